Background: an optimization exercise with open tools, aiming at small area. Do not read the settings as production practice.
Only simulation tests tie the RTL to the original design; equivalence was not proved.
The runs stand in the order in which they began. Some may have run side by side, so a run need not build on the results above it, and the first need not be the original design.
Not every run is shown, and edits may drop behaviour that the tests do not exercise.
The clock cells of runs 11 to 13 and 17 to 22 come from the design's own scripts or RTL, not from TritonCTS.
The flow treats the clock pin as an ideal source. Dropping or thinning the clock tree relies on that and would not hold on a real chip.

==> design.v <==
`timescale 1ns / 1ps
module battleship(
input wire clk,
input wire rst,  
input wire ARDUINO_A0,    
input wire ARDUINO_A1,    
input wire ARDUINO_A2,    
input wire ARDUINO_A3,    
output reg ARDUINO_IO0,   
output reg ARDUINO_IO1,   
output reg ARDUINO_IO2,   
output reg ARDUINO_IO6,   
output reg ARDUINO_IO7,   
output reg ARDUINO_IO8,   
output reg ARDUINO_IO9,   
output reg ARDUINO_IO10,  
output reg ARDUINO_IO11,  
output reg ARDUINO_A4,  
output reg ARDUINO_A5,  
output reg PMOD1_D0_P,  
output reg PMOD1_D0_N,  
output reg PMOD1_D1_P,  
output reg PMOD1_D1_N,  
output reg PMOD1_D2_P,  
output reg PMOD1_D2_N,  
output reg PMOD2_D0_P,  
output reg PMOD2_D0_N,  
output reg PMOD2_D1_P,  
output reg PMOD2_D2_P,  
output reg PMOD2_D2_N,  
output reg PMOD2_D3_P,  
output reg ARDUINO_IO3,   
output reg ARDUINO_IO4,   
output reg ARDUINO_IO5    
);
reg makeBoards;
reg make2DArray;
reg [7:0] playerOneBoard [0:2][0:2];     
reg [1:0] a;  
reg [1:0] b;  
reg [7:0] playerOneSHIPSBoard [0:2][0:2];  
reg [1:0] c;  
reg [1:0] d;  
reg [2:0] numShipsP1;
reg [2:0] hitsP1;
reg [7:0] playerTwoBoard [0:2][0:2];  
reg [1:0] e;  
reg [1:0] f;  
reg [7:0] playerTwoSHIPSBoard [0:2][0:2];  
reg [1:0] g;  
reg [1:0] h;  
reg [2:0] numShipsP2;
reg [2:0] hitsP2;
reg [2:0] playerTurn;
integer i, j;  
reg [3:0] nineStates; 
reg [3:0] nineStates2;
reg [5:0] gameLogicState;
reg [2:0] inputRow;  
reg [2:0] inputCol;  
reg [26:0] customCounter;  
reg customClk; 
reg [26:0] oneSecondCounter;  
reg oneSecondClk; 
reg [1:0] turnOnFirstBoard;
reg [1:0] turnOnSecondBoard;
localparam [26:0] DISP_DIV = 27'd24;
localparam [26:0] GAME_DIV = 27'd1249;
wire customTick    = (customCounter == DISP_DIV) && (customClk == 1'b0);
wire oneSecondTick = (oneSecondCounter == GAME_DIV) && (oneSecondClk == 1'b0);
always@(posedge clk)
begin
if (rst)
    begin
        customClk <= 0;
        customCounter <= 0;
    end
else if (customCounter == DISP_DIV)  
    begin
        customClk <= ~customClk;  
        customCounter <= 0;  
    end
else
    begin
        customCounter <= customCounter + 1;  
    end
end
always@(posedge clk)
begin
if (rst)
    begin
        oneSecondClk <= 0;
        oneSecondCounter <= 0;
    end
else if (oneSecondCounter == GAME_DIV)  
    begin
        oneSecondClk <= ~oneSecondClk;  
        oneSecondCounter <= 0;  
    end
else
    begin
        oneSecondCounter <= oneSecondCounter + 1;  
    end
end
always @ (posedge clk)
begin
if (rst)
begin
    gameLogicState = 0;
    inputRow = 0;
    inputCol = 0;
    numShipsP1 = 0;
    hitsP1 = 0;
    numShipsP2 = 0;
    hitsP2 = 0;
    playerTurn = 1;
    turnOnFirstBoard <= 0;
    turnOnSecondBoard <= 0;
    ARDUINO_A4 = 0;
    ARDUINO_A5 = 0;
end
else if (oneSecondTick)
begin
case (gameLogicState) 
0:  
begin
    for (i = 0; i < 3; i = i + 1) begin
        for (j = 0; j < 3; j = j + 1) begin
            playerOneBoard[i][j] <= 1;
            playerOneSHIPSBoard[i][j] <= 1;
            playerTwoBoard[i][j] <= 1;
            playerTwoSHIPSBoard[i][j] <= 1;
        end
    end
    gameLogicState = gameLogicState + 1;
end
1:  
begin
    ARDUINO_A4 = 1;
    ARDUINO_A5 = 0;
    if (ARDUINO_A0 == 0) 
    begin
        if(ARDUINO_A1 == 0)  
        begin
            inputRow = 0;
        end
        else if(ARDUINO_A2 == 0)  
        begin
            inputRow = 1;
        end
        else if(ARDUINO_A3 == 0)  
        begin
            inputRow = 2;
        end
        gameLogicState = gameLogicState + 1;  
   end 
end
2:  
begin
    ARDUINO_A4 = 0;
    ARDUINO_A5 = 1;
    if (ARDUINO_A0 == 0) 
    begin
        if(ARDUINO_A1 == 0 )  
        begin
            inputCol = 0;
        end
        else if(ARDUINO_A2 == 0)  
        begin
            inputCol = 1;
        end
        else if(ARDUINO_A3 == 0)  
        begin
            inputCol = 2;
        end
        gameLogicState = gameLogicState + 1;  
   end 
end
3:  
begin
    playerOneSHIPSBoard[inputRow][inputCol] <= 2;
    numShipsP1 = numShipsP1 + 1;
    if (numShipsP1 == 2) 
    begin
        gameLogicState = 4;  
    end
    else
    begin
        gameLogicState = 1;  
    end
end
4:  
begin
    ARDUINO_A4 = 1;
    ARDUINO_A5 = 0;
    if (ARDUINO_A0 == 0) 
    begin
        if(ARDUINO_A1 == 0)  
        begin
            inputRow = 0;
        end
        else if(ARDUINO_A2 == 0)  
        begin
            inputRow = 1;
        end
        else if(ARDUINO_A3 == 0)  
        begin
            inputRow = 2;
        end
        gameLogicState = gameLogicState + 1;  
   end 
end
5:  
begin
    ARDUINO_A4 = 0;
    ARDUINO_A5 = 1;
    if (ARDUINO_A0 == 0) 
    begin
        if(ARDUINO_A1 == 0 )  
        begin
            inputCol = 0;
        end
        else if(ARDUINO_A2 == 0)  
        begin
            inputCol = 1;
        end
        else if(ARDUINO_A3 == 0)  
        begin
            inputCol = 2;
        end
        gameLogicState = gameLogicState + 1;  
   end 
end
6:  
begin
    if(inputCol == 2)
    begin
        playerOneSHIPSBoard[inputRow][inputCol-1] <= 2;
        playerOneSHIPSBoard[inputRow][inputCol] <= 2;
    end
    else if (inputCol == 1 || inputCol == 0)
    begin
        playerOneSHIPSBoard[inputRow][inputCol] <= 2;
        playerOneSHIPSBoard[inputRow][inputCol+1] <= 2;
    end
    else
    begin
    end
    gameLogicState = 7;
end
7:  
begin
    ARDUINO_A4 = 1;
    ARDUINO_A5 = 0;
    if (ARDUINO_A0 == 0) 
    begin
        if(ARDUINO_A1 == 0)  
        begin
            inputRow = 0;
        end
        else if(ARDUINO_A2 == 0)  
        begin
            inputRow = 1;
        end
        else if(ARDUINO_A3 == 0)  
        begin
            inputRow = 2;
        end
        gameLogicState = gameLogicState + 1;  
   end 
end
8:  
begin
    ARDUINO_A4 = 0;
    ARDUINO_A5 = 1;
    if (ARDUINO_A0 == 0) 
    begin
        if(ARDUINO_A1 == 0 )  
        begin
            inputCol = 0;
        end
        else if(ARDUINO_A2 == 0)  
        begin
            inputCol = 1;
        end
        else if(ARDUINO_A3 == 0)  
        begin
            inputCol = 2;
        end
        gameLogicState = gameLogicState + 1;  
   end 
end
9:  
begin
    playerTwoSHIPSBoard[inputRow][inputCol] <= 2;
    numShipsP2 = numShipsP2 + 1;
    if (numShipsP2 == 2) 
    begin
        gameLogicState = 10;  
    end
    else
    begin
        gameLogicState = 7;  
    end
end
10:  
begin
    ARDUINO_A4 = 1;
    ARDUINO_A5 = 0;
    if (ARDUINO_A0 == 0) 
    begin
        if(ARDUINO_A1 == 0)  
        begin
            inputRow = 0;
        end
        else if(ARDUINO_A2 == 0)  
        begin
            inputRow = 1;
        end
        else if(ARDUINO_A3 == 0)  
        begin
            inputRow = 2;
        end
        gameLogicState = gameLogicState + 1;  
   end 
end
11:  
begin
    ARDUINO_A4 = 0;
    ARDUINO_A5 = 1;
    if (ARDUINO_A0 == 0) 
    begin
        if(ARDUINO_A1 == 0 )  
        begin
            inputCol = 0;
        end
        else if(ARDUINO_A2 == 0)  
        begin
            inputCol = 1;
        end
        else if(ARDUINO_A3 == 0)  
        begin
            inputCol = 2;
        end
        gameLogicState = gameLogicState + 1;  
   end 
end
12:  
begin
    if(inputCol == 2)
    begin
        playerTwoSHIPSBoard[inputRow][inputCol-1] <= 2;
        playerTwoSHIPSBoard[inputRow][inputCol] <= 2;
    end
    else if (inputCol == 1 || inputCol == 0)
    begin
        playerTwoSHIPSBoard[inputRow][inputCol] <= 2;
        playerTwoSHIPSBoard[inputRow][inputCol+1] <= 2;
    end
    else
    begin
    end
    turnOnFirstBoard <= 1;
    turnOnSecondBoard <= 1;
    gameLogicState = 13;
end
13:  
begin
    ARDUINO_A4 = 1;
    ARDUINO_A5 = 0;
    if (ARDUINO_A0 == 0) 
    begin
        if(ARDUINO_A1 == 0)  
        begin
            inputRow = 0;
        end
        else if(ARDUINO_A2 == 0)  
        begin
            inputRow = 1;
        end
        else if(ARDUINO_A3 == 0)  
        begin
            inputRow = 2;
        end
        gameLogicState = gameLogicState + 1;  
   end 
end
14:  
begin
    ARDUINO_A4 = 0;
    ARDUINO_A5 = 1;
    if (ARDUINO_A0 == 0) 
    begin
        if(ARDUINO_A1 == 0 )  
        begin
            inputCol = 0;
        end
        else if(ARDUINO_A2 == 0)  
        begin
            inputCol = 1;
        end
        else if(ARDUINO_A3 == 0)  
        begin
            inputCol = 2;
        end
        gameLogicState = gameLogicState + 1;  
   end 
end
15:  
begin
    if (playerTurn == 1)
    begin
        if (playerOneSHIPSBoard[inputRow][inputCol] == 2 )
        begin
            playerOneBoard[inputRow][inputCol] <= 2; 
            playerTurn = 2;
            hitsP2 = hitsP2 + 1;
        end
        else 
        begin
            playerOneBoard[inputRow][inputCol] <= 3;
            playerTurn = 2;
        end
    end  
    else
    begin
     if (playerTwoSHIPSBoard[inputRow][inputCol] == 2 )
       begin
           playerTwoBoard[inputRow][inputCol] <= 2;
           playerTurn = 1;
           hitsP1 = hitsP1 + 1;
       end
       else 
       begin
           playerTwoBoard[inputRow][inputCol] <= 3;
           playerTurn = 1;
       end
    end
    if(hitsP2 == 4)
    begin
        turnOnFirstBoard <= 0;
        gameLogicState = 16;  
    end
    else if ( hitsP1 == 4)
    begin
        turnOnSecondBoard <= 0;
        gameLogicState = 16;  
    end
    else
    begin
        gameLogicState = 13;  
    end
end
16: 
begin
   ARDUINO_A4 = 0;
   ARDUINO_A5 = 0;
   if (ARDUINO_A1 == 0 && ARDUINO_A3 == 0 && ARDUINO_A2 == 0)
   begin
       a = 0;
       b = 0;
       c = 0;
       d = 0;
       e = 0;
       f = 0;
       g = 0;
       hitsP1 = 0;
       hitsP2 = 0;
       playerTurn = 1;
       turnOnFirstBoard <= 0;
       turnOnSecondBoard <= 0;
       gameLogicState = 0;
   end
end
default:
begin
end
endcase
end  
end  
always @ (posedge clk)
begin
if (rst)
begin
    nineStates <= 1;
    ARDUINO_IO0 = 0; ARDUINO_IO1 = 0; ARDUINO_IO2 = 0;
    ARDUINO_IO3 = 1; ARDUINO_IO4 = 1; ARDUINO_IO5 = 1;
    ARDUINO_IO6 = 0; ARDUINO_IO7 = 0; ARDUINO_IO8 = 0;
    ARDUINO_IO9 = 0; ARDUINO_IO10 = 0; ARDUINO_IO11 = 0;
end
else if (customTick)
begin
if (turnOnFirstBoard == 1)
begin
case (nineStates)
1:    
begin
    if (playerOneBoard[0][0] == 1)  
    begin
        ARDUINO_IO0 = 1;  
        ARDUINO_IO1 = 0;  
        ARDUINO_IO2 = 0;  
        ARDUINO_IO9 = 0;  
        ARDUINO_IO10 = 0;  
        ARDUINO_IO11 = 0;  
        ARDUINO_IO6 = 0;  
        ARDUINO_IO7 = 0;  
        ARDUINO_IO8 = 0;  
        ARDUINO_IO3 = 0;  
        ARDUINO_IO4 = 1; 
        ARDUINO_IO5 = 1;
    end
    else if ( playerOneBoard[0][0] == 3)
    begin
        ARDUINO_IO0 = 0;  
        ARDUINO_IO1 = 0;  
        ARDUINO_IO2 = 0;  
        ARDUINO_IO9 = 1;  
        ARDUINO_IO10 = 0;  
        ARDUINO_IO11 = 0;  
        ARDUINO_IO6 = 0;  
        ARDUINO_IO7 = 0;  
        ARDUINO_IO8 = 0;  
        ARDUINO_IO3 = 0;  
        ARDUINO_IO4 = 1; 
        ARDUINO_IO5 = 1;
    end
    else if ( playerOneBoard[0][0] == 2)
    begin
        ARDUINO_IO0 = 0;  
        ARDUINO_IO1 = 0;  
        ARDUINO_IO2 = 0;  
        ARDUINO_IO9 = 0;  
        ARDUINO_IO10 = 0;  
        ARDUINO_IO11 = 0;  
        ARDUINO_IO6 = 1;  
        ARDUINO_IO7 = 0;  
        ARDUINO_IO8 = 0;  
        ARDUINO_IO3 = 0;  
        ARDUINO_IO4 = 1; 
        ARDUINO_IO5 = 1;
    end
    else  
    begin
        ARDUINO_IO0 = 0;  
        ARDUINO_IO1 = 0;  
        ARDUINO_IO2 = 0;  
        ARDUINO_IO9 = 0;  
        ARDUINO_IO10 = 0;  
        ARDUINO_IO11 = 0;  
        ARDUINO_IO6 = 0;  
        ARDUINO_IO7 = 0;  
        ARDUINO_IO8 = 0;  
        ARDUINO_IO3 = 1;  
        ARDUINO_IO4 = 1; 
        ARDUINO_IO5 = 1;
       end
end
2:  
begin
    if (playerOneBoard[0][1] == 1)  
    begin
        ARDUINO_IO0 = 0;  
        ARDUINO_IO1 = 1;  
        ARDUINO_IO2 = 0;  
        ARDUINO_IO9 = 0;  
        ARDUINO_IO10 = 0;  
        ARDUINO_IO11 = 0;  
        ARDUINO_IO6 = 0;  
        ARDUINO_IO7 = 0;  
        ARDUINO_IO8 = 0;  
        ARDUINO_IO3 = 0;  
        ARDUINO_IO4 = 1; 
        ARDUINO_IO5 = 1;
    end
    else if ( playerOneBoard[0][1] == 2)
    begin
        ARDUINO_IO0 = 0;  
        ARDUINO_IO1 = 0;  
        ARDUINO_IO2 = 0;  
        ARDUINO_IO9 = 0;  
        ARDUINO_IO10 = 0;  
        ARDUINO_IO11 = 0;  
        ARDUINO_IO6 = 0;  
        ARDUINO_IO7 = 1;  
        ARDUINO_IO8 = 0;  
        ARDUINO_IO3 = 0;  
        ARDUINO_IO4 = 1; 
        ARDUINO_IO5 = 1;
    end
    else if ( playerOneBoard[0][1] == 3)
    begin
        ARDUINO_IO0 = 0;  
        ARDUINO_IO1 = 0;  
        ARDUINO_IO2 = 0;  
        ARDUINO_IO9 = 0;  
        ARDUINO_IO10 = 1;  
        ARDUINO_IO11 = 0;  
        ARDUINO_IO6 = 0;  
        ARDUINO_IO7 = 0;  
        ARDUINO_IO8 = 0;  
        ARDUINO_IO3 = 0;  
        ARDUINO_IO4 = 1; 
        ARDUINO_IO5 = 1;
    end
    else  
    begin
        ARDUINO_IO0 = 0;  
        ARDUINO_IO1 = 0;  
        ARDUINO_IO2 = 0;  
        ARDUINO_IO9 = 0;  
        ARDUINO_IO10 = 0;  
        ARDUINO_IO11 = 0;  
        ARDUINO_IO6 = 0;  
        ARDUINO_IO7 = 0;  
        ARDUINO_IO8 = 0;  
        ARDUINO_IO3 = 1;  
        ARDUINO_IO4 = 1; 
        ARDUINO_IO5 = 1;
       end
end
3:  
begin
    if (playerOneBoard[0][2] == 1)  
    begin
        ARDUINO_IO0 = 0;  
        ARDUINO_IO1 = 0;  
        ARDUINO_IO2 = 1;  
        ARDUINO_IO9 = 0;  
        ARDUINO_IO10 = 0;  
        ARDUINO_IO11 = 0;  
        ARDUINO_IO6 = 0;  
        ARDUINO_IO7 = 0;  
        ARDUINO_IO8 = 0;  
        ARDUINO_IO3 = 0;  
        ARDUINO_IO4 = 1; 
        ARDUINO_IO5 = 1;
    end
    else if ( playerOneBoard[0][2] == 2)
    begin
        ARDUINO_IO0 = 0;  
        ARDUINO_IO1 = 0;  
        ARDUINO_IO2 = 0;  
        ARDUINO_IO9 = 0;  
        ARDUINO_IO10 = 0;  
        ARDUINO_IO11 = 0;  
        ARDUINO_IO6 = 0;  
        ARDUINO_IO7 = 0;  
        ARDUINO_IO8 = 1;  
        ARDUINO_IO3 = 0;  
        ARDUINO_IO4 = 1; 
        ARDUINO_IO5 = 1;
    end
    else if ( playerOneBoard[0][2] == 3)
    begin
        ARDUINO_IO0 = 0;  
        ARDUINO_IO1 = 0;  
        ARDUINO_IO2 = 0;  
        ARDUINO_IO9 = 0;  
        ARDUINO_IO10 = 0;  
        ARDUINO_IO11 = 1;  
        ARDUINO_IO6 = 0;  
        ARDUINO_IO7 = 0;  
        ARDUINO_IO8 = 0;  
        ARDUINO_IO3 = 0;  
        ARDUINO_IO4 = 1; 
        ARDUINO_IO5 = 1;
    end
    else  
    begin
        ARDUINO_IO0 = 0;  
        ARDUINO_IO1 = 0;  
        ARDUINO_IO2 = 0;  
        ARDUINO_IO9 = 0;  
        ARDUINO_IO10 = 0;  
        ARDUINO_IO11 = 0;  
        ARDUINO_IO6 = 0;  
        ARDUINO_IO7 = 0;  
        ARDUINO_IO8 = 0;  
        ARDUINO_IO3 = 1;  
        ARDUINO_IO4 = 1; 
        ARDUINO_IO5 = 1;
       end
end
4:  
begin
    if (playerOneBoard[1][0] == 1)  
    begin
        ARDUINO_IO0 = 1;  
        ARDUINO_IO1 = 0;  
        ARDUINO_IO2 = 0;  
        ARDUINO_IO9 = 0;  
        ARDUINO_IO10 = 0;  
        ARDUINO_IO11 = 0;  
        ARDUINO_IO6 = 0;  
        ARDUINO_IO7 = 0;  
        ARDUINO_IO8 = 0;  
        ARDUINO_IO3 = 1;  
        ARDUINO_IO4 = 0; 
        ARDUINO_IO5 = 1;
    end
    else if ( playerOneBoard[1][0] == 2)
    begin
        ARDUINO_IO0 = 0;  
        ARDUINO_IO1 = 0;  
        ARDUINO_IO2 = 0;  
        ARDUINO_IO9 = 0;  
        ARDUINO_IO10 = 0;  
        ARDUINO_IO11 = 0;  
        ARDUINO_IO6 = 1;  
        ARDUINO_IO7 = 0;  
        ARDUINO_IO8 = 0;  
        ARDUINO_IO3 = 1; 
        ARDUINO_IO4 = 0; 
        ARDUINO_IO5 = 1;
    end
    else if ( playerOneBoard[1][0] == 3)
    begin
        ARDUINO_IO0 = 0;  
        ARDUINO_IO1 = 0;  
        ARDUINO_IO2 = 0;  
        ARDUINO_IO9 = 1;  
        ARDUINO_IO10 = 0;  
        ARDUINO_IO11 = 0;  
        ARDUINO_IO6 = 0;  
        ARDUINO_IO7 = 0;  
        ARDUINO_IO8 = 0;  
        ARDUINO_IO3 = 1; 
        ARDUINO_IO4 = 0;  
        ARDUINO_IO5 = 1;
    end
    else  
    begin
        ARDUINO_IO0 = 0;  
        ARDUINO_IO1 = 0;  
        ARDUINO_IO2 = 0;  
        ARDUINO_IO9 = 0;  
        ARDUINO_IO10 = 0;  
        ARDUINO_IO11 = 0;  
        ARDUINO_IO6 = 0;  
        ARDUINO_IO7 = 0;  
        ARDUINO_IO8 = 0;  
        ARDUINO_IO3 = 1;  
        ARDUINO_IO4 = 1; 
        ARDUINO_IO5 = 1;
       end
end
5:  
begin
    if (playerOneBoard[1][1] == 1)  
    begin
        ARDUINO_IO0 = 0;  
        ARDUINO_IO1 = 1;  
        ARDUINO_IO2 = 0;  
        ARDUINO_IO9 = 0;  
        ARDUINO_IO10 = 0;  
        ARDUINO_IO11 = 0;  
        ARDUINO_IO6 = 0;  
        ARDUINO_IO7 = 0;  
        ARDUINO_IO8 = 0;  
        ARDUINO_IO3 = 1; 
        ARDUINO_IO4 = 0;  
        ARDUINO_IO5 = 1;
    end
    else if ( playerOneBoard[1][1] == 2)
    begin
        ARDUINO_IO0 = 0;  
        ARDUINO_IO1 = 0;  
        ARDUINO_IO2 = 0;  
        ARDUINO_IO9 = 0;  
        ARDUINO_IO10 = 0;  
        ARDUINO_IO11 = 0;  
        ARDUINO_IO6 = 0;  
        ARDUINO_IO7 = 1;  
        ARDUINO_IO8 = 0;  
        ARDUINO_IO3 = 1; 
        ARDUINO_IO4 = 0; 
        ARDUINO_IO5 = 1;
    end
    else if ( playerOneBoard[1][1] == 3)
    begin
        ARDUINO_IO0 = 0;  
        ARDUINO_IO1 = 0;  
        ARDUINO_IO2 = 0;  
        ARDUINO_IO9 = 0;  
        ARDUINO_IO10 = 1;  
        ARDUINO_IO11 = 0;  
        ARDUINO_IO6 = 0;  
        ARDUINO_IO7 = 0;  
        ARDUINO_IO8 = 0;  
        ARDUINO_IO3 = 1; 
        ARDUINO_IO4 = 0;  
        ARDUINO_IO5 = 1;
    end
    else  
    begin
        ARDUINO_IO0 = 0;  
        ARDUINO_IO1 = 0;  
        ARDUINO_IO2 = 0;  
        ARDUINO_IO9 = 0;  
        ARDUINO_IO10 = 0;  
        ARDUINO_IO11 = 0;  
        ARDUINO_IO6 = 0;  
        ARDUINO_IO7 = 0;  
        ARDUINO_IO8 = 0;  
        ARDUINO_IO3 = 1;  
        ARDUINO_IO4 = 1; 
        ARDUINO_IO5 = 1;
       end
end
6:  
begin
    if (playerOneBoard[1][2] == 1)  
    begin
        ARDUINO_IO0 = 0;  
        ARDUINO_IO1 = 0;  
        ARDUINO_IO2 = 1;  
        ARDUINO_IO9 = 0;  
        ARDUINO_IO10 = 0;  
        ARDUINO_IO11 = 0;  
        ARDUINO_IO6 = 0;  
        ARDUINO_IO7 = 0;  
        ARDUINO_IO8 = 0;  
        ARDUINO_IO3 = 1; 
        ARDUINO_IO4 = 0;  
        ARDUINO_IO5 = 1;
    end
    else if ( playerOneBoard[1][2] == 2)
    begin
        ARDUINO_IO0 = 0;  
        ARDUINO_IO1 = 0;  
        ARDUINO_IO2 = 0;  
        ARDUINO_IO9 = 0;  
        ARDUINO_IO10 = 0;  
        ARDUINO_IO11 = 0;  
        ARDUINO_IO6 = 0;  
        ARDUINO_IO7 = 0;  
        ARDUINO_IO8 = 1;  
        ARDUINO_IO3 = 1;  
        ARDUINO_IO4 = 0; 
        ARDUINO_IO5 = 1;
    end
    else if ( playerOneBoard[1][2] == 3)
    begin
        ARDUINO_IO0 = 0;  
        ARDUINO_IO1 = 0;  
        ARDUINO_IO2 = 0;  
        ARDUINO_IO9 = 0;  
        ARDUINO_IO10 = 0;  
        ARDUINO_IO11 = 1;  
        ARDUINO_IO6 = 0;  
        ARDUINO_IO7 = 0;  
        ARDUINO_IO8 = 0;  
        ARDUINO_IO3 = 1; 
        ARDUINO_IO4 = 0;  
        ARDUINO_IO5 = 1;
    end
    else  
    begin
        ARDUINO_IO0 = 0;  
        ARDUINO_IO1 = 0;  
        ARDUINO_IO2 = 0;  
        ARDUINO_IO9 = 0;  
        ARDUINO_IO10 = 0;  
        ARDUINO_IO11 = 0;  
        ARDUINO_IO6 = 0;  
        ARDUINO_IO7 = 0;  
        ARDUINO_IO8 = 0;  
        ARDUINO_IO3 = 1;  
        ARDUINO_IO4 = 1; 
        ARDUINO_IO5 = 1;
       end
end
7:  
begin
    if (playerOneBoard[2][0] == 1)  
    begin
        ARDUINO_IO0 = 1;  
        ARDUINO_IO1 = 0;  
        ARDUINO_IO2 = 0;  
        ARDUINO_IO9 = 0;  
        ARDUINO_IO10 = 0;  
        ARDUINO_IO11 = 0;  
        ARDUINO_IO6 = 0;  
        ARDUINO_IO7 = 0;  
        ARDUINO_IO8 = 0;  
        ARDUINO_IO3 = 1; 
        ARDUINO_IO4 = 1; 
        ARDUINO_IO5 = 0;  
    end
    else if ( playerOneBoard[2][0] == 2)
    begin
        ARDUINO_IO0 = 0;  
        ARDUINO_IO1 = 0;  
        ARDUINO_IO2 = 0;  
        ARDUINO_IO9 = 0;  
        ARDUINO_IO10 = 0;  
        ARDUINO_IO11 = 0;  
        ARDUINO_IO6 = 1;  
        ARDUINO_IO7 = 0;  
        ARDUINO_IO8 = 0;  
        ARDUINO_IO3 = 1; 
        ARDUINO_IO4 = 1; 
        ARDUINO_IO5 = 0;
    end
    else if ( playerOneBoard[2][0] == 3)
    begin
        ARDUINO_IO0 = 0;  
        ARDUINO_IO1 = 0;  
        ARDUINO_IO2 = 0;  
        ARDUINO_IO9 = 1;  
        ARDUINO_IO10 = 0;  
        ARDUINO_IO11 = 0;  
        ARDUINO_IO6 = 0;  
        ARDUINO_IO7 = 0;  
        ARDUINO_IO8 = 0;  
        ARDUINO_IO3 = 1; 
        ARDUINO_IO4 = 1; 
        ARDUINO_IO5 = 0;  
    end
    else  
    begin
        ARDUINO_IO0 = 0;  
        ARDUINO_IO1 = 0;  
        ARDUINO_IO2 = 0;  
        ARDUINO_IO9 = 0;  
        ARDUINO_IO10 = 0;  
        ARDUINO_IO11 = 0;  
        ARDUINO_IO6 = 0;  
        ARDUINO_IO7 = 0;  
        ARDUINO_IO8 = 0;  
        ARDUINO_IO3 = 1;  
        ARDUINO_IO4 = 1; 
        ARDUINO_IO5 = 1;
       end
end
8:  
begin
    if (playerOneBoard[2][1] == 1)  
    begin
        ARDUINO_IO0 = 0;  
        ARDUINO_IO1 = 1;  
        ARDUINO_IO2 = 0;  
        ARDUINO_IO9 = 0;  
        ARDUINO_IO10 = 0;  
        ARDUINO_IO11 = 0;  
        ARDUINO_IO6 = 0;  
        ARDUINO_IO7 = 0;  
        ARDUINO_IO8 = 0;  
        ARDUINO_IO3 = 1; 
        ARDUINO_IO4 = 1; 
        ARDUINO_IO5 = 0;  
    end
    else if ( playerOneBoard[2][1] == 2)
    begin
        ARDUINO_IO0 = 0;  
        ARDUINO_IO1 = 0;  
        ARDUINO_IO2 = 0;  
        ARDUINO_IO9 = 0;  
        ARDUINO_IO10 = 0;  
        ARDUINO_IO11 = 0;  
        ARDUINO_IO6 = 0;  
        ARDUINO_IO7 = 1;  
        ARDUINO_IO8 = 0;  
        ARDUINO_IO3 = 1; 
        ARDUINO_IO4 = 1; 
        ARDUINO_IO5 = 0;
    end
    else if ( playerOneBoard[2][1] == 3)
    begin
        ARDUINO_IO0 = 0;  
        ARDUINO_IO1 = 0;  
        ARDUINO_IO2 = 0;  
        ARDUINO_IO9 = 0;  
        ARDUINO_IO10 = 1;  
        ARDUINO_IO11 = 0;  
        ARDUINO_IO6 = 0;  
        ARDUINO_IO7 = 0;  
        ARDUINO_IO8 = 0;  
        ARDUINO_IO3 = 1; 
        ARDUINO_IO4 = 1; 
        ARDUINO_IO5 = 0;  
    end
    else  
    begin
        ARDUINO_IO0 = 0;  
        ARDUINO_IO1 = 0;  
        ARDUINO_IO2 = 0;  
        ARDUINO_IO9 = 0;  
        ARDUINO_IO10 = 0;  
        ARDUINO_IO11 = 0;  
        ARDUINO_IO6 = 0;  
        ARDUINO_IO7 = 0;  
        ARDUINO_IO8 = 0;  
        ARDUINO_IO3 = 1;  
        ARDUINO_IO4 = 1; 
        ARDUINO_IO5 = 1;
       end
end
9:  
begin
    if (playerOneBoard[2][2] == 1)  
    begin
        ARDUINO_IO0 = 0;  
        ARDUINO_IO1 = 0;  
        ARDUINO_IO2 = 1;  
        ARDUINO_IO9 = 0;  
        ARDUINO_IO10 = 0;  
        ARDUINO_IO11 = 0;  
        ARDUINO_IO6 = 0;  
        ARDUINO_IO7 = 0;  
        ARDUINO_IO8 = 0;  
        ARDUINO_IO3 = 1; 
        ARDUINO_IO4 = 1; 
        ARDUINO_IO5 = 0;  
    end
    else if ( playerOneBoard[2][2] == 2)
    begin
        ARDUINO_IO0 = 0;  
        ARDUINO_IO1 = 0;  
        ARDUINO_IO2 = 0;  
        ARDUINO_IO9 = 0;  
        ARDUINO_IO10 = 0;  
        ARDUINO_IO11 = 0;  
        ARDUINO_IO6 = 0;  
        ARDUINO_IO7 = 0;  
        ARDUINO_IO8 = 1;  
        ARDUINO_IO3 = 1; 
        ARDUINO_IO4 = 1; 
        ARDUINO_IO5 = 0;
    end
    else if ( playerOneBoard[2][2] == 3)
    begin
        ARDUINO_IO0 = 0;  
        ARDUINO_IO1 = 0;  
        ARDUINO_IO2 = 0;  
        ARDUINO_IO9 = 0;  
        ARDUINO_IO10 = 0;  
        ARDUINO_IO11 = 1;  
        ARDUINO_IO6 = 0;  
        ARDUINO_IO7 = 0;  
        ARDUINO_IO8 = 0;  
        ARDUINO_IO3 = 1; 
        ARDUINO_IO4 = 1; 
        ARDUINO_IO5 = 0;  
    end
    else  
    begin
        ARDUINO_IO0 = 0;  
        ARDUINO_IO1 = 0;  
        ARDUINO_IO2 = 0;  
        ARDUINO_IO9 = 0;  
        ARDUINO_IO10 = 0;  
        ARDUINO_IO11 = 0;  
        ARDUINO_IO6 = 0;  
        ARDUINO_IO7 = 0;  
        ARDUINO_IO8 = 0;  
        ARDUINO_IO3 = 1;  
        ARDUINO_IO4 = 1; 
        ARDUINO_IO5 = 1;
       end
end
default:  
begin
    ARDUINO_IO0 = 0;    
    ARDUINO_IO1 = 0;    
    ARDUINO_IO2 = 0;     
    ARDUINO_IO3 = 1;    
    ARDUINO_IO4 = 1;   
    ARDUINO_IO5 = 1;    
    ARDUINO_IO9 = 0;  
    ARDUINO_IO10 = 0;  
    ARDUINO_IO11 = 0;  
    ARDUINO_IO6 = 0;  
    ARDUINO_IO7 = 0;  
    ARDUINO_IO8 = 0;  
end
endcase
end  
nineStates <= nineStates + 1;
if (nineStates >= 10 )
begin
    nineStates <= 1;
end
end  
end  
always @ (posedge clk)
begin
if (rst)
begin
    nineStates2 <= 1;
    PMOD1_D0_P = 0; PMOD1_D0_N = 0; PMOD1_D1_P = 0;
    PMOD1_D1_N = 0; PMOD1_D2_P = 0; PMOD1_D2_N = 0;
    PMOD2_D0_P = 0; PMOD2_D0_N = 0; PMOD2_D1_P = 0;
    PMOD2_D2_P = 1; PMOD2_D2_N = 1; PMOD2_D3_P = 1;
end
else if (customTick)
begin
if (turnOnSecondBoard == 1)
begin
case (nineStates2)
1:    
begin
    if (playerTwoBoard[0][0] == 1)  
    begin
        PMOD1_D1_N = 1;  
        PMOD1_D2_P = 0;  
        PMOD1_D2_N = 0;  
        PMOD1_D0_P = 0;  
        PMOD1_D0_N = 0;  
        PMOD1_D1_P = 0;  
        PMOD2_D0_P = 0;  
        PMOD2_D0_N = 0;  
        PMOD2_D1_P = 0;  
        PMOD2_D2_P = 0;  
        PMOD2_D2_N = 1; 
        PMOD2_D3_P = 1;
    end
    else if ( playerTwoBoard[0][0] == 3)
    begin
        PMOD1_D1_N = 0;  
        PMOD1_D2_P = 0;  
        PMOD1_D2_N = 0;  
        PMOD1_D0_P = 1;  
        PMOD1_D0_N = 0;  
        PMOD1_D1_P = 0;  
        PMOD2_D0_P = 0;  
        PMOD2_D0_N = 0;  
        PMOD2_D1_P = 0;  
        PMOD2_D2_P = 0;  
        PMOD2_D2_N = 1; 
        PMOD2_D3_P = 1;
    end
    else if ( playerTwoBoard[0][0] == 2)
    begin
        PMOD1_D1_N = 0;  
        PMOD1_D2_P = 0;  
        PMOD1_D2_N = 0;  
        PMOD1_D0_P = 0;  
        PMOD1_D0_N = 0;  
        PMOD1_D1_P = 0;  
        PMOD2_D0_P = 1;  
        PMOD2_D0_N = 0;  
        PMOD2_D1_P = 0;  
        PMOD2_D2_P = 0;  
        PMOD2_D2_N = 1; 
        PMOD2_D3_P = 1;
    end
    else  
    begin
        PMOD1_D1_N = 0;  
        PMOD1_D2_P = 0;  
        PMOD1_D2_N = 0;  
        PMOD1_D0_P = 0;  
        PMOD1_D0_N = 0;  
        PMOD1_D1_P = 0;  
        PMOD2_D0_P = 0;  
        PMOD2_D0_N = 0;  
        PMOD2_D1_P = 0;  
        PMOD2_D2_P = 1;  
        PMOD2_D2_N = 1; 
        PMOD2_D3_P = 1;
       end
end
2:  
begin
    if (playerTwoBoard[0][1] == 1)  
    begin
        PMOD1_D1_N = 0;  
        PMOD1_D2_P = 1;  
        PMOD1_D2_N = 0;  
        PMOD1_D0_P = 0;  
        PMOD1_D0_N = 0;  
        PMOD1_D1_P = 0;  
        PMOD2_D0_P = 0;  
        PMOD2_D0_N = 0;  
        PMOD2_D1_P = 0;  
        PMOD2_D2_P = 0;  
        PMOD2_D2_N = 1; 
        PMOD2_D3_P = 1;
    end
    else if ( playerTwoBoard[0][1] == 2)
    begin
        PMOD1_D1_N = 0;  
        PMOD1_D2_P = 0;  
        PMOD1_D2_N = 0;  
        PMOD1_D0_P = 0;  
        PMOD1_D0_N = 0;  
        PMOD1_D1_P = 0;  
        PMOD2_D0_P = 0;  
        PMOD2_D0_N = 1;  
        PMOD2_D1_P = 0;  
        PMOD2_D2_P = 0;  
        PMOD2_D2_N = 1; 
        PMOD2_D3_P = 1;
    end
    else if ( playerTwoBoard[0][1] == 3)
    begin
        PMOD1_D1_N = 0;  
        PMOD1_D2_P = 0;  
        PMOD1_D2_N = 0;  
        PMOD1_D0_P = 0;  
        PMOD1_D0_N = 1;  
        PMOD1_D1_P = 0;  
        PMOD2_D0_P = 0;  
        PMOD2_D0_N = 0;  
        PMOD2_D1_P = 0;  
        PMOD2_D2_P = 0;  
        PMOD2_D2_N = 1; 
        PMOD2_D3_P = 1;
    end
    else  
    begin
        PMOD1_D1_N = 0;  
        PMOD1_D2_P = 0;  
        PMOD1_D2_N = 0;  
        PMOD1_D0_P = 0;  
        PMOD1_D0_N = 0;  
        PMOD1_D1_P = 0;  
        PMOD2_D0_P = 0;  
        PMOD2_D0_N = 0;  
        PMOD2_D1_P = 0;  
        PMOD2_D2_P = 1;  
        PMOD2_D2_N = 1; 
        PMOD2_D3_P = 1;
       end
end
3:  
begin
    if (playerTwoBoard[0][2] == 1)  
    begin
        PMOD1_D1_N = 0;  
        PMOD1_D2_P = 0;  
        PMOD1_D2_N = 1;  
        PMOD1_D0_P = 0;  
        PMOD1_D0_N = 0;  
        PMOD1_D1_P = 0;  
        PMOD2_D0_P = 0;  
        PMOD2_D0_N = 0;  
        PMOD2_D1_P = 0;  
        PMOD2_D2_P = 0;  
        PMOD2_D2_N = 1; 
        PMOD2_D3_P = 1;
    end
    else if ( playerTwoBoard[0][2] == 2)
    begin
        PMOD1_D1_N = 0;  
        PMOD1_D2_P = 0;  
        PMOD1_D2_N = 0;  
        PMOD1_D0_P = 0;  
        PMOD1_D0_N = 0;  
        PMOD1_D1_P = 0;  
        PMOD2_D0_P = 0;  
        PMOD2_D0_N = 0;  
        PMOD2_D1_P = 1;  
        PMOD2_D2_P = 0;  
        PMOD2_D2_N = 1; 
        PMOD2_D3_P = 1;
    end
    else if ( playerTwoBoard[0][2] == 3)
    begin
        PMOD1_D1_N = 0;  
        PMOD1_D2_P = 0;  
        PMOD1_D2_N = 0;  
        PMOD1_D0_P = 0;  
        PMOD1_D0_N = 0;  
        PMOD1_D1_P = 1;  
        PMOD2_D0_P = 0;  
        PMOD2_D0_N = 0;  
        PMOD2_D1_P = 0;  
        PMOD2_D2_P = 0;  
        PMOD2_D2_N = 1; 
        PMOD2_D3_P = 1;
    end
    else  
    begin
        PMOD1_D1_N = 0;  
        PMOD1_D2_P = 0;  
        PMOD1_D2_N = 0;  
        PMOD1_D0_P = 0;  
        PMOD1_D0_N = 0;  
        PMOD1_D1_P = 0;  
        PMOD2_D0_P = 0;  
        PMOD2_D0_N = 0;  
        PMOD2_D1_P = 0;  
       PMOD2_D2_P = 1;  
       PMOD2_D2_N = 1; 
       PMOD2_D3_P = 1;
       end
end
4:  
begin
    if (playerTwoBoard[1][0] == 1)  
    begin
        PMOD1_D1_N = 1;  
        PMOD1_D2_P = 0;  
        PMOD1_D2_N = 0;  
        PMOD1_D0_P = 0;  
        PMOD1_D0_N = 0;  
        PMOD1_D1_P = 0;  
        PMOD2_D0_P = 0;  
        PMOD2_D0_N = 0;  
        PMOD2_D1_P = 0;  
        PMOD2_D2_P = 1;  
        PMOD2_D2_N = 0; 
        PMOD2_D3_P = 1;
    end
    else if ( playerTwoBoard[1][0] == 2)
    begin
        PMOD1_D1_N = 0;  
        PMOD1_D2_P = 0;  
        PMOD1_D2_N = 0;  
        PMOD1_D0_P = 0;  
        PMOD1_D0_N = 0;  
        PMOD1_D1_P = 0;  
        PMOD2_D0_P = 1;  
        PMOD2_D0_N = 0;  
        PMOD2_D1_P = 0;  
        PMOD2_D2_P = 1;  
        PMOD2_D2_N = 0; 
        PMOD2_D3_P = 1;
    end
    else if ( playerTwoBoard[1][0] == 3)
    begin
        PMOD1_D1_N = 0;  
        PMOD1_D2_P = 0;  
        PMOD1_D2_N = 0;  
        PMOD1_D0_P = 1;  
        PMOD1_D0_N = 0;  
        PMOD1_D1_P = 0;  
        PMOD2_D0_P = 0;  
        PMOD2_D0_N = 0;  
        PMOD2_D1_P = 0;  
        PMOD2_D2_P = 1;  
        PMOD2_D2_N = 0; 
        PMOD2_D3_P = 1;
    end
    else  
    begin
        PMOD1_D1_N = 0;  
        PMOD1_D2_P = 0;  
        PMOD1_D2_N = 0;  
        PMOD1_D0_P = 0;  
        PMOD1_D0_N = 0;  
        PMOD1_D1_P = 0;  
        PMOD2_D0_P = 0;  
        PMOD2_D0_N = 0;  
        PMOD2_D1_P = 0;  
        PMOD2_D2_P = 1;  
        PMOD2_D2_N = 1; 
        PMOD2_D3_P = 1;
       end
end
5:  
begin
    if (playerTwoBoard[1][1] == 1)  
    begin
        PMOD1_D1_N = 0;  
        PMOD1_D2_P = 1;  
        PMOD1_D2_N = 0;  
        PMOD1_D0_P = 0;  
        PMOD1_D0_N = 0;  
        PMOD1_D1_P = 0;  
        PMOD2_D0_P = 0;  
        PMOD2_D0_N = 0;  
        PMOD2_D1_P = 0;  
        PMOD2_D2_P = 1;  
        PMOD2_D2_N = 0; 
        PMOD2_D3_P = 1;
    end
    else if ( playerTwoBoard[1][1] == 2)
    begin
        PMOD1_D1_N = 0;  
        PMOD1_D2_P = 0;  
        PMOD1_D2_N = 0;  
        PMOD1_D0_P = 0;  
        PMOD1_D0_N = 0;  
        PMOD1_D1_P = 0;  
        PMOD2_D0_P = 0;  
        PMOD2_D0_N = 1;  
        PMOD2_D1_P = 0;  
        PMOD2_D2_P = 1;  
        PMOD2_D2_N = 0; 
        PMOD2_D3_P = 1;
    end
    else if ( playerTwoBoard[1][1] == 3)
    begin
        PMOD1_D1_N = 0;  
        PMOD1_D2_P = 0;  
        PMOD1_D2_N = 0;  
        PMOD1_D0_P = 0;  
        PMOD1_D0_N = 1;  
        PMOD1_D1_P = 0;  
        PMOD2_D0_P = 0;  
        PMOD2_D0_N = 0;  
        PMOD2_D1_P = 0;  
        PMOD2_D2_P = 1;  
        PMOD2_D2_N = 0; 
        PMOD2_D3_P = 1;
    end
    else  
    begin
        PMOD1_D1_N = 0;  
        PMOD1_D2_P = 0;  
        PMOD1_D2_N = 0;  
        PMOD1_D0_P = 0;  
        PMOD1_D0_N = 0;  
        PMOD1_D1_P = 0;  
        PMOD2_D0_P = 0;  
        PMOD2_D0_N = 0;  
        PMOD2_D1_P = 0;  
        PMOD2_D2_P = 1; 
        PMOD2_D2_N = 1; 
        PMOD2_D3_P = 1;
       end
end
6:  
begin
    if (playerTwoBoard[1][2] == 1)  
    begin
        PMOD1_D1_N = 0;  
        PMOD1_D2_P = 0;  
        PMOD1_D2_N = 1;  
        PMOD1_D0_P = 0;  
        PMOD1_D0_N = 0;  
        PMOD1_D1_P = 0;  
        PMOD2_D0_P = 0;  
        PMOD2_D0_N = 0;  
        PMOD2_D1_P = 0;  
        PMOD2_D2_P = 1;  
        PMOD2_D2_N = 0; 
        PMOD2_D3_P = 1;
    end
    else if ( playerTwoBoard[1][2] == 2)
    begin
        PMOD1_D1_N = 0;  
        PMOD1_D2_P = 0;  
        PMOD1_D2_N = 0;  
        PMOD1_D0_P = 0;  
        PMOD1_D0_N = 0;  
        PMOD1_D1_P = 0;  
        PMOD2_D0_P = 0;  
        PMOD2_D0_N = 0;  
        PMOD2_D1_P = 1;  
        PMOD2_D2_P = 1;  
        PMOD2_D2_N = 0; 
        PMOD2_D3_P = 1;
    end
    else if ( playerTwoBoard[1][2] == 3)
    begin
        PMOD1_D1_N = 0;  
        PMOD1_D2_P = 0;  
        PMOD1_D2_N = 0;  
        PMOD1_D0_P = 0;  
        PMOD1_D0_N = 0;  
        PMOD1_D1_P = 1;  
        PMOD2_D0_P = 0;  
        PMOD2_D0_N = 0;  
        PMOD2_D1_P = 0;  
        PMOD2_D2_P = 1;  
        PMOD2_D2_N = 0; 
        PMOD2_D3_P = 1;
    end
    else  
    begin
        PMOD1_D1_N = 0;  
        PMOD1_D2_P = 0;  
        PMOD1_D2_N = 0;  
        PMOD1_D0_P = 0;  
        PMOD1_D0_N = 0;  
        PMOD1_D1_P = 0;  
        PMOD2_D0_P = 0;  
        PMOD2_D0_N = 0;  
        PMOD2_D1_P = 0;  
        PMOD2_D2_P = 1;  
        PMOD2_D2_N = 1; 
        PMOD2_D3_P = 1;
       end
end
7:  
begin
    if (playerTwoBoard[2][0] == 1)  
    begin
        PMOD1_D1_N = 1;  
        PMOD1_D2_P = 0;  
        PMOD1_D2_N = 0;  
        PMOD1_D0_P = 0;  
        PMOD1_D0_N = 0;  
        PMOD1_D1_P = 0;  
        PMOD2_D0_P = 0;  
        PMOD2_D0_N = 0;  
        PMOD2_D1_P = 0;  
        PMOD2_D2_P = 1;  
        PMOD2_D2_N = 1; 
        PMOD2_D3_P = 0; 
    end
    else if ( playerTwoBoard[2][0] == 2)
    begin
        PMOD1_D1_N = 0;  
        PMOD1_D2_P = 0;  
        PMOD1_D2_N = 0;  
        PMOD1_D0_P = 0;  
        PMOD1_D0_N = 0;  
        PMOD1_D1_P = 0;  
        PMOD2_D0_P = 1;  
        PMOD2_D0_N = 0;  
        PMOD2_D1_P = 0;  
        PMOD2_D2_P = 1;  
        PMOD2_D2_N = 1; 
        PMOD2_D3_P = 0;
    end
    else if ( playerTwoBoard[2][0] == 3)
    begin
        PMOD1_D1_N = 0;  
        PMOD1_D2_P = 0;  
        PMOD1_D2_N = 0;  
        PMOD1_D0_P = 1;  
        PMOD1_D0_N = 0;  
        PMOD1_D1_P = 0;  
        PMOD2_D0_P = 0;  
        PMOD2_D0_N = 0;  
        PMOD2_D1_P = 0;  
        PMOD2_D2_P = 1;  
        PMOD2_D2_N = 1; 
        PMOD2_D3_P = 0;
    end
    else  
    begin
        PMOD1_D1_N = 0;  
        PMOD1_D2_P = 0;  
        PMOD1_D2_N = 0;  
        PMOD1_D0_P = 0;  
        PMOD1_D0_N = 0;  
        PMOD1_D1_P = 0;  
        PMOD2_D0_P = 0;  
        PMOD2_D0_N = 0;  
        PMOD2_D1_P = 0;  
        PMOD2_D2_P = 1;  
        PMOD2_D2_N = 1; 
        PMOD2_D3_P = 1;
       end
end
8:  
begin
    if (playerTwoBoard[2][1] == 1)  
    begin
        PMOD1_D1_N = 0;  
        PMOD1_D2_P = 1;  
        PMOD1_D2_N = 0;  
        PMOD1_D0_P = 0;  
        PMOD1_D0_N = 0;  
        PMOD1_D1_P = 0;  
        PMOD2_D0_P = 0;  
        PMOD2_D0_N = 0;  
        PMOD2_D1_P = 0;  
        PMOD2_D2_P = 1;  
        PMOD2_D2_N = 1; 
        PMOD2_D3_P = 0;
    end
    else if ( playerTwoBoard[2][1] == 2)
    begin
        PMOD1_D1_N = 0;  
        PMOD1_D2_P = 0;  
        PMOD1_D2_N = 0;  
        PMOD1_D0_P = 0;  
        PMOD1_D0_N = 0;  
        PMOD1_D1_P = 0;  
        PMOD2_D0_P = 0;  
        PMOD2_D0_N = 1;  
        PMOD2_D1_P = 0;  
        PMOD2_D2_P = 1;  
        PMOD2_D2_N = 1; 
        PMOD2_D3_P = 0;
    end
    else if ( playerTwoBoard[2][1] == 3)
    begin
        PMOD1_D1_N = 0;  
        PMOD1_D2_P = 0;  
        PMOD1_D2_N = 0;  
        PMOD1_D0_P = 0;  
        PMOD1_D0_N = 1;  
        PMOD1_D1_P = 0;  
        PMOD2_D0_P = 0;  
        PMOD2_D0_N = 0;  
        PMOD2_D1_P = 0;  
        PMOD2_D2_P = 1;  
        PMOD2_D2_N = 1; 
        PMOD2_D3_P = 0;
    end
    else  
    begin
        PMOD1_D1_N = 0;  
        PMOD1_D2_P = 0;  
        PMOD1_D2_N = 0;  
        PMOD1_D0_P = 0;  
        PMOD1_D0_N = 0;  
        PMOD1_D1_P = 0;  
        PMOD2_D0_P = 0;  
        PMOD2_D0_N = 0;  
        PMOD2_D1_P = 0;  
        PMOD2_D2_P = 1;  
        PMOD2_D2_N = 1; 
        PMOD2_D3_P = 1;
       end
end
9:  
begin
    if (playerTwoBoard[2][2] == 1)  
    begin
        PMOD1_D1_N = 0;  
        PMOD1_D2_P = 0;  
        PMOD1_D2_N = 1;  
        PMOD1_D0_P = 0;  
        PMOD1_D0_N = 0;  
        PMOD1_D1_P = 0;  
        PMOD2_D0_P = 0;  
        PMOD2_D0_N = 0;  
        PMOD2_D1_P = 0;  
        PMOD2_D2_P = 1;  
        PMOD2_D2_N = 1; 
        PMOD2_D3_P = 0;
    end
    else if ( playerTwoBoard[2][2] == 2)
    begin
        PMOD1_D1_N = 0;  
        PMOD1_D2_P = 0;  
        PMOD1_D2_N = 0;  
        PMOD1_D0_P = 0;  
        PMOD1_D0_N = 0;  
        PMOD1_D1_P = 0;  
        PMOD2_D0_P = 0;  
        PMOD2_D0_N = 0;  
        PMOD2_D1_P = 1;  
        PMOD2_D2_P = 1;  
        PMOD2_D2_N = 1; 
        PMOD2_D3_P = 0;
    end
    else if ( playerTwoBoard[2][2] == 3)
    begin
        PMOD1_D1_N = 0;  
        PMOD1_D2_P = 0;  
        PMOD1_D2_N = 0;  
        PMOD1_D0_P = 0;  
        PMOD1_D0_N = 0;  
        PMOD1_D1_P = 1;  
        PMOD2_D0_P = 0;  
        PMOD2_D0_N = 0;  
        PMOD2_D1_P = 0;  
        PMOD2_D2_P = 1;  
        PMOD2_D2_N = 1; 
        PMOD2_D3_P = 0;
    end
    else  
    begin
        PMOD1_D1_N = 0;  
        PMOD1_D2_P = 0;  
        PMOD1_D2_N = 0;  
        PMOD1_D0_P = 0;  
        PMOD1_D0_N = 0;  
        PMOD1_D1_P = 0;  
        PMOD2_D0_P = 0;  
        PMOD2_D0_N = 0;  
        PMOD2_D1_P = 0;  
        PMOD2_D2_P = 1;  
        PMOD2_D2_N = 1; 
        PMOD2_D3_P = 0;
       end
end
default:  
begin
    PMOD1_D1_N = 0;  
    PMOD1_D2_P = 0;  
    PMOD1_D2_N = 0;  
    PMOD2_D2_P = 1;  
    PMOD2_D2_N = 1;  
    PMOD2_D3_P = 1;  
    PMOD1_D0_P = 0;  
    PMOD1_D0_N = 0;  
    PMOD1_D1_P = 0;  
    PMOD2_D0_P = 0;  
    PMOD2_D0_N = 0;  
    PMOD2_D1_P = 0;  
end
endcase
end
nineStates2 <= nineStates2 + 1;
if (nineStates2 >= 10 )
begin
    nineStates2 <= 1;
end
end  
end  
endmodule 
==> run.sh <==
#!/bin/bash
# synth_recipe.tcl (not shown) runs the flow's synth.tcl, then flattens the netlist and writes it again
# the make line also repeats each setting of config.mk as NAME=value (left out here)
make -C /OpenROAD-flow-scripts/flow DESIGN_CONFIG=/design/flow/config.mk WORK_HOME=/design/flow/orfs CLKGATE_MAP_FILE= SYNTH_SCRIPT=/design/flow/synth_recipe.tcl finish
==> config.mk <==
export PLATFORM = sky130hd
export DESIGN_NAME = battleship
export DESIGN_NICKNAME = battleship
export VERILOG_FILES = /design/flow/design.v
export SDC_FILE = /design/flow/constraint.sdc
export NUM_CORES = 4
export LEC_CHECK = 0
export CAP_MARGIN = 20
export CORE_MARGIN = 2
export CORE_UTILIZATION = 40
export SLEW_MARGIN = 20
==> constraint.sdc <==
create_clock -name core_clock -period 5.0 [get_ports {clk}]
set_input_delay 1.0000 -clock core_clock [delete_from_list [all_inputs] [get_ports {clk}]]
set_output_delay 1.0000 -clock core_clock [all_outputs]
set_load 0.01 [all_outputs]
==> results of run 1 <==
[cells in the final DEF (no fill, tap or decap), types with 29 or more instances in the layout]
cell               n
xor2_1            42
nand2_1           87
nor2_1           182
ha_1              29
clkdlybuf4s50_1   30
a21oi_1           33
o21ai_0           44
dfxtp_1          170
nand3_1           51
nor3_1            39
inv_1             43
[metrics by stage]
stage / hold WS [ns] / util [%] / instance area (sq um)
finish: 0.444 / 45.5 / 10700
global route: 0.466 / 45.5 / 10700
CTS: 0.447 / 45.5 / 10700
detailed placement: 0.433 / 43.0 / 10100
global placement: 0.426 / 43.0 / 10100
floorplan: 0.418 / - / 9600
[routing by layer]
layer  GRT usage (%)  share of wire, %  up-vias
met3            3.13               3.9       35
met1            24.2                48     3753
met4            6.94               2.2        0
met5               0                 0        -
li1                -                 -     4039
met2            28.5                46      177
[synthesized netlist by cell type (all sizes together), types with 8 or more instances]
library cell	number
a31oi	8
and2	10
nand4	28
o21ai	48
nor2b	16
nor3b	9
ha	29
nor2	184
xor2	43
a21oi	33
or3	10
nand3	53
inv	43
xnor2	25
clkbuf	38
o22ai	18
buf	12
and3	17
nand2b	10
nand2	87
a211o	10
a21o	16
a211oi	17
a21boi	13
nor3	41
or2	8
nor4	11
mux2i	11
edfxtp	18
dfxtp	170
[cell families (layout without fill, tap and decap cells)]
family,count (synthesis),count (layout)
flip-flops,188,188
AND/OR/NAND/NOR,508,508
adder cells (fa/ha/maj),33,33
multiplexers,17,17
XOR/XNOR,68,68
buffers and inverters,93,109
AO/OA/AOI/OAI,226,226
[worst min path at each step]
stage | depth (start not counted) | slack, ns | end | start
floorplan | 1 | 0.42 | playerOneSHIPSBoard[6][1]$_SDFFE_PP1P_ | playerOneSHIPSBoard[6][1]$_SDFFE_PP1P_
global placement | 1 | 0.43 | playerTwoSHIPSBoard[4][1]$_SDFFE_PP1P_ | playerTwoSHIPSBoard[4][1]$_SDFFE_PP1P_
detailed placement | 1 | 0.43 | playerTwoSHIPSBoard[4][1]$_SDFFE_PP1P_ | playerTwoSHIPSBoard[4][1]$_SDFFE_PP1P_
CTS | 2 | 0.45 | playerOneSHIPSBoard[3][1]$_SDFFE_PP1P_ | playerOneSHIPSBoard[3][1]$_SDFFE_PP1P_
global route | 2 | 0.47 | playerOneSHIPSBoard[1][1]$_SDFFE_PP1P_ | playerOneSHIPSBoard[1][1]$_SDFFE_PP1P_
finish | 2 | 0.44 | playerOneSHIPSBoard[3][1]$_SDFFE_PP1P_ | playerOneSHIPSBoard[3][1]$_SDFFE_PP1P_
[cell type report]
cell class                      count  area (sq um)  area share (%)
Multi-Input combinational cell    852          5290            49.4
Inverter                           43           161            1.51
Timing Repair Buffer               34           328            3.06
Clock inverter                     10          93.8           0.877
Sequential cell                   188          3940            36.8
Clock buffer                       22           485            4.54
Tap cell                          319           399            3.73
[state kept, by name (all words and copies together) (netlist names), 2 cells and up]
name                 count
playerOneBoard          18
customCounter           27
hitsP2                   3
playerOneSHIPSBoard     18
playerTwoBoard          18
numShipsP1               3
playerTwoSHIPSBoard     18
nineStates               4
inputRow                 2
hitsP1                   3
gameLogicState           6
nineStates2              4
inputCol                 2
oneSecondCounter        27
numShipsP2               3
playerTurn               2
[critical path, delay by kind of cell (launching register included)]
family | cells | cell delay (ns)
flip-flops | 1 | 0.38
buffers and inverters | 1 | 0.11
AO/OA/AOI/OAI | 5 | 1.10
adder cells (fa/ha/maj) | 2 | 1.28
multiplexers | 2 | 0.90
==> impl_metrics.json, run 1 <==
{
  "synth-main-ff-cell": "dfxtp_1",
  "cp-endpoint": "gameLogicState[3]$_SDFFE_PP0P_",
  "first_pass_iters": 5,
  "avgViaCountPerCell": 5.45,
  "worstReg2RegStart": "inputRow[0]$_SDFFE_PP0P_",
  "cts_root_buf": "clkbuf_16",
  "synthSimpleGateAreaFrac_pct": 25.8,
  "cts_resized": 0,
  "slowest_delay_ns": 0.88,
  "post_cts_buffers": 0,
  "crit_top_cell": "a31oi_1",
  "synth_area_per_cell_sq_um": 8.48,
  "antenna_found_initial": 0,
  "min_period_ns": 3.85,
  "clk_latency_ns": 0.46,
  "final_nets": 1175,
  "drt_wl_total_um": 22300,
  "r2r_end": "gameLogicState[3]$_SDFFE_PP0P_",
  "syn_area_sq_um": 9600,
  "synth_top_family_by_area": "simple AND/OR/NAND/NOR gates",
  "crit_path_cell_trace": "inv_1 -> ha_1 -> fa_1 -> mux4_2 -> a222oi_1 -> o31a_1 -> a211o_1 -> mux2i_1 -> a31oi_1 -> a31oi_1",
  "dieArea_sq_um": 25300,
  "rrSetupSlack_ns": 1.15,
  "grt_setup_unrepaired": "no",
  "finalCritPeriodShare_pct": 77.1,
  "setup_violations": 0,
  "synthTopCellsByArea": "dfxtp_1, nor2_1, edfxtp_1",
  "ios": 32,
  "crit_slowest_cell": "fa_1",
  "initial_utilization_pct": 40.8,
  "cp_max_fo": 13,
  "start_kind": "flop",
  "synth_compound_area_share_pct": 16.1,
  "crit_arrival_ns": 4.22,
  "synth_seq_cells": 188,
  "hold_viol_final": 0,
  "drive_above_1_share_pct": 5.31,
  "cts_sinks": 188,
  "cts_tree": "done",
  "place_ws_ns": 1.12,
  "synth_top_area_cell": "dfxtp_1",
  "core_sq_um": 23500,
  "grt_pass1_wl_um": 37400,
  "dpl.cell_count": 1436,
  "muxShareOfSynthArea_pct": 2.24,
  "status": "timing/DRC/antenna clean",
  "finClkSkew_ns": 0.0267,
  "synth_edf_count": 18,
  "synth_top_area_share_pct": 35.4,
  "place.gp.congestion": 0.845,
  "synthCells": 1133,
  "rows": 56,
  "vias": 8004,
  "fin_cells": 1468,
  "routedWlPerCell_um": 15.2,
  "worstSetupEndpointType": "flop",
  "drc": 0,
  "async_flop_share_pct": 0,
  "path_clk_slew_ns": 0.07,
  "synthXorXnorAreaFrac_pct": 6.28,
  "clockBufferDepth": 2,
  "grt_usage_pct": 17.9,
  "area_growth_pct": 11.5,
  "yosys_warnings": 1,
  "diodes": 0,
  "htree_levels": 4,
  "ff2ff_path_depth": 10,
  "hold_class": "reg2reg",
  "hpwl_um": 15900,
  "n_fill_cell": 2361,
  "tightestPinTransition_ns": 0.995,
  "synth_cell_types": 79,
  "first_global_vias": 7434,
  "tns_ns": 0,
  "overflow": 0,
  "ys_seq_area_share_pct": 41.1,
  "grt_max_degree": 63,
  "hold_buffers": 0,
  "fp.dieW_um": 159,
  "io_buffer_count": 31,
  "fmax_mhz": 260,
  "setup_slack_ns": 1.15,
  "die_h_um": 159,
  "syn_nets": 1172,
  "synthAdderAreaFrac_pct": 4.61,
  "critPathLaunch": "inputRow[0]$_SDFFE_PP0P_",
  "cp_data_required_time_ns": 5.37,
  "worstSetupPathType": "reg2reg",
  "drtAntennaViolNets": 0,
  "numCtsBuffers": 17,
  "drv_slew": 0,
  "maxSlewHeadroom_pct": 33.5,
  "drt_first_iter_violations": 498,
  "cap_violations": 0
}
Power of run 1 is not shown: the default activity estimate is doubtful for this run.
==> inputs of run 2 (changes only) <==
==> design.v (replaced) <==
`timescale 1ns / 1ps
module battleship(
input wire clk,
input wire rst,
input wire ARDUINO_A0,
input wire ARDUINO_A1,
input wire ARDUINO_A2,
input wire ARDUINO_A3,
output wire ARDUINO_IO0,
output wire ARDUINO_IO1,
output wire ARDUINO_IO2,
output wire ARDUINO_IO6,
output wire ARDUINO_IO7,
output wire ARDUINO_IO8,
output wire ARDUINO_IO9,
output wire ARDUINO_IO10,
output wire ARDUINO_IO11,
output reg ARDUINO_A4,
output reg ARDUINO_A5,
output wire PMOD1_D0_P,
output wire PMOD1_D0_N,
output wire PMOD1_D1_P,
output wire PMOD1_D1_N,
output wire PMOD1_D2_P,
output wire PMOD1_D2_N,
output wire PMOD2_D0_P,
output wire PMOD2_D0_N,
output wire PMOD2_D1_P,
output wire PMOD2_D2_P,
output wire PMOD2_D2_N,
output wire PMOD2_D3_P,
output wire ARDUINO_IO3,
output wire ARDUINO_IO4,
output wire ARDUINO_IO5
);
reg [5:0] sub;
reg [1:0] pr, pc;
reg [2:0] q;
wire dtick = (sub == 6'd24);
wire gtick = (sub == 6'd49) && (q == 3'd2) && (pr == 2'd1) && (pc == 2'd1);
wire       slot_wrap = (pc == 2'd2) || (pr == 2'd3);
wire [1:0] nr = slot_wrap ? pr + 2'd1 : pr;
wire [1:0] nc = slot_wrap ? 2'd0 : pc + 2'd1;
always @(posedge clk) begin
    if (rst) begin
        sub <= 0;
        pr <= 2'd3;
        pc <= 2'd0;
        q <= 0;
    end else begin
        sub <= (sub == 6'd49) ? 6'd0 : sub + 6'd1;
        if (dtick) begin
            pr <= nr;
            pc <= nc;
            if (pr == 2'd2 && pc == 2'd2)
                q <= (q == 3'd4) ? 3'd0 : q + 3'd1;
        end
    end
end
localparam [4:0] CLR = 5'b00011;
localparam [4:0] END = 5'b10011;
reg [2:0] grp;
reg [1:0] step;
reg [1:0] inputRow, inputCol;
reg [2:0] cnt;        
reg       first;      
reg [1:0] hitsP1, hitsP2;
reg       turn;       
reg [8:0] fired1, fired2, ship1, ship2;
wire is_clr = (grp == 3'd0) && (step == 2'd3);
wire is_end = (grp == 3'd4) && (step == 2'd3);
wire on1 = (grp == 3'd4) && (step != 2'd3 || !turn);
wire on2 = (grp == 3'd4) && (step != 2'd3 || turn);
wire any_sw = !ARDUINO_A1 || !ARDUINO_A2 || !ARDUINO_A3;
wire [1:0] sw_val = !ARDUINO_A1 ? 2'd0 : !ARDUINO_A2 ? 2'd1 : 2'd2;
wire [2:0] row_hot = 3'b001 << inputRow;
wire [2:0] col_hot = 3'b001 << inputCol;
wire [2:0] col2_hot = (inputCol == 2'd0) ? 3'b011 : 3'b110;
wire [8:0] cell_hot = {{3{row_hot[2]}} & col_hot, {3{row_hot[1]}} & col_hot, {3{row_hot[0]}} & col_hot};
wire [8:0] ship_hot = {{3{row_hot[2]}}, {3{row_hot[1]}}, {3{row_hot[0]}}} &
                      {3{grp[0] ? col2_hot : col_hot}};
wire [8:0] tgt_ship = turn ? ship2 : ship1;
wire hit = |(tgt_ship & cell_hot);
wire [1:0] tgt_hits = turn ? hitsP1 : hitsP2;
wire win = hit && (tgt_hits == 2'd3);
always @(posedge clk) begin
    if (rst) begin
        grp <= 3'd0;
        step <= 2'd3;
        inputRow <= 0;
        inputCol <= 0;
        cnt <= 0;
        first <= 1'b1;
        hitsP1 <= 0;
        hitsP2 <= 0;
        turn <= 0;
        ARDUINO_A4 <= 0;
        ARDUINO_A5 <= 0;
    end else if (gtick) begin
        if (is_clr) begin
            fired1 <= 0; fired2 <= 0; ship1 <= 0; ship2 <= 0;
            step <= 2'd0;
        end else if (is_end) begin
            ARDUINO_A4 <= 0;
            ARDUINO_A5 <= 0;
            if (!ARDUINO_A1 && !ARDUINO_A2 && !ARDUINO_A3) begin
                hitsP1 <= 0;
                hitsP2 <= 0;
                turn <= 0;
                grp <= 3'd0;
                step <= 2'd3;
            end
        end else if (step == 2'd0) begin
            ARDUINO_A4 <= 1;
            ARDUINO_A5 <= 0;
            if (!ARDUINO_A0) begin
                if (any_sw) inputRow <= sw_val;
                step <= 2'd1;
            end
        end else if (step == 2'd1) begin
            ARDUINO_A4 <= 0;
            ARDUINO_A5 <= 1;
            if (!ARDUINO_A0) begin
                if (any_sw) inputCol <= sw_val;
                step <= 2'd2;
            end
        end else begin
            step <= 2'd0;
            case (grp)
            3'd0, 3'd2: begin
                if (grp[1]) ship2 <= ship2 | ship_hot;
                else        ship1 <= ship1 | ship_hot;
                cnt <= cnt + 3'd1;
                if (cnt == 3'd1) grp <= grp + 3'd1;
            end
            3'd1, 3'd3: begin
                if (grp[1]) ship2 <= ship2 | ship_hot;
                else        ship1 <= ship1 | ship_hot;
                if (!grp[1]) begin
                    if (first) cnt <= 0;
                    first <= 0;
                end
                grp <= grp + 3'd1;
            end
            default: begin
                if (turn) fired2 <= fired2 | cell_hot;
                else      fired1 <= fired1 | cell_hot;
                if (hit) begin
                    if (turn) hitsP1 <= hitsP1 + 2'd1;
                    else      hitsP2 <= hitsP2 + 2'd1;
                end
                turn <= !turn;
                if (win) step <= 2'd3;
            end
            endcase
        end
    end
end
reg [1:0] colr1, colr2;
wire [3:0] nidx = {nr, 2'b00} - {2'b00, nr} + {2'b00, nc};  
wire lit = (nr != 2'd3);
wire f1 = fired1[nidx], s1 = ship1[nidx];
wire f2 = fired2[nidx], s2 = ship2[nidx];
always @(posedge clk) begin
    if (rst) begin
        colr1 <= 0;
        colr2 <= 0;
    end else if (dtick) begin
        if (on1) colr1 <= {lit & f1, lit & (!f1 | s1)};
        if (on2) colr2 <= {lit & f2, lit & (!f2 | s2)};
    end
end
wire [1:0] sr1 = on1 ? pr : 2'd1;
wire [1:0] sc1 = on1 ? pc : 2'd1;
wire [1:0] sr2 = on2 ? pr : 2'd1;
wire [1:0] sc2 = on2 ? pc : 2'd1;
wire g1 = (colr1 == 2'b01), r1 = (colr1 == 2'b10), b1 = (colr1 == 2'b11), l1 = |colr1;
wire g2 = (colr2 == 2'b01), r2 = (colr2 == 2'b10), b2 = (colr2 == 2'b11), l2 = |colr2;
assign ARDUINO_IO0  = g1 & (sc1 == 2'd0);
assign ARDUINO_IO1  = g1 & (sc1 == 2'd1);
assign ARDUINO_IO2  = g1 & (sc1 == 2'd2);
assign ARDUINO_IO6  = b1 & (sc1 == 2'd0);
assign ARDUINO_IO7  = b1 & (sc1 == 2'd1);
assign ARDUINO_IO8  = b1 & (sc1 == 2'd2);
assign ARDUINO_IO9  = r1 & (sc1 == 2'd0);
assign ARDUINO_IO10 = r1 & (sc1 == 2'd1);
assign ARDUINO_IO11 = r1 & (sc1 == 2'd2);
assign ARDUINO_IO3  = !(l1 & (sr1 == 2'd0));
assign ARDUINO_IO4  = !(l1 & (sr1 == 2'd1));
assign ARDUINO_IO5  = !(l1 & (sr1 == 2'd2));
assign PMOD1_D1_N = g2 & (sc2 == 2'd0);
assign PMOD1_D2_P = g2 & (sc2 == 2'd1);
assign PMOD1_D2_N = g2 & (sc2 == 2'd2);
assign PMOD2_D0_P = b2 & (sc2 == 2'd0);
assign PMOD2_D0_N = b2 & (sc2 == 2'd1);
assign PMOD2_D1_P = b2 & (sc2 == 2'd2);
assign PMOD1_D0_P = r2 & (sc2 == 2'd0);
assign PMOD1_D0_N = r2 & (sc2 == 2'd1);
assign PMOD1_D1_P = r2 & (sc2 == 2'd2);
assign PMOD2_D2_P = !(l2 & (sr2 == 2'd0));
assign PMOD2_D2_N = !(l2 & (sr2 == 2'd1));
assign PMOD2_D3_P = !(l2 & (sr2 == 2'd2));
endmodule
==> run 2 against run 1 <==
Count of clock-buffer cells in the layout decreased by 11. Cell area decreased by 51%. Routed wire length decreased by 52%. Cell count decreased by 54%. Global-route usage about the same. Worst hold slack improved by 0.029 ns. Setup slack improved by 0.011 ns.
==> impl_metrics.json, run 2 <==
{
  "status": "timing/DRC/antenna clean",
  "rows": 39,
  "tns_ns": 0,
  "async_flop_share_pct": 0,
  "hold_path_depth": 2,
  "yosys_warnings": 1,
  "setup_violations": 0,
  "final_common_cell": "nor2_1",
  "grt_max_degree": 38,
  "critPathLaunch": "step[1]$_SDFFE_PP1P_",
  "tightestPinTransition_ns": 0.999,
  "final_cell_mix": "nor2_1, dfxtp_1, edfxtp_1, nand2_1, clkdlybuf4s50_1",
  "synth_seq_cells": 73,
  "synthCells": 517,
  "diodes": 0,
  "rrSetupSlack_ns": 1.33,
  "slowest_delay_ns": 0.74,
  "place.gp.congestion": 0.787,
  "crit_slowest_cell": "dfxtp_1",
  "drive_above_1_share_pct": 8.43,
  "cp_top_family": "compound AO/OA/AOI/OAI gates",
  "n_fill_cell": 1088,
  "synth-main-ff-cell": "dfxtp_1",
  "worst-path-buf-inv": 1,
  "initial_utilization_pct": 40.9,
  "grt_pass1_wl_um": 17900,
  "first_pass_iters": 4,
  "cts_tree": "done",
  "drc": 0,
  "antenna_found_initial": 0,
  "crit_path_cell_trace": "nand2_1 -> o211ai_1 -> o21ai_0 -> nor2_1 -> clkdlybuf4s50_1",
  "synth_common_cells": "nor2_1, dfxtp_1, edfxtp_1, nand2_1",
  "maxSlewHeadroom_pct": 33.4,
  "ios": 32,
  "clockBufferDepth": 2,
  "hold_class": "reg2reg",
  "routedWlPerCell_um": 16.0,
  "start_kind": "flop",
  "finalCritPeriodShare_pct": 76.9,
  "hpwl_um": 7860,
  "dieArea_sq_um": 12500,
  "synth_cell_types": 69,
  "first_global_vias": 3498,
  "worstSetupEndpointType": "output pin",
  "worstHoldEndpoint": "first$_SDFFE_PP1P_",
  "core_sq_um": 11400,
  "synthTopCellsByArea": "edfxtp_1, dfxtp_1, nor2_1",
  "worstSetupPathType": "reg2out",
  "cp_data_required_time_ns": 4.00,
  "cts_root_buf": "clkbuf_16",
  "drt_wl_total_um": 10800,
  "synth_area_per_cell_sq_um": 9.00,
  "cts_sinks": 73,
  "cap_violations": 0,
  "post_cts_buffers": 0,
  "drv_slew": 0,
  "drt_first_iter_violations": 231,
  "area_growth_pct": 13.9,
  "yosysMostFrequentCell": "nor2_1",
  "synth_top_area_cell": "edfxtp_1",
  "synth_edf_count": 36,
  "vias": 3689,
  "cts_resized": 0,
  "min-delay-start": "first$_SDFFE_PP1P_",
  "place_ws_ns": 1.35,
  "clk_latency_ns": 0.34,
  "syn_nets": 544,
  "hold_buffers": 0,
  "die_h_um": 112,
  "setup_slack_ns": 1.16,
  "r2r_end": "colr2[0]$_SDFFE_PP0P_",
  "avgViaCountPerCell": 5.45,
  "htree_levels": 3,
  "drtAntennaViolNets": 0,
  "grt_usage_pct": 17.9,
  "final_nets": 557,
  "syn_area_sq_um": 4650,
  "synth_top_area_share_pct": 23.2,
  "cp_max_fo": 19,
  "hold_viol_final": 0,
  "worstReg2RegStart": "pc[0]$_SDFFE_PP0P_",
  "path_clk_slew_ns": 0.05,
  "grt_setup_unrepaired": "no",
  "fmax_mhz": 260,
  "overflow": 0,
  "min_period_ns": 3.84,
  "fp.dieW_um": 112,
  "cp.depth": 5,
  "finClkSkew_ns": 0.00796,
  "crit_arrival_ns": 2.84,
  "ff2ff_path_depth": 11,
  "io_buffer_count": 31,
  "ys_seq_area_share_pct": 39.2,
  "numCtsBuffers": 9
}
-- run 2: final cells by class --
type	instances	area [sq um]	share of cell area, %
clock inverter	4	68.8	1.30
timing repair buffer	35	340	6.43
clock buffer	11	233	4.40
multi-input combinational	388	2570	48.5
tap	143	179	3.38
inverter	23	86.3	1.63
sequential	73	1820	34.4
-- run 2: how the worst max path moves through the flow --
stage,end
finish,PMOD2_D0_N
global route,PMOD2_D0_N
CTS,PMOD2_D0_N
detailed placement,colr2[0]$_SDFFE_PP0P_
global placement,colr2[0]$_SDFFE_PP0P_
floorplan,colr2[0]$_SDFFE_PP0P_
-- run 2: worst min-delay path: stages (launching register included) --
cell and delay (ns):
dfxtp_1 0.30, o21ai_0 0.07, nand2b_1 0.06
-- run 2: metal layers --
layer | wire length (um) | up-vias | track usage (%)
met5 | 0 | - | 0
met3 | 605 | 12 | 4.41
met1 | 4960 | 1724 | 23.7
met4 | 201 | 0 | 6.67
li1 | - | 1864 | -
met2 | 5060 | 89 | 28.4
-- run 2: kinds of logic after synthesis --
logic type	synth area share [%]
buf+inv	5.65
xor+xnor	2.18
flops	39.2
compound gates	10.8
fa+ha+maj	5.81
mux	7.18
simple gates	29.2
-- run 2: metrics by stage --
stage	std cells	utilization, %	area (sq um)	hold slack, ns
after CTS	677	46.6	5300	0.475
after floorplan	517	-	4650	0.444
after global routing	677	46.6	5300	0.503
after global placement	662	43.9	4990	0.464
final	677	46.6	5300	0.473
after detailed placement	662	43.9	4990	0.462
Power of run 2 is not shown: the default activity estimate is doubtful for this run.
==> inputs of run 3 (changes only) <==
==> design.v (replaced) <==
`timescale 1ns / 1ps
module battleship(
input wire clk,
input wire rst,
input wire ARDUINO_A0,
input wire ARDUINO_A1,
input wire ARDUINO_A2,
input wire ARDUINO_A3,
output wire ARDUINO_IO0,
output wire ARDUINO_IO1,
output wire ARDUINO_IO2,
output wire ARDUINO_IO6,
output wire ARDUINO_IO7,
output wire ARDUINO_IO8,
output wire ARDUINO_IO9,
output wire ARDUINO_IO10,
output wire ARDUINO_IO11,
output reg ARDUINO_A4,
output reg ARDUINO_A5,
output wire PMOD1_D0_P,
output wire PMOD1_D0_N,
output wire PMOD1_D1_P,
output wire PMOD1_D1_N,
output wire PMOD1_D2_P,
output wire PMOD1_D2_N,
output wire PMOD2_D0_P,
output wire PMOD2_D0_N,
output wire PMOD2_D1_P,
output wire PMOD2_D2_P,
output wire PMOD2_D2_N,
output wire PMOD2_D3_P,
output wire ARDUINO_IO3,
output wire ARDUINO_IO4,
output wire ARDUINO_IO5
);
reg [5:0] sub;        
reg [1:0] pr, pc;
reg [2:0] q;          
localparam [5:0] SUB_DISP = 6'd48;    
localparam [5:0] SUB_LAST = 6'd9;     
wire dtick = (sub == SUB_DISP);
wire sub_last = (sub == SUB_LAST);
wire gtick = sub_last && q[1] && q[0] && (pr == 2'd1) && (pc == 2'd1);
wire       slot_wrap = pc[1] || (pr == 2'd3);
wire [1:0] nr = slot_wrap ? pr + 2'd1 : pr;
wire [1:0] nc = {!slot_wrap && pc[0], !slot_wrap && !pc[0]};
always @(posedge clk) begin
    sub <= (rst || sub_last) ? 6'd0 : {sub[4:0], ~(sub[5] ^ sub[4])};
    if (rst) begin
        pr <= 2'd3;
        pc <= 2'd0;
        q <= 0;
    end else if (dtick) begin
        pr <= nr;
        pc <= nc;
        if (pr == 2'd2 && pc[1])
            q <= {q[1:0], !(q[2] || q[1])};
    end
end
reg [1:0] step;
reg p2, big, atk;
reg [1:0] inputRow, inputCol;
reg [2:0] cnt;        
reg       first;      
reg [1:0] hitsP1, hitsP2;    
reg       turn;       
reg       hit;        
reg [8:0] fired1, fired2, ship1, ship2;
wire s_row = (step == 2'd0);
wire s_col = (step == 2'd1);
wire s_com = (step == 2'd2);
wire s_spc = (step == 2'd3);
wire on1 = atk && (!s_spc || !turn);
wire on2 = atk && (!s_spc || turn);
wire any_sw = !ARDUINO_A1 || !ARDUINO_A2 || !ARDUINO_A3;
wire [1:0] sw_val = {ARDUINO_A1 && ARDUINO_A2, ARDUINO_A1 && !ARDUINO_A2};
wire tgt_hits3 = turn ? (hitsP1 == 2'b10) : (hitsP2 == 2'b10);
wire win = hit && tgt_hits3;
wire [2:0] row_hot = {inputRow[1], inputRow[0], !inputRow[1] && !inputRow[0]};
wire [2:0] col_msk = {inputCol[1] || (big && inputCol[0]), big || inputCol[0],
                      !inputCol[1] && !inputCol[0]};
wire commit = gtick && s_com;
wire clr_en = gtick && s_spc && !atk;
wire place1 = commit && !atk && !p2;
wire place2 = commit && !atk && p2;
wire shoot1 = commit && atk && !turn;
wire shoot2 = commit && atk && turn;
wire [8:0] cell_msk = {{3{row_hot[2]}} & col_msk, {3{row_hot[1]}} & col_msk, {3{row_hot[0]}} & col_msk};
always @(posedge clk) begin
    ship1  <= (ship1  & {9{!clr_en}}) | (cell_msk & {9{place1}});
    ship2  <= (ship2  & {9{!clr_en}}) | (cell_msk & {9{place2}});
    fired1 <= (fired1 & {9{!clr_en}}) | (cell_msk & {9{shoot1}});
    fired2 <= (fired2 & {9{!clr_en}}) | (cell_msk & {9{shoot2}});
end
wire lit = (nr != 2'd3);
reg f1, s1, f2, s2;
always @(*) begin
    case ({nr, nc})
    4'b0000: begin f1 = fired1[0]; s1 = ship1[0]; f2 = fired2[0]; s2 = ship2[0]; end
    4'b0001: begin f1 = fired1[1]; s1 = ship1[1]; f2 = fired2[1]; s2 = ship2[1]; end
    4'b0010: begin f1 = fired1[2]; s1 = ship1[2]; f2 = fired2[2]; s2 = ship2[2]; end
    4'b0100: begin f1 = fired1[3]; s1 = ship1[3]; f2 = fired2[3]; s2 = ship2[3]; end
    4'b0101: begin f1 = fired1[4]; s1 = ship1[4]; f2 = fired2[4]; s2 = ship2[4]; end
    4'b0110: begin f1 = fired1[5]; s1 = ship1[5]; f2 = fired2[5]; s2 = ship2[5]; end
    4'b1000: begin f1 = fired1[6]; s1 = ship1[6]; f2 = fired2[6]; s2 = ship2[6]; end
    4'b1001: begin f1 = fired1[7]; s1 = ship1[7]; f2 = fired2[7]; s2 = ship2[7]; end
    4'b1010: begin f1 = fired1[8]; s1 = ship1[8]; f2 = fired2[8]; s2 = ship2[8]; end
    default: begin f1 = 1'b0; s1 = 1'b0; f2 = 1'b0; s2 = 1'b0; end
    endcase
end
wire scan_tgt = atk && s_com && (nr == inputRow) && (nc == inputCol);
always @(posedge clk) begin
    if (scan_tgt) hit <= turn ? s2 : s1;
end
always @(posedge clk) begin
    if (rst) begin
        step <= 2'd3;
        p2 <= 0;
        big <= 0;
        atk <= 0;
        inputRow <= 0;
        inputCol <= 0;
        cnt <= 0;
        first <= 1'b1;
        hitsP1 <= 0;
        hitsP2 <= 0;
        turn <= 0;
        ARDUINO_A4 <= 0;
        ARDUINO_A5 <= 0;
    end else if (gtick) begin
        case (step)
        2'd0: begin
            ARDUINO_A4 <= 1;
            ARDUINO_A5 <= 0;
            if (!ARDUINO_A0) begin
                if (any_sw) inputRow <= sw_val;
                step <= 2'd1;
            end
        end
        2'd1: begin
            ARDUINO_A4 <= 0;
            ARDUINO_A5 <= 1;
            if (!ARDUINO_A0) begin
                if (any_sw) inputCol <= sw_val;
                step <= 2'd2;
            end
        end
        2'd2: begin
            step <= 2'd0;
            if (atk) begin
                if (hit) begin
                    if (turn) hitsP1 <= {hitsP1[0], !hitsP1[1]};
                    else      hitsP2 <= {hitsP2[0], !hitsP2[1]};
                end
                turn <= !turn;
                if (win) step <= 2'd3;
            end else if (!big) begin
                cnt <= {cnt[1:0], cnt[2] ^ (cnt[1] || !cnt[0])};
                if (cnt == 3'b001) big <= 1;
            end else begin
                big <= 0;
                if (p2) begin
                    p2 <= 0;
                    atk <= 1;
                end else begin
                    p2 <= 1;
                    if (first) cnt <= 0;
                    first <= 0;
                end
            end
        end
        2'd3: begin
            if (!atk) begin
                step <= 2'd0;
            end else begin
                ARDUINO_A4 <= 0;
                ARDUINO_A5 <= 0;
                if (!ARDUINO_A1 && !ARDUINO_A2 && !ARDUINO_A3) begin
                    hitsP1 <= 0;
                    hitsP2 <= 0;
                    turn <= 0;
                    atk <= 0;
                end
            end
        end
        endcase
    end
end
reg [1:0] colr1, colr2;
always @(posedge clk) begin
    if (rst) begin
        colr1 <= 0;
        colr2 <= 0;
    end else if (dtick) begin
        if (on1) colr1 <= {lit & f1, lit & (!f1 | s1)};
        if (on2) colr2 <= {lit & f2, lit & (!f2 | s2)};
    end
end
wire [2:0] pr_hot = {pr[1] && !pr[0], !pr[1] && pr[0], !pr[1] && !pr[0]};
wire [2:0] pc_hot = {pc[1], pc[0], !pc[1] && !pc[0]};
wire [2:0] sr1 = {on1 && pr_hot[2], !on1 || pr_hot[1], on1 && pr_hot[0]};
wire [2:0] sc1 = {on1 && pc_hot[2], !on1 || pc_hot[1], on1 && pc_hot[0]};
wire [2:0] sr2 = {on2 && pr_hot[2], !on2 || pr_hot[1], on2 && pr_hot[0]};
wire [2:0] sc2 = {on2 && pc_hot[2], !on2 || pc_hot[1], on2 && pc_hot[0]};
wire g1 = !colr1[1] && colr1[0], r1 = colr1[1] && !colr1[0], b1 = colr1[1] && colr1[0], l1 = colr1[1] || colr1[0];
wire g2 = !colr2[1] && colr2[0], r2 = colr2[1] && !colr2[0], b2 = colr2[1] && colr2[0], l2 = colr2[1] || colr2[0];
assign ARDUINO_IO0  = g1 & sc1[0];
assign ARDUINO_IO1  = g1 & sc1[1];
assign ARDUINO_IO2  = g1 & sc1[2];
assign ARDUINO_IO6  = b1 & sc1[0];
assign ARDUINO_IO7  = b1 & sc1[1];
assign ARDUINO_IO8  = b1 & sc1[2];
assign ARDUINO_IO9  = r1 & sc1[0];
assign ARDUINO_IO10 = r1 & sc1[1];
assign ARDUINO_IO11 = r1 & sc1[2];
assign ARDUINO_IO3  = !(l1 & sr1[0]);
assign ARDUINO_IO4  = !(l1 & sr1[1]);
assign ARDUINO_IO5  = !(l1 & sr1[2]);
assign PMOD1_D1_N = g2 & sc2[0];
assign PMOD1_D2_P = g2 & sc2[1];
assign PMOD1_D2_N = g2 & sc2[2];
assign PMOD2_D0_P = b2 & sc2[0];
assign PMOD2_D0_N = b2 & sc2[1];
assign PMOD2_D1_P = b2 & sc2[2];
assign PMOD1_D0_P = r2 & sc2[0];
assign PMOD1_D0_N = r2 & sc2[1];
assign PMOD1_D1_P = r2 & sc2[2];
assign PMOD2_D2_P = !(l2 & sr2[0]);
assign PMOD2_D2_N = !(l2 & sr2[1]);
assign PMOD2_D3_P = !(l2 & sr2[2]);
endmodule
==> run 3 against run 2 <==
Still clean. Utilization grew 0.54 points. First-iteration DRC count shrank 36%. Sequential cell count increased by 1. Sequential share of layout area grew 1.5 points. Synthesized cell count shrank 15%. Cell area shrank 22%. Fmax up 8.3%. Critical endpoint is now PMOD2_D3_P. Highest routed layer unchanged.
==> impl_metrics.json, run 3 <==
{
  "status": "timing/DRC/antenna clean",
  "numCtsBuffers": 9,
  "final_nets": 469,
  "cts_resized": 0,
  "synth_edf_count": 1,
  "syn_nets": 453,
  "ff2ff_path_depth": 5,
  "place.gp.congestion": 0.866,
  "syn_area_sq_um": 3660,
  "vias": 3104,
  "final_common_cell": "dfxtp_1",
  "cts_sinks": 74,
  "rrSetupSlack_ns": 2.19,
  "worstSetupPathType": "reg2out",
  "final_cell_mix": "dfxtp_1, nand2_1, nor2_1, o21ai_1, clkdlybuf4s50_1",
  "worstReg2RegStart": "pc[0]$_SDFFE_PP0P_",
  "first_pass_iters": 4,
  "grt_max_degree": 37,
  "ys_seq_area_share_pct": 40.8,
  "synthTopCellsByArea": "dfxtp_1, nand2_1, o21ai_1",
  "worstSetupEndpointType": "output pin",
  "grt_pass1_wl_um": 14400,
  "cts_tree": "done",
  "fmax_mhz": 282,
  "path_clk_slew_ns": 0.08,
  "synth_area_per_cell_sq_um": 8.33,
  "hold_viol_final": 0,
  "die_h_um": 99.6,
  "async_flop_share_pct": 0,
  "cp_max_fo": 18,
  "rows": 34,
  "hold_path_depth": 2,
  "grt_usage_pct": 18.3,
  "cap_violations": 0,
  "synthCells": 439,
  "io_buffer_count": 31,
  "clockBufferDepth": 2,
  "finClkSkew_ns": 0.0125,
  "drt_first_iter_violations": 147,
  "min-delay-start": "fired2[8]$_DFF_P_",
  "hpwl_um": 6140,
  "tightestPinTransition_ns": 0.983,
  "drtAntennaViolNets": 0,
  "avgViaCountPerCell": 5.46,
  "r2r_end": "fired2[1]$_DFF_P_",
  "maxSlewHeadroom_pct": 34.2,
  "drive_above_1_share_pct": 7.17,
  "drc": 0,
  "synth_top_area_share_pct": 40.0,
  "area_growth_pct": 13.5,
  "dieArea_sq_um": 9920,
  "cp_data_required_time_ns": 4.00,
  "antenna_found_initial": 0,
  "start_kind": "flop",
  "cts_root_buf": "clkbuf_8",
  "overflow": 0,
  "routedWlPerCell_um": 15.2,
  "tns_ns": 0,
  "synth_seq_cells": 74,
  "synth_top_area_cell": "dfxtp_1",
  "hold_class": "reg2reg",
  "worstHoldEndpoint": "fired2[8]$_DFF_P_",
  "crit_arrival_ns": 2.55,
  "synth_cell_types": 62,
  "setup_violations": 0,
  "ios": 32,
  "post_cts_buffers": 0,
  "drv_slew": 0,
  "yosys_warnings": 1,
  "first_global_vias": 2918,
  "min_period_ns": 3.55,
  "diodes": 0,
  "htree_levels": 3,
  "synth-main-ff-cell": "dfxtp_1",
  "synth_common_cells": "dfxtp_1, nand2_1, nor2_1, o21ai_1, a21oi_1",
  "grt_setup_unrepaired": "no",
  "initial_utilization_pct": 41.5,
  "clk_latency_ns": 0.35,
  "core_sq_um": 8810,
  "finalCritPeriodShare_pct": 71.0,
  "hold_buffers": 0,
  "yosysMostFrequentCell": "dfxtp_1",
  "fp.dieW_um": 99.6,
  "drt_wl_total_um": 8640
}
## run 3: changes by cell type after synthesis, moves of 12 or more
| cell | change |
|---|---|
| o21ai_1 | +32 |
| nand2_1 | +38 |
| nor2_1 | -79 |
| edfxtp_1 | -35 |
| ha_1 | -12 |
| dfxtp_1 | +36 |
## run 3: worst max-delay path by stage
| stage | from | endpoint |
|---|---|---|
| finish | step[0]$_SDFFE_PP1P_ | PMOD2_D3_P |
| global route | step[0]$_SDFFE_PP1P_ | PMOD2_D2_P |
| CTS | step[0]$_SDFFE_PP1P_ | PMOD2_D2_P |
| detailed placement | step[0]$_SDFFE_PP1P_ | PMOD2_D2_P |
| global placement | step[0]$_SDFFE_PP1P_ | PMOD2_D3_P |
| floorplan | atk$_SDFFE_PP0P_ | PMOD1_D1_N |
## run 3: final cells by class
type	count	area [sq um]
fill	857	4660
multi-input combinational	326	1970
sequential	74	1490
timing repair buffer	32	318
tap	108	135
clock buffer	9	124
clock inverter	7	68.8
inverter	12	45.0
## run 3: kinds of logic (layout without fill, tap and decap cells)
group | Yosys count | after routing | share of synthesized area (%)
buffers and inverters | 39 | 60 | 5.44
and+or+nand+nor | 188 | 188 | 26.0
DFF | 74 | 74 | 40.8
muxes | 17 | 17 | 5.71
AOI/OAI and AO/OA | 108 | 108 | 18.1
adders and majority gates | 8 | 8 | 2.74
xor gates and xnor gates | 5 | 5 | 1.20
## run 3: worst max-delay path: stages (launching register included)
cell             delay, ns
dfxtp_1               0.69
nand2_1               0.32
o21ai_0               0.40
nor2_1                0.15
nand2_1               0.09
clkdlybuf4s50_1       0.53
## run 3: through the flow
step	worst slack (ns)	util, %	hold slack (ns)	area (sq um)	cells
after floorplan	2.68	-	0.425	3660	439
after global routing	1.27	47.1	0.470	4150	568
after detailed placement	1.84	44.9	0.442	3960	552
after CTS	1.44	47.1	0.453	4150	568
after global placement	1.97	44.9	0.434	3960	552
final	1.45	47.1	0.450	4150	568
## run 3: layer usage
layer  vias up  global-route usage [%]  share of wire [%]
met3        13                    4.43                4.0
met2        56                    29.1                 46
met4         0                    7.38                1.8
met1      1461                    23.9                 48
met5         -                       0                  0
li1       1574                       -                  -
Power of run 3 is not shown: the default activity estimate is doubtful for this run.
==> inputs of run 4 (changes only) <==
==> flow/run.sh (new file) <==
#!/bin/bash
# Standard layout, with the port buffers made from the smallest buffer cell.
set -e
export BUFFER_PORTS_ARGS="-buffer_cell sky130_fd_sc_hd__buf_1"
bash standard.sh > standard.log 2>&1
==> standard.sh (new file) <==
#!/bin/bash
# synth_recipe.tcl (not shown) runs the flow's synth.tcl, then flattens the netlist and writes it again
# the make line also repeats each setting of config.mk as NAME=value (left out here)
make -C /OpenROAD-flow-scripts/flow DESIGN_CONFIG=/design/flow/config.mk WORK_HOME=/design/flow/orfs CLKGATE_MAP_FILE= SYNTH_SCRIPT=/design/flow/synth_recipe.tcl "${@:-finish}"
--- a/config.mk
+++ b/config.mk
@@ -7,5 +7,6 @@
 export LEC_CHECK = 0
 export CAP_MARGIN = 20
 export CORE_MARGIN = 2
-export CORE_UTILIZATION = 40
+export CORE_UTILIZATION = 65
+export CTS_BUF_LIST = sky130_fd_sc_hd__clkbuf_4 sky130_fd_sc_hd__clkbuf_8
 export SLEW_MARGIN = 20
removed: run.sh
==> run 4 against run 3 <==
Synthesized area unchanged. Count of clock-buffer cells in the layout grew 1. Global-route usage up 8.6 points. Fmax grew 12%. Routed wire length decreased by 8.0%. Critical path depth is the same. Sequential cell count stayed put. Non-clock buffer count increased by 1. Via count fell by 0.71%. First-iteration DRC count is 32% higher. Clock skew rose by 0.00053 ns. Cell area decreased by 4.6%.
==> impl_metrics.json, run 4 <==
{
  "synthCells": 439,
  "drtAntennaViolNets": 0,
  "drt_wl_total_um": 7950,
  "drive_above_1_share_pct": 7.16,
  "synth_area_per_cell_sq_um": 8.33,
  "synth_top_area_cell": "dfxtp_1",
  "vias": 3082,
  "synth_cell_types": 62,
  "rows": 27,
  "drc": 0,
  "cp_top_family": "flip-flops",
  "worst-path-buf-inv": 1,
  "post_cts_buffers": 0,
  "fmax_mhz": 316,
  "first_global_vias": 2679,
  "crit_path_cell_trace": "nand2_1 -> o21ai_0 -> nor2_1 -> nand2_1 -> buf_1",
  "tightestPinTransition_ns": 0.778,
  "final_core_util_pct": 72.3,
  "worstSetupPathType": "reg2out",
  "cp_data_required_time_ns": 4.00,
  "synth_edf_count": 1,
  "finalCritPeriodShare_pct": 63.3,
  "grt_pass1_wl_um": 13000,
  "path_clk_slew_ns": 0.08,
  "die_h_um": 79.0,
  "min_period_ns": 3.16,
  "hold_class": "reg2reg",
  "grt_max_degree": 39,
  "regArea_sq_um": 1490,
  "cts_root_buf": "clkbuf_8",
  "fp.dieW_um": 79.0,
  "syn_nets": 453,
  "avgViaCountPerCell": 5.78,
  "place.gp.congestion": 0.825,
  "hold_path_depth": 2,
  "synth_top_area_share_pct": 40.0,
  "synthTopCellsByArea": "dfxtp_1, nand2_1, o21ai_1",
  "io_buffer_count": 31,
  "overflow": 0,
  "tns_ns": 0,
  "synth-main-ff-cell": "dfxtp_1",
  "rrSetupSlack_ns": 2.42,
  "routedWlPerCell_um": 14.9,
  "drv_slew": 0,
  "status": "timing/DRC/antenna clean",
  "setup_violations": 0,
  "initial_utilization_pct": 66.8,
  "clockBufferDepth": 2,
  "cts_sinks": 74,
  "hpwl_um": 5630,
  "cts_tree": "done",
  "crit_slowest_cell": "dfxtp_1",
  "async_flop_share_pct": 0,
  "final_nets": 470,
  "slowest_delay_ns": 0.71,
  "ff2ff_path_depth": 6,
  "cts_resized": 0,
  "n_fill_cell": 450,
  "clk_latency_ns": 0.36,
  "ios": 32,
  "cp.depth": 5,
  "dieArea_sq_um": 6240,
  "hold_buffers": 0,
  "multi_input_area_sq_um": 1970,
  "first_pass_iters": 5,
  "yosys_warnings": 1,
  "numCtsBuffers": 9,
  "crit_top_cell": "nand2_1",
  "core_sq_um": 5470,
  "drt_first_iter_violations": 194,
  "ys_seq_area_share_pct": 40.8,
  "finClkSkew_ns": 0.0130,
  "grt_usage_pct": 26.9,
  "diodes": 0,
  "cp_max_fo": 18,
  "maxSlewHeadroom_pct": 48.1,
  "area_growth_pct": 8.28,
  "synth_seq_cells": 74,
  "synth_common_cells": "dfxtp_1, nand2_1, nor2_1, o21ai_1, a21oi_1",
  "hold_viol_final": 0,
  "final_common_cell": "dfxtp_1",
  "grt_setup_unrepaired": "no",
  "htree_levels": 3,
  "crit_arrival_ns": 2.16,
  "start_kind": "flop",
  "worstSetupEndpointType": "output pin",
  "antenna_found_initial": 0,
  "yosysMostFrequentCell": "dfxtp_1",
  "syn_area_sq_um": 3660,
  "cap_violations": 0,
  "final_cell_mix": "dfxtp_1, nand2_1, nor2_1, o21ai_1, buf_1"
}
run 4: tightest hold or removal path: cells and delay by family (launching register included):
kind	cells	cell delay [ns]
flops	1	0.31
simple gates	1	0.05
compound gates	1	0.05
run 4: cell families after synthesis:
group	Yosys count	share of synthesized area [%]
compound gates	108	18.1
xor+xnor	5	1.20
fa+ha+maj	8	2.74
buf+inv	39	5.44
flops	74	40.8
mux	17	5.71
simple gates	188	26.0
run 4: metrics by stage:
step                      worst slack (ns)  hold slack [ns]  area, sq um  cells
after floorplan                       2.68            0.425         3660    439
after global placement                2.24            0.433         3720    516
after detailed placement              2.17            0.439         3720    516
after CTS                             1.86            0.449         3940    532
after global routing                  1.63            0.469         3960    533
final                                 1.84            0.449         3960    533
run 4: layout make-up:
class	count	area share (%)
Clock buffer	10	3.48
Clock inverter	6	2.28
Inverter	12	1.14
Multi-Input combinational cell	326	49.7
Sequential cell	74	37.7
Tap cell	72	2.28
Timing Repair Buffer	33	3.51
run 4: routing by layer:
| metal | track usage (%) | vias up | wire [um] |
|---|---|---|---|
| li1 | - | 1572 | - |
| met1 | 37.1 | 1414 | 3740 |
| met2 | 40.8 | 82 | 3710 |
| met3 | 4.43 | 14 | 323 |
| met4 | 13.8 | 0 | 176 |
| met5 | 0 | - | 0 |
run 4: final timing paths:
path / start / end
worst max-delay path: step[0]$_SDFFE_PP1P_ / PMOD2_D3_P
worst min-delay path: ship2[7]$_DFF_P_ / ship2[7]$_DFF_P_
worst max register to register: pc[0]$_SDFFE_PP0P_ / fired1[1]$_DFF_P_
worst min register to register: ship2[7]$_DFF_P_ / ship2[7]$_DFF_P_
Power of run 4 is not shown: the default activity estimate is doubtful for this run.
==> inputs of run 5 (changes only) <==
--- a/config.mk
+++ b/config.mk
@@ -8,5 +8,7 @@
 export CAP_MARGIN = 20
 export CORE_MARGIN = 2
 export CORE_UTILIZATION = 65
-export CTS_BUF_LIST = sky130_fd_sc_hd__clkbuf_4 sky130_fd_sc_hd__clkbuf_8
+export CTS_BUF_LIST = sky130_fd_sc_hd__clkbuf_8
+export CTS_CLUSTER_DIAMETER = 200
+export CTS_CLUSTER_SIZE = 40
 export SLEW_MARGIN = 20
==> run 5 against run 4 <==
Cell count unchanged. Synthesized area unchanged. Worst hold slack unchanged. Die area unchanged. Routed wire length unchanged. Setup slack unchanged.
==> impl_metrics.json, run 5 <==
{
  "status": "timing/DRC/antenna clean",
  "min_period_ns": 3.16,
  "yosysMostFrequentCell": "dfxtp_1",
  "async_flop_share_pct": 0,
  "synthTopCellsByArea": "dfxtp_1, nand2_1, o21ai_1",
  "synth_cell_types": 62,
  "worstSetupEndpointType": "output pin",
  "multi_input_area_sq_um": 1970,
  "rows": 27,
  "ys_seq_area_share_pct": 40.8,
  "regArea_sq_um": 1490,
  "syn_area_sq_um": 3660,
  "synth_top_area_share_pct": 40.0,
  "cp_top_family": "flip-flops",
  "final_nets": 470,
  "rrSetupSlack_ns": 2.42,
  "dpl.cell_count": 516,
  "die_h_um": 79.0,
  "clockBufferDepth": 2,
  "clk_latency_ns": 0.36,
  "grt_max_degree": 39,
  "synth_top_area_cell": "dfxtp_1",
  "antenna_found_initial": 0,
  "fmax_mhz": 316,
  "vias": 3082,
  "io_buffer_count": 31,
  "drt_first_iter_violations": 194,
  "cp_data_required_time_ns": 4.00,
  "drtAntennaViolNets": 0,
  "finClkSkew_ns": 0.0130,
  "fin_cells": 533,
  "setup_violations": 0,
  "core_sq_um": 5470,
  "routedWlPerCell_um": 14.9,
  "yosys_warnings": 1,
  "tightestPinTransition_ns": 0.778,
  "synth_edf_count": 1,
  "worstSetupPathType": "reg2out",
  "crit_top_cell": "nand2_1",
  "grt_setup_unrepaired": "no",
  "numCtsBuffers": 9,
  "cts_sinks": 74,
  "synth-main-ff-cell": "dfxtp_1",
  "dieArea_sq_um": 6240,
  "grt_pass1_wl_um": 13000,
  "grt_usage_pct": 26.9,
  "hold_buffers": 0,
  "syn_nets": 453,
  "first_pass_iters": 5,
  "avgViaCountPerCell": 5.78,
  "post_cts_buffers": 0,
  "worst-path-buf-inv": 1,
  "start_kind": "flop",
  "synth_seq_cells": 74,
  "initial_utilization_pct": 66.8,
  "cts_resized": 0,
  "cp_max_fo": 18,
  "cts_root_buf": "clkbuf_8",
  "cts_tree": "done",
  "first_global_vias": 2679,
  "maxSlewHeadroom_pct": 48.1,
  "crit_path_cell_trace": "nand2_1 -> o21ai_0 -> nor2_1 -> nand2_1 -> buf_1",
  "synth_area_per_cell_sq_um": 8.33,
  "ios": 32,
  "overflow": 0,
  "drv_slew": 0,
  "tns_ns": 0,
  "synthCells": 439,
  "drive_above_1_share_pct": 7.16,
  "final_common_cell": "dfxtp_1",
  "cap_violations": 0,
  "hpwl_um": 5630,
  "fp.dieW_um": 79.0,
  "finalCritPeriodShare_pct": 63.3,
  "htree_levels": 3,
  "area_growth_pct": 8.28,
  "hold_viol_final": 0,
  "crit_arrival_ns": 2.16,
  "n_fill_cell": 450,
  "diodes": 0,
  "slowest_delay_ns": 0.71,
  "place.gp.congestion": 0.825,
  "drc": 0,
  "crit_slowest_cell": "dfxtp_1",
  "hold_class": "reg2reg",
  "drt_wl_total_um": 7950,
  "path_clk_slew_ns": 0.08,
  "final_cell_mix": "dfxtp_1, nand2_1, nor2_1, o21ai_1, buf_1",
  "synth_common_cells": "dfxtp_1, nand2_1, nor2_1, o21ai_1, a21oi_1"
}
-- run 5: cell counts after synthesis --
No cell type changed its count.
-- run 5: cell families (layout without fill, tap and decap cells) --
group           after synthesis  in the layout  synth area share, %
mux                          17             17                 5.71
fa+ha+maj                     8              8                 2.74
simple gates                188            188                 26.0
compound gates              108            108                 18.1
flops                        74             74                 40.8
buf+inv                      39             61                 5.44
xor+xnor                      5              5                 1.20
-- run 5: final cells by class --
cell class,count,share of cell area [%]
repair buffers,33,3.51
multi-input cells,326,49.7
flip-flops and latches,74,37.7
clock inverters,6,2.28
inverters,12,1.14
well taps,72,2.28
clock buffers,10,3.48
-- run 5: final timing paths --
kind                              from                end  cells past startpoint
hold reg to reg       ship2[7]$_DFF_P_   ship2[7]$_DFF_P_                      2
setup / recovery  step[0]$_SDFFE_PP1P_         PMOD2_D3_P                      5
hold / removal        ship2[7]$_DFF_P_   ship2[7]$_DFF_P_                      2
setup reg to reg    pc[0]$_SDFFE_PP0P_  fired1[1]$_DFF_P_                      6
-- run 5: through the flow --
step | hold WS, ns | utilization, % | instance area (sq um) | setup WS [ns]
2_1_floorplan | 0.425 | - | 3660 | 2.68
3_3_place_gp | 0.433 | 67.9 | 3720 | 2.24
3_5_place_dp | 0.439 | 67.9 | 3720 | 2.17
4_1_cts | 0.449 | 72.1 | 3940 | 1.86
5_1_grt | 0.469 | 72.3 | 3960 | 1.63
6_report | 0.449 | 72.3 | 3960 | 1.84
-- run 5: routing by layer --
| layer | wire, um | track usage (%) |
|---|---|---|
| met5 | 0 | 0 |
| met4 | 176 | 13.8 |
| met3 | 323 | 4.43 |
| met2 | 3710 | 40.8 |
| met1 | 3740 | 37.1 |
-- run 5: worst min-delay path, delay by kind of cell, from the launching register on --
kind / cells / cell delay [ns]
AND/OR/NAND/NOR: 1 / 0.05
AO/OA/AOI/OAI: 1 / 0.05
flip-flops: 1 / 0.31
Power of run 5 is not shown: the default activity estimate is doubtful for this run.
==> inputs of run 6 (changes only) <==
--- a/config.mk
+++ b/config.mk
@@ -8,7 +8,7 @@
 export CAP_MARGIN = 20
 export CORE_MARGIN = 2
 export CORE_UTILIZATION = 65
-export CTS_BUF_LIST = sky130_fd_sc_hd__clkbuf_8
-export CTS_CLUSTER_DIAMETER = 200
-export CTS_CLUSTER_SIZE = 40
+export CTS_BUF_LIST = sky130_fd_sc_hd__clkbuf_16
+export CTS_CLUSTER_DIAMETER = 500
+export CTS_CLUSTER_SIZE = 80
 export SLEW_MARGIN = 20
==> run 6 against run 5 <==
Still clean. Clock skew shrank 0.0048 ns. Setup slack worse by 0.023 ns. Fmax fell by 0.73%. First-iteration DRC count fell by 16%. Register-to-register slack worse by 0.15 ns. Worst hold slack lost 0.0056 ns. Sequential share of layout area decreased by 0.72 points. Die area unchanged. Critical endpoint unchanged.
==> impl_metrics.json, run 6 <==
{
  "synth_top_area_cell": "dfxtp_1",
  "fmax_mhz": 314,
  "die_h_um": 79.0,
  "yosysMostFrequentCell": "dfxtp_1",
  "syn_area_sq_um": 3660,
  "cp_max_fo": 18,
  "synth_area_per_cell_sq_um": 8.33,
  "grt_setup_unrepaired": "no",
  "drtAntennaViolNets": 0,
  "rows": 27,
  "synth_cell_types": 62,
  "area_growth_pct": 10.4,
  "hold_buffers": 0,
  "ios": 32,
  "tns_ns": 0,
  "final_cell_mix": "dfxtp_1, nand2_1, nor2_1, o21ai_1, buf_1",
  "place.gp.congestion": 0.825,
  "htree_levels": 3,
  "cts_resized": 0,
  "setup_violations": 0,
  "drt_wl_total_um": 8270,
  "synthCells": 439,
  "final_nets": 469,
  "synth_edf_count": 1,
  "numCtsBuffers": 9,
  "cts_root_buf": "clkbuf_16",
  "cts_sinks": 74,
  "hold_viol_final": 0,
  "first_global_vias": 2726,
  "io_buffer_count": 31,
  "crit_arrival_ns": 2.19,
  "hpwl_um": 5630,
  "clockBufferDepth": 2,
  "worstSetupPathType": "reg2out",
  "grt_usage_pct": 27.8,
  "hold_class": "reg2reg",
  "path_clk_slew_ns": 0.06,
  "yosys_warnings": 1,
  "final_common_cell": "dfxtp_1",
  "status": "timing/DRC/antenna clean",
  "worstSetupEndpointType": "output pin",
  "crit_path_cell_trace": "nand2_1 -> o21ai_0 -> nor2_1 -> nand2_1 -> buf_1",
  "cp_data_required_time_ns": 4.00,
  "routedWlPerCell_um": 15.5,
  "start_kind": "flop",
  "dieArea_sq_um": 6240,
  "finClkSkew_ns": 0.00821,
  "tightestPinTransition_ns": 0.817,
  "finalCritPeriodShare_pct": 63.7,
  "drc": 0,
  "cap_violations": 0,
  "n_fill_cell": 428,
  "clk_latency_ns": 0.33,
  "grt_max_degree": 39,
  "fp.dieW_um": 79.0,
  "core_sq_um": 5470,
  "timing.hold.ws_ns": 0.444,
  "first_pass_iters": 4,
  "cts_tree": "done",
  "diodes": 0,
  "min_period_ns": 3.19,
  "slowest_delay_ns": 0.73,
  "synth_seq_cells": 74,
  "drt_first_iter_violations": 162,
  "vias": 3122,
  "crit_slowest_cell": "dfxtp_1",
  "maxSlewHeadroom_pct": 45.5,
  "async_flop_share_pct": 0,
  "synth-main-ff-cell": "dfxtp_1",
  "synth_common_cells": "dfxtp_1, nand2_1, nor2_1, o21ai_1, a21oi_1",
  "overflow": 0,
  "drive_above_1_share_pct": 6.96,
  "ys_seq_area_share_pct": 40.8,
  "initial_utilization_pct": 66.8,
  "post_cts_buffers": 0,
  "crit_top_cell": "nand2_1",
  "synthTopCellsByArea": "dfxtp_1, nand2_1, o21ai_1",
  "drv_slew": 0,
  "grt_pass1_wl_um": 13300,
  "syn_nets": 453,
  "avgViaCountPerCell": 5.87,
  "synth_top_area_share_pct": 40.0,
  "antenna_found_initial": 0
}
[run 6: metal layers]
layer / global-route usage, % / vias to the layer above / share of wire [%]
li1: - / 1574 / -
met1: 37.7 / 1456 / 48
met2: 43.8 / 77 / 47
met3: 6.36 / 15 / 4.1
met4: 9.83 / 0 / 1.7
met5: 0 / - / 0
[run 6: logic make-up (layout without fill, tap and decap cells)]
group	Yosys count	count (layout)	share of synthesized area (%)
buffers and inverters	39	60	5.44
flip-flops	74	74	40.8
XOR/XNOR	5	5	1.20
multiplexers	17	17	5.71
AND/OR/NAND/NOR	188	188	26.0
AO/OA/AOI/OAI	108	108	18.1
adder cells (fa/ha/maj)	8	8	2.74
[run 6: metrics by stage]
stage	setup WS (ns)	util (%)	cell area, sq um	std cells
4_1_cts	1.84	73.7	4040	532
3_3_place_gp	2.24	67.9	3720	516
5_1_grt	1.63	73.8	4040	532
3_5_place_dp	2.17	67.9	3720	516
2_1_floorplan	2.68	-	3660	439
6_report	1.81	73.8	4040	532
[run 6: path summary, 6_finish.rpt]
check,startpoint,to,slack (ns),cells past startpoint
hold reg to reg,ship2[7]$_DFF_P_,ship2[7]$_DFF_P_,0.44,2
hold / removal,ship2[7]$_DFF_P_,ship2[7]$_DFF_P_,0.44,2
setup reg to reg,pc[0]$_SDFFE_PP0P_,fired1[1]$_DFF_P_,2.27,5
setup / recovery,step[0]$_SDFFE_PP1P_,PMOD2_D3_P,1.81,5
[run 6: worst max-delay path: cells and delay by family, from the launching register on]
| family | cells | cell delay (ns) |
|---|---|---|
| flops | 1 | 0.73 |
| compound gates | 1 | 0.41 |
| simple gates | 3 | 0.57 |
| buf+inv | 1 | 0.15 |
[run 6: layout make-up]
| type | count | area, sq um | share of cell area (%) |
|---|---|---|---|
| clock buffers | 9 | 225 | 5.58 |
| clock inverters | 7 | 93.8 | 2.32 |
| inverters | 12 | 45.0 | 1.12 |
| multi-input cells | 326 | 1970 | 48.7 |
| flip-flops and latches | 74 | 1490 | 36.9 |
| well taps | 72 | 90.1 | 2.23 |
| repair buffers | 32 | 124 | 3.07 |
Power of run 6 is not shown: the default activity estimate is doubtful for this run.
==> inputs of run 7 (changes only) <==
==> flow/run.sh (replaced) <==
#!/bin/bash
# Standard layout, with the port buffers made from the smallest buffer cell
# and a clock tree of few, large buffers without dummy loads.
set -e
export BUFFER_PORTS_ARGS="-buffer_cell sky130_fd_sc_hd__buf_1"
export CTS_ARGS="-sink_clustering_enable -sink_clustering_size 40 -sink_clustering_max_diameter 300 -buf_list sky130_fd_sc_hd__clkbuf_8 -root_buf sky130_fd_sc_hd__clkbuf_8 -dont_use_dummy_load -repair_clock_nets"
bash standard.sh > standard.log 2>&1
--- a/config.mk
+++ b/config.mk
@@ -8,7 +8,4 @@
 export CAP_MARGIN = 20
 export CORE_MARGIN = 2
 export CORE_UTILIZATION = 65
-export CTS_BUF_LIST = sky130_fd_sc_hd__clkbuf_16
-export CTS_CLUSTER_DIAMETER = 500
-export CTS_CLUSTER_SIZE = 80
 export SLEW_MARGIN = 20
==> run 7 against run 6 <==
Clock skew rose by 0.010 ns. Synthesized area unchanged. First-iteration DRC count down 5.6%. Cell count is 1.1% lower. Critical path type unchanged. Critical endpoint unchanged. Routed wire length fell by 5.7%. Global-route usage fell by 1.2 points. Critical path depth unchanged. Sequential cell count stayed put. Die area did not move. Count of clock-buffer cells in the layout is the same. Still clean on timing, DRC and antenna. Via count is 1.8% lower.
==> impl_metrics.json, run 7 <==
{
  "maxSlewHeadroom_pct": 47.5,
  "synthAdderAreaFrac_pct": 2.74,
  "drv_slew": 0,
  "n_fill_cell": 470,
  "hold_class": "reg2reg",
  "tns_ns": 0,
  "cap_violations": 0,
  "muxShareOfSynthArea_pct": 5.72,
  "cp_top_family": "flip-flops",
  "status": "timing/DRC/antenna clean",
  "synth_common_cells": "dfxtp_1, nand2_1, nor2_1, o21ai_1, a21oi_1",
  "synth_top_area_cell": "dfxtp_1",
  "synthTopCellsByArea": "dfxtp_1, nand2_1, o21ai_1",
  "drt_first_iter_violations": 153,
  "worstSetupPathType": "reg2out",
  "synth_seq_cells": 74,
  "synth_top_family_by_area": "simple AND/OR/NAND/NOR gates",
  "cts_resized": 0,
  "crit_path_cell_trace": "nand2_1 -> o21ai_0 -> nor2_1 -> nand2_1 -> buf_1",
  "final_core_util_pct": 70.4,
  "hold_viol_final": 0,
  "crit_slowest_cell": "dfxtp_1",
  "place.gp.congestion": 0.825,
  "async_flop_share_pct": 0,
  "setup_violations": 0,
  "die_h_um": 79.0,
  "start_kind": "flop",
  "synth-main-ff-cell": "dfxtp_1",
  "ios": 32,
  "critPathLaunch": "step[0]$_SDFFE_PP1P_",
  "first_global_vias": 2679,
  "drive_above_1_share_pct": 5.73,
  "syn_area_sq_um": 3660,
  "htree_levels": 3,
  "yosys_warnings": 1,
  "overflow": 0,
  "final_cell_mix": "dfxtp_1, nand2_1, nor2_1, o21ai_1, buf_1",
  "diodes": 0,
  "syn_nets": 453,
  "synth_compound_area_share_pct": 18.1,
  "area_growth_pct": 5.44,
  "tightestPinTransition_ns": 0.786,
  "antenna_found_initial": 0,
  "initial_utilization_pct": 66.8,
  "cp_max_fo": 18,
  "clk_latency_ns": 0.34,
  "synth_area_per_cell_sq_um": 8.33,
  "cp_data_required_time_ns": 4.00,
  "drtAntennaViolNets": 0,
  "io_buffer_count": 31,
  "slowest_delay_ns": 0.70,
  "rows": 27,
  "cts_root_buf": "clkbuf_8",
  "post_cts_buffers": 0,
  "grt_setup_unrepaired": "no",
  "crit_top_cell": "nand2_1",
  "final_common_cell": "dfxtp_1",
  "timing.hold.ws_ns": 0.446,
  "first_pass_iters": 5,
  "hold_path_depth": 2,
  "synth_top_area_share_pct": 40.0,
  "synthXorXnorAreaFrac_pct": 1.20,
  "fp.dieW_um": 79.0,
  "dieArea_sq_um": 6240,
  "worstHoldEndpoint": "ship2[7]$_DFF_P_",
  "grt_usage_pct": 26.6,
  "drc": 0,
  "path_clk_slew_ns": 0.07,
  "cts_sinks": 74,
  "avgViaCountPerCell": 5.83,
  "hold_buffers": 0,
  "synthCells": 439,
  "core_sq_um": 5470,
  "synth_cell_types": 62,
  "synthSimpleGateAreaFrac_pct": 26.0,
  "finClkSkew_ns": 0.0185,
  "final_nets": 470,
  "clockBufferDepth": 2,
  "yosysMostFrequentCell": "dfxtp_1",
  "finalCritPeriodShare_pct": 62.2,
  "worst-path-buf-inv": 1,
  "vias": 3065,
  "fmax_mhz": 322,
  "min_period_ns": 3.11,
  "min-delay-start": "ship2[7]$_DFF_P_",
  "grt_pass1_wl_um": 12900,
  "cts_tree": "done",
  "worstReg2RegStart": "pc[0]$_SDFFE_PP0P_",
  "drt_wl_total_um": 7800,
  "worstSetupEndpointType": "output pin",
  "r2r_end": "fired2[8]$_DFF_P_",
  "synth_edf_count": 1,
  "grt_max_degree": 39,
  "crit_arrival_ns": 2.11,
  "ys_seq_area_share_pct": 40.8,
  "ff2ff_path_depth": 6,
  "rrSetupSlack_ns": 2.42,
  "numCtsBuffers": 9,
  "hpwl_um": 5630,
  "routedWlPerCell_um": 14.8
}
run 7: cell families (layout without fill, tap and decap cells):
family | Yosys count | in the layout
AND/OR/NAND/NOR | 188 | 188
AO/OA/AOI/OAI | 108 | 108
multiplexers | 17 | 17
XOR/XNOR | 5 | 5
buffers and inverters | 39 | 54
adder cells (fa/ha/maj) | 8 | 8
flip-flops | 74 | 74
run 7: per-layer routing:
| layer | global-route usage [%] | up-vias | part of all wire, % |
|---|---|---|---|
| met5 | 0 | - | 0 |
| met4 | 11.6 | 0 | 2.4 |
| met1 | 36.9 | 1404 | 47 |
| met2 | 40.3 | 84 | 45 |
| met3 | 5.45 | 18 | 5.0 |
| li1 | - | 1559 | - |
run 7: final cells by class:
class / count / area, sq um / share of cell area [%]
repair buffers: 33 / 139 / 3.60
clock buffers: 9 / 124 / 3.21
inverters: 12 / 45.0 / 1.17
multi-input cells: 326 / 1970 / 51.0
well taps: 72 / 90.1 / 2.34
flip-flops and latches: 74 / 1490 / 38.7
run 7: worst max-delay path by stage:
stage                     cells after the start           endpoint  slack (ns)
after floorplan                               4         PMOD1_D1_N        2.68
after global placement                        5  fired1[7]$_DFF_P_        2.24
after detailed placement                      5  fired1[1]$_DFF_P_        2.17
after CTS                                     5         PMOD2_D3_P        1.88
after global routing                          5         PMOD2_D3_P        1.65
final                                         5         PMOD2_D3_P        1.89
run 7: worst register-to-register path, stage by stage (launching register included):
cell	delay (ns)
dfxtp_1	0.83
and4_4	0.38
nand4b_4	0.27
or3_1	0.59
buf_8	0.24
nand2_1	0.09
o21ai_1	0.07
run 7: stage by stage:
| stage | setup slack, ns | instances | area [sq um] |
|---|---|---|---|
| 6_report | 1.89 | 526 | 3850 |
| 5_1_grt | 1.65 | 526 | 3850 |
| 4_1_cts | 1.88 | 525 | 3840 |
| 3_5_place_dp | 2.17 | 516 | 3720 |
| 3_3_place_gp | 2.24 | 516 | 3720 |
| 2_1_floorplan | 2.68 | 439 | 3660 |
Power of run 7 is not shown: the default activity estimate is doubtful for this run.
==> inputs of run 8 (changes only) <==
==> flow/run.sh (replaced) <==
#!/bin/bash
# Standard layout, with the port buffers made from the smallest buffer cell
# and a clock tree of few, large buffers without dummy loads.
set -e
export BUFFER_PORTS_ARGS="-buffer_cell sky130_fd_sc_hd__buf_1"
export CTS_ARGS="-buf_list sky130_fd_sc_hd__clkbuf_8 -root_buf sky130_fd_sc_hd__clkbuf_8 -dont_use_dummy_load -repair_clock_nets"
bash standard.sh > standard.log 2>&1
==> run 8 against run 7 <==
Global-route usage did not move. Cell count is the same. Utilization is the same. Highest routed layer unchanged.
==> impl_metrics.json, run 8 <==
{
  "first_global_vias": 2679,
  "worstSetupEndpointType": "output pin",
  "cp_top_family": "flip-flops",
  "yosysMostFrequentCell": "dfxtp_1",
  "setup_slack_ns": 1.89,
  "grt_pass1_wl_um": 12900,
  "start_kind": "flop",
  "tns_ns": 0,
  "crit_path_cell_trace": "nand2_1 -> o21ai_0 -> nor2_1 -> nand2_1 -> buf_1",
  "async_flop_share_pct": 0,
  "final_core_util_pct": 70.4,
  "synth_seq_cells": 74,
  "synth_cell_types": 62,
  "synth_common_cells": "dfxtp_1, nand2_1, nor2_1, o21ai_1, a21oi_1",
  "worst-path-buf-inv": 1,
  "dpl.cell_count": 516,
  "fp.dieW_um": 79.0,
  "vias": 3065,
  "worstSetupPathType": "reg2out",
  "synth_area_per_cell_sq_um": 8.33,
  "synth_top_area_cell": "dfxtp_1",
  "min-delay-start": "ship2[7]$_DFF_P_",
  "hold_viol_final": 0,
  "ys_seq_area_share_pct": 40.8,
  "synth_top_family_by_area": "simple AND/OR/NAND/NOR gates",
  "drt_wl_total_um": 7800,
  "overflow": 0,
  "crit_top_cell": "nand2_1",
  "avgViaCountPerCell": 5.83,
  "initial_utilization_pct": 66.8,
  "synth_edf_count": 1,
  "place.gp.congestion": 0.825,
  "cap_violations": 0,
  "place_ws_ns": 2.17,
  "cts_tree": "done",
  "fin_cells": 526,
  "numCtsBuffers": 9,
  "drtAntennaViolNets": 0,
  "synthSimpleGateAreaFrac_pct": 26.0,
  "muxShareOfSynthArea_pct": 5.72,
  "post_cts_buffers": 0,
  "status": "timing/DRC/antenna clean",
  "drive_above_1_share_pct": 5.73,
  "hold_path_depth": 2,
  "hpwl_um": 5630,
  "hold_class": "reg2reg",
  "drc": 0,
  "final_cell_mix": "dfxtp_1, nand2_1, nor2_1, o21ai_1, buf_1",
  "rrSetupSlack_ns": 2.42,
  "final_nets": 470,
  "maxSlewHeadroom_pct": 47.5,
  "cp_max_fo": 18,
  "area_growth_pct": 5.44,
  "htree_levels": 3,
  "synth-main-ff-cell": "dfxtp_1",
  "dieArea_sq_um": 6240,
  "finClkSkew_ns": 0.0185,
  "grt_setup_unrepaired": "no",
  "synthCells": 439,
  "io_buffer_count": 31,
  "core_sq_um": 5470,
  "synthTopCellsByArea": "dfxtp_1, nand2_1, o21ai_1",
  "cts_root_buf": "clkbuf_8",
  "finalCritPeriodShare_pct": 62.2,
  "crit_slowest_cell": "dfxtp_1",
  "first_pass_iters": 5,
  "synth_top_area_share_pct": 40.0,
  "fmax_mhz": 322,
  "r2r_end": "fired2[8]$_DFF_P_",
  "final_common_cell": "dfxtp_1",
  "hold_buffers": 0,
  "synth_compound_area_share_pct": 18.1,
  "rows": 27,
  "antenna_found_initial": 0,
  "drt_first_iter_violations": 153,
  "grt_max_degree": 39,
  "syn_nets": 453,
  "clk_latency_ns": 0.34,
  "slowest_delay_ns": 0.70,
  "synthAdderAreaFrac_pct": 2.74,
  "clockBufferDepth": 2,
  "crit_arrival_ns": 2.11,
  "ios": 32,
  "cts_sinks": 74,
  "cts_resized": 0,
  "path_clk_slew_ns": 0.07,
  "syn_area_sq_um": 3660,
  "routedWlPerCell_um": 14.8,
  "tightestPinTransition_ns": 0.786,
  "diodes": 0,
  "yosys_warnings": 1,
  "drv_slew": 0,
  "synthXorXnorAreaFrac_pct": 1.20,
  "setup_violations": 0,
  "min_period_ns": 3.11,
  "ff2ff_path_depth": 6,
  "worstHoldEndpoint": "ship2[7]$_DFF_P_",
  "cp_data_required_time_ns": 4.00,
  "die_h_um": 79.0,
  "grt_usage_pct": 26.6,
  "worstReg2RegStart": "pc[0]$_SDFFE_PP0P_"
}
-- run 8: final cells by class --
type | count | area (sq um)
Tap cell | 72 | 90.1
Multi-Input combinational cell | 326 | 1970
Inverter | 12 | 45.0
Clock buffer | 9 | 124
Sequential cell | 74 | 1490
Timing Repair Buffer | 33 | 139
Fill cell | 470 | 1620
-- run 8: cells by family (layout without fill, tap and decap cells) --
kind of cell	after synthesis	count (layout)
buf+inv	39	54
simple gates	188	188
fa+ha+maj	8	8
mux	17	17
flops	74	74
xor+xnor	5	5
compound gates	108	108
-- run 8: layer usage --
layer	global-route usage (%)	share of wire, %	vias up
li1	-	-	1559
met1	36.9	47	1404
met2	40.3	45	84
met3	5.45	5.0	18
met4	11.6	2.4	0
met5	0	0	-
-- run 8: per-stage QoR --
stage	hold WS (ns)	area, sq um
finish	0.446	3850
global route	0.467	3850
CTS	0.447	3840
detailed placement	0.439	3720
global placement	0.433	3720
floorplan	0.425	3660
-- run 8: worst max path at each step --
| stage | start | end | cells after the start |
|---|---|---|---|
| 2_1_floorplan | atk$_SDFFE_PP0P_ | PMOD1_D1_N | 4 |
| 3_5_place_dp | pc[0]$_SDFFE_PP0P_ | fired1[1]$_DFF_P_ | 5 |
| 6_report | step[0]$_SDFFE_PP1P_ | PMOD2_D3_P | 5 |
| 3_3_place_gp | pc[0]$_SDFFE_PP0P_ | fired1[7]$_DFF_P_ | 5 |
| 5_1_grt | step[0]$_SDFFE_PP1P_ | PMOD2_D3_P | 5 |
| 4_1_cts | step[0]$_SDFFE_PP1P_ | PMOD2_D3_P | 5 |
-- run 8: worst reg2reg max path, delay by kind of cell, from the launching register on --
family	cells	cell delay, ns
flip-flops	1	0.83
buffers and inverters	1	0.24
AO/OA/AOI/OAI	1	0.07
AND/OR/NAND/NOR	4	1.33
Power of run 8 is not shown: the default activity estimate is doubtful for this run.
==> inputs of run 9 (changes only) <==
==> flow/run.sh (replaced) <==
#!/bin/bash
# Standard layout, with the port buffers made from the smallest buffer cell
# and a clock tree of few, large buffers without dummy loads.
set -e
export BUFFER_PORTS_ARGS="-buffer_cell sky130_fd_sc_hd__buf_1"
export CTS_ARGS="-sink_clustering_enable -sink_clustering_size 80 -sink_clustering_max_diameter 300 -buf_list sky130_fd_sc_hd__clkbuf_16 -root_buf sky130_fd_sc_hd__clkbuf_16 -dont_use_dummy_load -repair_clock_nets"
bash standard.sh > standard.log 2>&1
==> run 9 against run 8 <==
Worst hold slack got worse by 0.0033 ns. Register-to-register slack got worse by 0.15 ns. Via count rose by 1.2%. Setup slack barely moved. Routed wire length rose by 3.9%. Critical path depth did not move. Cell area rose by 2.3%. Still clean. Sequential cell count did not move. Global-route usage rose by 0.81 points.
==> impl_metrics.json, run 9 <==
{
  "status": "timing/DRC/antenna clean",
  "use_met1_pct": 37.2,
  "synth_edf_count": 1,
  "synthTopCellsByArea": "dfxtp_1, nand2_1, o21ai_1",
  "rows": 27,
  "first_global_vias": 2702,
  "worstSetupPathType": "reg2out",
  "cts_root_buf": "clkbuf_16",
  "setup_slack_ns": 1.89,
  "htree_levels": 3,
  "rrSetupSlack_ns": 2.27,
  "cap_violations": 0,
  "hold_buffers": 0,
  "finClkSkew_ns": 0.0150,
  "ys_seq_area_share_pct": 40.8,
  "cts_sinks": 74,
  "synthCells": 439,
  "drt_wl_total_um": 8100,
  "drtAntennaViolNets": 0,
  "synth_common_cells": "dfxtp_1, nand2_1, nor2_1, o21ai_1, a21oi_1",
  "gr-usage-met2_pct": 42.9,
  "routedWlPerCell_um": 15.4,
  "vias": 3103,
  "drc": 0,
  "worstReg2RegStart": "pc[0]$_SDFFE_PP0P_",
  "fmax_mhz": 322,
  "n_fill_cell": 444,
  "hpwl_um": 5630,
  "final_cell_mix": "dfxtp_1, nand2_1, nor2_1, o21ai_1, buf_1",
  "post_cts_buffers": 0,
  "ff2ff_path_depth": 5,
  "cts_resized": 0,
  "place_ws_ns": 2.17,
  "hold_class": "reg2reg",
  "grt_pass1_wl_um": 13100,
  "numCtsBuffers": 9,
  "finalCritPeriodShare_pct": 62.2,
  "first_pass_iters": 5,
  "ios": 32,
  "drive_above_1_share_pct": 5.74,
  "syn_nets": 453,
  "timing.hold.ws_ns": 0.443,
  "syn_area_sq_um": 3660,
  "grt_util_met3_pct": 6.25,
  "fp.dieW_um": 79.0,
  "drv_slew": 0,
  "synth_area_per_cell_sq_um": 8.33,
  "overflow": 0,
  "drt_first_iter_violations": 165,
  "io_buffer_count": 31,
  "area_growth_pct": 7.84,
  "setup_violations": 0,
  "worstSetupEndpointType": "output pin",
  "synth_top_area_cell": "dfxtp_1",
  "initial_utilization_pct": 66.8,
  "min-delay-start": "ship2[7]$_DFF_P_",
  "placed_cell_area_sq_um": 3720,
  "stdcell_area_sq_um": 3940,
  "antenna_found_initial": 0,
  "yosysMostFrequentCell": "dfxtp_1",
  "synth_top_area_share_pct": 40.0,
  "clk_latency_ns": 0.33,
  "hold_path_depth": 2,
  "synth_seq_cells": 74,
  "tightestPinTransition_ns": 0.817,
  "async_flop_share_pct": 0,
  "cp_max_fo": 18,
  "grt_usage_pct": 27.4,
  "min_period_ns": 3.11,
  "place.gp.congestion": 0.825,
  "hold_viol_final": 0,
  "clockBufferDepth": 2,
  "die_h_um": 79.0,
  "tns_ns": 0,
  "grt_busiest_layer": "met2",
  "dieArea_sq_um": 6240,
  "cts_tree": "done",
  "diodes": 0,
  "synth_cell_types": 62,
  "final_nets": 469,
  "synth-main-ff-cell": "dfxtp_1",
  "cp_data_required_time_ns": 4.00,
  "r2r_end": "fired1[1]$_DFF_P_",
  "path_clk_slew_ns": 0.05,
  "yosys_warnings": 1,
  "core_sq_um": 5470,
  "start_kind": "flop",
  "maxSlewHeadroom_pct": 45.5,
  "crit_arrival_ns": 2.11,
  "worstHoldEndpoint": "ship2[7]$_DFF_P_",
  "final_common_cell": "dfxtp_1",
  "grt_setup_unrepaired": "no",
  "avgViaCountPerCell": 5.91,
  "grt_max_degree": 39
}
-- run 9: final cells by class --
class	instances	area (sq um)	share of cell area, %
clock buffer	9	225	5.71
inverter	12	45.0	1.14
multi-input combinational	326	1970	49.9
sequential	74	1490	37.8
tap	72	90.1	2.28
timing repair buffer	32	124	3.14
-- run 9: cell families after synthesis --
group | synth area share (%)
muxes | 5.71
AOI/OAI and AO/OA | 18.1
xor gates and xnor gates | 1.20
adders and majority gates | 2.74
DFF | 40.8
buffers and inverters | 5.44
and+or+nand+nor | 26.0
-- run 9: routing by layer --
metal	wire, um	up-vias
met2	3770	85
met5	0	-
met1	3820	1437
met4	130	0
met3	385	15
li1	-	1566
-- run 9: worst max path at each step --
stage                               from  cells after the start           endpoint  slack, ns
floorplan               atk$_SDFFE_PP0P_                      4         PMOD1_D1_N       2.68
global placement      pc[0]$_SDFFE_PP0P_                      5  fired1[7]$_DFF_P_       2.24
detailed placement    pc[0]$_SDFFE_PP0P_                      5  fired1[1]$_DFF_P_       2.17
CTS                 step[0]$_SDFFE_PP1P_                      5         PMOD2_D3_P       1.90
global route        step[0]$_SDFFE_PP1P_                      5         PMOD2_D3_P       1.68
finish              step[0]$_SDFFE_PP1P_                      5         PMOD2_D3_P       1.89
-- run 9: metrics by stage --
step                cells  util (%)
floorplan             439         -
global placement      516      67.9
detailed placement    516      67.9
CTS                   525      72.0
global route          525      72.0
finish                525      72.0
-- run 9: critical path: stages, from the launching register on --
cell and delay (ns):
dfxtp_1 0.70, nand2_1 0.32, o21ai_0 0.38, nor2_1 0.14
nand2_1 0.09, buf_1 0.15
Power of run 9 is not shown: the default activity estimate is doubtful for this run.
==> inputs of run 10 (changes only) <==
==> flow/run.sh (replaced) <==
#!/bin/bash
# The standard layout with three changes:
#  - synthesis maps the logic with an area-oriented ABC script (flow/area.abc);
#    everything else in synthesis (registers, flattening, renaming) is the standard flow's own
#  - the port buffers are made from the smallest buffer cell
#  - the clock tree uses clkbuf_8 buffers and no dummy loads
set -e
here=$PWD
export MY_ABC_SCRIPT=$here/flow/area.abc
sed 's#log_cmd abc {\*}\$abc_args#log_cmd abc -script $::env(MY_ABC_SCRIPT) {*}[lrange $abc_args 2 end]#' \
    $FLOW_HOME/scripts/synth.tcl > $here/synth_area.tcl
grep -q 'MY_ABC_SCRIPT' $here/synth_area.tcl
sed "s#\$::env(SCRIPTS_DIR)/synth.tcl#$here/synth_area.tcl#" synth_recipe.tcl > $here/synth_recipe_area.tcl
grep -q 'synth_area.tcl' $here/synth_recipe_area.tcl
export BUFFER_PORTS_ARGS="-buffer_cell sky130_fd_sc_hd__buf_1"
export CTS_ARGS="-buf_list sky130_fd_sc_hd__clkbuf_8 -root_buf sky130_fd_sc_hd__clkbuf_8 -dont_use_dummy_load -repair_clock_nets"
bash standard.sh SYNTH_SCRIPT=$here/synth_recipe_area.tcl finish > standard.log 2>&1
==> flow/area.abc (new file) <==
strash
&get -n
&fraig -x
&put
scorr
dc2
strash
&get -n
&dch -f
&nf -R 1000 -p
&put
==> run 10 against run 9 <==
Routed wire length decreased by 3.4%. Still clean on timing, DRC and antenna. Clock skew is 0.0029 ns higher. Sequential cell count did not move. Critical endpoint is now PMOD1_D0_N.
==> impl_metrics.json, run 10 <==
{
  "status": "timing/DRC/antenna clean",
  "r2r_end": "hitsP2[0]$_SDFFE_PP0P_",
  "async_flop_share_pct": 0,
  "grt_usage_pct": 30.5,
  "tns_ns": 0,
  "diodes": 0,
  "min_period_ns": 3.04,
  "crit_path_cell_trace": "nand2_1 -> o21ai_0 -> nor2_1 -> nor2_1 -> buf_1",
  "finClkSkew_ns": 0.0179,
  "synth_seq_cells": 74,
  "place.gp.congestion": 0.984,
  "area_growth_pct": 10.5,
  "critPathLaunch": "step[1]$_SDFFE_PP1P_",
  "antenna_found_initial": 0,
  "maxSlewHeadroom_pct": 50.0,
  "numCtsBuffers": 9,
  "crit_arrival_ns": 2.04,
  "post_cts_buffers": 0,
  "core_sq_um": 4750,
  "drc": 0,
  "cp_max_fo": 8,
  "htree_levels": 3,
  "ff2ff_path_depth": 10,
  "drt_wl_total_um": 7820,
  "worstSetupEndpointType": "output pin",
  "yosysMostFrequentCell": "nand2_1",
  "grt_pass1_wl_um": 12700,
  "path_clk_slew_ns": 0.07,
  "synth_top_area_cell": "dfxtp_1",
  "final_common_cell": "nand2_1",
  "synth_top_area_share_pct": 45.1,
  "worstSetupPathType": "reg2out",
  "hpwl_um": 5630,
  "avgViaCountPerCell": 6.09,
  "synthTopCellsByArea": "dfxtp_1, nand2_1, o21ai_0",
  "setup_violations": 0,
  "crit_slowest_cell": "o21ai_0",
  "cp-endpoint": "PMOD1_D0_N",
  "rrSetupSlack_ns": 2.15,
  "synth_cell_types": 39,
  "synth_area_per_cell_sq_um": 8.02,
  "cp_data_required_time_ns": 4.00,
  "worstReg2RegStart": "sub[4]$_SDFF_PP0_",
  "yosys_warnings": 1,
  "cts_resized": 0,
  "drt_first_iter_violations": 301,
  "cts_root_buf": "clkbuf_8",
  "syn_area_sq_um": 3240,
  "overflow": 0,
  "die_h_um": 74.6,
  "rows": 25,
  "final_cell_mix": "nand2_1, dfxtp_1, nor2_1, o21ai_0, buf_1",
  "crit_top_cell": "nor2_1",
  "initial_utilization_pct": 68.2,
  "routedWlPerCell_um": 15.2,
  "synth_common_cells": "nand2_1, dfxtp_1, nor2_1, o21ai_0, a21oi_1",
  "ios": 32,
  "first_pass_iters": 6,
  "syn_nets": 418,
  "drtAntennaViolNets": 0,
  "clockBufferDepth": 2,
  "stdcell_area_sq_um": 3580,
  "cts_sinks": 74,
  "fp.dieW_um": 74.6,
  "ys_seq_area_share_pct": 46.0,
  "io_buffer_count": 31,
  "drive_above_1_share_pct": 2.47,
  "cap_violations": 0,
  "final_nets": 462,
  "cts_tree": "done",
  "hold_class": "reg2reg",
  "hold_viol_final": 0,
  "synth-main-ff-cell": "dfxtp_1",
  "synth_edf_count": 1,
  "clk_latency_ns": 0.36,
  "grt_max_degree": 37,
  "start_kind": "flop",
  "placed_cell_area_sq_um": 3460,
  "dieArea_sq_um": 5570,
  "hold_buffers": 0,
  "synthCells": 404,
  "drv_slew": 0,
  "tightestPinTransition_ns": 0.740,
  "first_global_vias": 2720,
  "vias": 3123,
  "slowest_delay_ns": 0.57,
  "fmax_mhz": 329,
  "grt_setup_unrepaired": "no",
  "finalCritPeriodShare_pct": 60.8
}
[run 10: changes by cell type after synthesis, moves of 8 or more]
cell,delta
inv_1,-12
mux2i_1,-8
o21ai_0,+35
clkinv_1,+8
nor2_1,+12
o21ai_1,-38
clkbuf_1,-15
nand2_1,+9
[run 10: final cells by class]
class,count,area (sq um)
clock buffer,9,124
fill,373,1170
inverter,8,30.0
multi-input combinational,322,1720
sequential,74,1490
tap,67,83.8
timing repair buffer,33,131
[run 10: critical path: cells and delay by family (launching register included)]
kind | cells | cell delay [ns]
flops | 1 | 0.46
buf+inv | 1 | 0.15
compound gates | 1 | 0.57
simple gates | 3 | 0.50
[run 10: worst min-delay path by stage]
stage / startpoint / end / slack, ns / cells after the start
6_report: ship2[0]$_DFF_P_ / ship2[0]$_DFF_P_ / 0.46 / 2
3_3_place_gp: ship2[0]$_DFF_P_ / ship2[0]$_DFF_P_ / 0.44 / 2
3_5_place_dp: ship1[0]$_DFF_P_ / ship1[0]$_DFF_P_ / 0.44 / 2
4_1_cts: sub[4]$_SDFF_PP0_ / sub[5]$_SDFF_PP0_ / 0.46 / 2
5_1_grt: fired1[6]$_DFF_P_ / fired1[6]$_DFF_P_ / 0.48 / 2
2_1_floorplan: fired1[5]$_DFF_P_ / fired1[5]$_DFF_P_ / 0.42 / 2
[run 10: layer usage]
| layer | vias up | GRT usage (%) | wire length, um |
|---|---|---|---|
| met1 | 1450 | 41.5 | 3550 |
| li1 | 1525 | - | - |
| met5 | - | 0 | 0 |
| met4 | 0 | 12.9 | 167 |
| met2 | 134 | 47.8 | 3570 |
| met3 | 14 | 6.02 | 535 |
[run 10: stage by stage]
stage / hold slack (ns) / util [%] / cells / setup WS [ns]
6_report: 0.458 / 75.3 / 513 / 1.96
5_1_grt: 0.479 / 75.3 / 513 / 1.75
4_1_cts: 0.456 / 75.3 / 513 / 2.03
3_5_place_dp: 0.442 / 72.7 / 504 / 2.19
3_3_place_gp: 0.436 / 72.7 / 504 / 2.27
2_1_floorplan: 0.424 / - / 404 / 2.62
[run 10: cells by family (layout without fill, tap and decap cells)]
family | count (synthesis) | count (layout) | share of synthesized area (%)
buffers and inverters | 8 | 50 | 0.927
muxes | 5 | 5 | 1.54
DFF | 74 | 74 | 46.0
adders and majority gates | 8 | 8 | 3.09
and+or+nand+nor | 201 | 201 | 28.1
xor gates and xnor gates | 2 | 2 | 0.541
AOI/OAI and AO/OA | 106 | 106 | 19.7
Power of run 10 is not shown: the default activity estimate is doubtful for this run.
==> inputs of run 11 (changes only) <==
==> flow/run.sh (replaced) <==
#!/bin/bash
# The standard layout with three changes:
#  - synthesis maps the logic with an area-oriented ABC script (flow/area.abc);
#    everything else in synthesis (registers, flattening, renaming) is the standard flow's own
#  - the port buffers are made from the smallest buffer cell
#  - the clock port drives four clock buffers, one per group of registers (flow/cts_hook.tcl)
set -e
here=$PWD
export MY_ABC_SCRIPT=$here/flow/area.abc
sed 's#log_cmd abc {\*}\$abc_args#log_cmd abc -script $::env(MY_ABC_SCRIPT) {*}[lrange $abc_args 2 end]#' \
    $FLOW_HOME/scripts/synth.tcl > $here/synth_area.tcl
grep -q 'MY_ABC_SCRIPT' $here/synth_area.tcl
sed "s#\$::env(SCRIPTS_DIR)/synth.tcl#$here/synth_area.tcl#" synth_recipe.tcl > $here/synth_recipe_area.tcl
grep -q 'synth_area.tcl' $here/synth_recipe_area.tcl
export BUFFER_PORTS_ARGS="-buffer_cell sky130_fd_sc_hd__buf_1"
export FLOW_CLOCK_PORT=clk
export FLOW_CLOCK_BUF=${FLOW_CLOCK_BUF_OVERRIDE:-sky130_fd_sc_hd__clkbuf_8}
export FLOW_CLOCK_LEVELS=${FLOW_CLOCK_LEVELS_OVERRIDE:-2}
export PRE_CTS_TCL=$here/flow/cts_hook.tcl
bash standard.sh SYNTH_SCRIPT=$here/synth_recipe_area.tcl finish > standard.log 2>&1
==> flow/cts_hook.tcl (new file) <==
# Sourced before ORFS's CTS step (PRE_CTS_TCL). The clock port drives a few
# clock buffers directly; the registers are split into as many groups by
# recursive bisection of their placement, and each group's buffer sits at the
# group's centre. This replaces TritonCTS's tree; the rest of the CTS step
# (legalisation, timing repair) runs as usual.
proc my_split { sinks levels } {
  if { $levels == 0 || [llength $sinks] < 2 } { return [list $sinks] }
  set xs {}
  set ys {}
  foreach s $sinks { lappend xs [lindex $s 1]; lappend ys [lindex $s 2] }
  set w [expr { [tcl::mathfunc::max {*}$xs] - [tcl::mathfunc::min {*}$xs] }]
  set h [expr { [tcl::mathfunc::max {*}$ys] - [tcl::mathfunc::min {*}$ys] }]
  set key [expr { $w >= $h ? 1 : 2 }]
  set sorted [lsort -integer -index $key $sinks]
  set half [expr { [llength $sorted] / 2 }]
  return [concat [my_split [lrange $sorted 0 [expr { $half - 1 }]] [expr { $levels - 1 }]] \
                 [my_split [lrange $sorted $half end] [expr { $levels - 1 }]]]
}

proc clock_tree_synthesis { args } {
  set block [ord::get_db_block]
  set db [ord::get_db]
  set port_net [$block findNet $::env(FLOW_CLOCK_PORT)]
  set master [$db findMaster $::env(FLOW_CLOCK_BUF)]
  set sinks {}
  foreach it [$port_net getITerms] {
    set inst [$it getInst]
    set bb [$inst getBBox]
    lappend sinks [list $it [expr { ([$bb xMin] + [$bb xMax]) / 2 }] [expr { ([$bb yMin] + [$bb yMax]) / 2 }]]
  }
  set groups [my_split $sinks $::env(FLOW_CLOCK_LEVELS)]
  set k 0
  foreach g $groups {
    set buf [odb::dbInst_create $block $master clkbuf_leaf_$k]
    set net [odb::dbNet_create $block clknet_leaf_$k]
    $net setSigType CLOCK
    set sx 0
    set sy 0
    foreach s $g {
      set it [lindex $s 0]
      $it disconnect
      $it connect $net
      set sx [expr { $sx + [lindex $s 1] }]
      set sy [expr { $sy + [lindex $s 2] }]
    }
    set n [llength $g]
    [$buf findITerm A] connect $port_net
    [$buf findITerm X] connect $net
    $buf setLocation [expr { $sx / $n }] [expr { $sy / $n }]
    $buf setPlacementStatus PLACED
    puts "clock: buffer $k drives $n register clock pins"
    incr k
  }
  set_propagated_clock [all_clocks]
}
==> run 11 against run 10 <==
Fmax up 5.8%. Global-route usage decreased by 1.9 points. Die area did not move. Clock skew decreased by 0.0061 ns. Setup slack better by 0.17 ns. Cell count down 0.97%. Critical path type is now reg2reg. Highest routed layer unchanged.
==> impl_metrics.json, run 11 <==
{
  "status": "timing/DRC/antenna clean",
  "first_pass_iters": 6,
  "crit_arrival_ns": 2.93,
  "maxSlewHeadroom_pct": 51.4,
  "setup_violations": 0,
  "grt_setup_unrepaired": "no",
  "syn_area_sq_um": 3240,
  "setup_slack_ns": 2.12,
  "place.gp.congestion": 0.984,
  "synthTopCellsByArea": "dfxtp_1, nand2_1, o21ai_0",
  "rrSetupSlack_ns": 2.12,
  "fp.dieW_um": 74.6,
  "path_clk_slew_ns": 0.11,
  "grt_pass1_wl_um": 12700,
  "grt_max_degree": 37,
  "ios": 32,
  "hold_class": "reg2reg",
  "synthCells": 404,
  "initial_utilization_pct": 68.2,
  "tns_ns": 0,
  "post_cts_buffers": 0,
  "synth_top_area_share_pct": 45.1,
  "tightestPinTransition_ns": 0.718,
  "n_fill_cell": 387,
  "cp_data_required_time_ns": 5.06,
  "avgViaCountPerCell": 5.97,
  "syn_nets": 418,
  "final_nets": 457,
  "first_global_vias": 2690,
  "fmax_mhz": 348,
  "yosys_warnings": 1,
  "final_common_cell": "nand2_1",
  "fin_cells": 508,
  "synth_edf_count": 1,
  "place_ws_ns": 2.19,
  "grt_usage_pct": 28.6,
  "hold_buffers": 0,
  "worstSetupPathType": "reg2reg",
  "synth_top_area_cell": "dfxtp_1",
  "overflow": 0,
  "synth_common_cells": "nand2_1, dfxtp_1, nor2_1, o21ai_0, a21oi_1",
  "die_h_um": 74.6,
  "synth_seq_cells": 74,
  "drt_first_iter_violations": 255,
  "crit_path_cell_trace": "clkinv_1 -> ha_1 -> nor4b_1 -> nand3_1 -> nor2_1 -> nand3_1 -> a211oi_1 -> nor2b_1 -> a31oi_1 -> nor2_1",
  "start_kind": "flop",
  "drc": 0,
  "worst-path-buf-inv": 1,
  "cp_top_family": "simple AND/OR/NAND/NOR gates",
  "dieArea_sq_um": 5570,
  "core_sq_um": 4750,
  "io_buffer_count": 31,
  "synth_area_per_cell_sq_um": 8.02,
  "drive_above_1_share_pct": 1.36,
  "hold_viol_final": 0,
  "drt_wl_total_um": 7570,
  "yosysMostFrequentCell": "nand2_1",
  "final_cell_mix": "nand2_1, dfxtp_1, nor2_1, o21ai_0, buf_1",
  "finClkSkew_ns": 0.0118,
  "antenna_found_initial": 0,
  "diodes": 0,
  "cp_max_fo": 10,
  "cap_violations": 0,
  "async_flop_share_pct": 0,
  "drv_slew": 0,
  "synth-main-ff-cell": "dfxtp_1",
  "clk_latency_ns": 0.17,
  "vias": 3035,
  "cts_resized": 0,
  "slowest_delay_ns": 0.59,
  "worstSetupEndpointType": "flop",
  "min_period_ns": 2.88,
  "rows": 25,
  "ys_seq_area_share_pct": 46.0,
  "finalCritPeriodShare_pct": 57.5,
  "routedWlPerCell_um": 14.9,
  "crit_slowest_cell": "nor4b_1",
  "area_growth_pct": 8.34,
  "synth_cell_types": 39,
  "drtAntennaViolNets": 0,
  "hpwl_um": 5630,
  "dpl.cell_count": 504
}
-- run 11: cell counts after synthesis --
Identical to the previous run, type by type.
-- run 11: worst paths after layout --
path                     start                endpoint  cells past startpoint
max          sub[4]$_SDFF_PP0_  hitsP2[0]$_SDFFE_PP0P_                     10
min           ship1[0]$_DFF_P_        ship1[0]$_DFF_P_                      2
max reg2reg  sub[4]$_SDFF_PP0_  hitsP2[0]$_SDFFE_PP0P_                     10
min reg2reg   ship1[0]$_DFF_P_        ship1[0]$_DFF_P_                      2
-- run 11: logic make-up (layout without fill, tap and decap cells) --
kind of cell / Yosys count / in the layout / share of synthesized area [%]
AOI/OAI and AO/OA: 106 / 106 / 19.7
and+or+nand+nor: 201 / 201 / 28.1
muxes: 5 / 5 / 1.54
buffers and inverters: 8 / 45 / 0.927
DFF: 74 / 74 / 46.0
xor gates and xnor gates: 2 / 2 / 0.541
adders and majority gates: 8 / 8 / 3.09
-- run 11: per-stage QoR --
step | hold slack (ns) | util [%] | instance area [sq um]
2_1_floorplan | 0.424 | - | 3240
3_3_place_gp | 0.436 | 72.7 | 3460
3_5_place_dp | 0.442 | 72.7 | 3460
4_1_cts | 0.468 | 73.8 | 3510
5_1_grt | 0.489 | 73.8 | 3510
6_report | 0.462 | 73.8 | 3510
-- run 11: final cells by class --
class	count	area, sq um	share of cell area [%]
tap	67	83.8	2.39
timing repair buffer	33	131	3.74
inverter	8	30.0	0.855
sequential	74	1490	42.5
buffer	4	55.1	1.57
multi-input combinational	322	1720	49.0
-- run 11: per-layer routing --
layer	vias up	track usage, %	share of wire [%]
met2	122	48.0	46
met1	1381	41.7	45
met3	14	2.81	7.5
li1	1518	-	-
met5	-	0	0
met4	0	3.37	1.5
-- run 11: worst min-delay path, delay by kind of cell, from the launching register on --
| kind | cells | cell delay [ns] |
|---|---|---|
| compound gates | 1 | 0.05 |
| flops | 1 | 0.34 |
| simple gates | 1 | 0.05 |
Power of run 11 is not shown: the default activity estimate is doubtful for this run.
==> inputs of run 12 (changes only) <==
--- a/flow/run.sh
+++ b/flow/run.sh
@@ -14,7 +14,7 @@
 grep -q 'synth_area.tcl' $here/synth_recipe_area.tcl
 export BUFFER_PORTS_ARGS="-buffer_cell sky130_fd_sc_hd__buf_1"
 export FLOW_CLOCK_PORT=clk
-export FLOW_CLOCK_BUF=${FLOW_CLOCK_BUF_OVERRIDE:-sky130_fd_sc_hd__clkbuf_8}
-export FLOW_CLOCK_LEVELS=${FLOW_CLOCK_LEVELS_OVERRIDE:-2}
+export FLOW_CLOCK_BUF=${FLOW_CLOCK_BUF_OVERRIDE:-sky130_fd_sc_hd__clkbuf_16}
+export FLOW_CLOCK_LEVELS=${FLOW_CLOCK_LEVELS_OVERRIDE:-1}
 export PRE_CTS_TCL=$here/flow/cts_hook.tcl
 bash standard.sh SYNTH_SCRIPT=$here/synth_recipe_area.tcl finish > standard.log 2>&1
==> run 12 against run 11 <==
Routed wire length shrank 1.0%. Global-route usage fell by 0.67 points. Die area unchanged. Critical path depth down 5. Worst hold slack better by 0.0044 ns. Cell area shrank 0.14%. Cell count is 0.39% lower. Utilization down 0.11 points. Setup slack got worse by 0.0037 ns. Register-to-register slack about the same.
==> impl_metrics.json, run 12 <==
{
  "synth_area_per_cell_sq_um": 8.02,
  "drt_first_iter_violations": 264,
  "die_h_um": 74.6,
  "synthCells": 404,
  "syn_area_sq_um": 3240,
  "start_kind": "flop",
  "first_pass_iters": 5,
  "synth_cell_types": 39,
  "critPathLaunch": "step[1]$_SDFFE_PP1P_",
  "async_flop_share_pct": 0,
  "post_cts_buffers": 0,
  "final_cell_mix": "nand2_1, dfxtp_1, nor2_1, o21ai_0, buf_1",
  "worstSetupPathType": "reg2out",
  "final_core_util_pct": 73.7,
  "final_nets": 455,
  "worstReg2RegStart": "sub[4]$_SDFF_PP0_",
  "r2r_end": "hitsP2[0]$_SDFFE_PP0P_",
  "cts_resized": 0,
  "final_common_cell": "nand2_1",
  "tns_ns": 0,
  "synth_seq_cells": 74,
  "finClkSkew_ns": 0.00846,
  "dieArea_sq_um": 5570,
  "overflow": 0,
  "first_global_vias": 2654,
  "fmax_mhz": 347,
  "clk_latency_ns": 0.18,
  "hold_viol_final": 0,
  "fp.dieW_um": 74.6,
  "rows": 25,
  "yosys_warnings": 1,
  "io_buffer_count": 31,
  "n_fill_cell": 383,
  "synthTopCellsByArea": "dfxtp_1, nand2_1, o21ai_0",
  "timing.hold.ws_ns": 0.467,
  "hold_buffers": 0,
  "cp_data_required_time_ns": 4.00,
  "synth_top_area_share_pct": 45.1,
  "setup_violations": 0,
  "vias": 3034,
  "grt_max_degree": 38,
  "cp-endpoint": "PMOD1_D0_N",
  "synth_common_cells": "nand2_1, dfxtp_1, nor2_1, o21ai_0, a21oi_1",
  "crit_arrival_ns": 1.88,
  "syn_nets": 418,
  "drtAntennaViolNets": 0,
  "synth_edf_count": 1,
  "min_period_ns": 2.88,
  "hpwl_um": 5630,
  "routedWlPerCell_um": 14.8,
  "drt_wl_total_um": 7490,
  "yosysMostFrequentCell": "nand2_1",
  "cp_max_fo": 8,
  "synth_top_area_cell": "dfxtp_1",
  "drc": 0,
  "avgViaCountPerCell": 6.00,
  "status": "timing/DRC/antenna clean",
  "worstSetupEndpointType": "output pin",
  "maxSlewHeadroom_pct": 51.3,
  "hold_class": "reg2reg",
  "ff2ff_path_depth": 10,
  "area_growth_pct": 8.19,
  "path_clk_slew_ns": 0.13,
  "cap_violations": 0,
  "drive_above_1_share_pct": 0.911,
  "synth-main-ff-cell": "dfxtp_1",
  "grt_setup_unrepaired": "no",
  "ys_seq_area_share_pct": 46.0,
  "place.gp.congestion": 0.984,
  "diodes": 0,
  "grt_pass1_wl_um": 12500,
  "drv_slew": 0,
  "ios": 32,
  "initial_utilization_pct": 68.2,
  "rrSetupSlack_ns": 2.13,
  "tightestPinTransition_ns": 0.721,
  "core_sq_um": 4750,
  "grt_usage_pct": 27.9,
  "finalCritPeriodShare_pct": 57.6,
  "antenna_found_initial": 0
}
[run 12: area by class of cell]
class,count,area (sq um),area share (%)
plain buffers,2,50.0,1.43
flip-flops and latches,74,1490,42.5
inverters,8,30.0,0.857
multi-input cells,322,1720,49.0
well taps,67,83.8,2.39
repair buffers,33,131,3.75
[run 12: per-layer routing]
layer | up-vias | GRT usage [%] | share of wire (%)
met4 | 0 | 2.98 | 0.91
li1 | 1514 | - | -
met1 | 1409 | 41.1 | 47
met3 | 6 | 2.01 | 5.5
met5 | - | 0 | 0
met2 | 105 | 47.1 | 47
[run 12: stage by stage]
stage	area, sq um	std cells	setup WS (ns)
global placement	3460	504	2.27
detailed placement	3460	504	2.19
floorplan	3240	404	2.62
finish	3510	506	2.12
CTS	3510	506	2.17
global route	3510	506	1.73
[run 12: kinds of logic after synthesis]
family / count (synthesis) / share of synthesized area, %
AO/OA/AOI/OAI: 106 / 19.7
XOR/XNOR: 2 / 0.541
adder cells (fa/ha/maj): 8 / 3.09
buffers and inverters: 8 / 0.927
flip-flops: 74 / 46.0
multiplexers: 5 / 1.54
AND/OR/NAND/NOR: 201 / 28.1
[run 12: worst min-delay path by stage]
| stage | slack (ns) | endpoint | start | cells past startpoint |
|---|---|---|---|---|
| 2_1_floorplan | 0.42 | fired1[5]$_DFF_P_ | fired1[5]$_DFF_P_ | 2 |
| 3_3_place_gp | 0.44 | ship2[0]$_DFF_P_ | ship2[0]$_DFF_P_ | 2 |
| 3_5_place_dp | 0.44 | ship1[0]$_DFF_P_ | ship1[0]$_DFF_P_ | 2 |
| 4_1_cts | 0.47 | ship1[0]$_DFF_P_ | ship1[0]$_DFF_P_ | 2 |
| 5_1_grt | 0.49 | fired1[6]$_DFF_P_ | fired1[6]$_DFF_P_ | 2 |
| 6_report | 0.47 | ship1[0]$_DFF_P_ | ship1[0]$_DFF_P_ | 2 |
[run 12: worst max-delay path, cell delays in order (launching register included)]
cell,delay (ns)
dfxtp_1,0.48
nand2_1,0.22
o21ai_0,0.56
nor2_1,0.15
nor2_1,0.13
buf_1,0.15
Power of run 12 is not shown: the default activity estimate is doubtful for this run.
==> inputs of run 13 (changes only) <==
--- a/design.v
+++ b/design.v
@@ -61,11 +61,11 @@
 reg p2, big, atk;
 reg [1:0] inputRow, inputCol;
 reg [2:0] cnt;        
-reg       first;      
 reg [1:0] hitsP1, hitsP2;    
 reg       turn;       
 reg       hit;        
 reg [8:0] fired1, fired2, ship1, ship2;
+wire never_shown;
 wire s_row = (step == 2'd0);
 wire s_col = (step == 2'd1);
 wire s_com = (step == 2'd2);
@@ -121,7 +121,6 @@
         inputRow <= 0;
         inputCol <= 0;
         cnt <= 0;
-        first <= 1'b1;
         hitsP1 <= 0;
         hitsP2 <= 0;
         turn <= 0;
@@ -164,8 +163,7 @@
                     atk <= 1;
                 end else begin
                     p2 <= 1;
-                    if (first) cnt <= 0;
-                    first <= 0;
+                    if (never_shown) cnt <= 0;
                 end
             end
         end
@@ -187,6 +185,7 @@
     end
 end
 reg [1:0] colr1, colr2;
+assign never_shown = (colr1 == 2'b00);
 always @(posedge clk) begin
     if (rst) begin
         colr1 <= 0;
--- a/flow/run.sh
+++ b/flow/run.sh
@@ -3,7 +3,9 @@
 #  - synthesis maps the logic with an area-oriented ABC script (flow/area.abc);
 #    everything else in synthesis (registers, flattening, renaming) is the standard flow's own
 #  - the port buffers are made from the smallest buffer cell
-#  - the clock port drives four clock buffers, one per group of registers (flow/cts_hook.tcl)
+#  - the clock port drives four clkbuf_8 buffers, one per group of registers
+#    (flow/cts_hook.tcl), in place of TritonCTS's tree
+# Each tool's output goes to standard.log and the ORFS logs under orfs/logs.
 set -e
 here=$PWD
 export MY_ABC_SCRIPT=$here/flow/area.abc
@@ -14,7 +16,7 @@
 grep -q 'synth_area.tcl' $here/synth_recipe_area.tcl
 export BUFFER_PORTS_ARGS="-buffer_cell sky130_fd_sc_hd__buf_1"
 export FLOW_CLOCK_PORT=clk
-export FLOW_CLOCK_BUF=${FLOW_CLOCK_BUF_OVERRIDE:-sky130_fd_sc_hd__clkbuf_16}
-export FLOW_CLOCK_LEVELS=${FLOW_CLOCK_LEVELS_OVERRIDE:-1}
+export FLOW_CLOCK_BUF=sky130_fd_sc_hd__clkbuf_8
+export FLOW_CLOCK_LEVELS=2
 export PRE_CTS_TCL=$here/flow/cts_hook.tcl
 bash standard.sh SYNTH_SCRIPT=$here/synth_recipe_area.tcl finish > standard.log 2>&1
==> run 13 against run 12 <==
Cell count fell by 2.4%. Still clean on timing, DRC and antenna. Cell area shrank 0.93%. Sequential cell count shrank 1.
==> impl_metrics.json, run 13 <==
{
  "grt_usage_pct": 27.7,
  "tns_ns": 0,
  "place.gp.congestion": 0.915,
  "final_common_cell": "dfxtp_1",
  "first_global_vias": 2560,
  "drt_first_iter_violations": 197,
  "routedWlPerCell_um": 15.1,
  "fmax_mhz": 330,
  "min_period_ns": 3.03,
  "multi_input_area_sq_um": 1710,
  "drtAntennaViolNets": 0,
  "hold_viol_final": 0,
  "diodes": 0,
  "tightestPinTransition_ns": 0.995,
  "dieArea_sq_um": 5510,
  "finClkSkew_ns": 0.0184,
  "path_clk_slew_ns": 0.11,
  "post_cts_buffers": 0,
  "core_sq_um": 4720,
  "yosysMostFrequentCell": "dfxtp_1",
  "hpwl_um": 5490,
  "die_h_um": 74.2,
  "cap_violations": 0,
  "regArea_sq_um": 1470,
  "syn_nets": 404,
  "grt_pass1_wl_um": 12300,
  "rows": 25,
  "critPathLaunch": "sub[4]$_SDFF_PP0_",
  "drive_above_1_share_pct": 1.41,
  "ys_seq_area_share_pct": 45.9,
  "fp.dieW_um": 74.2,
  "synth_top_area_cell": "dfxtp_1",
  "n_fill_cell": 373,
  "antenna_found_initial": 0,
  "drc": 0,
  "status": "timing/DRC/antenna clean",
  "clk_latency_ns": 0.17,
  "overflow": 0,
  "crit_arrival_ns": 3.10,
  "syn_area_sq_um": 3200,
  "cts_resized": 0,
  "finalCritPeriodShare_pct": 60.5,
  "synthTopCellsByArea": "dfxtp_1, nand2_1, o21ai_0",
  "initial_utilization_pct": 67.8,
  "async_flop_share_pct": 0,
  "grt_setup_unrepaired": "no",
  "synthCells": 390,
  "hold_path_depth": 2,
  "avgViaCountPerCell": 6.00,
  "synth_edf_count": 1,
  "synth_seq_cells": 73,
  "synth-main-ff-cell": "dfxtp_1",
  "drv_slew": 0,
  "setup_violations": 0,
  "maxSlewHeadroom_pct": 33.1,
  "ios": 32,
  "first_pass_iters": 5,
  "synth_area_per_cell_sq_um": 8.21,
  "cp_data_required_time_ns": 5.08,
  "final_nets": 443,
  "area_growth_pct": 8.44,
  "ff2ff_path_depth": 7,
  "worstSetupPathType": "reg2reg",
  "vias": 2963,
  "cp_max_fo": 10,
  "min-delay-start": "ship2[8]$_DFF_P_",
  "synth_common_cells": "dfxtp_1, nand2_1, nor2_1, o21ai_0, a21oi_1",
  "stdcell_area_sq_um": 3470,
  "synth_cell_types": 41,
  "start_kind": "flop",
  "grt_max_degree": 37,
  "hold_buffers": 0,
  "yosys_warnings": 1,
  "worstReg2RegStart": "sub[4]$_SDFF_PP0_",
  "drt_wl_total_um": 7440,
  "io_buffer_count": 31,
  "worstSetupEndpointType": "flop",
  "final_cell_mix": "dfxtp_1, nand2_1, nor2_1, o21ai_0, buf_1",
  "hold_class": "reg2reg",
  "placed_cell_area_sq_um": 3420,
  "synth_top_area_share_pct": 45.0
}
run 13: cells by family after synthesis:
group	count (synthesis)	share of synthesized area [%]
AO/OA/AOI/OAI	97	19.0
XOR/XNOR	3	0.820
adder cells (fa/ha/maj)	8	3.13
buffers and inverters	7	0.820
flip-flops	73	45.9
multiplexers	9	2.81
AND/OR/NAND/NOR	193	27.5
run 13: layout make-up:
class                      count  share of cell area, %
buffer                         4                   1.59
multi-input combinational    310                   49.1
sequential                    73                   42.4
timing repair buffer          33                   3.78
inverter                       7                  0.756
tap                           67                   2.41
run 13: critical path, stage by stage, from the launching register on:
cell,delay (ns)
dfxtp_1,0.34
clkinv_1,0.06
ha_1,0.13
nor4b_1,0.64
nand3_1,0.47
nor4_1,0.96
nor2_1,0.08
a211oi_1,0.26
run 13: path summary, 6_finish.rpt:
path | endpoint | slack [ns]
setup reg to reg | cnt[1]$_SDFFE_PP0P_ | 1.97
hold / removal | ship2[8]$_DFF_P_ | 0.46
setup / recovery | cnt[1]$_SDFFE_PP0P_ | 1.97
hold reg to reg | ship2[8]$_DFF_P_ | 0.46
run 13: stage by stage:
step,hold slack (ns),worst slack [ns],util (%),cells
floorplan,0.424,2.62,-,390
global placement,0.434,2.19,72.4,490
detailed placement,0.443,2.05,72.4,490
CTS,0.469,2.00,73.5,494
global route,0.494,1.59,73.5,494
finish,0.464,1.97,73.5,494
run 13: metal layers:
metal | routed length (um) | GRT usage, %
met1 | 3490 | 39.8
met2 | 3350 | 46.2
met3 | 424 | 2.17
met4 | 181 | 5.86
met5 | 0 | 0
Power of run 13 is not shown: the default activity estimate is doubtful for this run.
==> inputs of run 14 (changes only) <==
--- a/config.mk
+++ b/config.mk
@@ -7,5 +7,5 @@
 export LEC_CHECK = 0
 export CAP_MARGIN = 20
 export CORE_MARGIN = 2
-export CORE_UTILIZATION = 65
+export CORE_UTILIZATION = 90
 export SLEW_MARGIN = 20
==> run 14 against run 13 <==
The flow now stops in global placement without I/O. Synthesized cell count stayed put. Synthesized area stayed put.
==> impl_metrics.json, run 14 <==
{
  "status": "did not finish",
  "haltStage": "global placement without I/O",
  "tool.error": "[ERROR GPL-0301] Utilization 108.922 % exceeds 100%.",
  "synth_area_per_cell_sq_um": 8.21,
  "fp.dieW_um": 63.7,
  "die_h_um": 63.7,
  "async_flop_share_pct": 0,
  "synthCells": 390,
  "syn_area_sq_um": 3200,
  "syn_nets": 404,
  "ys_seq_area_share_pct": 45.9,
  "yosysMostFrequentCell": "dfxtp_1",
  "synth_edf_count": 1,
  "synth_seq_cells": 73,
  "synth_cell_types": 41,
  "synth-main-ff-cell": "dfxtp_1",
  "rows": 21,
  "yosys_warnings": 1,
  "synth_common_cells": "dfxtp_1, nand2_1, nor2_1, o21ai_0, a21oi_1",
  "synth_top_area_share_pct": 45.0,
  "initial_utilization_pct": 94.5,
  "synthTopCellsByArea": "dfxtp_1, nand2_1, o21ai_0",
  "synth_top_area_cell": "dfxtp_1"
}
[run 14: logic make-up after synthesis]
logic type               synth area share [%]
AO/OA/AOI/OAI                            19.0
XOR/XNOR                                0.820
adder cells (fa/ha/maj)                  3.13
buffers and inverters                   0.820
flip-flops                               45.9
multiplexers                             2.81
AND/OR/NAND/NOR                          27.5
==> inputs of run 15 (changes only) <==
--- a/config.mk
+++ b/config.mk
@@ -7,5 +7,5 @@
 export LEC_CHECK = 0
 export CAP_MARGIN = 20
 export CORE_MARGIN = 2
-export CORE_UTILIZATION = 90
+export CORE_UTILIZATION = 80
 export SLEW_MARGIN = 20
==> run 15 against run 14 <==
The run fails in global placement. Synthesized area unchanged. Synthesized cell count unchanged.
==> impl_metrics.json, run 15 <==
{
  "yosysMostFrequentCell": "dfxtp_1",
  "status": "did not finish",
  "die_h_um": 67.3,
  "yosys_warnings": 1,
  "synth_edf_count": 1,
  "haltStage": "global placement",
  "synthCells": 390,
  "synth_cell_types": 41,
  "syn_nets": 404,
  "synth_area_per_cell_sq_um": 8.21,
  "synth_common_cells": "dfxtp_1, nand2_1, nor2_1, o21ai_0, a21oi_1",
  "synth_top_area_cell": "dfxtp_1",
  "ys_seq_area_share_pct": 45.9,
  "async_flop_share_pct": 0,
  "rows": 22,
  "syn_area_sq_um": 3200,
  "io_buffer_count": 31,
  "synth-main-ff-cell": "dfxtp_1",
  "synthTopCellsByArea": "dfxtp_1, nand2_1, o21ai_0",
  "fp.dieW_um": 67.3,
  "synth_seq_cells": 73,
  "initial_utilization_pct": 85.6,
  "tool.error": "[ERROR GPL-0301] Utilization 101.604 % exceeds 100%.",
  "synth_top_area_share_pct": 45.0,
  "ios": 32
}
-- run 15: logic make-up after synthesis --
logic type	after synthesis	share of synthesized area [%]
adders and majority gates	8	3.13
AOI/OAI and AO/OA	97	19.0
DFF	73	45.9
and+or+nand+nor	193	27.5
buffers and inverters	7	0.820
muxes	9	2.81
xor gates and xnor gates	3	0.820
==> inputs of run 16 (changes only) <==
--- a/config.mk
+++ b/config.mk
@@ -5,7 +5,7 @@
 export SDC_FILE = /design/flow/constraint.sdc
 export NUM_CORES = 4
 export LEC_CHECK = 0
-export CAP_MARGIN = 20
+export CAP_MARGIN = 0
 export CORE_MARGIN = 2
 export CORE_UTILIZATION = 80
-export SLEW_MARGIN = 20
+export SLEW_MARGIN = 0
==> run 16 against run 15 <==
The run again fails in global placement. Synthesized cell count unchanged. Synthesized area stayed put.
==> impl_metrics.json, run 16 <==
{
  "synth-main-ff-cell": "dfxtp_1",
  "synth_top_area_cell": "dfxtp_1",
  "die_h_um": 67.3,
  "synth_top_area_share_pct": 45.0,
  "ios": 32,
  "rows": 22,
  "synth_top_family_by_area": "simple AND/OR/NAND/NOR gates",
  "status": "did not finish",
  "async_flop_share_pct": 0,
  "synth_seq_cells": 73,
  "synthXorXnorAreaFrac_pct": 0.820,
  "haltStage": "global placement",
  "synth_compound_area_share_pct": 19.0,
  "synth_common_cells": "dfxtp_1, nand2_1, nor2_1, o21ai_0, a21oi_1",
  "synth_cell_types": 41,
  "syn_nets": 404,
  "muxShareOfSynthArea_pct": 2.81,
  "synth_edf_count": 1,
  "fp.dieW_um": 67.3,
  "syn_area_sq_um": 3200,
  "initial_utilization_pct": 85.6,
  "tool.error": "[ERROR GPL-0301] Utilization 101.604 % exceeds 100%.",
  "synth_area_per_cell_sq_um": 8.21,
  "synthAdderAreaFrac_pct": 3.13,
  "synthSimpleGateAreaFrac_pct": 27.5,
  "synthCells": 390,
  "synthTopCellsByArea": "dfxtp_1, nand2_1, o21ai_0",
  "io_buffer_count": 31,
  "yosys_warnings": 1,
  "yosysMostFrequentCell": "dfxtp_1",
  "ys_seq_area_share_pct": 45.9
}
-- run 16: cell counts after synthesis --
No cell type changed its count.
-- run 16: logic make-up after synthesis --
group	Yosys count
fa+ha+maj	8
xor+xnor	3
simple gates	193
buf+inv	7
flops	73
mux	9
compound gates	97
==> inputs of run 17 (changes only) <==
--- a/design.v
+++ b/design.v
@@ -112,18 +112,39 @@
 always @(posedge clk) begin
     if (scan_tgt) hit <= turn ? s2 : s1;
 end
+wire com_atk  = commit && atk;
+wire com_small = commit && !atk && !big;
+wire com_big   = commit && !atk && big;
+wire do_clr    = clr_en;
+always @(posedge clk) begin
+    if (do_clr) begin
+        hitsP1 <= 0;
+        hitsP2 <= 0;
+        turn <= 0;
+        p2 <= 0;
+        big <= 0;
+    end else begin
+        if (com_atk) begin
+            if (hit) begin
+                if (turn) hitsP1 <= {hitsP1[0], !hitsP1[1]};
+                else      hitsP2 <= {hitsP2[0], !hitsP2[1]};
+            end
+            turn <= !turn;
+        end
+        if (com_small && cnt == 3'b001) big <= 1;
+        if (com_big) begin
+            big <= 0;
+            p2 <= !p2;
+        end
+    end
+end
 always @(posedge clk) begin
     if (rst) begin
         step <= 2'd3;
-        p2 <= 0;
-        big <= 0;
         atk <= 0;
         inputRow <= 0;
         inputCol <= 0;
         cnt <= 0;
-        hitsP1 <= 0;
-        hitsP2 <= 0;
-        turn <= 0;
         ARDUINO_A4 <= 0;
         ARDUINO_A5 <= 0;
     end else if (gtick) begin
@@ -147,24 +168,12 @@
         2'd2: begin
             step <= 2'd0;
             if (atk) begin
-                if (hit) begin
-                    if (turn) hitsP1 <= {hitsP1[0], !hitsP1[1]};
-                    else      hitsP2 <= {hitsP2[0], !hitsP2[1]};
-                end
-                turn <= !turn;
                 if (win) step <= 2'd3;
             end else if (!big) begin
                 cnt <= {cnt[1:0], cnt[2] ^ (cnt[1] || !cnt[0])};
-                if (cnt == 3'b001) big <= 1;
             end else begin
-                big <= 0;
-                if (p2) begin
-                    p2 <= 0;
-                    atk <= 1;
-                end else begin
-                    p2 <= 1;
-                    if (never_shown) cnt <= 0;
-                end
+                if (p2) atk <= 1;
+                else if (never_shown) cnt <= 0;
             end
         end
         2'd3: begin
@@ -173,12 +182,7 @@
             end else begin
                 ARDUINO_A4 <= 0;
                 ARDUINO_A5 <= 0;
-                if (!ARDUINO_A1 && !ARDUINO_A2 && !ARDUINO_A3) begin
-                    hitsP1 <= 0;
-                    hitsP2 <= 0;
-                    turn <= 0;
-                    atk <= 0;
-                end
+                if (!ARDUINO_A1 && !ARDUINO_A2 && !ARDUINO_A3) atk <= 0;
             end
         end
         endcase
--- a/flow/run.sh
+++ b/flow/run.sh
@@ -1,6 +1,7 @@
 #!/bin/bash
 # The standard layout with three changes:
-#  - synthesis maps the logic with an area-oriented ABC script (flow/area.abc);
+#  - synthesis maps the logic with an area-oriented ABC script (flow/area.abc)
+#    and leaves adders to ABC instead of mapping them to adder cells;
 #    everything else in synthesis (registers, flattening, renaming) is the standard flow's own
 #  - the port buffers are made from the smallest buffer cell
 #  - the clock port drives four clkbuf_8 buffers, one per group of registers
@@ -19,4 +20,4 @@
 export FLOW_CLOCK_BUF=sky130_fd_sc_hd__clkbuf_8
 export FLOW_CLOCK_LEVELS=2
 export PRE_CTS_TCL=$here/flow/cts_hook.tcl
-bash standard.sh SYNTH_SCRIPT=$here/synth_recipe_area.tcl finish > standard.log 2>&1
+bash standard.sh SYNTH_SCRIPT=$here/synth_recipe_area.tcl ADDER_MAP_FILE= finish > standard.log 2>&1
--- a/config.mk
+++ b/config.mk
@@ -5,7 +5,7 @@
 export SDC_FILE = /design/flow/constraint.sdc
 export NUM_CORES = 4
 export LEC_CHECK = 0
-export CAP_MARGIN = 0
+export CAP_MARGIN = 20
 export CORE_MARGIN = 2
-export CORE_UTILIZATION = 80
-export SLEW_MARGIN = 0
+export CORE_UTILIZATION = 70
+export SLEW_MARGIN = 20
==> run 17 against run 16 <==
Now clean on timing, DRC and antenna. Synthesized area shrank 3.5%. Synthesized cell count shrank 0.51%.
==> impl_metrics.json, run 17 <==
{
  "fp.dieW_um": 70.4,
  "hold_class": "reg2reg",
  "grt_max_degree": 39,
  "synth_seq_cells": 73,
  "yosysMostFrequentCell": "dfxtp_1",
  "initial_utilization_pct": 72.0,
  "tns_ns": 0,
  "start_kind": "flop",
  "drt_first_iter_violations": 297,
  "fmax_mhz": 323,
  "grt_usage_pct": 29.5,
  "finClkSkew_ns": 0.00870,
  "synth_top_area_share_pct": 46.6,
  "setup_violations": 0,
  "overflow": 0,
  "multi_input_area_sq_um": 1620,
  "hold_viol_final": 0,
  "syn_nets": 394,
  "antenna_found_initial": 0,
  "synth_cell_types": 33,
  "synth_edf_count": 1,
  "first_pass_iters": 5,
  "synthCells": 388,
  "syn_area_sq_um": 3090,
  "hold_buffers": 0,
  "worstReg2RegStart": "pc[1]$_SDFFE_PP0P_",
  "ios": 32,
  "io_buffer_count": 31,
  "grt_setup_unrepaired": "no",
  "final_nets": 433,
  "maxSlewHeadroom_pct": 35.2,
  "drc": 0,
  "cp_data_required_time_ns": 4.00,
  "worstSetupPathType": "reg2out",
  "hold_path_depth": 1,
  "drt_wl_total_um": 7350,
  "cts_resized": 0,
  "drive_above_1_share_pct": 1.41,
  "area_growth_pct": 8.14,
  "hpwl_um": 5340,
  "avgViaCountPerCell": 6.10,
  "final_common_cell": "dfxtp_1",
  "timing.hold.ws_ns": 0.465,
  "place.gp.congestion": 0.844,
  "post_cts_buffers": 0,
  "synth-main-ff-cell": "dfxtp_1",
  "first_global_vias": 2499,
  "vias": 2911,
  "ys_seq_area_share_pct": 47.6,
  "routedWlPerCell_um": 15.4,
  "path_clk_slew_ns": 0.11,
  "clk_latency_ns": 0.17,
  "yosys_warnings": 1,
  "drtAntennaViolNets": 0,
  "core_sq_um": 4290,
  "n_fill_cell": 334,
  "final_cell_mix": "dfxtp_1, nand2_1, nor2_1, o21ai_0, buf_1",
  "synth_top_area_cell": "dfxtp_1",
  "finalCritPeriodShare_pct": 61.9,
  "cap_violations": 0,
  "r2r_end": "ship1[0]$_DFF_P_",
  "die_h_um": 70.4,
  "status": "timing/DRC/antenna clean",
  "diodes": 0,
  "async_flop_share_pct": 0,
  "synthTopCellsByArea": "dfxtp_1, nand2_1, nor2_1",
  "worstHoldEndpoint": "hitsP1[0]$_SDFFE_PP0P_",
  "rrSetupSlack_ns": 2.31,
  "regArea_sq_um": 1470,
  "grt_pass1_wl_um": 12200,
  "crit_arrival_ns": 2.10,
  "synth_area_per_cell_sq_um": 7.97,
  "drv_slew": 0,
  "dieArea_sq_um": 4960,
  "synth_common_cells": "dfxtp_1, nand2_1, nor2_1, o21ai_0, nor3_1",
  "ff2ff_path_depth": 6,
  "min_period_ns": 3.10,
  "worstSetupEndpointType": "output pin",
  "tightestPinTransition_ns": 0.962,
  "cp_max_fo": 11,
  "rows": 24,
  "min-delay-start": "hitsP1[1]$_SDFFE_PP0P_"
}
## run 17: cell count changes after synthesis, sizes merged, moves of 5 or more
cell	delta
a222oi	-5
clkinv	-6
nand2b	+6
ha	-8
nor3	+7
nor2	+8
nor4	-7
## run 17: metrics by stage
| step | worst slack (ns) | std cells | instance area, sq um | utilization (%) |
|---|---|---|---|---|
| finish | 1.90 | 477 | 3340 | 77.8 |
| global route | 1.69 | 477 | 3340 | 77.8 |
| CTS | 1.96 | 477 | 3340 | 77.8 |
| detailed placement | 2.16 | 473 | 3290 | 76.5 |
| global placement | 2.26 | 473 | 3290 | 76.5 |
| floorplan | 2.56 | 388 | 3090 | - |
## run 17: worst max path at each step
stage,slack [ns],from,end,cells past startpoint
global placement,2.26,step[1]$_SDFFE_PP1P_,PMOD2_D0_N,5
finish,1.90,step[1]$_SDFFE_PP1P_,PMOD1_D0_N,5
floorplan,2.56,step[1]$_SDFFE_PP1P_,PMOD1_D0_N,4
detailed placement,2.16,step[1]$_SDFFE_PP1P_,PMOD1_D0_N,5
CTS,1.96,step[1]$_SDFFE_PP1P_,PMOD1_D0_N,5
global route,1.69,step[1]$_SDFFE_PP1P_,PMOD1_D0_N,5
## run 17: final cells by class
| type | instances | area share [%] |
|---|---|---|
| Multi-Input combinational cell | 314 | 48.3 |
| Buffer | 4 | 1.65 |
| Tap cell | 52 | 1.95 |
| Sequential cell | 73 | 44.0 |
| Inverter | 1 | 0.112 |
| Timing Repair Buffer | 33 | 3.93 |
## run 17: logic make-up (layout without fill, tap and decap cells)
kind of cell / after synthesis / count (layout) / synth area share [%]
and+or+nand+nor: 205 / 205 / 29.9
AOI/OAI and AO/OA: 97 / 97 / 18.7
DFF: 73 / 73 / 47.6
xor gates and xnor gates: 6 / 6 / 1.70
muxes: 6 / 6 / 1.94
buffers and inverters: 1 / 38 / 0.121
## run 17: per-layer routing
layer / part of all wire, % / up-vias / global-route usage, %
li1: - / 1440 / -
met1: 47 / 1339 / 45.8
met2: 44 / 118 / 45.6
met3: 7.7 / 14 / 2.45
met4: 1.5 / 0 / 4.91
met5: 0 / - / 0
## run 17: worst max-delay path, cell delays in order (launching register included)
cell and delay, ns:
dfxtp_1 0.50, nand2_1 0.16, o21ai_0 0.78, nor2_1 0.19
nor2_1 0.15, buf_1 0.16
Power of run 17 is not shown: the default activity estimate is doubtful for this run.
==> inputs of run 18 (changes only) <==
--- a/config.mk
+++ b/config.mk
@@ -7,5 +7,5 @@
 export LEC_CHECK = 0
 export CAP_MARGIN = 20
 export CORE_MARGIN = 2
-export CORE_UTILIZATION = 70
+export CORE_UTILIZATION = 65
 export SLEW_MARGIN = 20
==> run 18 against run 17 <==
Synthesized area unchanged. Utilization shrank 6.2 points. Setup slack lost 0.024 ns. Sequential cell count stayed put. Via count fell by 1.1%. Synthesized cell count unchanged. Global-route usage down 2.8 points. Worst hold slack barely moved. Cell count increased by 0.21%. Critical path depth unchanged. Critical path type unchanged. Highest routed layer unchanged.
==> impl_metrics.json, run 18 <==
{
  "hpwl_um": 5250,
  "synth_edf_count": 1,
  "cap_violations": 0,
  "tightestPinTransition_ns": 0.978,
  "timing.hold.ws_ns": 0.466,
  "io_buffer_count": 31,
  "crit_arrival_ns": 2.12,
  "routedWlPerCell_um": 15.1,
  "clk_latency_ns": 0.16,
  "grt_pass1_wl_um": 11400,
  "synth_seq_cells": 73,
  "async_flop_share_pct": 0,
  "dr.max_layer_used": "met4",
  "hold_class": "reg2reg",
  "area_growth_pct": 8.02,
  "drc": 0,
  "drv_slew": 0,
  "route.met3.wl_um": 405,
  "finalCritPeriodShare_pct": 62.4,
  "stdcell_area_sq_um": 3340,
  "synth-main-ff-cell": "dfxtp_1",
  "initial_utilization_pct": 66.3,
  "synth_common_cells": "dfxtp_1, nand2_1, nor2_1, o21ai_0, nor3_1",
  "drive_above_1_share_pct": 1.42,
  "cts_resized": 0,
  "min_period_ns": 3.12,
  "dieArea_sq_um": 5320,
  "post_cts_buffers": 0,
  "synth_top_area_share_pct": 46.6,
  "overflow": 0,
  "antenna_found_initial": 0,
  "synth_cell_types": 33,
  "grt_usage_pct": 26.8,
  "drt_wl_total_um": 7200,
  "synthTopCellsByArea": "dfxtp_1, nand2_1, nor2_1",
  "drt_first_iter_violations": 272,
  "status": "timing/DRC/antenna clean",
  "met2WireLength_um": 3490,
  "drtAntennaViolNets": 0,
  "syn_nets": 394,
  "syn_area_sq_um": 3090,
  "path_clk_slew_ns": 0.11,
  "tns_ns": 0,
  "first_pass_iters": 5,
  "dpl.cell_count": 474,
  "ys_seq_area_share_pct": 47.6,
  "avgViaCountPerCell": 6.02,
  "worstSetupPathType": "reg2out",
  "fin_cells": 478,
  "met1_length_um": 3190,
  "core_sq_um": 4660,
  "diodes": 0,
  "synth_area_per_cell_sq_um": 7.97,
  "final_cell_mix": "dfxtp_1, nand2_1, nor2_1, o21ai_0, buf_1",
  "synth_top_area_cell": "dfxtp_1",
  "start_kind": "flop",
  "finClkSkew_ns": 0.00953,
  "setup_violations": 0,
  "ios": 32,
  "first_global_vias": 2409,
  "worstSetupEndpointType": "output pin",
  "yosysMostFrequentCell": "dfxtp_1",
  "final_nets": 432,
  "cp_max_fo": 11,
  "hold_viol_final": 0,
  "yosys_warnings": 1,
  "rows": 25,
  "grt_setup_unrepaired": "no",
  "hold_buffers": 0,
  "fp.dieW_um": 73.0,
  "maxSlewHeadroom_pct": 34.1,
  "die_h_um": 73.0,
  "place.gp.congestion": 0.893,
  "synthCells": 388,
  "fmax_mhz": 321,
  "cp_data_required_time_ns": 4.00,
  "rrSetupSlack_ns": 2.13,
  "final_common_cell": "dfxtp_1",
  "vias": 2878,
  "placed_cell_area_sq_um": 3280,
  "grt_max_degree": 37
}
-- run 18: critical path, cell delays in order, from the launching register on --
cell	delay, ns
dfxtp_1	0.52
nand2_1	0.15
o21ai_0	0.79
nor2_1	0.17
nor2_1	0.17
buf_1	0.16
-- run 18: final timing paths --
path                                            from                end  cells past startpoint
worst max-delay path            step[1]$_SDFFE_PP1P_         PMOD1_D2_P                      5
worst min-delay path               fired1[2]$_DFF_P_  fired1[2]$_DFF_P_                      2
worst max register to register    pc[1]$_SDFFE_PP0P_   ship1[7]$_DFF_P_                      6
worst min register to register     fired1[2]$_DFF_P_  fired1[2]$_DFF_P_                      2
-- run 18: cells by family (layout without fill, tap and decap cells) --
logic type      count (synthesis)  count (layout)  synth area share [%]
simple gates                  205             205                  29.9
compound gates                 97              97                  18.7
flops                          73              73                  47.6
xor+xnor                        6               6                  1.70
mux                             6               6                  1.94
buf+inv                         1              37                 0.121
-- run 18: area by class of cell --
| class | instances | area, sq um |
|---|---|---|
| Buffer | 4 | 55.1 |
| Fill cell | 391 | 1320 |
| Inverter | 1 | 3.75 |
| Multi-Input combinational cell | 314 | 1620 |
| Sequential cell | 73 | 1470 |
| Tap cell | 54 | 67.6 |
| Timing Repair Buffer | 32 | 125 |
-- run 18: layer usage --
metal  up-vias  global-route usage, %
met2        89                   46.7
li1       1436                      -
met3        14                   2.21
met5         -                      0
met4         0                   4.53
met1      1339                   36.8
-- run 18: through the flow --
| step | utilization, % | worst slack [ns] |
|---|---|---|
| after floorplan | - | 2.56 |
| after global placement | 70.4 | 2.25 |
| after detailed placement | 70.4 | 2.16 |
| after CTS | 71.6 | 1.94 |
| after global routing | 71.6 | 1.71 |
| final | 71.6 | 1.88 |
Power of run 18 is not shown: the default activity estimate is doubtful for this run.
==> inputs of run 19 (changes only) <==
--- a/design.v
+++ b/design.v
@@ -58,12 +58,15 @@
     end
 end
 reg [1:0] step;
-reg p2, big, atk;
+reg atk;
 reg [1:0] inputRow, inputCol;
-reg [2:0] cnt;        
-reg [1:0] hitsP1, hitsP2;    
-reg       turn;       
-reg       hit;        
+reg hit;              
+reg [2:0] X;
+reg p2, big;
+wire       turn   = big;
+wire [1:0] hitsP1 = {p2, X[2]};
+wire [1:0] hitsP2 = X[1:0];
+wire       big_s  = big && !atk;
 reg [8:0] fired1, fired2, ship1, ship2;
 wire never_shown;
 wire s_row = (step == 2'd0);
@@ -77,7 +80,7 @@
 wire tgt_hits3 = turn ? (hitsP1 == 2'b10) : (hitsP2 == 2'b10);
 wire win = hit && tgt_hits3;
 wire [2:0] row_hot = {inputRow[1], inputRow[0], !inputRow[1] && !inputRow[0]};
-wire [2:0] col_msk = {inputCol[1] || (big && inputCol[0]), big || inputCol[0],
+wire [2:0] col_msk = {inputCol[1] || (big_s && inputCol[0]), big_s || inputCol[0],
                       !inputCol[1] && !inputCol[0]};
 wire commit = gtick && s_com;
 wire clr_en = gtick && s_spc && !atk;
@@ -112,39 +115,13 @@
 always @(posedge clk) begin
     if (scan_tgt) hit <= turn ? s2 : s1;
 end
-wire com_atk  = commit && atk;
-wire com_small = commit && !atk && !big;
-wire com_big   = commit && !atk && big;
-wire do_clr    = clr_en;
-always @(posedge clk) begin
-    if (do_clr) begin
-        hitsP1 <= 0;
-        hitsP2 <= 0;
-        turn <= 0;
-        p2 <= 0;
-        big <= 0;
-    end else begin
-        if (com_atk) begin
-            if (hit) begin
-                if (turn) hitsP1 <= {hitsP1[0], !hitsP1[1]};
-                else      hitsP2 <= {hitsP2[0], !hitsP2[1]};
-            end
-            turn <= !turn;
-        end
-        if (com_small && cnt == 3'b001) big <= 1;
-        if (com_big) begin
-            big <= 0;
-            p2 <= !p2;
-        end
-    end
-end
 always @(posedge clk) begin
     if (rst) begin
         step <= 2'd3;
         atk <= 0;
         inputRow <= 0;
         inputCol <= 0;
-        cnt <= 0;
+        X <= 0;
         ARDUINO_A4 <= 0;
         ARDUINO_A5 <= 0;
     end else if (gtick) begin
@@ -168,12 +145,20 @@
         2'd2: begin
             step <= 2'd0;
             if (atk) begin
+                if (hit) begin
+                    if (turn) X[2] <= !p2;
+                    else      X[1:0] <= {X[0], !X[1]};
+                end
                 if (win) step <= 2'd3;
             end else if (!big) begin
-                cnt <= {cnt[1:0], cnt[2] ^ (cnt[1] || !cnt[0])};
+                X <= {X[1:0], X[2] ^ (X[1] || !X[0])};
             end else begin
-                if (p2) atk <= 1;
-                else if (never_shown) cnt <= 0;
+                if (p2) begin
+                    atk <= 1;
+                    X <= 0;
+                end else begin
+                    if (never_shown) X <= 0;
+                end
             end
         end
         2'd3: begin
@@ -182,10 +167,29 @@
             end else begin
                 ARDUINO_A4 <= 0;
                 ARDUINO_A5 <= 0;
-                if (!ARDUINO_A1 && !ARDUINO_A2 && !ARDUINO_A3) atk <= 0;
+                if (!ARDUINO_A1 && !ARDUINO_A2 && !ARDUINO_A3) begin
+                    atk <= 0;
+                    X <= 3'b010;    
+                end
             end
         end
         endcase
+    end
+end
+always @(posedge clk) begin
+    if (clr_en) begin
+        p2 <= 0;
+        big <= 0;
+    end else if (commit) begin
+        if (atk) begin
+            if (hit && turn) p2 <= X[2];
+            big <= !big;
+        end else if (!big) begin
+            if (X == 3'b001) big <= 1;
+        end else begin
+            big <= 0;
+            p2 <= !p2;
+        end
     end
 end
 reg [1:0] colr1, colr2;
==> run 19 against run 18 <==
Still clean on timing, DRC and antenna. Synthesized area shrank 4.1%. Register-to-register slack gained 0.42 ns. Routed wire length grew 0.19%.
==> impl_metrics.json, run 19 <==
{
  "drt_first_iter_violations": 271,
  "fin_cells": 475,
  "grt_pass1_wl_um": 12100,
  "final_core_util_pct": 73.2,
  "setup_slack_ns": 1.96,
  "yosysMostFrequentCell": "nand2_1",
  "avgViaCountPerCell": 6.12,
  "synth_seq_cells": 68,
  "syn_area_sq_um": 2960,
  "n_fill_cell": 367,
  "drv_slew": 0,
  "cap_violations": 0,
  "rows": 24,
  "dieArea_sq_um": 5120,
  "post_cts_buffers": 0,
  "hold_viol_final": 0,
  "routedWlPerCell_um": 15.2,
  "clk_latency_ns": 0.16,
  "start_kind": "flop",
  "worstSetupEndpointType": "output pin",
  "synthAdderAreaFrac_pct": 0,
  "hold_class": "reg2reg",
  "grt_max_degree": 38,
  "final_cell_mix": "nand2_1, dfxtp_1, nor2_1, o21ai_0, buf_1",
  "place.gp.congestion": 0.913,
  "initial_utilization_pct": 67.6,
  "path_clk_slew_ns": 0.11,
  "die_h_um": 71.5,
  "crit_top_cell": "nor2_1",
  "fmax_mhz": 329,
  "synthTopCellsByArea": "dfxtp_1, o21ai_0, nand2_1",
  "synth_top_area_cell": "dfxtp_1",
  "synth_top_area_share_pct": 45.3,
  "diodes": 0,
  "tightestPinTransition_ns": 0.934,
  "drc": 0,
  "synthCells": 387,
  "core_sq_um": 4380,
  "finalCritPeriodShare_pct": 60.8,
  "crit_slowest_cell": "o21ai_0",
  "area_growth_pct": 8.32,
  "hold_buffers": 0,
  "drtAntennaViolNets": 0,
  "dpl.cell_count": 471,
  "synth_edf_count": 1,
  "cts_resized": 0,
  "ys_seq_area_share_pct": 46.3,
  "final_common_cell": "nand2_1",
  "overflow": 0,
  "synth-main-ff-cell": "dfxtp_1",
  "slowest_delay_ns": 0.77,
  "status": "timing/DRC/antenna clean",
  "ios": 32,
  "vias": 2907,
  "setup_violations": 0,
  "fp.dieW_um": 71.5,
  "place_ws_ns": 2.17,
  "worstSetupPathType": "reg2out",
  "synthXorXnorAreaFrac_pct": 0.591,
  "final_nets": 431,
  "async_flop_share_pct": 0,
  "maxSlewHeadroom_pct": 37.0,
  "io_buffer_count": 31,
  "synth_cell_types": 31,
  "antenna_found_initial": 0,
  "synth_compound_area_share_pct": 20.9,
  "drt_wl_total_um": 7210,
  "min_period_ns": 3.04,
  "first_global_vias": 2547,
  "yosys_warnings": 1,
  "crit_arrival_ns": 2.04,
  "finClkSkew_ns": 0.00959,
  "synth_common_cells": "nand2_1, dfxtp_1, nor2_1, o21ai_0, nor3_1",
  "hpwl_um": 5360,
  "grt_setup_unrepaired": "no",
  "first_pass_iters": 7,
  "muxShareOfSynthArea_pct": 1.01,
  "syn_nets": 393,
  "synth_top_family_by_area": "simple AND/OR/NAND/NOR gates",
  "cp_max_fo": 10,
  "rrSetupSlack_ns": 2.55,
  "cp_data_required_time_ns": 4.00,
  "synth_area_per_cell_sq_um": 7.66,
  "synthSimpleGateAreaFrac_pct": 30.8,
  "grt_usage_pct": 28.8,
  "crit_path_cell_trace": "nand2_1 -> o21ai_0 -> nor2_1 -> nor2_1 -> buf_1",
  "drive_above_1_share_pct": 1.42,
  "tns_ns": 0
}
## run 19: cell count changes in the layout (fill, tap and decap cells not counted), moves of 4 or more
cell | previous run | this run
nor2b_1 | 7 | 11
o21ai_0 | 48 | 57
nand2b_1 | 16 | 8
dfxtp_1 | 72 | 67
## run 19: final timing paths
kind / from / endpoint / cells past startpoint
max: step[1]$_SDFFE_PP1P_ / PMOD1_D2_P / 5
min: fired2[8]$_DFF_P_ / fired2[8]$_DFF_P_ / 2
max reg2reg: pc[1]$_SDFFE_PP0P_ / ship2[2]$_DFF_P_ / 6
min reg2reg: fired2[8]$_DFF_P_ / fired2[8]$_DFF_P_ / 2
## run 19: worst max-delay path, delay by kind of cell (launching register included)
family / cells / cell delay [ns]
AO/OA/AOI/OAI: 1 / 0.77
flip-flops: 1 / 0.47
buffers and inverters: 1 / 0.15
AND/OR/NAND/NOR: 3 / 0.49
## run 19: kinds of logic after synthesis
group,count (synthesis)
AOI/OAI and AO/OA,105
xor gates and xnor gates,2
buffers and inverters,4
DFF,68
muxes,3
and+or+nand+nor,205
## run 19: metal layers
| metal | vias to the layer above | GRT usage [%] | wire length [um] |
|---|---|---|---|
| li1 | 1446 | - | - |
| met1 | 1339 | 43.2 | 3330 |
| met2 | 109 | 46.8 | 3270 |
| met3 | 13 | 2.25 | 514 |
| met4 | 0 | 4.19 | 99 |
| met5 | - | 0 | 0 |
## run 19: area by class of cell
class                   count  area [sq um]  share of cell area [%]
multi-input cells         315          1580                    49.2
flip-flops and latches     68          1370                    42.7
repair buffers             32           124                    3.86
well taps                  52          65.1                    2.03
plain buffers               4          55.1                    1.71
inverters                   4          15.0                   0.468
## run 19: metrics by stage
stage          hold WS [ns]  instance area (sq um)
2_1_floorplan         0.425                   2960
3_3_place_gp          0.434                   3150
3_5_place_dp          0.443                   3150
4_1_cts               0.468                   3210
5_1_grt               0.492                   3210
6_report              0.464                   3210
Power of run 19 is not shown: the default activity estimate is doubtful for this run.
==> inputs of run 20 (changes only) <==
--- a/flow/run.sh
+++ b/flow/run.sh
@@ -17,7 +17,7 @@
 grep -q 'synth_area.tcl' $here/synth_recipe_area.tcl
 export BUFFER_PORTS_ARGS="-buffer_cell sky130_fd_sc_hd__buf_1"
 export FLOW_CLOCK_PORT=clk
-export FLOW_CLOCK_BUF=sky130_fd_sc_hd__clkbuf_8
+export FLOW_CLOCK_BUF=sky130_fd_sc_hd__buf_6
 export FLOW_CLOCK_LEVELS=2
 export PRE_CTS_TCL=$here/flow/cts_hook.tcl
 bash standard.sh SYNTH_SCRIPT=$here/synth_recipe_area.tcl ADDER_MAP_FILE= finish > standard.log 2>&1
==> run 20 against run 19 <==
First-iteration DRC count grew 12%. Highest routed layer unchanged. Critical endpoint unchanged. Synthesized cell count is the same. Largest cell class unchanged. Clock skew grew 0.00094 ns. Synthesized area is the same. Critical path type unchanged. Utilization shrank 0.23 points. Die area is the same.
==> impl_metrics.json, run 20 <==
{
  "finClkSkew_ns": 0.0105,
  "drt_wl_total_um": 7240,
  "post_cts_buffers": 0,
  "dpl.cell_count": 471,
  "area_growth_pct": 7.98,
  "cp_max_fo": 10,
  "hpwl_um": 5360,
  "grt_usage_pct": 28.8,
  "vias": 2917,
  "placed_cell_area_sq_um": 3150,
  "synth_edf_count": 1,
  "synth_seq_cells": 68,
  "final_nets": 431,
  "grt_setup_unrepaired": "no",
  "synth_top_area_cell": "dfxtp_1",
  "met1_length_um": 3380,
  "io_buffer_count": 31,
  "hold_class": "reg2reg",
  "synthTopCellsByArea": "dfxtp_1, o21ai_0, nand2_1",
  "worstSetupEndpointType": "output pin",
  "worstSetupPathType": "reg2out",
  "core_sq_um": 4380,
  "regArea_sq_um": 1370,
  "clk_latency_ns": 0.14,
  "n_fill_cell": 368,
  "syn_area_sq_um": 2960,
  "synth-main-ff-cell": "dfxtp_1",
  "synth_top_area_share_pct": 45.3,
  "tightestPinTransition_ns": 0.947,
  "ys_seq_area_share_pct": 46.3,
  "place.gp.congestion": 0.913,
  "grt_max_degree": 38,
  "finalCritPeriodShare_pct": 60.5,
  "overflow": 0,
  "start_kind": "flop",
  "route.met3.wl_um": 460,
  "synth_area_per_cell_sq_um": 7.66,
  "cts_resized": 0,
  "crit_arrival_ns": 2.02,
  "ff2ff_path_depth": 6,
  "worstReg2RegStart": "pc[1]$_SDFFE_PP0P_",
  "die_h_um": 71.5,
  "status": "timing/DRC/antenna clean",
  "avgViaCountPerCell": 6.14,
  "cap_violations": 0,
  "antenna_found_initial": 0,
  "met2WireLength_um": 3320,
  "final_common_cell": "nand2_1",
  "min_period_ns": 3.02,
  "tns_ns": 0,
  "drive_above_1_share_pct": 1.42,
  "routedWlPerCell_um": 15.3,
  "fin_cells": 475,
  "hold_viol_final": 0,
  "final_cell_mix": "nand2_1, dfxtp_1, nor2_1, o21ai_0, buf_1",
  "worstHoldEndpoint": "fired2[8]$_DFF_P_",
  "first_global_vias": 2550,
  "hold_buffers": 0,
  "synthCells": 387,
  "fmax_mhz": 331,
  "initial_utilization_pct": 67.6,
  "fp.dieW_um": 71.5,
  "setup_slack_ns": 1.98,
  "rrSetupSlack_ns": 2.55,
  "grt_pass1_wl_um": 12100,
  "setup_violations": 0,
  "yosys_warnings": 1,
  "stdcell_area_sq_um": 3200,
  "synth_cell_types": 31,
  "ios": 32,
  "drt_first_iter_violations": 304,
  "rows": 24,
  "async_flop_share_pct": 0,
  "dr.max_layer_used": "met4",
  "multi_input_area_sq_um": 1580,
  "dieArea_sq_um": 5120,
  "diodes": 0,
  "first_pass_iters": 5,
  "cp_data_required_time_ns": 4.00,
  "r2r_end": "fired1[1]$_DFF_P_",
  "yosysMostFrequentCell": "nand2_1",
  "path_clk_slew_ns": 0.12,
  "place_ws_ns": 2.17,
  "syn_nets": 393,
  "hold_path_depth": 2,
  "drv_slew": 0,
  "drc": 0,
  "min-delay-start": "fired2[8]$_DFF_P_",
  "synth_common_cells": "nand2_1, dfxtp_1, nor2_1, o21ai_0, nor3_1",
  "maxSlewHeadroom_pct": 36.2,
  "drtAntennaViolNets": 0
}
==> run 20: cell count changes in the layout (fill, tap and decap cells not counted), sizes merged <==
cell	before	now
buf	32	36
clkbuf	4	0
==> run 20: kinds of logic after synthesis <==
| family | synth area share [%] |
|---|---|
| compound gates | 20.9 |
| xor+xnor | 0.591 |
| buf+inv | 0.506 |
| flops | 46.3 |
| mux | 1.01 |
| simple gates | 30.8 |
==> run 20: area by class of cell <==
cell class | count | share of cell area, %
multi-input combinational | 315 | 49.4
inverter | 4 | 0.469
timing repair buffer | 32 | 3.87
buffer | 4 | 1.41
tap | 52 | 2.03
sequential | 68 | 42.8
==> run 20: metrics by stage <==
stage	hold slack [ns]	util, %
after floorplan	0.425	-
after global placement	0.434	71.9
after detailed placement	0.443	71.9
after CTS	0.470	72.9
after global routing	0.495	73.0
final	0.466	73.0
==> run 20: worst max path at each step <==
stage / cells after the start / to / startpoint
3_3_place_gp: 5 / PMOD1_D0_N / step[1]$_SDFFE_PP1P_
2_1_floorplan: 4 / PMOD1_D0_N / step[1]$_SDFFE_PP1P_
4_1_cts: 5 / PMOD1_D2_P / step[1]$_SDFFE_PP1P_
5_1_grt: 5 / PMOD2_D0_N / step[1]$_SDFFE_PP1P_
6_report: 5 / PMOD1_D2_P / step[1]$_SDFFE_PP1P_
3_5_place_dp: 5 / PMOD1_D2_P / step[1]$_SDFFE_PP1P_
==> run 20: per-layer routing <==
metal,up-vias,global-route usage [%]
li1,1451,-
met2,90,46.4
met1,1365,43.6
met5,-,0
met3,11,2.25
met4,0,4.40
==> run 20: worst max-delay path: stages (launching register included) <==
cell     delay, ns
dfxtp_1       0.47
nand2_1       0.18
o21ai_0       0.78
nor2_1        0.16
nor2_1        0.14
buf_1         0.15
Power of run 20 is not shown: the default activity estimate is doubtful for this run.
==> inputs of run 21 (changes only) <==
--- a/design.v
+++ b/design.v
@@ -77,7 +77,7 @@
 wire on2 = atk && (!s_spc || turn);
 wire any_sw = !ARDUINO_A1 || !ARDUINO_A2 || !ARDUINO_A3;
 wire [1:0] sw_val = {ARDUINO_A1 && ARDUINO_A2, ARDUINO_A1 && !ARDUINO_A2};
-wire tgt_hits3 = turn ? (hitsP1 == 2'b10) : (hitsP2 == 2'b10);
+wire tgt_hits3 = turn ? (hitsP1 == 2'b10) : (hitsP2 == 2'b11);
 wire win = hit && tgt_hits3;
 wire [2:0] row_hot = {inputRow[1], inputRow[0], !inputRow[1] && !inputRow[0]};
 wire [2:0] col_msk = {inputCol[1] || (big_s && inputCol[0]), big_s || inputCol[0],
@@ -155,7 +155,6 @@
             end else begin
                 if (p2) begin
                     atk <= 1;
-                    X <= 0;
                 end else begin
                     if (never_shown) X <= 0;
                 end
--- a/flow/run.sh
+++ b/flow/run.sh
@@ -17,7 +17,7 @@
 grep -q 'synth_area.tcl' $here/synth_recipe_area.tcl
 export BUFFER_PORTS_ARGS="-buffer_cell sky130_fd_sc_hd__buf_1"
 export FLOW_CLOCK_PORT=clk
-export FLOW_CLOCK_BUF=sky130_fd_sc_hd__buf_6
+export FLOW_CLOCK_BUF=sky130_fd_sc_hd__clkbuf_8
 export FLOW_CLOCK_LEVELS=2
 export PRE_CTS_TCL=$here/flow/cts_hook.tcl
 bash standard.sh SYNTH_SCRIPT=$here/synth_recipe_area.tcl ADDER_MAP_FILE= finish > standard.log 2>&1
==> flow/area.abc (replaced) <==
strash
&get -n
&fraig -x
&put
scorr
dc2
strash
&get -n
&dch -f
&nf -R 1000 -p -C 32 -F 8 -A 8
&put
==> run 21 against run 20 <==
Critical path depth is the same. Worst hold slack better by 0.0038 ns. Via count decreased by 4.5%. Utilization is 0.20 points higher. First-iteration DRC count rose by 23%. Clock skew is 0.0031 ns lower. Cell count is 4.0% lower. Highest routed layer unchanged.
==> impl_metrics.json, run 21 <==
{
  "status": "timing/DRC/antenna clean",
  "synth_top_area_cell": "dfxtp_1",
  "final_common_cell": "dfxtp_1",
  "worstSetupPathType": "reg2out",
  "muxShareOfSynthArea_pct": 2.06,
  "rrSetupSlack_ns": 2.06,
  "syn_area_sq_um": 2910,
  "ff2ff_path_depth": 8,
  "grt_max_degree": 39,
  "min-delay-start": "ship2[0]$_DFF_P_",
  "synth_area_per_cell_sq_um": 7.94,
  "crit_arrival_ns": 1.97,
  "final_core_util_pct": 73.2,
  "regArea_sq_um": 1370,
  "die_h_um": 71.0,
  "timing.hold.ws_ns": 0.470,
  "path_clk_slew_ns": 0.10,
  "final_nets": 412,
  "area_growth_pct": 8.63,
  "synth_compound_area_share_pct": 21.6,
  "io_buffer_count": 31,
  "cts_resized": 0,
  "tns_ns": 0,
  "ys_seq_area_share_pct": 47.1,
  "synthTopCellsByArea": "dfxtp_1, o21ai_0, nand2_1",
  "hold_path_depth": 2,
  "vias": 2787,
  "synth_seq_cells": 68,
  "hpwl_um": 5220,
  "routedWlPerCell_um": 15.6,
  "overflow": 0,
  "synthXorXnorAreaFrac_pct": 0.902,
  "tightestPinTransition_ns": 0.888,
  "dieArea_sq_um": 5030,
  "min_period_ns": 2.97,
  "place.gp.congestion": 0.866,
  "first_global_vias": 2478,
  "drc": 0,
  "final_cell_mix": "dfxtp_1, nand2_1, nor2_1, o21ai_0, buf_1",
  "async_flop_share_pct": 0,
  "fp.dieW_um": 71.0,
  "worstSetupEndpointType": "output pin",
  "multi_input_area_sq_um": 1520,
  "avgViaCountPerCell": 6.11,
  "crit_slowest_cell": "o21ai_0",
  "syn_nets": 373,
  "hold_buffers": 0,
  "grt_setup_unrepaired": "no",
  "yosys_warnings": 1,
  "drt_first_iter_violations": 373,
  "diodes": 0,
  "hold_class": "reg2reg",
  "ios": 32,
  "hold_viol_final": 0,
  "maxSlewHeadroom_pct": 40.2,
  "cap_violations": 0,
  "crit_top_cell": "nor2_1",
  "n_fill_cell": 352,
  "worstHoldEndpoint": "ship2[0]$_DFF_P_",
  "initial_utilization_pct": 67.4,
  "cp_data_required_time_ns": 4.00,
  "drt_wl_total_um": 7130,
  "synth-main-ff-cell": "dfxtp_1",
  "setup_violations": 0,
  "yosysMostFrequentCell": "dfxtp_1",
  "synth_top_family_by_area": "simple AND/OR/NAND/NOR gates",
  "synth_common_cells": "dfxtp_1, nand2_1, nor2_1, o21ai_0, a21oi_1",
  "first_pass_iters": 5,
  "synth_edf_count": 1,
  "synthCells": 367,
  "clk_latency_ns": 0.16,
  "r2r_end": "X[2]$_SDFFE_PP0P_",
  "drive_above_1_share_pct": 1.49,
  "crit_path_cell_trace": "nand2_1 -> o21ai_0 -> nor2_1 -> nor2_1 -> buf_1",
  "finClkSkew_ns": 0.00744,
  "post_cts_buffers": 0,
  "drtAntennaViolNets": 0,
  "synthSimpleGateAreaFrac_pct": 27.7,
  "antenna_found_initial": 0,
  "synth_top_area_share_pct": 46.0,
  "synthAdderAreaFrac_pct": 0,
  "grt_usage_pct": 28.5,
  "cp_max_fo": 8,
  "slowest_delay_ns": 0.67,
  "start_kind": "flop",
  "synth_cell_types": 33,
  "worstReg2RegStart": "pc[1]$_SDFFE_PP0P_",
  "finalCritPeriodShare_pct": 59.3,
  "core_sq_um": 4320,
  "grt_pass1_wl_um": 11800,
  "drv_slew": 0,
  "rows": 24,
  "fmax_mhz": 337
}
run 21: cell count changes after synthesis, moves of 4 or more:
cell	change
a21oi_1	+4
o21ai_0	-5
nor2_1	-5
nor3_1	-9
a22oi_1	-12
nand2_1	-7
a222oi_1	+12
run 21: area by class of cell:
type | count | share of cell area (%)
Inverter | 5 | 0.593
Timing Repair Buffer | 33 | 4.15
Buffer | 4 | 1.74
Tap cell | 52 | 2.06
Sequential cell | 68 | 43.3
Multi-Input combinational cell | 294 | 48.1
run 21: worst max path at each step:
stage                         startpoint  cells past startpoint           endpoint
finish              step[1]$_SDFFE_PP1P_                      5         PMOD1_D0_N
global route          pc[1]$_SDFFE_PP0P_                      8  X[2]$_SDFFE_PP0P_
CTS                 step[1]$_SDFFE_PP1P_                      5         PMOD1_D0_N
detailed placement    pc[1]$_SDFFE_PP0P_                      8  X[2]$_SDFFE_PP0P_
global placement      pc[1]$_SDFFE_PP0P_                      8  X[2]$_SDFFE_PP0P_
floorplan             pc[1]$_SDFFE_PP0P_                      6   big$_SDFFE_PP0N_
run 21: metal layers:
layer / up-vias / GRT usage, % / wire, um
li1: 1400 / - / -
met5: - / 0 / 0
met4: 0 / 5.45 / 104
met1: 1251 / 42.7 / 3190
met3: 11 / 2.85 / 609
met2: 125 / 45.3 / 3230
run 21: worst max-delay path, delay by kind of cell (launching register included):
family / cells / cell delay, ns
and+or+nand+nor: 3 / 0.52
buffers and inverters: 1 / 0.16
AOI/OAI and AO/OA: 1 / 0.67
DFF: 1 / 0.46
run 21: through the flow:
step           instance area, sq um  std cells  setup WS, ns
3_5_place_dp                   3110        452          2.14
6_report                       3170        456          2.03
3_3_place_gp                   3110        452          2.29
5_1_grt                        3170        456          1.70
4_1_cts                        3170        456          2.04
2_1_floorplan                  2910        367          2.48
run 21: cells by family after synthesis:
family	count (synthesis)
buf+inv	5
xor+xnor	3
flops	68
simple gates	182
mux	6
compound gates	103
Power of run 21 is not shown: the default activity estimate is doubtful for this run.
==> inputs of run 22 (changes only) <==
--- a/config.mk
+++ b/config.mk
@@ -5,7 +5,7 @@
 export SDC_FILE = /design/flow/constraint.sdc
 export NUM_CORES = 4
 export LEC_CHECK = 0
-export CAP_MARGIN = 20
+export CAP_MARGIN = 0
 export CORE_MARGIN = 2
 export CORE_UTILIZATION = 65
-export SLEW_MARGIN = 20
+export SLEW_MARGIN = 0
==> run 22 against run 21 <==
Worst hold slack unchanged. Sequential cell count unchanged. Setup slack unchanged. Largest cell class unchanged. Clock skew is the same. Sequential share of layout area unchanged.
==> impl_metrics.json, run 22 <==
{
  "async_flop_share_pct": 0,
  "vias": 2787,
  "place.gp.congestion": 0.866,
  "first_pass_iters": 5,
  "final_common_cell": "dfxtp_1",
  "start_kind": "flop",
  "drt_first_iter_violations": 373,
  "cts_resized": 0,
  "drive_above_1_share_pct": 1.49,
  "fin_cells": 456,
  "clk_latency_ns": 0.16,
  "die_h_um": 71.0,
  "post_cts_buffers": 0,
  "synthTopCellsByArea": "dfxtp_1, o21ai_0, nand2_1",
  "setup_violations": 0,
  "drc": 0,
  "tightestPinTransition_ns": 0.888,
  "n_fill_cell": 352,
  "cp_data_required_time_ns": 4.00,
  "path_clk_slew_ns": 0.10,
  "grt_max_degree": 39,
  "route.met3.wl_um": 609,
  "area_growth_pct": 8.63,
  "hold_buffers": 0,
  "rows": 24,
  "synth_top_area_cell": "dfxtp_1",
  "hpwl_um": 5220,
  "first_global_vias": 2478,
  "fp.dieW_um": 71.0,
  "grt_setup_unrepaired": "no",
  "overflow": 0,
  "cap_violations": 0,
  "ios": 32,
  "syn_area_sq_um": 2910,
  "yosys_warnings": 1,
  "avgViaCountPerCell": 6.11,
  "dpl.cell_count": 452,
  "synth_area_per_cell_sq_um": 7.94,
  "io_buffer_count": 31,
  "dieArea_sq_um": 5030,
  "synth_common_cells": "dfxtp_1, nand2_1, nor2_1, o21ai_0, a21oi_1",
  "grt_pass1_wl_um": 11800,
  "dr.max_layer_used": "met4",
  "synth_seq_cells": 68,
  "hold_viol_final": 0,
  "worstSetupEndpointType": "output pin",
  "diodes": 0,
  "crit_arrival_ns": 1.97,
  "met2WireLength_um": 3230,
  "initial_utilization_pct": 67.4,
  "antenna_found_initial": 0,
  "finalCritPeriodShare_pct": 59.3,
  "drv_slew": 0,
  "synth_edf_count": 1,
  "final_nets": 412,
  "fmax_mhz": 337,
  "placed_cell_area_sq_um": 3110,
  "core_sq_um": 4320,
  "drtAntennaViolNets": 0,
  "final_cell_mix": "dfxtp_1, nand2_1, nor2_1, o21ai_0, buf_1",
  "synthCells": 367,
  "synth_cell_types": 33,
  "met1_length_um": 3190,
  "status": "timing/DRC/antenna clean",
  "synth-main-ff-cell": "dfxtp_1",
  "syn_nets": 373,
  "worstSetupPathType": "reg2out",
  "hold_class": "reg2reg",
  "tns_ns": 0,
  "stdcell_area_sq_um": 3170,
  "routedWlPerCell_um": 15.6,
  "min_period_ns": 2.97,
  "yosysMostFrequentCell": "dfxtp_1",
  "maxSlewHeadroom_pct": 40.2,
  "finClkSkew_ns": 0.00744,
  "ys_seq_area_share_pct": 47.1,
  "cp_max_fo": 8,
  "drt_wl_total_um": 7130,
  "grt_usage_pct": 28.5,
  "synth_top_area_share_pct": 46.0
}
## run 22: layer usage
metal | global-route usage [%] | up-vias
met3 | 2.85 | 11
met5 | 0 | -
met2 | 45.3 | 125
li1 | - | 1400
met4 | 5.45 | 0
met1 | 42.7 | 1251
## run 22: cells by family (layout without fill, tap and decap cells)
logic type	after synthesis	in the layout	synth area share, %
AO/OA/AOI/OAI	103	103	21.6
buffers and inverters	5	42	0.644
multiplexers	6	6	2.06
XOR/XNOR	3	3	0.902
AND/OR/NAND/NOR	182	182	27.7
flip-flops	68	68	47.1
## run 22: metrics by stage
stage	hold WS (ns)	setup WS, ns	utilization (%)
2_1_floorplan	0.424	2.48	-
6_report	0.470	2.03	73.2
3_5_place_dp	0.441	2.14	71.9
4_1_cts	0.465	2.04	73.2
5_1_grt	0.490	1.70	73.2
3_3_place_gp	0.435	2.29	71.9
## run 22: worst max-delay path, cell delays in order (launching register included)
cell and delay, ns:
dfxtp_1 0.46, nand2_1 0.22, o21ai_0 0.67, nor2_1 0.16, nor2_1 0.14, buf_1 0.16
## run 22: path summary, 6_finish.rpt
kind / startpoint / endpoint / slack [ns] / cells after the start
min: ship2[0]$_DFF_P_ / ship2[0]$_DFF_P_ / 0.47 / 2
min reg2reg: ship2[0]$_DFF_P_ / ship2[0]$_DFF_P_ / 0.47 / 2
max: step[1]$_SDFFE_PP1P_ / PMOD1_D0_N / 2.03 / 5
max reg2reg: pc[1]$_SDFFE_PP0P_ / X[2]$_SDFFE_PP0P_ / 2.06 / 8
## run 22: cell type report
cell class | instances | area (sq um) | area share, %
inverter | 5 | 18.8 | 0.593
sequential | 68 | 1370 | 43.3
buffer | 4 | 55.1 | 1.74
timing repair buffer | 33 | 131 | 4.15
multi-input combinational | 294 | 1520 | 48.1
tap | 52 | 65.1 | 2.06
Power of run 22 is not shown: the default activity estimate is doubtful for this run.

separate check: timing with driven ports:
In the flow no input, the clock included, has a driving cell. The finished layouts below were timed again as built, in two steps. Step 1, drivers: a clkbuf_16 drives clk and a buf_2 each remaining input, both assumed. Step 2, shift: input delay + t, output delay - t, t = (earliest + latest rising clock arrival at the registers) / 2. This alone moves slack from input paths to output paths. Slacks: ideal ports / drivers / drivers and shift; pairs: ideal ports / drivers.
run | t (ns) | setup slack, ns | hold WS [ns] | worst register clock-pin slew, ns
run 1 | 0.491 | 1.147 / 1.147 / 1.147 | 0.444 / 0.444 / 0.444 | 0.07 / 0.07
run 2 | 0.368 | 1.157 / 1.121 / 1.334 | 0.473 / 0.473 / 0.473 | 0.06 / 0.06
run 3 | 0.379 | 1.451 / 1.420 / 1.799 | 0.450 / 0.450 / 0.450 | 0.08 / 0.08
run 4 | 0.385 | 1.837 / 1.806 / 2.191 | 0.449 / 0.449 / 0.449 | 0.08 / 0.08
run 5 | 0.385 | 1.837 / 1.806 / 2.191 | 0.449 / 0.449 / 0.449 | 0.08 / 0.08
run 6 | 0.365 | 1.813 / 1.778 / 2.143 | 0.444 / 0.444 / 0.444 | 0.06 / 0.06
run 7 | 0.363 | 1.891 / 1.862 / 2.225 | 0.446 / 0.446 / 0.446 | 0.07 / 0.07
run 8 | 0.363 | 1.891 / 1.862 / 2.225 | 0.446 / 0.446 / 0.446 | 0.07 / 0.07
run 9 | 0.354 | 1.891 / 1.856 / 2.210 | 0.443 / 0.443 / 0.443 | 0.06 / 0.06
run 10 | 0.379 | 1.959 / 1.929 / 2.149 | 0.458 / 0.458 / 0.458 | 0.07 / 0.07
run 11 | 0.223 | 2.125 / 2.093 / 2.125 | 0.462 / 0.462 / 0.462 | 0.11 / 0.11
run 12 | 0.229 | 2.121 / 2.072 / 2.133 | 0.467 / 0.467 / 0.467 | 0.13 / 0.13
run 13 | 0.220 | 1.974 / 1.974 / 1.974 | 0.464 / 0.464 / 0.464 | 0.12 / 0.12
run 17 | 0.224 | 1.904 / 1.843 / 2.066 | 0.465 / 0.465 / 0.465 | 0.11 / 0.11
run 18 | 0.221 | 1.880 / 1.819 / 2.040 | 0.466 / 0.466 / 0.466 | 0.11 / 0.11
run 19 | 0.214 | 1.959 / 1.902 / 2.116 | 0.464 / 0.464 / 0.464 | 0.11 / 0.11
run 20 | 0.196 | 1.977 / 1.918 / 2.114 | 0.466 / 0.466 / 0.466 | 0.12 / 0.12
run 21 | 0.216 | 2.035 / 1.976 / 2.059 | 0.470 / 0.470 / 0.470 | 0.11 / 0.11
run 22 | 0.216 | 2.035 / 1.976 / 2.059 | 0.470 / 0.470 / 0.470 | 0.11 / 0.11
After both steps every run listed still meets setup and hold.
